What follows belongs to an exercise in optimizing a design on an open flow for a short achievable clock period and few clock cycles; a production flow would make more cautious choices. RTL that was checked went through simulation tests only; none was proved equivalent to the original. Runs are listed by start time; runs that overlapped did not see each other's results, and the first one shown may already differ from the original design. The series may have gaps, and a smaller design here may also do less where the tests do not look. The RTL of run 1 was laid out without a check of its function. Power is estimated from default activity; no workload was simulated.

## flow/run.sh

```bash
#!/bin/bash
# synth_recipe.tcl (not shown) runs the flow's synth.tcl, then flattens the netlist and writes it again
# the make line also repeats each setting of config.mk as NAME=value (left out here)
make -C /OpenROAD-flow-scripts/flow DESIGN_CONFIG=/design/flow/config.mk WORK_HOME=/design/flow/orfs CLKGATE_MAP_FILE= SYNTH_SCRIPT=/design/flow/synth_recipe.tcl finish
```

## flow/config.mk

```make
export PLATFORM = sky130hd
export DESIGN_NAME = CPU_pipelined_module
export DESIGN_NICKNAME = CPU_pipelined_module
export VERILOG_FILES = /design/flow/design.v
export SDC_FILE = /design/flow/constraint.sdc
export NUM_CORES = 4
export LEC_CHECK = 0
export CAP_MARGIN = 20
export CORE_MARGIN = 2
export CORE_UTILIZATION = 40
export SETUP_SLACK_MARGIN = 1.0
export SLEW_MARGIN = 20
```

## flow/constraint.sdc

```tcl
create_clock -name core_clock -period 13.5 [get_ports {clk}]
set_input_delay 2.7000 -clock core_clock [delete_from_list [all_inputs] [get_ports {clk}]]
set_output_delay 2.7000 -clock core_clock [all_outputs]
set_load 0.01 [all_outputs]
```

## flow/design.v

```verilog
module alu_module (
        input [31:0] in_A,in_B,
        input [2:0] alu_sel,
        input variant_sel,
        output [31:0] alu_out
  );
  reg [31:0] alu_result;
  assign alu_out = alu_result;
  always @(*) begin
        case (alu_sel)
        3'b000: begin
            if (variant_sel == 1'b0) alu_result = in_A + in_B;
            else alu_result = in_A - in_B; 
        end
        3'b001: begin
            alu_result = in_A << in_B[4:0];
        end
        3'b010: begin
            if ($signed(in_A) < $signed(in_B)) alu_result = 1;
            else alu_result = 0;
        end
        3'b011: begin
            if (in_A < in_B) alu_result = 1;
            else alu_result = 0;
        end
        3'b100: alu_result = in_A ^ in_B;
        3'b110: alu_result = in_A | in_B;
        3'b111: alu_result = in_A & in_B;
        3'b101: begin
            if (variant_sel == 1'b0) alu_result = in_A >> in_B[4:0];
            else alu_result = $signed(in_A) >>> in_B[4:0];
        end
        default: alu_result = 0;
        endcase
    end
endmodule
module branch_comp(
    input [31:0] rs1,
    input [31:0] rs2,
    input [2:0] branch_sel,
    input branch_cmp_en,
    output branch_taken
    );
    reg branch_pass;
    wire bc_en;
    assign branch_taken = branch_pass;
    assign bc_en = branch_cmp_en;
    always @(*) begin
        if (bc_en == 1'b1) begin
            case (branch_sel)
                3'b000: branch_pass = (rs1 == rs2);
                3'b001: branch_pass = (rs1 != rs2);
                3'b100: branch_pass = ($signed(rs1) < $signed(rs2));
                3'b101: branch_pass = ($signed(rs1) >= $signed(rs2));
                3'b110: branch_pass = (rs1 < rs2);
                3'b111: branch_pass = (rs1 >= rs2);
                default: branch_pass = 0;
            endcase
         end else branch_pass = 0;
    end
endmodule
module instruction_decoder(
    input [31:0] inst_raw,  
    input nop_inject,  
    output reg [4:0] rs1,  
    output reg [4:0] rs2,  
    output [4:0] rd,  
    output reg [31:0] immediate,  
    output reg immediate_enabled,  
    output reg pc_enabled,  
    output reg [2:0] alu_sel,  
    output reg variant_sel,  
    output reg [2:0] branch_sel,  
    output reg branch_en,  
    output reg mem_write_en,  
    output reg mem_read_en,  
    output [2:0] mem_mask_sel,  
    output reg reg_write_en,  
    output reg jalr_en,  
    output reg jal_en,  
    output reg [31:0] jump_offset
);
    wire [31:0] instruction;
    assign instruction = nop_inject === 1 ? 32'h00000013 : inst_raw;
    assign rd = instruction[11:7];
    assign mem_mask_sel = instruction[14:12];
    always @(*) begin
        rs1 = instruction[19:15];
        rs2 = instruction[24:20];
        immediate_enabled = 1'b0;
        immediate = 0;
        alu_sel = 3'b000;
        branch_sel = 3'b0;
        branch_en = 1'b0;
        pc_enabled = 1'b0;
        mem_write_en = 1'b0;
        mem_read_en = 1'b0;
        reg_write_en = 1'b0;
        variant_sel = 1'b0;
        jalr_en = 1'b0;
        jal_en = 1'b0;
        jump_offset = 19'b0;
        case (instruction[6:2])
            5'b01101: begin
            alu_sel = 3'b000;
		      rs1 = 0;
                immediate = {instruction[31:12], 12'b0000_0000_0000};
                immediate_enabled = 1'b1;
		reg_write_en = 1'b1;
            end
            5'b00101: begin
		rs1 = 0;
                immediate = {instruction[31:12], 12'b0000_0000_0000};
                immediate_enabled = 1'b1;
		pc_enabled = 1'b1;
		reg_write_en = 1'b1;
            end
            5'b11011: begin
		rs2 = 0;
                jump_offset = $signed({instruction[19:12], instruction[20], instruction[30:21], 1'b0});
		immediate = 32'd4;
		immediate_enabled = 1'b1;
		pc_enabled = 1'b1;
		reg_write_en = 1'b1;
		jal_en = 1'b1;
		alu_sel = 3'b000;
		variant_sel = 1'b0;
            end
            5'b11001: begin
		rs2 = 0; 
                jump_offset = $signed({instruction[31:20]});
		immediate = 32'd4;
		immediate_enabled = 1'b1;
		pc_enabled = 1'b1;
		reg_write_en = 1'b1;
		jalr_en = 1'b1;
		alu_sel = 3'b000;
		variant_sel = 1'b0;
            end
            5'b11000: begin
                jump_offset = $signed({instruction[31], instruction[7], instruction[30:25], instruction[11:8], 1'b0});
		branch_sel = instruction[14:12];
		branch_en = 1'b1;
		pc_enabled = 1'b1;
            end
            5'b01000: begin
                immediate = {{21{instruction[31]}}, instruction[30:25], instruction[11:7]};
                immediate_enabled = 1'b1; 
		      mem_write_en = 1'b1;
           end
            5'b00000: begin
                rs2 = 0;
                immediate = {{21{instruction[31]}}, instruction[30:20]};
                immediate_enabled = 1'b1;
	           	mem_read_en = 1'b1;
		        reg_write_en = 1'b1;
            end
            5'b01100: begin
                immediate = 32'hXXXX_XXXX;
                alu_sel = instruction[14:12];
		reg_write_en = 1'b1;
		variant_sel = instruction[30];
	    end
            5'b00100: begin
                if (instruction[14:12] == 3'b001 || instruction[14:12] == 3'b101) begin
		    immediate = instruction[24:20];
		    variant_sel = instruction[30];
		end else begin
                    immediate = $signed({instruction[31:20]});
                end
                immediate_enabled = 1'b1;
                alu_sel = instruction[14:12];
		reg_write_en = 1'b1;
            end
        endcase
    end
endmodule
module reg_file (
    input clk,
    input we,
    input [4:0] ra1, ra2, wa,
    input [31:0] wd,
    output [31:0] rd1, rd2
);
    (* ram_style = "distributed" *) reg [31:0] registers [31:0];
    assign rd1 = ra1 == 0 ? 32'h00000000 : registers[ra1];
    assign rd2 = ra2 == 0 ? 32'h00000000 : registers[ra2];
    always @(posedge clk) begin
        if (we) begin
            if (wa != 5'b0) begin
                registers[wa] <= wd;
            end else begin
                registers[wa] <= 32'b0;
            end
        end else begin
            registers[wa] <= registers[wa];
        end
    end
endmodule
module mem_r_decoder(
    input [2:0] fnc,  
    input [1:0] byte_offset,  
    input [31:0] raw_data,  
    output [31:0] data_out
    );
    reg [31:0] dout_reg;
    assign data_out = dout_reg;
    always @(*) begin
        case (fnc)
            3'b010: dout_reg = raw_data;
            3'b001:
                case (byte_offset)
                    2'b00: dout_reg = {{16{raw_data[15]}}, raw_data[15:0]};
                    2'b01: dout_reg = {{16{raw_data[23]}}, raw_data[23:8]};
                    2'b10: dout_reg = {{16{raw_data[31]}}, raw_data[31:16]};
                default: dout_reg = 32'b0;
                endcase
            3'b000:
                case (byte_offset)
                    2'b00: dout_reg = {{24{raw_data[7]}}, raw_data[7:0]};
                    2'b01: dout_reg = {{24{raw_data[15]}}, raw_data[15:8]};
                    2'b10: dout_reg = {{24{raw_data[23]}}, raw_data[23:16]};
                    2'b11: dout_reg = {{24{raw_data[31]}}, raw_data[31:24]};
                default: dout_reg = 32'b0;
                endcase
            3'b101:
                case (byte_offset)
                    2'b00: dout_reg = {{16{1'b0}}, raw_data[15:0]};
                    2'b01: dout_reg = {{16{1'b0}}, raw_data[23:8]};
                    2'b10: dout_reg = {{16{1'b0}}, raw_data[31:16]};
                default: dout_reg = 32'b0;
                endcase
            3'b100:
                case (byte_offset)
                    2'b00: dout_reg = {{24{1'b0}}, raw_data[7:0]};
                    2'b01: dout_reg = {{24{1'b0}}, raw_data[15:8]};
                    2'b10: dout_reg = {{24{1'b0}}, raw_data[23:16]};
                    2'b11: dout_reg = {{24{1'b0}}, raw_data[31:24]};
                default: dout_reg = 32'b0;
                endcase
            default: dout_reg = 32'b0;
        endcase
    end
endmodule
module mem_wr_decoder(
    input [2:0] fnc,
    input [31:0] addr,
    input [31:0] wr_data,
    output reg [31:0] wr_dout,
    output reg [3:0] wr_mask,
    output reg invalid_addr
);
    always @(*) begin
        invalid_addr = 0;
        case (fnc)
        3'b010: begin
            wr_dout = wr_data;
            wr_mask = 4'b1111;
        end
        3'b001: begin
            case (addr[1:0])
                2'b00: begin
                    wr_mask = 4'b0011;
                    wr_dout = wr_data[15:0];
                end
                2'b01: begin
                    wr_mask = 4'b0110;
                    wr_dout = {8'h00, wr_data[15:0], 8'h00 };
                end
                2'b10: begin
                    wr_mask = 4'b1100;
                    wr_dout = {wr_data[15:0], 16'h0000};
                end
                default: begin
                    wr_mask = 0;
                    wr_dout = 0;
                    invalid_addr = 1'b1;
                end
            endcase
        end
        3'b000: begin
            case (addr[1:0])
                2'b00: begin
                    wr_mask = 4'b0001;
                    wr_dout = wr_data[7:0];
                end
                2'b01: begin
                    wr_mask = 4'b0010;
                    wr_dout = {16'h0000, wr_data[7:0], 8'h00};
                end
                2'b10: begin
                    wr_mask = 4'b0100;
                    wr_dout = {8'h00, wr_data[7:0], 16'h0000};
                end
                2'b11: begin
                    wr_mask = 4'b1000;
                    wr_dout = {wr_data[7:0], 24'h000000};
                end
            endcase
        end
        default: begin
            wr_mask = 0;
            wr_dout = 0;
            invalid_addr = 1'b1;
        end
        endcase
    end
endmodule
module hazard_control (
    input [4:0] ex_rs1, ex_rs2,
    input [4:0] ma_rd,
    input ma_rf_wb_en,
    input [31:0] ma_rd_val,
    input ma_load_en,
    output [31:0] forward_value_ex,
    output ex_rs1_fwd, ex_rs2_fwd
);
    assign forward_value_ex = ma_rd_val;
    assign ex_rs1_fwd = !ma_load_en && ma_rf_wb_en && ex_rs1 != 0 && ex_rs1 == ma_rd;
    assign ex_rs2_fwd = !ma_load_en && ma_rf_wb_en && ex_rs2 != 0 && ex_rs2 == ma_rd;
endmodule
module if_module(
    input clk,
    input rst,
    input [31:0] new_pc,
    input pc_override,
    output [31:0] pc
);
    reg [31:0] curr_pc;
    reg [31:0] next_pc;
    always @(posedge clk) begin
        if (rst) begin
            curr_pc <= 32'h40000000;
        end else if (pc_override) begin
            curr_pc <= new_pc;
        end else begin
            curr_pc <= next_pc;
        end
    end
    always @(*) begin
        if (rst) begin
            next_pc = 32'h40000000;
        end else if (pc_override) begin
            next_pc = new_pc + 4;
        end else begin
            next_pc = pc + 4;
        end
    end
    assign pc = curr_pc;
endmodule
module dex_module(
    input clk,  
    input rst,  
    input [31:0] pc,
    input [31:0] instruction,
    input rf_wb_enable,
    input [4:0] rf_wb_rd,
    input [31:0] rf_wb_data,
    output [31:0] alu_out,
    output [4:0] rd,
    output reg [31:0] pc_pl,
    output [31:0] mem_wr_data,
    output mem_write_enable,
    output mem_read_enable,
    output [2:0] mem_mask_sel,
    output rf_wb_later,
    output reg [31:0] new_pc,
    output pc_override,
    output reg stall,
    output [4:0] rs1,
    output [4:0] rs2,
    input rs1_fw_enable,
    input rs2_fw_enable,
    input [31:0] fw_val
);
    always @(posedge clk) begin
        if (rst) begin
            pc_pl <= 32'h40000000;
        end else begin
            pc_pl <= pc;
        end
    end
    wire [31:0] rs1_data_fw;
    wire [31:0] rs2_data_fw;
    wire [31:0] rs1_data;
    wire [31:0] rs2_data;
    assign rs1_data_fw = rs1_fw_enable ? fw_val : rs1_data;
    assign rs2_data_fw = rs2_fw_enable ? fw_val : rs2_data;
    assign mem_wr_data = rs2_data_fw;
    wire [31:0] immediate;
    wire immediate_enable;
    wire pc_enable;
    wire [2:0] alu_sel;
    wire variant_sel;
    wire [2:0] branch_sel;
    wire branch_enable;
    wire jal_enable;
    wire jalr_enable;
    wire [31:0] jump_offset;
    instruction_decoder decoder (
        .inst_raw(instruction),
        .nop_inject(stall),
        .rs1(rs1),
        .rs2(rs2),
        .rd(rd),
        .immediate(immediate),
        .immediate_enabled(immediate_enable),
        .pc_enabled(pc_enable),
        .alu_sel(alu_sel),
        .variant_sel(variant_sel),
        .branch_sel(branch_sel),
        .branch_en(branch_enable),
        .mem_write_en(mem_write_enable),
        .mem_read_en(mem_read_enable),
        .mem_mask_sel(mem_mask_sel),
        .reg_write_en(rf_wb_later),
        .jal_en(jal_enable),
        .jalr_en(jalr_enable),
        .jump_offset(jump_offset)
    );
    reg_file rf (
        .clk(clk),
        .we(rf_wb_enable),
        .ra1(rs1),
        .ra2(rs2),
        .wa(rf_wb_rd),
        .wd(rf_wb_data),
        .rd1(rs1_data),
        .rd2(rs2_data)
    );
    wire [31:0] alu_ina;
    wire [31:0] alu_inb;
    assign alu_ina = pc_enable ? pc_pl : rs1_data_fw;
    assign alu_inb = immediate_enable ? immediate : rs2_data_fw;
    alu_module alu (
        .in_A(alu_ina),
        .in_B(alu_inb),
        .alu_sel(alu_sel),
        .variant_sel(variant_sel),
        .alu_out(alu_out)
    );
    wire branch_taken;
    branch_comp bc (
        .rs1(rs1_data_fw),
        .rs2(rs2_data_fw),
        .branch_cmp_en(branch_enable),
        .branch_sel(branch_sel),
        .branch_taken(branch_taken)
    );
    always @(posedge clk) begin
        if (rst) begin
            stall <= 0;
        end else begin
            if (branch_taken || jal_enable || jalr_enable) begin
                stall <= 1;
            end else begin
                stall <= 0;
            end
        end 
    end
    assign pc_override = jal_enable || branch_taken || jalr_enable;
    always @(*) begin
        new_pc = 0;
        if (jal_enable || branch_taken) begin
            new_pc = pc_pl + jump_offset;
        end else if (jalr_enable) begin
            new_pc = (rs1_data_fw + jump_offset) & 32'hfffffffe;
        end
    end
endmodule
module ma_module(
    input clk,  
    input rst,  
    input [31:0] alu_out,  
    input rf_wb_later,
    input [4:0] rd,
    input [31:0] mem_wr_data,  
    input mem_wr_en,  
    input mem_rd_en,  
    input [2:0] mem_mask_sel,
    input [31:0] mem_data_rd,
    output mem_wr_en_out,
    output [31:0] mem_wr_data_out,
    output [31:0] mem_addr,  
    output [3:0] mem_wr_mask,
    output [31:0] wb_data_pl,  
    output reg wb_en_pl,
    output reg [4:0] wb_rd_pl
);
    reg mem_rd_en_pipe;  
    reg [31:0] alu_out_pipe;  
    wire [31:0] mem_data_rd_masked;
    reg [2:0] mem_mask_sel_pipe;
    reg [1:0] mem_byte_offset_pipe;
    wire invalid_addr;
    assign mem_wr_en_out = !invalid_addr && mem_wr_en;
    always @(posedge clk) begin
	if (rst) begin
            alu_out_pipe <= 0;
            mem_rd_en_pipe <= 0;
            mem_mask_sel_pipe <= 0;
            mem_byte_offset_pipe <= 0;
	    wb_en_pl <= 0;
	    wb_rd_pl <= 0;
	end else begin
	    alu_out_pipe <= alu_out;
	    mem_rd_en_pipe <= mem_rd_en;
	    mem_mask_sel_pipe <= mem_mask_sel;
	    mem_byte_offset_pipe <= alu_out[1:0];
	    wb_en_pl <= rf_wb_later;
	    wb_rd_pl <= rd;
	end
    end
    mem_r_decoder mem_read_decoder(
        .fnc(mem_mask_sel_pipe),
        .byte_offset(mem_byte_offset_pipe),
        .raw_data(mem_data_rd),
        .data_out(mem_data_rd_masked)
    );
    mem_wr_decoder mem_write_decoder (
        .fnc(mem_mask_sel),
        .addr(alu_out),
        .wr_data(mem_wr_data),
        .wr_dout(mem_wr_data_out),
        .wr_mask(mem_wr_mask),
        .invalid_addr(invalid_addr)
    );
    assign wb_data_pl = mem_rd_en_pipe ? mem_data_rd_masked: alu_out_pipe;
    assign mem_addr = alu_out & 32'hfffffffc;
endmodule
module CPU_pipelined_module (
    input clk,  
    input rst,  
    output [31:0] pc,  
    input [31:0] imem_data,  
    output [31:0] data_pc,  
    output data_wr_en,  
    output [31:0] data_addr,  
    output [3:0] data_wr_mask,
    output [31:0] data_wr_data,  
    input [31:0] data_rd_data  
);
    wire [31:0] new_pc;
    wire pc_override;
    if_module ifetch (
        .clk(clk),
        .rst(rst),
	.new_pc(new_pc),
	.pc_override(pc_override),
	.pc(pc)
    );
    wire [31:0] alu_out;
    wire [31:0] mem_wr_data;
    wire mem_wr_enable;
    wire mem_rd_enable;
    wire rf_wb_later;
    wire [2:0] mem_mask_sel;
    wire [4:0] rd;
    wire rf_wb_enable;
    wire [4:0] rf_wb_rd;
    wire [31:0] rf_wb_data;
    wire [4:0] rs1;
    wire [4:0] rs2;
    wire [31:0] fw_val;
    wire rs1_fw_enable;
    wire rs2_fw_enable;
    wire dex_stall;
    dex_module dex (
        .clk(clk),
        .rst(rst),
	   .stall(dex_stall),
	.pc(pc),
	.instruction(imem_data),
	.rf_wb_enable(rf_wb_enable),
	.rf_wb_rd(rf_wb_rd),
	.rf_wb_data(rf_wb_data),
	.alu_out(alu_out),
	.rd(rd),
	.pc_pl(data_pc),
	.mem_wr_data(mem_wr_data),
	.mem_write_enable(mem_wr_enable),
	.mem_read_enable(mem_rd_enable),
	.mem_mask_sel(mem_mask_sel),
	.rf_wb_later(rf_wb_later),
	.new_pc(new_pc),
	.pc_override(pc_override),
	.rs1(rs1),
	.rs2(rs2),
	.rs1_fw_enable(rs1_fw_enable),
	.rs2_fw_enable(rs2_fw_enable),
	.fw_val(fw_val)
    );
    wire rd_en_pl;
    ma_module ma (
        .clk(clk),
        .rst(rst),
        .alu_out(alu_out),
        .rf_wb_later(rf_wb_later),
        .rd(rd),
        .mem_wr_data(mem_wr_data),
        .mem_wr_en(mem_wr_enable),
        .mem_rd_en(mem_rd_enable),
        .mem_mask_sel(mem_mask_sel),
        .mem_data_rd(data_rd_data),
        .mem_wr_en_out(data_wr_en),
        .mem_wr_data_out(data_wr_data),
        .wb_data_pl(rf_wb_data),
        .wb_en_pl(rf_wb_enable),
        .wb_rd_pl(rf_wb_rd),
        .mem_addr(data_addr),
        .mem_wr_mask(data_wr_mask)
    );
    hazard_control haz_ctrl (
	.ex_rs1(rs1),
	.ex_rs2(rs2),
	.ma_rd(rf_wb_rd),
	.ma_rf_wb_en(rf_wb_enable),
	.ma_rd_val(rf_wb_data),
	.ma_load_en(1'b0),
	.forward_value_ex(fw_val),
	.ex_rs1_fwd(rs1_fw_enable), .ex_rs2_fwd(rs2_fw_enable)
    );
endmodule
```

==> results of run 1 <==
final cells by class:
class / count / area [um2]
fillers: 15800 / 85700
clock buffers: 154 / 3470
flip-flops and latches: 1131 / 32900
repair buffers: 1273 / 11300
well taps: 2325 / 2910
inverters: 207 / 797
multi-input cells: 5376 / 35700
diodes: 10 / 25.0
clock inverters: 83 / 827
repair_timing:
item | CTS | global route
setup buffers | 55 | 37
resized for setup | 368 | 209
hold buffers | 0 | 0
pin swaps | 80 | 95
setup endpoints to repair | 55 | 49
cloned | 6 | 3
worst max-delay path, delay by kind of cell:
kind | cells | cell delay (ps)
buffers and inverters | 15 | 2220
AO/OA/AOI/OAI | 16 | 3180
adder cells (fa/ha/maj) | 2 | 390
AND/OR/NAND/NOR | 7 | 1460
sequential cells by signal, indices dropped and copies added, names as in the netlist:
name                     count
ma.alu_out_pipe             31
ifetch.curr_pc              32
ma.mem_byte_offset_pipe      1
dex.stall                    1
dex.rf.registers          1024
dex.pc_pl                   32
ma.wb_rd_pl                  5
ma.mem_rd_en_pipe            1
ma.wb_en_pl                  1
ma.mem_mask_sel_pipe         3
cell families after synthesis:
group                      synth area share [%]
AOI/OAI and AO/OA                          21.0
xor gates and xnor gates                   1.33
adders and majority gates                  3.66
buffers and inverters                      4.88
DFF                                        47.1
muxes                                      5.36
other                                   0.00537
and+or+nand+nor                            16.7
synthesized netlist by cell type, drive strengths merged, types with 20 or more instances:
master  number
a211o       21
a211oi     139
a21o        62
a21oi      528
a221o       85
a221oi     196
a22oi       95
a311oi      65
a31oi      136
and2        45
and3       123
buf        215
clkbuf     385
dfxtp      107
edfxtp    1024
ha         198
inv        206
mux2        36
mux2i      285
mux4        21
nand2     1158
nand2b      30
nand3      307
nand4       33
nor2       502
nor2b       90
nor3       118
nor4        40
o211ai      83
o21a        23
o21ai      358
o21bai      22
o221ai      21
o22ai       99
or3         34
or4         20
xnor2       80
xor2        26
power by group through the flow:
stage | clock (mW) | combinational, mW | sequential (mW)
6_report | 3.61 | 4.43 | 4.21
5_1_grt | 3.76 | 4.57 | 4.21
4_1_cts | 3.63 | 4.12 | 4.21
3_5_place_dp | 0 | 3.96 | 4.28
3_3_place_gp | 0 | 3.94 | 4.29
2_1_floorplan | 0 | 2.00 | 4.27
layer usage:
| metal | global-route usage (%) | wire, um | vias up |
|---|---|---|---|
| met5 | 0 | 175 | - |
| met4 | 24.2 | 27800 | 6 |
| met3 | 10.2 | 49200 | 1248 |
| met2 | 55.7 | 148000 | 5911 |
| met1 | 50.8 | 132000 | 34200 |
| li1 | - | - | 29300 |
metrics by stage:
stage | hold slack, ps | cells | util (%) | setup WS [ps]
3_5_place_dp | 498 | 10200 | 46.5 | -1270
2_1_floorplan | 504 | 7313 | - | 1030
6_report | 501 | 10600 | 50.7 | 828
4_1_cts | 509 | 10500 | 49.9 | 772
3_3_place_gp | 494 | 10200 | 46.5 | -1240
5_1_grt | 535 | 10600 | 50.6 | 706
path summary, 6_finish.rpt:
| check | endpoint | depth (start not counted) | start |
|---|---|---|---|
| worst max-delay path | data_wr_en | 40 | imem_data[5] |
| worst min-delay path | dex.pc_pl[17] | 2 | ifetch.curr_pc[17] |
| worst max register to register | ifetch.curr_pc[30] | 31 | dex.stall |
| worst min register to register | dex.pc_pl[17] | 2 | ifetch.curr_pc[17] |
==> metrics.cfg, run 1 <==
[outcome]
run_status = finished clean

[worst_hold_path]
min_path_type = reg -> reg

[pwr]
worst_case_vdd_ir_drop_mv = 0.159
static-leakage-power_nw = 33.5
sequentialPowerShare_pct = 34.4
cell_internal_pwr_mw = 7.83
combinationalPowerShare_pct = 36.1
switching_part_of_the_total_power_pct = 36.1
total_switching_power_mw = 4.43
report.power.total_mw = 12.3
p_per_area_nw_per_um2 = 139
clock_power_share_pct = 29.5

[global_route]
overflow = 0
grt_pass1_vias = 65600
grt_first_pass_wirelength_um = 494000
antenna_found_initial = 18
largest_net_degree_at_the_start_of_global_routing = 82
gr_usage_total_pct = 38.4

[routing]
drt_iter0_markers = 11900
viasPerCell = 6.69
post_drt_wl_per_cell_um = 33.8
route.vias.total = 70700
remaining_drc_errors = 0
drt_pass1_iterations = 8
totalWireLength_um = 357000
ant_nets = 0

[cells_and_area]
layout_common_cells = 1141 x sky130_fd_sc_hd__nand2_1, 1024 x sky130_fd_sc_hd__edfxtp_1, 929 x sky130_fd_sc_hd__buf_4
final_layout_net_count = 8389
most_common_cell_after_layout_fill_and_taps_aside = sky130_fd_sc_hd__nand2_1
final_cell_area_um2 = 87900
drive_above_1_share_pct = 21.4
area_growth_pct = 25.9

[timing]
fin_tns_setup_ps = 0
grt_setup_unrepaired = true
post-route-period-util_pct = 93.9
hold_violations = 0
tightest_slew_ps = 1250
timing.final.max_slew_violations = 0
finClkSkew_ps = 42.4
fmax_mhz = 78.9
timing.final.crit_period_ps = 12670
setup_viol_count_final = 0
worst_slew_margin_rel_pct = 16.5

[worst_setup_path]
critPathArrivalTime_ps = 9970
critPathLaunchType = input port
crit_top_cell = sky130_fd_sc_hd__buf_6
critical-path-slowest-cell = sky130_fd_sc_hd__or4_4
critical_path_start_end_classification = in -> out
worstSetupEndpointType = output pin
ff2ff_setup_slack_ps = 5670
top_fanout_value_on_the_critical_path = 7
worst_ep_required_time_ps = 10800
critical_path.max_stage_delay_ps = 540

[clocking]
cts-root-to-sink-buffers = 3
clkTransAtPathRegs_ps = 50
tritoncts = yes
cts-htree-levels = 4
clk-insertion-delay-late_ps = 820
cts.root.buffer_cell = sky130_fd_sc_hd__clkbuf_16
cts_buffers = 132
clock_sinks = 1131

[placed_design]
hpwl_um = 242000
gp_congestion = 1.06
dpl_cell_area_um2 = 80700
port_buffers = 194

[floorplanning]
dieHeight_um = 422
dieWidth_um = 422
core_area_um2 = 174000
pin_count = 199
initial_utilization_pct = 40.2
die_area_um2 = 178000
fp-row-count = 153

[yosys]
synth-edff-count = 1024
synthDistinctLibCells = 115
post_synth_instance_area_um2 = 69900
synth_warnings = 9
post-synth-top-area-fraction_pct = 44.0
sequential_area_share_after_synthesis_pct = 47.1
ys_seq_elements = 1131
synth_top_cells_by_area = sky130_fd_sc_hd__edfxtp_1 44%, sky130_fd_sc_hd__nand2_1 6.2%, sky130_fd_sc_hd__mux2i_1 4.1%
ys_flop_type = sky130_fd_sc_hd__edfxtp_1
synth_top_area_cell = sky130_fd_sc_hd__edfxtp_1
synthArstFlopShare_pct = 0
synth.avg_cell_area_um2 = 9.56
synth_cells = 7312

[job]
max_cap_viol_count = 0

==> run 2: changes to the inputs <==
==> flow/design.v (replaced) <==
module alu_module (
    input [31:0] in_A, in_B,
    input [2:0] alu_sel,
    input variant_sel,
    output reg [31:0] alu_out
);
    wire [31:0] sum = variant_sel ? in_A - in_B : in_A + in_B;
    wire lt  = $signed(in_A) < $signed(in_B);
    wire ltu = in_A < in_B;
    wire [31:0] shl = in_A << in_B[4:0];
    wire [31:0] shr = $signed({variant_sel & in_A[31], in_A}) >>> in_B[4:0];
    always @(*) begin
        case (alu_sel)
        3'b000: alu_out = sum;
        3'b001:     alu_out = shl;
        3'b010:     alu_out = {31'd0, lt};
        3'b011:    alu_out = {31'd0, ltu};
        3'b100:     alu_out = in_A ^ in_B;
        3'b110:      alu_out = in_A | in_B;
        3'b111:     alu_out = in_A & in_B;
        default:      alu_out = shr;
        endcase
    end
endmodule
module branch_comp(
    input [31:0] rs1,
    input [31:0] rs2,
    input [2:0] branch_sel,
    output reg branch_taken
);
    wire eq  = rs1 == rs2;
    wire lt  = $signed(rs1) < $signed(rs2);
    wire ltu = rs1 < rs2;
    always @(*) begin
        case (branch_sel)
            3'b000:  branch_taken = eq;
            3'b001:  branch_taken = !eq;
            3'b100:  branch_taken = lt;
            3'b101:  branch_taken = !lt;
            3'b110: branch_taken = ltu;
            3'b111: branch_taken = !ltu;
            default:   branch_taken = 1'b0;
        endcase
    end
endmodule
module instruction_decoder(
    input [31:0] inst,
    output [4:0] rs1,
    output [4:0] rs2,
    output [4:0] rd,
    output uses_rs1,
    output uses_rs2,
    output reg_write,      
    output is_load,
    output is_store,
    output is_branch,
    output is_jal,
    output is_jalr,
    output a_pc,           
    output a_zero,         
    output b_imm,          
    output [2:0] alu_f3,
    output alu_alt,
    output [2:0] f3,
    output [31:0] alu_imm,
    output [31:0] tgt_imm  
);
    wire [4:0] op = inst[6:2];
    wire lui    = op == 5'b01101;
    wire auipc  = op == 5'b00101;
    wire jal    = op == 5'b11011;
    wire jalr   = op == 5'b11001;
    wire branch = op == 5'b11000;
    wire load   = op == 5'b00000;
    wire store  = op == 5'b01000;
    wire opimm  = op == 5'b00100;
    wire opreg  = op == 5'b01100;
    assign rs1 = inst[19:15];
    assign rs2 = inst[24:20];
    assign rd  = inst[11:7];
    assign f3  = inst[14:12];
    assign uses_rs1  = jalr | branch | load | store | opimm | opreg;
    assign uses_rs2  = branch | store | opreg;
    assign reg_write = lui | auipc | jal | jalr | load | opimm | opreg;
    assign is_load   = load;
    assign is_store  = store;
    assign is_branch = branch;
    assign is_jal    = jal;
    assign is_jalr   = jalr;
    assign a_pc      = auipc;
    assign a_zero    = lui;
    assign b_imm     = !opreg;
    assign alu_f3    = (opimm | opreg) ? inst[14:12] : 3'b000;
    assign alu_alt   = inst[30] & (opreg | (opimm & inst[14:12] == 3'b101));
    wire [31:0] imm_i = {{21{inst[31]}}, inst[30:20]};
    wire [31:0] imm_s = {{21{inst[31]}}, inst[30:25], inst[11:7]};
    wire [31:0] imm_u = {inst[31:12], 12'd0};
    wire [31:0] imm_b = {{20{inst[31]}}, inst[7], inst[30:25], inst[11:8], 1'b0};
    wire [31:0] imm_j = {{12{inst[31]}}, inst[19:12], inst[20], inst[30:21], 1'b0};
    assign alu_imm = (lui | auipc) ? imm_u : store ? imm_s : imm_i;
    assign tgt_imm = jal ? imm_j : jalr ? imm_i : imm_b;
endmodule
module reg_file (
    input clk,
    input we,
    input [4:0] ra1, ra2, wa,
    input [31:0] wd,
    output [31:0] rd1, rd2
);
    reg [31:0] registers [31:1];
    assign rd1 = ra1 == 5'd0 ? 32'h00000000 : registers[ra1];
    assign rd2 = ra2 == 5'd0 ? 32'h00000000 : registers[ra2];
    always @(posedge clk) begin
        if (we && wa != 5'd0)
            registers[wa] <= wd;
    end
endmodule
module mem_r_decoder(
    input [2:0] fnc,
    input [1:0] byte_offset,
    input [31:0] raw_data,
    output [31:0] data_out
);
    wire [15:0] half = byte_offset[1] ? raw_data[31:16] : raw_data[15:0];
    wire [7:0]  bsel = byte_offset[0] ? half[15:8] : half[7:0];
    wire sgn_b = !fnc[2] & bsel[7];
    wire sgn_h = !fnc[2] & half[15];
    assign data_out = fnc[1] ? raw_data :
                      fnc[0] ? {{16{sgn_h}}, half} :
                               {{24{sgn_b}}, bsel};
endmodule
module mem_wr_decoder(
    input [2:0] fnc,
    input [1:0] addr,
    input [31:0] wr_data,
    output reg [31:0] wr_dout,
    output reg [3:0] wr_mask
);
    always @(*) begin
        case (fnc[1:0])
        2'b00: begin
            wr_dout = {4{wr_data[7:0]}};
            wr_mask = 4'b0001 << addr;
        end
        2'b01: begin
            wr_dout = {2{wr_data[15:0]}};
            wr_mask = addr[1] ? 4'b1100 : 4'b0011;
        end
        default: begin
            wr_dout = wr_data;
            wr_mask = 4'b1111;
        end
        endcase
    end
endmodule
module hazard_control (
    input [4:0] rs1, rs2,
    input uses_rs1, uses_rs2,
    input [31:0] rf_rs1, rf_rs2,
    input ex_we, ex_ld,
    input [4:0] ex_rd,
    input [31:0] ex_val,
    input m1_we, m1_ld,
    input [4:0] m1_rd,
    input [31:0] m1_val,
    input m2_we,
    input [4:0] m2_rd,
    input [31:0] m2_val,
    output [31:0] rs1_val, rs2_val,
    output stall
);
    wire e1 = ex_we && rs1 == ex_rd;
    wire e2 = ex_we && rs2 == ex_rd;
    wire a1 = m1_we && rs1 == m1_rd;
    wire a2 = m1_we && rs2 == m1_rd;
    wire b1 = m2_we && rs1 == m2_rd;
    wire b2 = m2_we && rs2 == m2_rd;
    assign rs1_val = e1 ? ex_val : a1 ? m1_val : b1 ? m2_val : rf_rs1;
    assign rs2_val = e2 ? ex_val : a2 ? m1_val : b2 ? m2_val : rf_rs2;
    assign stall = (uses_rs1 && ((e1 && ex_ld) || (a1 && m1_ld))) ||
                   (uses_rs2 && ((e2 && ex_ld) || (a2 && m1_ld)));
endmodule
module if_module #(
    parameter ENTRIES = 4     
)(
    input clk,
    input rst,
    input hold,                  
    input redirect,              
    input [31:0] redirect_pc,
    input btb_we,                
    input [31:0] btb_wpc,
    input [31:0] btb_wtgt,
    output [31:0] pc,
    output pred_taken,           
    output [31:0] pred_tgt       
);
    reg [31:0] curr_pc;
    assign pc = curr_pc;
    reg [ENTRIES-1:0] valid;
    reg [29:0] tag [0:ENTRIES-1];
    reg [29:0] tgt [0:ENTRIES-1];
    reg [1:0] victim;
    reg hit;
    reg [29:0] hit_tgt;
    integer i;
    always @(*) begin
        hit = 1'b0;
        hit_tgt = 30'd0;
        for (i = 0; i < ENTRIES; i = i + 1) begin
            if (valid[i] && tag[i] == curr_pc[31:2]) begin
                hit = 1'b1;
                hit_tgt = hit_tgt | tgt[i];
            end
        end
    end
    assign pred_taken = hit;
    assign pred_tgt = {hit_tgt, 2'b00};
    always @(posedge clk) begin
        if (rst)
            curr_pc <= 32'h40000000;
        else if (redirect)
            curr_pc <= redirect_pc;
        else if (!hold)
            curr_pc <= hit ? {hit_tgt, 2'b00} : curr_pc + 32'd4;
    end
    always @(posedge clk) begin
        if (rst) begin
            valid <= 0;
            victim <= 0;
        end else if (btb_we) begin
            valid[victim] <= 1'b1;
            victim <= victim + 1'b1;
        end
    end
    always @(posedge clk) begin
        if (btb_we) begin
            tag[victim] <= btb_wpc[31:2];
            tgt[victim] <= btb_wtgt[31:2];
        end
    end
endmodule
module dex_module(
    input [31:0] pc,
    input [31:0] pc4,
    input [31:0] rs1_val,
    input [31:0] rs2_val,
    input [31:0] alu_imm,
    input [31:0] tgt_imm,
    input a_pc, a_zero, b_imm,
    input [2:0] alu_f3,
    input alu_alt,
    input [2:0] f3,
    input is_branch, is_jal, is_jalr,
    input pred_taken,
    input [31:0] pred_tgt,
    output [31:0] result,       
    output [31:0] addr,         
    output mispredict,          
    output [31:0] next_pc,      
    output learn                
);
    wire [31:0] alu_a = a_pc ? pc : a_zero ? 32'd0 : rs1_val;
    wire [31:0] alu_b = b_imm ? alu_imm : rs2_val;
    wire [31:0] alu_out;
    alu_module alu (
        .in_A(alu_a),
        .in_B(alu_b),
        .alu_sel(alu_f3),
        .variant_sel(alu_alt),
        .alu_out(alu_out)
    );
    assign result = (is_jal || is_jalr) ? pc4 : alu_out;
    assign addr = rs1_val + alu_imm;
    wire cond;
    branch_comp bc (
        .rs1(rs1_val),
        .rs2(rs2_val),
        .branch_sel(f3),
        .branch_taken(cond)
    );
    wire [31:0] tgt_sum = (is_jalr ? rs1_val : pc) + tgt_imm;
    wire [31:0] tgt = {tgt_sum[31:1], 1'b0};
    wire taken = (is_branch && cond) || is_jal || is_jalr;
    wire tgt_ok = tgt[31:2] == pred_tgt[31:2];
    assign mispredict = taken ? !(pred_taken && tgt_ok) : pred_taken;
    assign next_pc = taken ? tgt : pc4;
    assign learn = is_branch && cond && !(pred_taken && tgt_ok);
endmodule
module ma_module(
    input clk,
    input rst,
    input st_en,
    input [2:0] f3,
    input [31:0] addr,
    input [31:0] st_data,
    input [31:0] pc,
    output reg [31:0] mem_addr,
    output reg mem_wr_en,
    output reg [3:0] mem_wr_mask,
    output reg [31:0] mem_wr_data,
    output reg [31:0] mem_pc,
    input [2:0] ld_f3,
    input [1:0] ld_off,
    input [31:0] mem_rd_data,
    output [31:0] ld_data
);
    wire [31:0] wr_dout;
    wire [3:0] wr_mask;
    mem_wr_decoder wr_fmt (
        .fnc(f3),
        .addr(addr[1:0]),
        .wr_data(st_data),
        .wr_dout(wr_dout),
        .wr_mask(wr_mask)
    );
    always @(posedge clk) begin
        if (rst)
            mem_wr_en <= 1'b0;
        else
            mem_wr_en <= st_en;
        mem_addr <= {addr[31:2], 2'b00};
        mem_wr_mask <= wr_mask;
        mem_wr_data <= wr_dout;
        mem_pc <= pc;
    end
    mem_r_decoder rd_fmt (
        .fnc(ld_f3),
        .byte_offset(ld_off),
        .raw_data(mem_rd_data),
        .data_out(ld_data)
    );
endmodule
module CPU_pipelined_module (
    input clk,
    input rst,
    output [31:0] pc,
    input [31:0] imem_data,
    output [31:0] data_pc,
    output data_wr_en,
    output [31:0] data_addr,
    output [3:0] data_wr_mask,
    output [31:0] data_wr_data,
    input [31:0] data_rd_data
);
    wire stall;          
    wire redirect;       
    wire [31:0] redirect_pc;
    wire learn;
    wire pred_taken;
    wire [31:0] pred_tgt;
    reg        e_valid;
    reg [31:0] e_pc, e_pc4;
    if_module ifetch (
        .clk(clk),
        .rst(rst),
        .hold(stall),
        .redirect(redirect),
        .redirect_pc(redirect_pc),
        .btb_we(learn),
        .btb_wpc(e_pc),
        .btb_wtgt(redirect_pc),
        .pc(pc),
        .pred_taken(pred_taken),
        .pred_tgt(pred_tgt)
    );
    reg        d_valid;
    reg [31:0] d_pc;
    reg        d_pred;
    reg [31:0] d_ptgt;
    reg        stall_q;
    reg [31:0] held_ir;
    wire [31:0] ir = stall_q ? held_ir : imem_data;
    wire [4:0] rs1, rs2, rd;
    wire uses_rs1, uses_rs2, reg_write, is_load, is_store, is_branch, is_jal, is_jalr;
    wire a_pc, a_zero, b_imm, alu_alt;
    wire [2:0] alu_f3, f3;
    wire [31:0] alu_imm, tgt_imm;
    instruction_decoder dec (
        .inst(ir),
        .rs1(rs1), .rs2(rs2), .rd(rd),
        .uses_rs1(uses_rs1), .uses_rs2(uses_rs2),
        .reg_write(reg_write),
        .is_load(is_load), .is_store(is_store), .is_branch(is_branch),
        .is_jal(is_jal), .is_jalr(is_jalr),
        .a_pc(a_pc), .a_zero(a_zero), .b_imm(b_imm),
        .alu_f3(alu_f3), .alu_alt(alu_alt), .f3(f3),
        .alu_imm(alu_imm), .tgt_imm(tgt_imm)
    );
    reg        m2_we, m2_ld;
    reg [4:0]  m2_rd;
    reg [31:0] m2_res;
    reg [2:0]  m2_f3;
    reg [1:0]  m2_off;
    wire [31:0] ld_data;
    wire [31:0] wb_val = m2_ld ? ld_data : m2_res;
    wire [31:0] rf_rs1, rf_rs2;
    reg_file rf (
        .clk(clk),
        .we(m2_we),
        .ra1(rs1), .ra2(rs2), .wa(m2_rd),
        .wd(wb_val),
        .rd1(rf_rs1), .rd2(rf_rs2)
    );
    reg [31:0] e_rs1v, e_rs2v, e_aimm, e_timm, e_ptgt;
    reg [4:0]  e_rd;
    reg        e_we, e_ld, e_st, e_br, e_jal, e_jalr, e_apc, e_azero, e_bimm, e_alt, e_pred;
    reg [2:0]  e_aluf3, e_f3;
    wire [31:0] ex_result;
    reg        m1_we, m1_ld;
    reg [4:0]  m1_rd;
    reg [31:0] m1_res;
    reg [2:0]  m1_f3;
    reg [1:0]  m1_off;
    wire [31:0] rs1_val, rs2_val;
    wire haz;
    hazard_control haz_ctrl (
        .rs1(rs1), .rs2(rs2),
        .uses_rs1(uses_rs1), .uses_rs2(uses_rs2),
        .rf_rs1(rf_rs1), .rf_rs2(rf_rs2),
        .ex_we(e_we), .ex_ld(e_ld), .ex_rd(e_rd), .ex_val(ex_result),
        .m1_we(m1_we), .m1_ld(m1_ld), .m1_rd(m1_rd), .m1_val(m1_res),
        .m2_we(m2_we), .m2_rd(m2_rd), .m2_val(wb_val),
        .rs1_val(rs1_val), .rs2_val(rs2_val),
        .stall(haz)
    );
    assign stall = d_valid && haz;
    wire go = d_valid && !stall && !redirect;    
    always @(posedge clk) begin
        held_ir <= ir;
        if (rst) begin
            d_valid <= 1'b0;
            stall_q <= 1'b0;
        end else if (redirect) begin
            d_valid <= 1'b0;
            stall_q <= 1'b0;
        end else if (stall) begin
            stall_q <= 1'b1;
        end else begin
            d_valid <= 1'b1;
            stall_q <= 1'b0;
        end
        if (!stall) begin
            d_pc <= pc;
            d_pred <= pred_taken;
            d_ptgt <= pred_tgt;
        end
    end
    always @(posedge clk) begin
        if (rst) begin
            e_valid <= 1'b0;
            e_we <= 1'b0;
            e_ld <= 1'b0;
            e_st <= 1'b0;
            e_br <= 1'b0;
            e_jal <= 1'b0;
            e_jalr <= 1'b0;
            e_pred <= 1'b0;
        end else begin
            e_valid <= go;
            e_we <= go && reg_write && rd != 5'd0;
            e_ld <= go && is_load;
            e_st <= go && is_store;
            e_br <= go && is_branch;
            e_jal <= go && is_jal;
            e_jalr <= go && is_jalr;
            e_pred <= go && d_pred;
        end
        e_pc <= d_pc;
        e_pc4 <= d_pc + 32'd4;
        e_rs1v <= rs1_val;
        e_rs2v <= rs2_val;
        e_aimm <= alu_imm;
        e_timm <= tgt_imm;
        e_ptgt <= d_ptgt;
        e_rd <= rd;
        e_apc <= a_pc;
        e_azero <= a_zero;
        e_bimm <= b_imm;
        e_aluf3 <= alu_f3;
        e_alt <= alu_alt;
        e_f3 <= f3;
    end
    wire [31:0] ex_addr;
    wire mispredict;
    dex_module dex (
        .pc(e_pc), .pc4(e_pc4),
        .rs1_val(e_rs1v), .rs2_val(e_rs2v),
        .alu_imm(e_aimm), .tgt_imm(e_timm),
        .a_pc(e_apc), .a_zero(e_azero), .b_imm(e_bimm),
        .alu_f3(e_aluf3), .alu_alt(e_alt), .f3(e_f3),
        .is_branch(e_br), .is_jal(e_jal), .is_jalr(e_jalr),
        .pred_taken(e_pred), .pred_tgt(e_ptgt),
        .result(ex_result),
        .addr(ex_addr),
        .mispredict(mispredict),
        .next_pc(redirect_pc),
        .learn(learn)
    );
    assign redirect = e_valid && mispredict;
    ma_module ma (
        .clk(clk),
        .rst(rst),
        .st_en(e_st),
        .f3(e_f3),
        .addr(ex_addr),
        .st_data(e_rs2v),
        .pc(e_pc),
        .mem_addr(data_addr),
        .mem_wr_en(data_wr_en),
        .mem_wr_mask(data_wr_mask),
        .mem_wr_data(data_wr_data),
        .mem_pc(data_pc),
        .ld_f3(m2_f3),
        .ld_off(m2_off),
        .mem_rd_data(data_rd_data),
        .ld_data(ld_data)
    );
    always @(posedge clk) begin
        if (rst) begin
            m1_we <= 1'b0;
            m1_ld <= 1'b0;
            m2_we <= 1'b0;
            m2_ld <= 1'b0;
        end else begin
            m1_we <= e_we;
            m1_ld <= e_ld;
            m2_we <= m1_we;
            m2_ld <= m1_ld;
        end
        m1_rd <= e_rd;
        m1_res <= ex_result;
        m1_f3 <= e_f3;
        m1_off <= ex_addr[1:0];
        m2_rd <= m1_rd;
        m2_res <= m1_res;
        m2_f3 <= m1_f3;
        m2_off <= m1_off;
    end
endmodule
--- a/flow/config.mk
+++ b/flow/config.mk
@@ -6,7 +6,8 @@
 export NUM_CORES = 4
 export LEC_CHECK = 0
+export ABC_CLOCK_PERIOD_IN_PS = 3500
 export CAP_MARGIN = 20
 export CORE_MARGIN = 2
 export CORE_UTILIZATION = 40
-export SETUP_SLACK_MARGIN = 1.0
+export SETUP_SLACK_MARGIN = 5
 export SLEW_MARGIN = 20
==> run 2 against run 1 <==
Effect of this change:
- maximum frequency rose by 77%
- combinational power fell by 41%
- via count rose by 10%
- non-clock buffer count fell by 895
- sequential share of layout area rose by 9.7 points
- synthesized cell count rose by 29%
- critical path depth fell by 26
- wire length rose by 2.6%
- critical endpoint is now ifetch.curr_pc[30]
==> metrics.cfg, run 2 <==
[outcome]
run_status = finished clean

[clocking]
tritoncts = yes
clock_sinks = 1768
clkTransAtPathRegs_ps = 60
post_cts_resized = 0
cts-root-to-sink-buffers = 3
clk-insertion-delay-late_ps = 870
cts.root.buffer_cell = sky130_fd_sc_hd__clkbuf_16
post_cts.repair.setup_buffers = 0
cts-htree-levels = 4
hold_buffers = 0
cts_buffers = 188

[routing]
remaining_drc_errors = 0
totalWireLength_um = 366000
drt_iter0_markers = 10200
route.vias.total = 78000
drt_pass1_iterations = 7
ant_nets = 0
viasPerCell = 6.25
post_drt_wl_per_cell_um = 29.3

[timing]
timing.final.max_slew_violations = 0
post-route-period-util_pct = 53.0
fin_tns_setup_ps = 0
setup_viol_count_final = 0
fmax_mhz = 140
worst_slew_margin_rel_pct = 12.6
timing.final.crit_period_ps = 7160
grt_setup_unrepaired = false
tightest_slew_ps = 1300
finClkSkew_ps = 40.1
hold_violations = 0

[worst_setup_path]
timing.reg2reg.worst_path_depth = 15
critical_path_start_end_classification = in -> reg
worstSetupEndpointType = flop
worst_ep_required_time_ps = 14180
top_fanout_value_on_the_critical_path = 119
critPathLaunchType = input port
ff2ff_setup_slack_ps = 7020
critPathArrivalTime_ps = 7840

[yosys]
ys_seq_elements = 1768
yosys.cell_count.top_type = sky130_fd_sc_hd__nand2_1
post_synth_most_frequent_cells = 2267 x sky130_fd_sc_hd__nand2_1, 1295 x sky130_fd_sc_hd__edfxtp_1, 874 x sky130_fd_sc_hd__nand3_1
sequential_area_share_after_synthesis_pct = 52.9
synth_cells = 9465
synthDistinctLibCells = 95
synth_top_cells_by_area = sky130_fd_sc_hd__edfxtp_1 43%, sky130_fd_sc_hd__dfxtp_1 10%, sky130_fd_sc_hd__nand2_1 9.3%
ys_flop_type = sky130_fd_sc_hd__edfxtp_1
synth-edff-count = 1295
synth_warnings = 7
post_synth_instance_area_um2 = 91500
synthArstFlopShare_pct = 0
post-synth-top-area-fraction_pct = 42.5
synth.avg_cell_area_um2 = 9.66
synth_top_area_cell = sky130_fd_sc_hd__edfxtp_1

[global_route]
gr_usage_total_pct = 30.6
grt_first_pass_wirelength_um = 519000
largest_net_degree_at_the_start_of_global_routing = 156
overflow = 0
grt_pass1_vias = 72600
antenna_found_initial = 22

[floorplanning]
dieHeight_um = 482
fp-row-count = 175
pin_count = 199
die_area_um2 = 233000
dieWidth_um = 482
initial_utilization_pct = 40.2
core_area_um2 = 227000

[placed_design]
port_buffers = 194
hpwl_um = 237000
gp_congestion = 0.996

[cells_and_area]
most_common_cell_after_layout_fill_and_taps_aside = sky130_fd_sc_hd__nand2_1
drive_above_1_share_pct = 7.72
final_layout_net_count = 9575
top_register = rf.registers
flip_flop_count_of_the_largest_register_all_copies_and_words_added = 992
final.fill_count = 21200
reg_top3 = rf.registers x992, ifetch.tag x120, ifetch.tgt x120
layout.core_utilization_pct = 45.2
area_growth_pct = 12.3
layout_common_cells = 2267 x sky130_fd_sc_hd__nand2_1, 1295 x sky130_fd_sc_hd__edfxtp_1, 867 x sky130_fd_sc_hd__nand3_1

[pwr]
static-leakage-power_nw = 37.9
worst_case_vdd_ir_drop_mv = 0.140
p_per_area_nw_per_um2 = 140

[job]
max_cap_viol_count = 0

[worst_hold_path]
min_path_type = reg -> reg
hold_depth = 0

run 2: changes by cell type after synthesis, sizes merged, moves of 67 or more:
cell and change:
xnor2 +102, clkbuf +180, a221oi -188, o22ai -86
mux2i -136, nor2 -145, a221o -79, xor2 +67
a21oi -152, dfxtp +366, edfxtp +271, nand3 +567
nand2 +1110, a311oi +207
run 2: stage by stage:
| stage | instances | hold slack (ps) | total power, mW | worst slack [ps] | area [um2] |
|---|---|---|---|---|---|
| floorplan | 9466 | 310 | 7.99 | 6790 | 91500 |
| global placement | 12100 | 314 | 9.12 | 5650 | 96400 |
| detailed placement | 12100 | 316 | 9.16 | 5550 | 96400 |
| CTS | 12500 | 330 | 14.3 | 6440 | 103000 |
| global route | 12500 | 334 | 14.8 | 6080 | 103000 |
| finish | 12500 | 327 | 14.4 | 6340 | 103000 |
run 2: worst paths after layout:
| path | from | end |
|---|---|---|
| max reg2reg | e_bimm | e_rs2v[29] |
| max | imem_data[20] | ifetch.curr_pc[30] |
| min reg2reg | m1_f3[0] | m2_f3[0] |
| min | m1_f3[0] | m2_f3[0] |
run 2: critical path, cell delays in order:
cell and delay (ps):
sky130_fd_sc_hd__clkdlybuf4s50_1 490, sky130_fd_sc_hd__mux2i_4 200, sky130_fd_sc_hd__buf_12 310, sky130_fd_sc_hd__buf_4 630, sky130_fd_sc_hd__buf_12 450, sky130_fd_sc_hd__xnor2_1 130
sky130_fd_sc_hd__nand4b_1 260, sky130_fd_sc_hd__a211oi_1 450, sky130_fd_sc_hd__o21a_1 190, sky130_fd_sc_hd__buf_4 440, sky130_fd_sc_hd__inv_2 470, sky130_fd_sc_hd__buf_4 460
sky130_fd_sc_hd__o21ai_0 210, sky130_fd_sc_hd__a41oi_1 130
run 2: routing by layer:
| metal | GRT usage [%] | wire, um | up-vias |
|---|---|---|---|
| li1 | - | - | 34100 |
| met4 | 17.9 | 25200 | 16 |
| met2 | 48.3 | 167000 | 4805 |
| met1 | 38.3 | 137000 | 38000 |
| met3 | 6.96 | 37700 | 1025 |
| met5 | 0 | 103 | - |
run 2: cells by family (layout without fill, tap and decap cells):
family	after synthesis	count (layout)	share of synthesized area (%)
mux	280	280	3.88
fa+ha+maj	202	202	2.80
compound gates	1896	1896	14.2
other cells	1	10	0.00410
xor+xnor	282	282	2.81
flops	1768	1768	52.9
simple gates	4043	4043	19.3
buf+inv	993	994	4.19
run 2: where the power goes:
group	leakage (nW)	total, mW	internal [mW]	switching (mW)
combinational	19.0	2.61	0.744	1.86
clock	3.06	5.23	3.01	2.23
sequential	15.9	6.53	6.35	0.182
run 2: final cells by class:
type	count	area [um2]	share of cell area [%]
clock inverter	96	933	0.909
timing repair buffer	378	3510	3.41
multi-input combinational	6705	39800	38.7
inverter	266	1030	1.00
antenna	8	20.0	0.0195
sequential	1768	48400	47.1
clock buffer	254	5330	5.18
tap	3009	3760	3.66
Testbench counts for the RTL of run 2, summed over its fixed seeds: cycles 122,614.
==> run 3: changes to the inputs <==
==> flow/flow/run.sh (new file) <==
#!/bin/bash
set -euo pipefail
bash standard.sh SETUP_SLACK_MARGIN=9.5 finish > flow_make.log 2>&1
==> flow/standard.sh (new file) <==
#!/bin/bash
# synth_recipe.tcl (not shown) runs the flow's synth.tcl, then flattens the netlist and writes it again
# the make line also repeats each setting of config.mk as NAME=value (left out here)
make -C /OpenROAD-flow-scripts/flow DESIGN_CONFIG=/design/flow/config.mk WORK_HOME=/design/flow/orfs CLKGATE_MAP_FILE= SYNTH_SCRIPT=/design/flow/synth_recipe.tcl "${@:-finish}"
removed: flow/run.sh
==> run 3 against run 2 <==
Effect of this change:
- still clean
- critical path depth grew 3
- clock power increased by 2%
- utilization up 10 points
- die area unchanged
- power increased by 9.1%
- setup slack improved by 2400 ps
- maximum frequency grew 49%
==> metrics.cfg, run 3 <==
[clocking]
cts-htree-levels = 4
clk-insertion-delay-late_ps = 920
cts.root.buffer_cell = sky130_fd_sc_hd__clkbuf_16
cts-root-to-sink-buffers = 3
cts_buffers = 187
hold_buffers = 0
clkTransAtPathRegs_ps = 60
tritoncts = yes
clock_sinks = 1768

[worst_setup_path]
reg2reg_to = ifetch.tgt[3][1]
top_fanout_value_on_the_critical_path = 8
critPathArrivalTime_ps = 5510
worstSetupEndpointType = flop
ff2ff_setup_slack_ps = 8780
critPathLaunchType = input port
critical_path_start_end_classification = in -> reg
timing.reg2reg.worst_path_depth = 19
reg_to_reg_startpoint = e_jalr
worst_ep_required_time_ps = 14220

[cells_and_area]
final_layout_net_count = 10400
layout_common_cells = 2103 x sky130_fd_sc_hd__nand2_1, 1295 x sky130_fd_sc_hd__edfxtp_1, 790 x sky130_fd_sc_hd__nand3_1
top_register = rf.registers
area_growth_pct = 37.1
reg_top3 = rf.registers x992, ifetch.tag x120, ifetch.tgt x120
most_common_cell_after_layout_fill_and_taps_aside = sky130_fd_sc_hd__nand2_1
flip_flop_count_of_the_largest_register_all_copies_and_words_added = 992
final.fill_count = 18400
drive_above_1_share_pct = 29.0

[yosys]
synth_cells = 9465
main_combinational_cell_family_by_area_after_synthesis = simple AND/OR/NAND/NOR gates
synth_warnings = 7
post_synth_instance_area_um2 = 91500
ys_flop_type = sky130_fd_sc_hd__edfxtp_1
synthArstFlopShare_pct = 0
synth_top_cells_by_area = sky130_fd_sc_hd__edfxtp_1 43%, sky130_fd_sc_hd__dfxtp_1 10%, sky130_fd_sc_hd__nand2_1 9.3%
synth-edff-count = 1295
synthDistinctLibCells = 95
synth.avg_cell_area_um2 = 9.66
post_synth_most_frequent_cells = 2267 x sky130_fd_sc_hd__nand2_1, 1295 x sky130_fd_sc_hd__edfxtp_1, 874 x sky130_fd_sc_hd__nand3_1
synth-simple-area-share_pct = 19.3
post_synth_fa_ha_maj_area_fraction_pct = 2.80
post-synth-top-area-fraction_pct = 42.5
ys_seq_elements = 1768
post_synthesis_share_of_cell_area_spent_on_xor_and_xnor_gates_pct = 2.81
synth_top_area_cell = sky130_fd_sc_hd__edfxtp_1
yosys.cell_count.top_type = sky130_fd_sc_hd__nand2_1
synth-compound-area-share_pct = 14.2
sequential_area_share_after_synthesis_pct = 52.9
synth_mux_area_share_pct = 3.88

[worst_hold_path]
worstHoldStart = d_ptgt[23]
min_delay_worst_endpoint = e_ptgt[23]
min_path_type = reg -> reg
hold_depth = 0

[global_route]
groute.layer.met3.usage_pct = 14.7
grt_pass1_vias = 83800
largest_net_degree_at_the_start_of_global_routing = 65
globalRouteMet1Util_pct = 44.6
antenna_found_initial = 45
top_usage_layer = met2
met2_resource_use_gr_pct = 58.0
gr_usage_total_pct = 39.3
grt_first_pass_wirelength_um = 644000
overflow = 0

[floorplanning]
initial_utilization_pct = 40.2
die_area_um2 = 233000
dieWidth_um = 482
core_area_um2 = 227000
dieHeight_um = 482
pin_count = 199
fp-row-count = 175

[pwr]
p_per_area_nw_per_um2 = 125
worst_case_vdd_ir_drop_mv = 0.145
report.power.total_mw = 15.7
static-leakage-power_nw = 47.0

[timing]
fin_tns_setup_ps = 0
hold_violations = 0
timing.final.crit_period_ps = 4790
post-route-period-util_pct = 35.5
setup_viol_count_final = 0
finClkSkew_ps = 76.1
timing.final.max_slew_violations = 0
timing.final.ws_setup_ps = 8710
worst_slew_margin_rel_pct = 19.0
fmax_mhz = 209
tightest_slew_ps = 1200
grt_setup_unrepaired = true

[routing]
drt_pass1_iterations = 9
ant_nets = 0
post_drt_wl_per_cell_um = 35.8
route.vias.total = 89700
totalWireLength_um = 478000
drt_iter0_markers = 15500
remaining_drc_errors = 0
viasPerCell = 6.72

[placed_design]
port_buffers = 194
gp_congestion = 1.01
hpwl_um = 235000
place_ws_ps = 5520

[outcome]
run_status = finished clean

[job]
max_cap_viol_count = 0

run 3: worst max path at each step:
stage / startpoint / to / slack [ps] / cells past startpoint
after floorplan: imem_data[18] / ifetch.curr_pc[8] / 8730 / 12
after global placement: imem_data[20] / e_rs2v[23] / 5630 / 16
after detailed placement: imem_data[18] / ifetch.curr_pc[17] / 5520 / 16
after CTS: imem_data[20] / e_rs2v[19] / 8930 / 17
after global routing: imem_data[20] / e_rs2v[5] / 8700 / 17
final: imem_data[20] / e_rs2v[4] / 8710 / 17
run 3: kinds of logic after synthesis:
logic type / after synthesis
simple gates: 4043
xor+xnor: 282
compound gates: 1896
mux: 280
flops: 1768
fa+ha+maj: 202
other cells: 1
buf+inv: 993
run 3: cell type report:
type | count | area, um2 | area share, %
diodes | 24 | 60.1 | 0.0479
clock buffers | 259 | 5220 | 4.16
clock inverters | 86 | 1020 | 0.815
inverters | 266 | 1250 | 0.998
multi-input cells | 6741 | 48200 | 38.5
flip-flops and latches | 1768 | 48600 | 38.8
well taps | 3009 | 3760 | 3.00
repair buffers | 1165 | 16900 | 13.5
repair inverters | 26 | 339 | 0.270
run 3: report_power, final:
group          switching (mW)  internal (mW)  total [mW]
Sequential              0.220           6.34        6.56
Combinational            2.42           1.39        3.81
Clock                    2.32           2.99        5.31
run 3: routing by layer:
layer	wire length (um)	part of all wire, %
met5	480	0.10
met4	53700	11
met3	68400	14
met2	201000	42
met1	154000	32
run 3: what timing repair did:
item	in CTS	in global routing
buffers inserted	471	123
pin swaps	489	307
setup endpoints to repair	1689	1013
gates resized for setup	2426	609
cloned	251	18
run 3: critical path: stages:
cell	delay, ps
sky130_fd_sc_hd__buf_8	100
sky130_fd_sc_hd__mux2i_4	190
sky130_fd_sc_hd__buf_12	190
sky130_fd_sc_hd__buf_12	140
sky130_fd_sc_hd__clkinv_16	130
sky130_fd_sc_hd__buf_12	170
sky130_fd_sc_hd__buf_16	160
sky130_fd_sc_hd__buf_12	140
sky130_fd_sc_hd__buf_16	140
sky130_fd_sc_hd__nand2_4	50
sky130_fd_sc_hd__nand3_2	70
sky130_fd_sc_hd__a311oi_2	320
sky130_fd_sc_hd__a2111oi_2	90
sky130_fd_sc_hd__a21oi_2	430
sky130_fd_sc_hd__o221ai_2	190
sky130_fd_sc_hd__o211ai_1	160
sky130_fd_sc_hd__o21ai_1	100
run 3: stage by stage:
step | hold slack [ps] | util (%) | instance area (um2) | std cells
after floorplan | 310 | - | 93900 | 9466
after global placement | 315 | 42.7 | 97000 | 12100
after detailed placement | 314 | 42.7 | 97000 | 12100
after CTS | 329 | 53.1 | 121000 | 13200
after global routing | 334 | 55.2 | 125000 | 13300
final | 324 | 55.2 | 125000 | 13300
==> run 4: changes to the inputs <==
--- a/flow/design.v
+++ b/flow/design.v
@@ -189,4 +189,6 @@
     input redirect,              
     input [31:0] redirect_pc,
+    input d_redirect,            
+    input [31:0] d_redirect_pc,
     input btb_we,                
     input [31:0] btb_wpc,
@@ -222,12 +224,26 @@
         else if (redirect)
             curr_pc <= redirect_pc;
-        else if (!hold)
+        else if (hold)
+            curr_pc <= curr_pc;
+        else if (d_redirect)
+            curr_pc <= d_redirect_pc;
+        else
             curr_pc <= hit ? {hit_tgt, 2'b00} : curr_pc + 32'd4;
     end
+    reg        w_en;
+    reg [29:0] w_tag, w_tgt;
+    always @(posedge clk) begin
+        if (rst)
+            w_en <= 1'b0;
+        else
+            w_en <= btb_we;
+        w_tag <= btb_wpc[31:2];
+        w_tgt <= btb_wtgt[31:2];
+    end
     always @(posedge clk) begin
         if (rst) begin
             valid <= 0;
             victim <= 0;
-        end else if (btb_we) begin
+        end else if (w_en) begin
             valid[victim] <= 1'b1;
             victim <= victim + 1'b1;
@@ -235,7 +251,7 @@
     end
     always @(posedge clk) begin
-        if (btb_we) begin
-            tag[victim] <= btb_wpc[31:2];
-            tgt[victim] <= btb_wtgt[31:2];
+        if (w_en) begin
+            tag[victim] <= w_tag;
+            tgt[victim] <= w_tgt;
         end
     end
@@ -248,4 +264,5 @@
     input [31:0] alu_imm,
     input [31:0] tgt_imm,
+    input [31:0] tgt,           
     input a_pc, a_zero, b_imm,
     input [2:0] alu_f3,
@@ -253,6 +270,7 @@
     input [2:0] f3,
     input is_branch, is_jal, is_jalr,
-    input pred_taken,
-    input [31:0] pred_tgt,
+    input btb_hit,              
+    input [31:0] btb_tgt,
+    input d_jump,               
     output [31:0] result,       
     output [31:0] addr,         
@@ -280,11 +298,15 @@
         .branch_taken(cond)
     );
-    wire [31:0] tgt_sum = (is_jalr ? rs1_val : pc) + tgt_imm;
-    wire [31:0] tgt = {tgt_sum[31:1], 1'b0};
-    wire taken = (is_branch && cond) || is_jal || is_jalr;
-    wire tgt_ok = tgt[31:2] == pred_tgt[31:2];
-    assign mispredict = taken ? !(pred_taken && tgt_ok) : pred_taken;
-    assign next_pc = taken ? tgt : pc4;
-    assign learn = is_branch && cond && !(pred_taken && tgt_ok);
+    wire [31:0] jalr_sum = rs1_val + tgt_imm;
+    wire btb_ok = tgt[31:2] == btb_tgt[31:2];
+    wire pred_ok = btb_hit ? btb_ok : d_jump;
+    wire pred_taken = btb_hit || d_jump;
+    assign mispredict = is_jalr ? 1'b1 :
+                        is_jal ? !pred_ok :
+                        is_branch ? (cond ? !pred_ok : pred_taken) :
+                        pred_taken;
+    assign next_pc = is_jalr ? {jalr_sum[31:1], 1'b0} :
+                     (is_jal || (is_branch && cond)) ? tgt : pc4;
+    assign learn = is_branch && cond && !(btb_hit && btb_ok);
 endmodule
 module ma_module(
@@ -347,9 +369,10 @@
     wire redirect;       
     wire [31:0] redirect_pc;
+    wire d_redirect;     
+    wire [31:0] d_tgt;
     wire learn;
     wire pred_taken;
     wire [31:0] pred_tgt;
-    reg        e_valid;
-    reg [31:0] e_pc, e_pc4;
+    reg [31:0] e_pc;
     if_module ifetch (
         .clk(clk),
@@ -358,4 +381,6 @@
         .redirect(redirect),
         .redirect_pc(redirect_pc),
+        .d_redirect(d_redirect),
+        .d_redirect_pc(d_tgt),
         .btb_we(learn),
         .btb_wpc(e_pc),
@@ -365,11 +390,15 @@
         .pred_tgt(pred_tgt)
     );
+    reg        f2_valid;
+    reg [31:0] f2_pc;
+    reg        f2_pred;
+    reg [31:0] f2_ptgt;
+    reg        stall_q;
+    reg        s_valid;
+    reg [31:0] s_ir, s_pc, s_ptgt;
+    reg        s_pred;
     reg        d_valid;
-    reg [31:0] d_pc;
+    reg [31:0] d_ir, d_pc, d_ptgt;
     reg        d_pred;
-    reg [31:0] d_ptgt;
-    reg        stall_q;
-    reg [31:0] held_ir;
-    wire [31:0] ir = stall_q ? held_ir : imem_data;
     wire [4:0] rs1, rs2, rd;
     wire uses_rs1, uses_rs2, reg_write, is_load, is_store, is_branch, is_jal, is_jalr;
@@ -378,5 +407,5 @@
     wire [31:0] alu_imm, tgt_imm;
     instruction_decoder dec (
-        .inst(ir),
+        .inst(d_ir),
         .rs1(rs1), .rs2(rs2), .rd(rd),
         .uses_rs1(uses_rs1), .uses_rs2(uses_rs2),
@@ -403,7 +432,9 @@
         .rd1(rf_rs1), .rd2(rf_rs2)
     );
-    reg [31:0] e_rs1v, e_rs2v, e_aimm, e_timm, e_ptgt;
+    reg        e_valid;
+    reg [31:0] e_pc4, e_rs1v, e_rs2v, e_aimm, e_timm, e_tgt, e_ptgt;
     reg [4:0]  e_rd;
-    reg        e_we, e_ld, e_st, e_br, e_jal, e_jalr, e_apc, e_azero, e_bimm, e_alt, e_pred;
+    reg        e_we, e_ld, e_st, e_br, e_jal, e_jalr, e_apc, e_azero, e_bimm, e_alt;
+    reg        e_btbhit, e_djump;
     reg [2:0]  e_aluf3, e_f3;
     wire [31:0] ex_result;
@@ -427,22 +458,41 @@
     assign stall = d_valid && haz;
     wire go = d_valid && !stall && !redirect;    
+    wire d_jump = !d_pred && (is_jal || (is_branch && d_ir[31]));
+    assign d_tgt = d_pc + tgt_imm;
+    assign d_redirect = go && d_jump;
     always @(posedge clk) begin
-        held_ir <= ir;
+        f2_pc <= pc;
+        f2_pred <= pred_taken;
+        f2_ptgt <= pred_tgt;
         if (rst) begin
-            d_valid <= 1'b0;
+            f2_valid <= 1'b0;
             stall_q <= 1'b0;
-        end else if (redirect) begin
+            s_valid <= 1'b0;
             d_valid <= 1'b0;
+        end else if (redirect) begin
+            f2_valid <= 1'b0;
             stall_q <= 1'b0;
+            d_valid <= 1'b0;
         end else if (stall) begin
+            f2_valid <= 1'b1;
             stall_q <= 1'b1;
+            if (!stall_q)
+                s_valid <= f2_valid;
         end else begin
-            d_valid <= 1'b1;
+            f2_valid <= !d_redirect;
             stall_q <= 1'b0;
+            d_valid <= !d_redirect && (stall_q ? s_valid : f2_valid);
+        end
+        if (!stall_q) begin
+            s_ir <= imem_data;
+            s_pc <= f2_pc;
+            s_pred <= f2_pred;
+            s_ptgt <= f2_ptgt;
         end
         if (!stall) begin
-            d_pc <= pc;
-            d_pred <= pred_taken;
-            d_ptgt <= pred_tgt;
+            d_ir <= stall_q ? s_ir : imem_data;
+            d_pc <= stall_q ? s_pc : f2_pc;
+            d_pred <= stall_q ? s_pred : f2_pred;
+            d_ptgt <= stall_q ? s_ptgt : f2_ptgt;
         end
     end
@@ -456,5 +506,6 @@
             e_jal <= 1'b0;
             e_jalr <= 1'b0;
-            e_pred <= 1'b0;
+            e_btbhit <= 1'b0;
+            e_djump <= 1'b0;
         end else begin
             e_valid <= go;
@@ -465,5 +516,6 @@
             e_jal <= go && is_jal;
             e_jalr <= go && is_jalr;
-            e_pred <= go && d_pred;
+            e_btbhit <= go && d_pred;
+            e_djump <= go && d_jump;
         end
         e_pc <= d_pc;
@@ -473,4 +525,5 @@
         e_aimm <= alu_imm;
         e_timm <= tgt_imm;
+        e_tgt <= d_tgt;
         e_ptgt <= d_ptgt;
         e_rd <= rd;
@@ -487,9 +540,9 @@
         .pc(e_pc), .pc4(e_pc4),
         .rs1_val(e_rs1v), .rs2_val(e_rs2v),
-        .alu_imm(e_aimm), .tgt_imm(e_timm),
+        .alu_imm(e_aimm), .tgt_imm(e_timm), .tgt(e_tgt),
         .a_pc(e_apc), .a_zero(e_azero), .b_imm(e_bimm),
         .alu_f3(e_aluf3), .alu_alt(e_alt), .f3(e_f3),
         .is_branch(e_br), .is_jal(e_jal), .is_jalr(e_jalr),
-        .pred_taken(e_pred), .pred_tgt(e_ptgt),
+        .btb_hit(e_btbhit), .btb_tgt(e_ptgt), .d_jump(e_djump),
         .result(ex_result),
         .addr(ex_addr),
--- a/flow/config.mk
+++ b/flow/config.mk
@@ -9,5 +9,5 @@
 export CAP_MARGIN = 20
 export CORE_MARGIN = 2
-export CORE_UTILIZATION = 40
+export CORE_UTILIZATION = 30
 export SETUP_SLACK_MARGIN = 5
 export SLEW_MARGIN = 20
==> run 4 against run 3 <==
Effect of this change:
- wire length shrank 24%
- setup slack improved by 620 ps
- area after synthesis grew 5.5%
- utilization down 19 points
- clock skew increased by 39 ps
- combinational power fell by 19%
- via count fell by 24%
- critical path type is now reg -> reg
- critical endpoint is now m1_res[28]
==> metrics.cfg, run 4 <==
[cells_and_area]
final.fill_count = 30500
footprint_of_the_multi_input_gates_um2 = 42900
top_register = rf.registers
layout_common_cells = 1325 x sky130_fd_sc_hd__edfxtp_1, 604 x sky130_fd_sc_hd__mux4_2, 537 x sky130_fd_sc_hd__dfxtp_1
most_common_cell_after_layout_fill_and_taps_aside = sky130_fd_sc_hd__edfxtp_1
reg_top3 = rf.registers x992, ifetch.tag x120, ifetch.tgt x120
area_growth_pct = 20.9
flip_flop_count_of_the_largest_register_all_copies_and_words_added = 992
layout.core_utilization_pct = 36.4
final_layout_net_count = 7861
drive_above_1_share_pct = 28.5
ff_latch_area_um2 = 54000

[yosys]
synthDistinctLibCells = 101
yosys.cell_count.top_type = sky130_fd_sc_hd__edfxtp_1
synth-edff-count = 1325
synthArstFlopShare_pct = 0
post-synth-top-area-fraction_pct = 41.2
synth_warnings = 7
synth_top_cells_by_area = sky130_fd_sc_hd__edfxtp_1 41%, sky130_fd_sc_hd__dfxtp_1 14%, sky130_fd_sc_hd__mux4_2 14%
post_synth_most_frequent_cells = 1325 x sky130_fd_sc_hd__edfxtp_1, 690 x sky130_fd_sc_hd__dfxtp_1, 604 x sky130_fd_sc_hd__mux4_2
sequential_area_share_after_synthesis_pct = 55.5
synth.avg_cell_area_um2 = 13.4
post_synth_instance_area_um2 = 96500
synth_top_area_cell = sky130_fd_sc_hd__edfxtp_1
ys_seq_elements = 2015
ys_flop_type = sky130_fd_sc_hd__edfxtp_1
synth_cells = 7190

[floorplanning]
fp-row-count = 208
dieWidth_um = 571
die_area_um2 = 326000
initial_utilization_pct = 30.1
pin_count = 199
dieHeight_um = 571
core_area_um2 = 321000

[routing]
ant_nets = 0
route.vias.total = 68100
post_drt_wl_per_cell_um = 30.0
drt_pass1_iterations = 8
remaining_drc_errors = 0
totalWireLength_um = 362000
viasPerCell = 5.64
drt_iter0_markers = 8399

[placed_design]
place_ws_ps = 7550
port_buffers = 194
hpwl_um = 230000
gp_congestion = 1.00

[timing]
timing.final.crit_period_ps = 4170
post-route-period-util_pct = 30.9
worst_slew_margin_rel_pct = 17.2
fmax_mhz = 240
tightest_slew_ps = 1230
timing.final.ws_setup_ps = 9330
fin_tns_setup_ps = 0
grt_setup_unrepaired = true
setup_viol_count_final = 0
timing.final.max_slew_violations = 0
hold_violations = 0
finClkSkew_ps = 116

[worst_setup_path]
critPathArrivalTime_ps = 4940
worstSetupEndpointType = flop
critPathLaunchType = flop
critical_path_start_end_classification = reg -> reg
crit_top_cell = sky130_fd_sc_hd__buf_12
critical_path_buf_inv_count = 5
critical-path-slowest-cell = sky130_fd_sc_hd__fa_2
timing.reg2reg.worst_path_depth = 18
path_depth = 18
worst_ep_required_time_ps = 14280
critical_path.max_stage_delay_ps = 420
crit_family = compound AO/OA/AOI/OAI gates
timing.critical_path.cells = buf_12, mux2i_4, buf_12, clkinv_8, buf_12, ha_4, fa_2, nor2_4, o211ai_1, nand3_2, a311o_1, buf_6, a211oi_4, o211a_1, or3_4, a211oi_2, and3b_2, o31ai_2
top_fanout_value_on_the_critical_path = 5

[pwr]
sequentialPowerShare_pct = 44.9
clock_power_share_pct = 36.3
worst_case_vdd_ir_drop_mv = 0.115
switching_part_of_the_total_power_pct = 28.9
cell_internal_pwr_mw = 11.7
combinationalPowerShare_pct = 18.8
static-leakage-power_nw = 41.4
p_per_area_nw_per_um2 = 140
total_switching_power_mw = 4.73
report.power.total_mw = 16.4

[clocking]
tritoncts = yes
cts-root-to-sink-buffers = 4
hold_buffers = 0
cts.root.buffer_cell = sky130_fd_sc_hd__clkbuf_16
cts_buffers = 210
clock_sinks = 2015
clk-insertion-delay-late_ps = 930
clkTransAtPathRegs_ps = 60
cts-htree-levels = 4

[outcome]
run_status = finished clean

[global_route]
largest_net_degree_at_the_start_of_global_routing = 99
grt_pass1_vias = 66400
antenna_found_initial = 34
gr_usage_total_pct = 21.4
grt_first_pass_wirelength_um = 500000
overflow = 0

[worst_hold_path]
hold_depth = 0
min_path_type = reg -> reg

[job]
max_cap_viol_count = 0

-- run 4: cell types whose count changed after synthesis, moves of 114 or more --
cell	change
sky130_fd_sc_hd__o21ai_0	-186
sky130_fd_sc_hd__nand3_1	-786
sky130_fd_sc_hd__nand2_1	-1849
sky130_fd_sc_hd__nor2_1	+114
sky130_fd_sc_hd__and3_1	-120
sky130_fd_sc_hd__clkbuf_1	-243
sky130_fd_sc_hd__a311oi_1	-264
sky130_fd_sc_hd__dfxtp_1	+217
sky130_fd_sc_hd__mux2i_1	+121
sky130_fd_sc_hd__mux4_2	+553
-- run 4: logic make-up (layout without fill, tap and decap cells) --
kind of cell,Yosys count,in the layout,share of synthesized area [%]
other,1,32,0.00389
XOR/XNOR,321,321,2.91
AND/OR/NAND/NOR,1453,1454,7.00
multiplexers,1024,1024,18.7
flip-flops,2015,2015,55.5
adder cells (fa/ha/maj),237,237,3.11
AO/OA/AOI/OAI,1413,1436,9.76
buffers and inverters,726,1241,2.99
-- run 4: path summary, 6_finish.rpt --
check | endpoint | from | slack [ps]
hold / removal | m2_f3[1] | m1_f3[1] | 330
setup / recovery | m1_res[28] | e_bimm | 9330
setup reg to reg | m1_res[28] | e_bimm | 9330
hold reg to reg | m2_f3[1] | m1_f3[1] | 330
-- run 4: final cells by class --
class / instances / area share, %
Antenna cell: 30 / 0.0644
Clock buffer: 273 / 4.99
Clock inverter: 111 / 1.02
Inverter: 235 / 0.808
Multi-Input combinational cell: 4474 / 36.7
Sequential cell: 2015 / 46.3
Tap cell: 4305 / 4.62
Timing Repair Buffer: 619 / 5.44
Timing Repair inverter: 3 / 0.0204
-- run 4: worst register-to-register path: cells and delay by family (launching register included) --
family | cells | cell delay (ps)
adder cells (fa/ha/maj) | 2 | 590
AND/OR/NAND/NOR | 4 | 1020
AO/OA/AOI/OAI | 6 | 1160
flip-flops | 1 | 400
multiplexers | 1 | 300
buffers and inverters | 5 | 630
-- run 4: per-layer routing --
layer  global-route usage, %  up-vias  part of all wire, %
met5                       0        -                0.015
met4                    14.0       10                  7.4
met3                    4.54      941                  9.4
met2                    34.3     3883                   47
met1                    26.1    34700                   37
li1                        -    28600                    -
-- run 4: metrics by stage --
| step | cells | instance area [um2] | hold slack, ps |
|---|---|---|---|
| finish | 12100 | 117000 | 330 |
| global route | 12100 | 117000 | 339 |
| CTS | 12000 | 115000 | 322 |
| detailed placement | 11400 | 104000 | 314 |
| global placement | 11400 | 104000 | 317 |
| floorplan | 7191 | 96800 | 310 |
-- run 4: power by group through the flow --
| stage | combinational, mW | clock [mW] | sequential, mW |
|---|---|---|---|
| final | 3.07 | 5.95 | 7.36 |
| after CTS | 2.89 | 6.03 | 7.34 |
| after detailed placement | 2.55 | 0 | 7.48 |
| after global routing | 3.22 | 6.27 | 7.36 |
| after floorplan | 1.54 | 0 | 7.35 |
| after global placement | 2.50 | 0 | 7.48 |
-- run 4: timing repair --
action / 4_1_cts / 5_1_grt
gates cloned: 42 / 2
endpoints found under the setup margin: 1145 / 357
buffers inserted: 193 / 57
gates resized for setup: 1187 / 225
pin swaps: 96 / 81
Testbench counts for the RTL of run 4, summed over its fixed seeds: cycles 127,278.
==> run 5: changes to the inputs <==
--- a/flow/design.v
+++ b/flow/design.v
@@ -371,4 +371,6 @@
     wire d_redirect;     
     wire [31:0] d_tgt;
+    wire f2_redirect;    
+    wire [31:0] f2_tgt;
     wire learn;
     wire pred_taken;
@@ -381,6 +383,6 @@
         .redirect(redirect),
         .redirect_pc(redirect_pc),
-        .d_redirect(d_redirect),
-        .d_redirect_pc(d_tgt),
+        .d_redirect(d_redirect || f2_redirect),
+        .d_redirect_pc(d_redirect ? d_tgt : f2_tgt),
         .btb_we(learn),
         .btb_wpc(e_pc),
@@ -394,4 +396,6 @@
     reg        f2_pred;
     reg [31:0] f2_ptgt;
+    reg [10:0] f2_hj, f2_hj_p, f2_hj_m;
+    reg [18:0] f2_hb, f2_hb_p, f2_hb_m;
     reg        stall_q;
     reg        s_valid;
@@ -401,4 +405,5 @@
     reg [31:0] d_ir, d_pc, d_ptgt;
     reg        d_pred;
+    reg        d_fj;         
     wire [4:0] rs1, rs2, rd;
     wire uses_rs1, uses_rs2, reg_write, is_load, is_store, is_branch, is_jal, is_jalr;
@@ -458,9 +463,25 @@
     assign stall = d_valid && haz;
     wire go = d_valid && !stall && !redirect;    
-    wire d_jump = !d_pred && (is_jal || (is_branch && d_ir[31]));
+    wire d_jump = !d_pred && !d_fj && (is_jal || (is_branch && d_ir[31]));
     assign d_tgt = d_pc + tgt_imm;
     assign d_redirect = go && d_jump;
+    wire [31:0] fi = imem_data;
+    wire f2_jal = fi[6:0] == 7'b1101111;
+    wire f2_bb  = fi[6:0] == 7'b1100011 && fi[31];
+    wire [21:0] f2_lj = {1'b0, f2_pc[20:0]} + {1'b0, fi[31], fi[19:12], fi[20], fi[30:21], 1'b0};
+    wire [13:0] f2_lb = {1'b0, f2_pc[12:0]} + {1'b0, fi[31], fi[7], fi[30:25], fi[11:8], 1'b0};
+    wire [10:0] f2_uj = (f2_lj[21] == fi[31]) ? f2_hj : f2_lj[21] ? f2_hj_p : f2_hj_m;
+    wire [18:0] f2_ub = (f2_lb[13] == fi[31]) ? f2_hb : f2_lb[13] ? f2_hb_p : f2_hb_m;
+    wire f2_jump = !f2_pred && (f2_jal || f2_bb);
+    assign f2_tgt = f2_jal ? {f2_uj, f2_lj[20:0]} : {f2_ub, f2_lb[12:0]};
+    assign f2_redirect = f2_valid && !stall_q && !stall && !redirect && !d_redirect && f2_jump;
     always @(posedge clk) begin
         f2_pc <= pc;
+        f2_hj <= pc[31:21];
+        f2_hj_p <= pc[31:21] + 11'd1;
+        f2_hj_m <= pc[31:21] - 11'd1;
+        f2_hb <= pc[31:13];
+        f2_hb_p <= pc[31:13] + 19'd1;
+        f2_hb_m <= pc[31:13] - 19'd1;
         f2_pred <= pred_taken;
         f2_ptgt <= pred_tgt;
@@ -480,5 +501,5 @@
                 s_valid <= f2_valid;
         end else begin
-            f2_valid <= !d_redirect;
+            f2_valid <= !d_redirect && !f2_redirect;
             stall_q <= 1'b0;
             d_valid <= !d_redirect && (stall_q ? s_valid : f2_valid);
@@ -495,4 +516,5 @@
             d_pred <= stall_q ? s_pred : f2_pred;
             d_ptgt <= stall_q ? s_ptgt : f2_ptgt;
+            d_fj <= f2_redirect;
         end
     end
@@ -517,5 +539,5 @@
             e_jalr <= go && is_jalr;
             e_btbhit <= go && d_pred;
-            e_djump <= go && d_jump;
+            e_djump <= go && (d_jump || d_fj);
         end
         e_pc <= d_pc;
==> run 5 against run 4 <==
Effect of this change:
- global-route usage increased by 1.6 points
- die area up 3.8%
- sequential share of layout area is 1.4 points lower
- clock power is 5.5% higher
- combinational power increased by 7.2%
==> metrics.cfg, run 5 <==
[worst_setup_path]
critPathLaunchType = input port
critPathArrivalTime_ps = 5600
worstSetupEndpointType = flop
critical_path_start_end_classification = in -> reg
timing.reg2reg.worst_path_depth = 17
top_fanout_value_on_the_critical_path = 6
worst_ep_required_time_ps = 14290

[pwr]
p_per_area_nw_per_um2 = 140
static-leakage-power_nw = 44.2
worst_case_vdd_ir_drop_mv = 0.106

[clocking]
clock_sinks = 2074
clk-insertion-delay-late_ps = 940
cts-htree-levels = 4
clkTransAtPathRegs_ps = 60
cts_buffers = 220
cts.root.buffer_cell = sky130_fd_sc_hd__clkbuf_16
cts-root-to-sink-buffers = 4
tritoncts = yes

[placed_design]
place_ws_ps = 6650
gp_congestion = 0.975
port_buffers = 196
hpwl_um = 259000

[global_route]
gr_usage_total_pct = 23.1
grt_pass1_vias = 72600
overflow = 0
antenna_found_initial = 31
largest_net_degree_at_the_start_of_global_routing = 111
grt_first_pass_wirelength_um = 559000

[routing]
viasPerCell = 5.79
ant_nets = 0
totalWireLength_um = 406000
drt_iter0_markers = 9743
remaining_drc_errors = 0
route.vias.total = 74300
drt_pass1_iterations = 7
post_drt_wl_per_cell_um = 31.7

[floorplanning]
die_area_um2 = 339000
pin_count = 199
fp-row-count = 212
initial_utilization_pct = 30.1
dieHeight_um = 582
core_area_um2 = 333000
dieWidth_um = 582

[worst_hold_path]
hold_depth = 0
min_path_type = reg -> reg

[cells_and_area]
drive_above_1_share_pct = 29.6
final_layout_net_count = 8556
top_register = rf.registers
footprint_of_the_multi_input_gates_um2 = 46500
reg_top3 = rf.registers x992, ifetch.tag x120, ifetch.tgt x120
most_common_cell_after_layout_fill_and_taps_aside = sky130_fd_sc_hd__edfxtp_1
flip_flop_count_of_the_largest_register_all_copies_and_words_added = 992
area_growth_pct = 22.8
layout_common_cells = 1326 x sky130_fd_sc_hd__edfxtp_1, 600 x sky130_fd_sc_hd__nand2_1, 596 x sky130_fd_sc_hd__mux4_2
final.fill_count = 31300
ff_latch_area_um2 = 55200

[timing]
grt_setup_unrepaired = true
tightest_slew_ps = 1270
setup_viol_count_final = 0
timing.final.crit_period_ps = 4810
post-route-period-util_pct = 35.6
fmax_mhz = 208
worst_slew_margin_rel_pct = 14.9
hold_violations = 0
timing.final.ws_setup_ps = 8690
fin_tns_setup_ps = 0
finClkSkew_ps = 85.2
timing.final.max_slew_violations = 0

[yosys]
synthArstFlopShare_pct = 0
sequential_area_share_after_synthesis_pct = 54.7
synthDistinctLibCells = 87
synth_cells = 7748
synth_top_cells_by_area = sky130_fd_sc_hd__edfxtp_1 40%, sky130_fd_sc_hd__dfxtp_1 15%, sky130_fd_sc_hd__mux4_2 13%
synth-simple-area-share_pct = 7.45
synth.avg_cell_area_um2 = 12.9
yosys.cell_count.top_type = sky130_fd_sc_hd__edfxtp_1
synth-compound-area-share_pct = 10.2
ys_flop_type = sky130_fd_sc_hd__edfxtp_1
post_synth_instance_area_um2 = 100000
ys_seq_elements = 2074
post_synth_fa_ha_maj_area_fraction_pct = 3.42
synth_warnings = 7
main_combinational_cell_family_by_area_after_synthesis = multiplexers
synth_mux_area_share_pct = 17.8
synth-edff-count = 1326
synth_top_area_cell = sky130_fd_sc_hd__edfxtp_1
post_synth_most_frequent_cells = 1326 x sky130_fd_sc_hd__edfxtp_1, 748 x sky130_fd_sc_hd__dfxtp_1, 620 x sky130_fd_sc_hd__nand2_1
post-synth-top-area-fraction_pct = 39.7
post_synthesis_share_of_cell_area_spent_on_xor_and_xnor_gates_pct = 3.56

[job]
max_cap_viol_count = 0

[outcome]
run_status = finished clean

## run 5: changes by cell type in the layout (fill, tap and decap cells not counted), moves of 29 or more
cell | before | now
sky130_fd_sc_hd__nand3_1 | 85 | 117
sky130_fd_sc_hd__a21oi_1 | 288 | 334
sky130_fd_sc_hd__buf_4 | 328 | 398
sky130_fd_sc_hd__a21o_1 | 101 | 70
sky130_fd_sc_hd__nand2_1 | 409 | 600
sky130_fd_sc_hd__a31oi_1 | 65 | 33
sky130_fd_sc_hd__dfxtp_1 | 537 | 581
sky130_fd_sc_hd__nor2_1 | 431 | 395
sky130_fd_sc_hd__xor2_1 | 78 | 132
sky130_fd_sc_hd__o211ai_1 | 53 | 138
sky130_fd_sc_hd__clkdlybuf4s50_1 | 49 | 20
sky130_fd_sc_hd__buf_6 | 124 | 155
sky130_fd_sc_hd__o21ai_0 | 171 | 252
## run 5: timing repair
item	CTS	global route
gates cloned	39	8
gates resized for setup	1479	299
endpoints found under the setup margin	1171	429
buffers inserted	240	81
hold buffers	0	0
pin swaps	188	165
endpoints found under the hold margin	0	0
## run 5: power breakdown
part | internal, mW | total [mW] | switching (mW)
Combinational | 1.20 | 3.29 | 2.09
Sequential | 7.32 | 7.61 | 0.294
Clock | 3.63 | 6.28 | 2.64
Total | 12.1 | 17.2 | 5.03
## run 5: logic make-up (layout without fill, tap and decap cells)
logic type | after synthesis | in the layout
flops | 2074 | 2074
buf+inv | 748 | 1378
compound gates | 1585 | 1608
fa+ha+maj | 270 | 270
simple gates | 1645 | 1651
mux | 1018 | 1018
xor+xnor | 407 | 407
other cells | 1 | 33
## run 5: cell type report
| class | instances | share of cell area, % |
|---|---|---|
| Inverter | 240 | 0.784 |
| Antenna cell | 31 | 0.0630 |
| Sequential cell | 2074 | 44.9 |
| Clock inverter | 116 | 1.01 |
| Timing Repair Buffer | 725 | 5.95 |
| Clock buffer | 294 | 5.06 |
| Timing Repair inverter | 3 | 0.0163 |
| Multi-Input combinational cell | 4956 | 37.8 |
| Tap cell | 4387 | 4.46 |
## run 5: final timing paths
check | from | endpoint | slack [ps]
max | imem_data[21] | ifetch.curr_pc[31] | 8690
min | m1_off[1] | m2_off[1] | 330
max reg2reg | e_bimm | e_rs2v[30] | 8990
min reg2reg | m1_off[1] | m2_off[1] | 330
## run 5: layer usage
layer | vias to the layer above | track usage (%) | wire, um
met4 | 16 | 14.1 | 29900
met1 | 37800 | 28.4 | 150000
li1 | 30700 | - | -
met2 | 4659 | 36.7 | 186000
met5 | - | 0 | 171
met3 | 1116 | 5.38 | 41200
## run 5: through the flow
| stage | cells | total power, mW | instance area [um2] | hold WS, ps | utilization (%) |
|---|---|---|---|---|---|
| 2_1_floorplan | 7749 | 9.16 | 101000 | 310 | - |
| 3_3_place_gp | 12000 | 10.4 | 108000 | 316 | 32.5 |
| 3_5_place_dp | 12000 | 10.4 | 108000 | 315 | 32.5 |
| 4_1_cts | 12700 | 17.0 | 121000 | 332 | 36.3 |
| 5_1_grt | 12800 | 17.6 | 123000 | 340 | 36.9 |
| 6_report | 12800 | 17.2 | 123000 | 332 | 36.9 |
## run 5: worst max-delay path: stages
cell and delay (ps):
sky130_fd_sc_hd__buf_8 80, sky130_fd_sc_hd__ha_4 130, sky130_fd_sc_hd__inv_2 40, sky130_fd_sc_hd__fa_2 330, sky130_fd_sc_hd__nand2b_4 160, sky130_fd_sc_hd__a211oi_4 310, sky130_fd_sc_hd__o311a_4 280, sky130_fd_sc_hd__nor4_4 50
sky130_fd_sc_hd__o21ai_2 240, sky130_fd_sc_hd__nand2_4 160, sky130_fd_sc_hd__buf_6 170, sky130_fd_sc_hd__mux2i_1 110, sky130_fd_sc_hd__mux2_4 280, sky130_fd_sc_hd__o211ai_1 230, sky130_fd_sc_hd__a21oi_1 100, sky130_fd_sc_hd__o31ai_1 240
Testbench counts for the RTL of run 5, summed over its fixed seeds: cycles 124,762.
==> run 6: changes to the inputs <==
--- a/flow/design.v
+++ b/flow/design.v
@@ -88,5 +88,5 @@
     assign is_jal    = jal;
     assign is_jalr   = jalr;
-    assign a_pc      = auipc;
+    assign a_pc      = auipc | jal | jalr;
     assign a_zero    = lui;
     assign b_imm     = !opreg;
@@ -98,5 +98,5 @@
     wire [31:0] imm_b = {{20{inst[31]}}, inst[7], inst[30:25], inst[11:8], 1'b0};
     wire [31:0] imm_j = {{12{inst[31]}}, inst[19:12], inst[20], inst[30:21], 1'b0};
-    assign alu_imm = (lui | auipc) ? imm_u : store ? imm_s : imm_i;
+    assign alu_imm = (lui | auipc) ? imm_u : store ? imm_s : (jal | jalr) ? 32'd4 : imm_i;
     assign tgt_imm = jal ? imm_j : jalr ? imm_i : imm_b;
 endmodule
@@ -158,4 +158,6 @@
     input uses_rs1, uses_rs2,
     input [31:0] rf_rs1, rf_rs2,
+    input a_pc, a_zero, b_imm,
+    input [31:0] pc, imm,
     input ex_we, ex_ld,
     input [4:0] ex_rd,
@@ -164,8 +166,13 @@
     input [4:0] m1_rd,
     input [31:0] m1_val,
-    input m2_we,
+    input m2_we, m2_ld,
     input [4:0] m2_rd,
     input [31:0] m2_val,
-    output [31:0] rs1_val, rs2_val,
+    input [31:0] m2_ld_val,
+    input w_we,
+    input [4:0] w_rd,
+    input [31:0] w_val,
+    output [31:0] rs1_val, rs2_val,    
+    output [31:0] a_val, b_val,        
     output stall
 );
@@ -176,6 +183,22 @@
     wire b1 = m2_we && rs1 == m2_rd;
     wire b2 = m2_we && rs2 == m2_rd;
-    assign rs1_val = e1 ? ex_val : a1 ? m1_val : b1 ? m2_val : rf_rs1;
-    assign rs2_val = e2 ? ex_val : a2 ? m1_val : b2 ? m2_val : rf_rs2;
+    wire c1 = w_we && rs1 == w_rd;
+    wire c2 = w_we && rs2 == w_rd;
+    wire l1 = b1 && m2_ld && !e1 && !a1;
+    wire l2 = b2 && m2_ld && !e2 && !a2;
+    wire [31:0] r1 = a1 ? m1_val : b1 ? m2_val : c1 ? w_val : rf_rs1;
+    wire [31:0] r2 = a2 ? m1_val : b2 ? m2_val : c2 ? w_val : rf_rs2;
+    function [31:0] pick3;
+        input s_ex, s_ld;
+        input [31:0] v_ex, v_ld, v_other;
+        pick3 = ({32{s_ex}} & v_ex) | ({32{s_ld}} & v_ld) | ({32{!s_ex && !s_ld}} & v_other);
+    endfunction
+    assign rs1_val = pick3(e1, l1, ex_val, m2_ld_val, r1);
+    assign rs2_val = pick3(e2, l2, ex_val, m2_ld_val, r2);
+    wire a_reg = !a_pc && !a_zero;
+    wire [31:0] a_early = a_pc ? pc : a_zero ? 32'd0 : r1;
+    wire [31:0] b_early = b_imm ? imm : r2;
+    assign a_val = pick3(a_reg && e1, a_reg && l1, ex_val, m2_ld_val, a_early);
+    assign b_val = pick3(!b_imm && e2, !b_imm && l2, ex_val, m2_ld_val, b_early);
     assign stall = (uses_rs1 && ((e1 && ex_ld) || (a1 && m1_ld))) ||
                    (uses_rs2 && ((e2 && ex_ld) || (a2 && m1_ld)));
@@ -194,10 +217,14 @@
     input [31:0] btb_wpc,
     input [31:0] btb_wtgt,
-    output [31:0] pc,
+    output [31:0] pc,            
+    output [31:0] pc_int,        
     output pred_taken,           
     output [31:0] pred_tgt       
 );
     reg [31:0] curr_pc;
+    reg [31:0] pc_n;
+    wire [31:0] pc_i = ~pc_n;
     assign pc = curr_pc;
+    assign pc_int = pc_i;
     reg [ENTRIES-1:0] valid;
     reg [29:0] tag [0:ENTRIES-1];
@@ -211,5 +238,5 @@
         hit_tgt = 30'd0;
         for (i = 0; i < ENTRIES; i = i + 1) begin
-            if (valid[i] && tag[i] == curr_pc[31:2]) begin
+            if (valid[i] && tag[i] == pc_i[31:2]) begin
                 hit = 1'b1;
                 hit_tgt = hit_tgt | tgt[i];
@@ -219,15 +246,20 @@
     assign pred_taken = hit;
     assign pred_tgt = {hit_tgt, 2'b00};
-    always @(posedge clk) begin
+    reg [31:0] next_pc;
+    always @(*) begin
         if (rst)
-            curr_pc <= 32'h40000000;
+            next_pc = 32'h40000000;
         else if (redirect)
-            curr_pc <= redirect_pc;
+            next_pc = redirect_pc;
         else if (hold)
-            curr_pc <= curr_pc;
+            next_pc = pc_i;
         else if (d_redirect)
-            curr_pc <= d_redirect_pc;
+            next_pc = d_redirect_pc;
         else
-            curr_pc <= hit ? {hit_tgt, 2'b00} : curr_pc + 32'd4;
+            next_pc = hit ? {hit_tgt, 2'b00} : pc_i + 32'd4;
+    end
+    always @(posedge clk) begin
+        curr_pc <= next_pc;
+        pc_n <= ~next_pc;
     end
     reg        w_en;
@@ -265,5 +297,5 @@
     input [31:0] tgt_imm,
     input [31:0] tgt,           
-    input a_pc, a_zero, b_imm,
+    input [31:0] alu_a, alu_b,   
     input [2:0] alu_f3,
     input alu_alt,
@@ -279,6 +311,4 @@
     output learn                
 );
-    wire [31:0] alu_a = a_pc ? pc : a_zero ? 32'd0 : rs1_val;
-    wire [31:0] alu_b = b_imm ? alu_imm : rs2_val;
     wire [31:0] alu_out;
     alu_module alu (
@@ -289,5 +319,5 @@
         .alu_out(alu_out)
     );
-    assign result = (is_jal || is_jalr) ? pc4 : alu_out;
+    assign result = alu_out;    
     assign addr = rs1_val + alu_imm;
     wire cond;
@@ -371,10 +401,9 @@
     wire d_redirect;     
     wire [31:0] d_tgt;
-    wire f2_redirect;    
-    wire [31:0] f2_tgt;
     wire learn;
     wire pred_taken;
     wire [31:0] pred_tgt;
     reg [31:0] e_pc;
+    wire [31:0] f1_pc;   
     if_module ifetch (
         .clk(clk),
@@ -383,10 +412,11 @@
         .redirect(redirect),
         .redirect_pc(redirect_pc),
-        .d_redirect(d_redirect || f2_redirect),
-        .d_redirect_pc(d_redirect ? d_tgt : f2_tgt),
+        .d_redirect(d_redirect),
+        .d_redirect_pc(d_tgt),
         .btb_we(learn),
         .btb_wpc(e_pc),
         .btb_wtgt(redirect_pc),
         .pc(pc),
+        .pc_int(f1_pc),
         .pred_taken(pred_taken),
         .pred_tgt(pred_tgt)
@@ -396,6 +426,4 @@
     reg        f2_pred;
     reg [31:0] f2_ptgt;
-    reg [10:0] f2_hj, f2_hj_p, f2_hj_m;
-    reg [18:0] f2_hb, f2_hb_p, f2_hb_m;
     reg        stall_q;
     reg        s_valid;
@@ -405,5 +433,4 @@
     reg [31:0] d_ir, d_pc, d_ptgt;
     reg        d_pred;
-    reg        d_fj;         
     wire [4:0] rs1, rs2, rd;
     wire uses_rs1, uses_rs2, reg_write, is_load, is_store, is_branch, is_jal, is_jalr;
@@ -429,10 +456,13 @@
     wire [31:0] ld_data;
     wire [31:0] wb_val = m2_ld ? ld_data : m2_res;
+    reg        w_we;
+    reg [4:0]  w_rd;
+    reg [31:0] w_val;
     wire [31:0] rf_rs1, rf_rs2;
     reg_file rf (
         .clk(clk),
-        .we(m2_we),
-        .ra1(rs1), .ra2(rs2), .wa(m2_rd),
-        .wd(wb_val),
+        .we(w_we),
+        .ra1(rs1), .ra2(rs2), .wa(w_rd),
+        .wd(w_val),
         .rd1(rf_rs1), .rd2(rf_rs2)
     );
@@ -440,5 +470,6 @@
     reg [31:0] e_pc4, e_rs1v, e_rs2v, e_aimm, e_timm, e_tgt, e_ptgt;
     reg [4:0]  e_rd;
-    reg        e_we, e_ld, e_st, e_br, e_jal, e_jalr, e_apc, e_azero, e_bimm, e_alt;
+    reg        e_we, e_ld, e_st, e_br, e_jal, e_jalr, e_alt;
+    reg [31:0] e_a, e_b;
     reg        e_btbhit, e_djump;
     reg [2:0]  e_aluf3, e_f3;
@@ -449,5 +480,5 @@
     reg [2:0]  m1_f3;
     reg [1:0]  m1_off;
-    wire [31:0] rs1_val, rs2_val;
+    wire [31:0] rs1_val, rs2_val, a_val, b_val;
     wire haz;
     hazard_control haz_ctrl (
@@ -457,31 +488,21 @@
         .ex_we(e_we), .ex_ld(e_ld), .ex_rd(e_rd), .ex_val(ex_result),
         .m1_we(m1_we), .m1_ld(m1_ld), .m1_rd(m1_rd), .m1_val(m1_res),
-        .m2_we(m2_we), .m2_rd(m2_rd), .m2_val(wb_val),
+        .m2_we(m2_we), .m2_ld(m2_ld), .m2_rd(m2_rd), .m2_val(m2_res), .m2_ld_val(ld_data),
+        .w_we(w_we), .w_rd(w_rd), .w_val(w_val),
+        .a_pc(a_pc), .a_zero(a_zero), .b_imm(b_imm),
+        .pc(d_pc), .imm(alu_imm),
         .rs1_val(rs1_val), .rs2_val(rs2_val),
+        .a_val(a_val), .b_val(b_val),
         .stall(haz)
     );
     assign stall = d_valid && haz;
     wire go = d_valid && !stall && !redirect;    
-    wire d_jump = !d_pred && !d_fj && (is_jal || (is_branch && d_ir[31]));
-    assign d_tgt = d_pc + tgt_imm;
+    wire d_jump = !d_pred && (is_jal || (is_branch && d_ir[31]));
+    wire [31:0] d_tgt_j = d_pc + {{12{d_ir[31]}}, d_ir[19:12], d_ir[20], d_ir[30:21], 1'b0};
+    wire [31:0] d_tgt_b = d_pc + {{20{d_ir[31]}}, d_ir[7], d_ir[30:25], d_ir[11:8], 1'b0};
+    assign d_tgt = is_jal ? d_tgt_j : d_tgt_b;
     assign d_redirect = go && d_jump;
-    wire [31:0] fi = imem_data;
-    wire f2_jal = fi[6:0] == 7'b1101111;
-    wire f2_bb  = fi[6:0] == 7'b1100011 && fi[31];
-    wire [21:0] f2_lj = {1'b0, f2_pc[20:0]} + {1'b0, fi[31], fi[19:12], fi[20], fi[30:21], 1'b0};
-    wire [13:0] f2_lb = {1'b0, f2_pc[12:0]} + {1'b0, fi[31], fi[7], fi[30:25], fi[11:8], 1'b0};
-    wire [10:0] f2_uj = (f2_lj[21] == fi[31]) ? f2_hj : f2_lj[21] ? f2_hj_p : f2_hj_m;
-    wire [18:0] f2_ub = (f2_lb[13] == fi[31]) ? f2_hb : f2_lb[13] ? f2_hb_p : f2_hb_m;
-    wire f2_jump = !f2_pred && (f2_jal || f2_bb);
-    assign f2_tgt = f2_jal ? {f2_uj, f2_lj[20:0]} : {f2_ub, f2_lb[12:0]};
-    assign f2_redirect = f2_valid && !stall_q && !stall && !redirect && !d_redirect && f2_jump;
     always @(posedge clk) begin
-        f2_pc <= pc;
-        f2_hj <= pc[31:21];
-        f2_hj_p <= pc[31:21] + 11'd1;
-        f2_hj_m <= pc[31:21] - 11'd1;
-        f2_hb <= pc[31:13];
-        f2_hb_p <= pc[31:13] + 19'd1;
-        f2_hb_m <= pc[31:13] - 19'd1;
+        f2_pc <= f1_pc;
         f2_pred <= pred_taken;
         f2_ptgt <= pred_tgt;
@@ -501,5 +522,5 @@
                 s_valid <= f2_valid;
         end else begin
-            f2_valid <= !d_redirect && !f2_redirect;
+            f2_valid <= !d_redirect;
             stall_q <= 1'b0;
             d_valid <= !d_redirect && (stall_q ? s_valid : f2_valid);
@@ -516,5 +537,4 @@
             d_pred <= stall_q ? s_pred : f2_pred;
             d_ptgt <= stall_q ? s_ptgt : f2_ptgt;
-            d_fj <= f2_redirect;
         end
     end
@@ -539,5 +559,5 @@
             e_jalr <= go && is_jalr;
             e_btbhit <= go && d_pred;
-            e_djump <= go && (d_jump || d_fj);
+            e_djump <= go && d_jump;
         end
         e_pc <= d_pc;
@@ -550,7 +570,6 @@
         e_ptgt <= d_ptgt;
         e_rd <= rd;
-        e_apc <= a_pc;
-        e_azero <= a_zero;
-        e_bimm <= b_imm;
+        e_a <= a_val;
+        e_b <= b_val;
         e_aluf3 <= alu_f3;
         e_alt <= alu_alt;
@@ -563,5 +582,5 @@
         .rs1_val(e_rs1v), .rs2_val(e_rs2v),
         .alu_imm(e_aimm), .tgt_imm(e_timm), .tgt(e_tgt),
-        .a_pc(e_apc), .a_zero(e_azero), .b_imm(e_bimm),
+        .alu_a(e_a), .alu_b(e_b),
         .alu_f3(e_aluf3), .alu_alt(e_alt), .f3(e_f3),
         .is_branch(e_br), .is_jal(e_jal), .is_jalr(e_jalr),
@@ -598,4 +617,5 @@
             m2_we <= 1'b0;
             m2_ld <= 1'b0;
+            w_we <= 1'b0;
         end else begin
             m1_we <= e_we;
@@ -603,4 +623,5 @@
             m2_we <= m1_we;
             m2_ld <= m1_ld;
+            w_we <= m2_we;
         end
         m1_rd <= e_rd;
@@ -612,4 +633,6 @@
         m2_f3 <= m1_f3;
         m2_off <= m1_off;
+        w_rd <= m2_rd;
+        w_val <= wb_val;
     end
 endmodule
==> flow/flow/run.sh (replaced) <==
#!/bin/bash
set -euo pipefail
bash standard.sh SETUP_SLACK_MARGIN=9.8 finish > flow_make.log 2>&1
--- a/flow/config.mk
+++ b/flow/config.mk
@@ -9,5 +9,7 @@
 export CAP_MARGIN = 20
 export CORE_MARGIN = 2
-export CORE_UTILIZATION = 30
+export CORE_UTILIZATION = 40
+export CTS_CLUSTER_DIAMETER = 100
+export CTS_CLUSTER_SIZE = 20
 export SETUP_SLACK_MARGIN = 5
 export SLEW_MARGIN = 20
==> run 6 against run 5 <==
Effect of this change:
- still clean on timing, DRC and antenna
- sequential share of layout area up 3.2 points
- clock power down 33%
- worst hold slack worse by 4.2 ps
- setup slack better by 660 ps
- non-clock buffer count up 12
- die area down 25%
- utilization up 11 points
- highest routed layer unchanged
==> metrics.cfg, run 6 <==
[clocking]
tritoncts = yes
cts.root.buffer_cell = sky130_fd_sc_hd__clkbuf_16
cts-root-to-sink-buffers = 3
clock_sinks = 2146
clkTransAtPathRegs_ps = 80
cts_buffers = 130
cts-htree-levels = 4
clk-insertion-delay-late_ps = 840

[placed_design]
hpwl_um = 239000
placed_cells = 10500
dpl_cell_area_um2 = 105000
gp_congestion = 1.02
port_buffers = 194
place_ws_ps = 7810

[worst_setup_path]
critical_path_start_end_classification = reg -> reg
critical_path_buf_inv_count = 5
crit_top_cell = sky130_fd_sc_hd__buf_6
critical-path-slowest-cell = sky130_fd_sc_hd__edfxtp_1
crit_family = compound AO/OA/AOI/OAI gates
worstSetupEndpointType = flop
critPathArrivalTime_ps = 4860
timing.critical_path.cells = nor2b_4, nand4_1, buf_6, buf_6, o21ai_4, buf_6, inv_2, fa_2, nand2b_4, a21o_1, a21o_1, nand4_1, nand3_4, o21ai_4, buf_6, xor2_4, nor2_1, o31a_1, a211oi_4
worst_ep_required_time_ps = 14210
top_fanout_value_on_the_critical_path = 4
critical_path.max_stage_delay_ps = 560
critPathLaunchType = flop

[pwr]
static-leakage-power_nw = 42.0
clock_power_share_pct = 27.1
report.power.total_mw = 15.5
sequentialPowerShare_pct = 53.6
combinationalPowerShare_pct = 19.3
worst_case_vdd_ir_drop_mv = 0.164
total_switching_power_mw = 4.69
p_per_area_nw_per_um2 = 131
switching_part_of_the_total_power_pct = 30.4
cell_internal_pwr_mw = 10.8

[timing]
fmax_mhz = 241
timing.final.crit_period_ps = 4150
timing.final.max_slew_violations = 0
grt_setup_unrepaired = true
fin_tns_setup_ps = 0
post-route-period-util_pct = 30.7
timing.final.ws_setup_ps = 9350
hold_violations = 0
tightest_slew_ps = 1120
hold-worst-slack_ps = 328
worst_slew_margin_rel_pct = 24.7
setup_viol_count_final = 0
finClkSkew_ps = 42.1

[floorplanning]
die_area_um2 = 253000
dieHeight_um = 503
initial_utilization_pct = 40.1
core_area_um2 = 248000
dieWidth_um = 503
fp-row-count = 183
pin_count = 199

[cells_and_area]
final_cell_area_um2 = 118000
reg_top3 = rf.registers x992, ifetch.tag x120, ifetch.tgt x120
final_cells = 11100
layout_common_cells = 1325 x sky130_fd_sc_hd__edfxtp_1, 623 x sky130_fd_sc_hd__mux4_2, 602 x sky130_fd_sc_hd__dfxtp_1
area_growth_pct = 18.8
flip_flop_count_of_the_largest_register_all_copies_and_words_added = 992
ff_latch_area_um2 = 56700
footprint_of_the_multi_input_gates_um2 = 44300
final_layout_net_count = 7987
layout.core_utilization_pct = 47.6
drive_above_1_share_pct = 31.7
most_common_cell_after_layout_fill_and_taps_aside = sky130_fd_sc_hd__edfxtp_1
final.fill_count = 21400
top_register = rf.registers

[routing]
drt_pass1_iterations = 6
drt_iter0_markers = 9636
viasPerCell = 6.31
totalWireLength_um = 379000
route.vias.total = 70100
post_drt_wl_per_cell_um = 34.1
ant_nets = 0
remaining_drc_errors = 0

[yosys]
post-synth-top-area-fraction_pct = 40.0
yosys.cell_count.top_type = sky130_fd_sc_hd__edfxtp_1
synthDistinctLibCells = 89
ys_seq_elements = 2146
synth.avg_cell_area_um2 = 13.6
synth-edff-count = 1325
ys_flop_type = sky130_fd_sc_hd__edfxtp_1
synthArstFlopShare_pct = 0
synth_warnings = 8
synth_top_cells_by_area = sky130_fd_sc_hd__edfxtp_1 40%, sky130_fd_sc_hd__dfxtp_1 17%, sky130_fd_sc_hd__mux4_2 14%
synth_top_area_cell = sky130_fd_sc_hd__edfxtp_1
synth_cells = 7298
post_synth_instance_area_um2 = 99400
post_synth_most_frequent_cells = 1325 x sky130_fd_sc_hd__edfxtp_1, 821 x sky130_fd_sc_hd__dfxtp_1, 623 x sky130_fd_sc_hd__mux4_2
sequential_area_share_after_synthesis_pct = 56.6

[global_route]
grt_first_pass_wirelength_um = 521000
antenna_found_initial = 24
gr_usage_total_pct = 29.1
overflow = 0
largest_net_degree_at_the_start_of_global_routing = 68
grt_pass1_vias = 67100

[worst_hold_path]
min_path_type = reg -> reg

[job]
max_cap_viol_count = 0

[outcome]
run_status = finished clean

run 6: changes by cell type after synthesis, sizes merged, moves of 66 or more:
| cell | delta |
|---|---|
| nand2 | -249 |
| o21ai | -95 |
| o211ai | -92 |
| mux2i | -83 |
| dfxtp | +73 |
| mux2 | +66 |
run 6: kinds of logic (layout without fill, tap and decap cells):
kind of cell / after synthesis / in the layout / synth area share [%]
flip-flops: 2146 / 2146 / 56.6
AO/OA/AOI/OAI: 1431 / 1431 / 9.65
AND/OR/NAND/NOR: 1385 / 1387 / 6.33
multiplexers: 1024 / 1024 / 18.4
buffers and inverters: 735 / 1199 / 3.07
XOR/XNOR: 341 / 341 / 3.00
adder cells (fa/ha/maj): 235 / 235 / 3.00
other: 1 / 15 / 0.00377
run 6: area by class of cell:
cell class | count | share of cell area [%]
flip-flops and latches | 2146 | 48.0
multi-input cells | 4420 | 37.5
repair buffers | 737 | 6.83
well taps | 3330 | 3.53
clock buffers | 187 | 3.02
inverters | 251 | 0.836
clock inverters | 24 | 0.273
diodes | 13 | 0.0275
run 6: final timing paths:
kind                  from            endpoint  slack [ps]  cells past startpoint
setup reg to reg   d_ir[5]  ifetch.curr_pc[21]        9350                     19
setup / recovery   d_ir[5]  ifetch.curr_pc[21]        9350                     19
hold reg to reg   e_pc[30]       ma.mem_pc[30]         330                      0
hold / removal    e_pc[30]       ma.mem_pc[30]         330                      0
run 6: layer usage:
layer  global-route usage [%]  routed length [um]  vias up
li1                         -                   -    28800
met1                     38.3              144000    36000
met2                     44.8              170000     4366
met3                     6.47               39700      903
met4                     16.0               24700       14
met5                        0                  94        -
run 6: power groups by stage:
stage               Clock [mW]  Combinational [mW]  Sequential [mW]
floorplan                    0                1.40             8.13
global placement             0                2.37             8.39
detailed placement           0                2.37             8.42
CTS                       4.23                2.72             8.27
global route              4.46                3.08             8.34
finish                    4.19                2.98             8.29
run 6: timing repair:
item / in CTS / in global routing
buffers inserted: 233 / 108
resized for setup: 1533 / 351
setup endpoints to repair: 439 / 304
gates cloned: 35 / 9
pin swaps: 197 / 149
hold buffers: 0 / 0
run 6: worst reg2reg max path: stages, from the launching register on:
cell	delay, ps
sky130_fd_sc_hd__edfxtp_1	560
sky130_fd_sc_hd__nor2b_4	260
sky130_fd_sc_hd__nand4_1	150
sky130_fd_sc_hd__buf_6	180
sky130_fd_sc_hd__buf_6	120
sky130_fd_sc_hd__o21ai_4	190
sky130_fd_sc_hd__buf_6	120
sky130_fd_sc_hd__inv_2	30
sky130_fd_sc_hd__fa_2	350
sky130_fd_sc_hd__nand2b_4	150
sky130_fd_sc_hd__a21o_1	200
sky130_fd_sc_hd__a21o_1	200
sky130_fd_sc_hd__nand4_1	150
sky130_fd_sc_hd__nand3_4	130
sky130_fd_sc_hd__o21ai_4	250
sky130_fd_sc_hd__buf_6	150
sky130_fd_sc_hd__xor2_4	160
sky130_fd_sc_hd__nor2_1	70
sky130_fd_sc_hd__o31a_1	310
sky130_fd_sc_hd__a211oi_4	310
Testbench counts for the RTL of run 6, summed over its fixed seeds: cycles 127,278.
==> run 7: changes to the inputs <==
--- a/flow/design.v
+++ b/flow/design.v
@@ -270,6 +270,8 @@
         else
             w_en <= btb_we;
-        w_tag <= btb_wpc[31:2];
-        w_tgt <= btb_wtgt[31:2];
+        if (btb_we) begin
+            w_tag <= btb_wpc[31:2];
+            w_tgt <= btb_wtgt[31:2];
+        end
     end
     always @(posedge clk) begin
==> run 7 against run 6 <==
Effect of this change:
- still clean on timing, DRC and antenna
- setup slack worse by 76 ps
- via count is 2.3% lower
- area after synthesis is 0.89% higher
- critical path depth is 8 lower
- power is 1.0% lower
- highest routed layer unchanged
==> metrics.cfg, run 7 <==
[timing]
finClkSkew_ps = 61.3
timing.final.max_slew_violations = 0
fmax_mhz = 237
fin_tns_setup_ps = 0
hold-worst-slack_ps = 339
post-route-period-util_pct = 31.3
setup_viol_count_final = 0
hold_violations = 0
tightest_slew_ps = 1150
timing.final.crit_period_ps = 4220
worst_slew_margin_rel_pct = 22.7
grt_setup_unrepaired = true

[clocking]
clk-insertion-delay-late_ps = 850
hold_buffers = 0
clock_sinks = 2176
cts.root.buffer_cell = sky130_fd_sc_hd__clkbuf_16
cts-root-to-sink-buffers = 3
cts_buffers = 131
cts-htree-levels = 4
clkTransAtPathRegs_ps = 90
tritoncts = yes

[yosys]
ys_seq_elements = 2176
synth_top_cells_by_area = sky130_fd_sc_hd__edfxtp_1 41%, sky130_fd_sc_hd__dfxtp_1 16%, sky130_fd_sc_hd__mux4_2 14%
synth_cells = 7371
post_synth_most_frequent_cells = 1385 x sky130_fd_sc_hd__edfxtp_1, 791 x sky130_fd_sc_hd__dfxtp_1, 620 x sky130_fd_sc_hd__mux4_2
main_combinational_cell_family_by_area_after_synthesis = multiplexers
synth.avg_cell_area_um2 = 13.6
synth-simple-area-share_pct = 6.59
ys_flop_type = sky130_fd_sc_hd__edfxtp_1
post_synth_fa_ha_maj_area_fraction_pct = 2.97
synth-edff-count = 1385
synth_warnings = 8
synth-compound-area-share_pct = 9.34
synthDistinctLibCells = 101
post-synth-top-area-fraction_pct = 41.5
synth_mux_area_share_pct = 17.9
synthArstFlopShare_pct = 0
synth_top_area_cell = sky130_fd_sc_hd__edfxtp_1
post_synthesis_share_of_cell_area_spent_on_xor_and_xnor_gates_pct = 3.03
post_synth_instance_area_um2 = 100000
yosys.cell_count.top_type = sky130_fd_sc_hd__edfxtp_1
sequential_area_share_after_synthesis_pct = 57.2

[placed_design]
gp_congestion = 0.969
hpwl_um = 224000
port_buffers = 194
placed_cells = 10600

[global_route]
antenna_found_initial = 15
overflow = 0
grt_first_pass_wirelength_um = 488000
grt_pass1_vias = 65600
gr_usage_total_pct = 26.5
largest_net_degree_at_the_start_of_global_routing = 69

[worst_setup_path]
ff2ff_setup_slack_ps = 9280
worstSetupEndpointType = flop
critical_path_start_end_classification = reg -> reg
top_fanout_value_on_the_critical_path = 31
critical_path_buf_inv_count = 2
crit_family = simple AND/OR/NAND/NOR gates
worst_ep_required_time_ps = 14080
timing.critical_path.cells = xor2_1, nand4_1, or4_1, nor4_2, buf_6, nor4_4, buf_4, a21oi_1, o21ai_0, nand2_1, a21oi_1
critical-path-slowest-cell = sky130_fd_sc_hd__dfxtp_1
critPathLaunchType = flop
critPathArrivalTime_ps = 4800
critical_path.max_stage_delay_ps = 670
crit_top_cell = sky130_fd_sc_hd__a21oi_1

[floorplanning]
core_area_um2 = 249000
dieHeight_um = 505
pin_count = 199
dieWidth_um = 505
die_area_um2 = 255000
initial_utilization_pct = 40.3
fp-row-count = 183

[cells_and_area]
top_register = rf.registers
reg_top3 = rf.registers x992, ifetch.tag x120, ifetch.tgt x120
layout_common_cells = 1385 x sky130_fd_sc_hd__edfxtp_1, 620 x sky130_fd_sc_hd__mux4_2, 592 x sky130_fd_sc_hd__dfxtp_1
flip_flop_count_of_the_largest_register_all_copies_and_words_added = 992
final_layout_net_count = 8004
final_cells = 11100
most_common_cell_after_layout_fill_and_taps_aside = sky130_fd_sc_hd__edfxtp_1
drive_above_1_share_pct = 29.8
area_growth_pct = 17.7

[pwr]
static-leakage-power_nw = 41.5
worst_case_vdd_ir_drop_mv = 0.142
p_per_area_nw_per_um2 = 130

[routing]
totalWireLength_um = 353000
drt_iter0_markers = 8368
drt_pass1_iterations = 6
remaining_drc_errors = 0
route.vias.total = 68500
post_drt_wl_per_cell_um = 31.7
viasPerCell = 6.17
ant_nets = 0

[job]
max_cap_viol_count = 0

[worst_hold_path]
min_path_type = reg -> reg

[outcome]
run_status = finished clean

run 7: changes by cell type in the layout (fill, tap and decap cells not counted), sizes merged, moves of 21 or more:
cell and delta:
xnor2 -47, edfxtp +60, a221oi -40, o21ai +55, buf -62, o22ai -39
dfxtp -30, mux2 -38, nand2 +42, nor3 -39, xor2 +53, a21oi +49
nand3 +21
run 7: repair_timing:
item / 4_1_cts / 5_1_grt
setup buffers: 170 / 116
endpoints found under the setup margin: 529 / 430
resized for setup: 1223 / 416
pin swaps: 119 / 142
cloned: 30 / 13
run 7: logic make-up (layout without fill, tap and decap cells):
| kind of cell | Yosys count | after routing |
|---|---|---|
| xor+xnor | 347 | 347 |
| mux | 1002 | 1002 |
| compound gates | 1441 | 1441 |
| simple gates | 1440 | 1445 |
| buf+inv | 729 | 1124 |
| flops | 2176 | 2176 |
| other cells | 1 | 9 |
| fa+ha+maj | 235 | 235 |
run 7: cell type report:
type / instances / area (um2)
sequential: 2176 / 57800
clock buffer: 176 / 3500
fill: 21600 / 131000
inverter: 248 / 957
antenna: 7 / 17.5
multi-input combinational: 4472 / 44000
timing repair buffer: 674 / 7160
clock inverter: 26 / 470
tap: 3330 / 4170
run 7: path summary, 6_finish.rpt:
| check | endpoint | from | cells after the start |
|---|---|---|---|
| max reg2reg | ifetch.curr_pc[0] | ifetch.pc_n[29] | 11 |
| min | e_ptgt[30] | d_ptgt[30] | 0 |
| max | ifetch.curr_pc[0] | ifetch.pc_n[29] | 11 |
| min reg2reg | e_ptgt[30] | d_ptgt[30] | 0 |
run 7: per-stage QoR:
stage	power [mW]	setup slack (ps)	area, um2	utilization (%)
2_1_floorplan	9.59	9160	101000	-
3_3_place_gp	10.7	7740	106000	42.8
3_5_place_dp	10.7	7560	106000	42.8
4_1_cts	15.1	9380	115000	46.2
5_1_grt	15.8	9250	118000	47.4
6_report	15.3	9280	118000	47.4
run 7: power breakdown:
part           switching, mW  internal [mW]  total, mW
Combinational           1.56           1.16       2.72
Clock                   2.31           1.90       4.20
Sequential             0.654           7.72       8.38
Total                   4.52           10.8       15.3
run 7: layer usage:
layer	share of wire (%)	routed length, um	vias to the layer above	GRT usage, %
li1	-	-	28900	-
met1	39	138000	35300	35.4
met2	47	165000	3618	42.2
met3	8.7	30600	682	4.34
met4	5.4	19100	4	12.9
met5	0.0077	27	-	0
Testbench counts for the RTL of run 7, summed over its fixed seeds: cycles 127,278.
==> run 8: changes to the inputs <==
--- a/flow/design.v
+++ b/flow/design.v
@@ -1,7 +1,7 @@
 module alu_module (
     input [31:0] in_A, in_B,
-    input [2:0] alu_sel,
+    input [7:0] alu_sel,
     input variant_sel,
-    output reg [31:0] alu_out
+    output [31:0] alu_out
 );
     wire [31:0] sum = variant_sel ? in_A - in_B : in_A + in_B;
@@ -10,16 +10,12 @@
     wire [31:0] shl = in_A << in_B[4:0];
     wire [31:0] shr = $signed({variant_sel & in_A[31], in_A}) >>> in_B[4:0];
-    always @(*) begin
-        case (alu_sel)
-        3'b000: alu_out = sum;
-        3'b001:     alu_out = shl;
-        3'b010:     alu_out = {31'd0, lt};
-        3'b011:    alu_out = {31'd0, ltu};
-        3'b100:     alu_out = in_A ^ in_B;
-        3'b110:      alu_out = in_A | in_B;
-        3'b111:     alu_out = in_A & in_B;
-        default:      alu_out = shr;
-        endcase
-    end
+    assign alu_out = ({32{alu_sel[3'b000]}} & sum) |
+                     ({32{alu_sel[3'b001]}}     & shl) |
+                     {31'd0, alu_sel[3'b010]  & lt} |
+                     {31'd0, alu_sel[3'b011] & ltu} |
+                     ({32{alu_sel[3'b100]}}     & (in_A ^ in_B)) |
+                     ({32{alu_sel[3'b110]}}      & (in_A | in_B)) |
+                     ({32{alu_sel[3'b111]}}     & (in_A & in_B)) |
+                     ({32{alu_sel[3'b101]}} & shr);
 endmodule
 module branch_comp(
@@ -212,7 +208,6 @@
     input redirect,              
     input [31:0] redirect_pc,
-    input d_redirect,            
-    input [31:0] d_redirect_pc,
     input btb_we,                
+    input btb_clear,             
     input [31:0] btb_wpc,
     input [31:0] btb_wtgt,
@@ -228,5 +223,5 @@
     assign pc_int = pc_i;
     reg [ENTRIES-1:0] valid;
-    reg [29:0] tag [0:ENTRIES-1];
+    reg [19:0] tag [0:ENTRIES-1];
     reg [29:0] tgt [0:ENTRIES-1];
     reg [1:0] victim;
@@ -238,5 +233,5 @@
         hit_tgt = 30'd0;
         for (i = 0; i < ENTRIES; i = i + 1) begin
-            if (valid[i] && tag[i] == pc_i[31:2]) begin
+            if (valid[i] && tag[i] == pc_i[21:2]) begin
                 hit = 1'b1;
                 hit_tgt = hit_tgt | tgt[i];
@@ -246,17 +241,17 @@
     assign pred_taken = hit;
     assign pred_tgt = {hit_tgt, 2'b00};
-    reg [31:0] next_pc;
+    reg [31:0] other_pc;
     always @(*) begin
         if (rst)
-            next_pc = 32'h40000000;
+            other_pc = 32'h40000000;
         else if (redirect)
-            next_pc = redirect_pc;
+            other_pc = redirect_pc;
         else if (hold)
-            next_pc = pc_i;
-        else if (d_redirect)
-            next_pc = d_redirect_pc;
+            other_pc = pc_i;
         else
-            next_pc = hit ? {hit_tgt, 2'b00} : pc_i + 32'd4;
+            other_pc = pc_i + 32'd4;
     end
+    wire use_btb = hit && !rst && !redirect && !hold;
+    wire [31:0] next_pc = use_btb ? {hit_tgt, 2'b00} : other_pc;
     always @(posedge clk) begin
         curr_pc <= next_pc;
@@ -264,5 +259,6 @@
     end
     reg        w_en;
-    reg [29:0] w_tag, w_tgt;
+    reg [19:0] w_tag;
+    reg [29:0] w_tgt;
     always @(posedge clk) begin
         if (rst)
@@ -271,10 +267,10 @@
             w_en <= btb_we;
         if (btb_we) begin
-            w_tag <= btb_wpc[31:2];
+            w_tag <= btb_wpc[21:2];
             w_tgt <= btb_wtgt[31:2];
         end
     end
     always @(posedge clk) begin
-        if (rst) begin
+        if (rst || btb_clear) begin
             valid <= 0;
             victim <= 0;
@@ -298,7 +294,6 @@
     input [31:0] alu_imm,
     input [31:0] tgt_imm,
-    input [31:0] tgt,           
     input [31:0] alu_a, alu_b,   
-    input [2:0] alu_f3,
+    input [7:0] alu_sel,        
     input alu_alt,
     input [2:0] f3,
@@ -306,9 +301,10 @@
     input btb_hit,              
     input [31:0] btb_tgt,
-    input d_jump,               
     output [31:0] result,       
     output [31:0] addr,         
     output mispredict,          
     output [31:0] next_pc,      
+    output [31:0] tgt,          
+    output btb_wrong,           
     output learn                
 );
@@ -317,5 +313,5 @@
         .in_A(alu_a),
         .in_B(alu_b),
-        .alu_sel(alu_f3),
+        .alu_sel(alu_sel),
         .variant_sel(alu_alt),
         .alu_out(alu_out)
@@ -330,15 +326,13 @@
         .branch_taken(cond)
     );
+    assign tgt = pc + tgt_imm;
     wire [31:0] jalr_sum = rs1_val + tgt_imm;
-    wire btb_ok = tgt[31:2] == btb_tgt[31:2];
-    wire pred_ok = btb_hit ? btb_ok : d_jump;
-    wire pred_taken = btb_hit || d_jump;
+    wire taken = is_jal || (is_branch && cond);
     assign mispredict = is_jalr ? 1'b1 :
-                        is_jal ? !pred_ok :
-                        is_branch ? (cond ? !pred_ok : pred_taken) :
-                        pred_taken;
+                        taken ? !btb_hit : btb_hit;
     assign next_pc = is_jalr ? {jalr_sum[31:1], 1'b0} :
-                     (is_jal || (is_branch && cond)) ? tgt : pc4;
-    assign learn = is_branch && cond && !(btb_hit && btb_ok);
+                     taken ? tgt : pc4;
+    assign btb_wrong = btb_hit && taken && tgt[31:2] != btb_tgt[31:2];
+    assign learn = is_branch && cond && !btb_hit;
 endmodule
 module ma_module(
@@ -401,7 +395,10 @@
     wire redirect;       
     wire [31:0] redirect_pc;
-    wire d_redirect;     
-    wire [31:0] d_tgt;
+    wire ex_redirect;
+    wire [31:0] ex_next_pc;
     wire learn;
+    reg        m1_bad;       
+    reg [31:0] m1_tgt;       
+    wire btb_clear = m1_bad;
     wire pred_taken;
     wire [31:0] pred_tgt;
@@ -414,9 +411,8 @@
         .redirect(redirect),
         .redirect_pc(redirect_pc),
-        .d_redirect(d_redirect),
-        .d_redirect_pc(d_tgt),
         .btb_we(learn),
+        .btb_clear(btb_clear),
         .btb_wpc(e_pc),
-        .btb_wtgt(redirect_pc),
+        .btb_wtgt(ex_next_pc),
         .pc(pc),
         .pc_int(f1_pc),
@@ -470,10 +466,11 @@
     );
     reg        e_valid;
-    reg [31:0] e_pc4, e_rs1v, e_rs2v, e_aimm, e_timm, e_tgt, e_ptgt;
+    reg [31:0] e_pc4, e_rs1v, e_rs2v, e_aimm, e_timm, e_ptgt;
     reg [4:0]  e_rd;
     reg        e_we, e_ld, e_st, e_br, e_jal, e_jalr, e_alt;
     reg [31:0] e_a, e_b;
-    reg        e_btbhit, e_djump;
-    reg [2:0]  e_aluf3, e_f3;
+    reg        e_btbhit;
+    reg [2:0]  e_f3;
+    reg [7:0]  e_alusel;     
     wire [31:0] ex_result;
     reg        m1_we, m1_ld;
@@ -500,9 +497,4 @@
     assign stall = d_valid && haz;
     wire go = d_valid && !stall && !redirect;    
-    wire d_jump = !d_pred && (is_jal || (is_branch && d_ir[31]));
-    wire [31:0] d_tgt_j = d_pc + {{12{d_ir[31]}}, d_ir[19:12], d_ir[20], d_ir[30:21], 1'b0};
-    wire [31:0] d_tgt_b = d_pc + {{20{d_ir[31]}}, d_ir[7], d_ir[30:25], d_ir[11:8], 1'b0};
-    assign d_tgt = is_jal ? d_tgt_j : d_tgt_b;
-    assign d_redirect = go && d_jump;
     always @(posedge clk) begin
         f2_pc <= f1_pc;
@@ -524,7 +516,7 @@
                 s_valid <= f2_valid;
         end else begin
-            f2_valid <= !d_redirect;
+            f2_valid <= 1'b1;
             stall_q <= 1'b0;
-            d_valid <= !d_redirect && (stall_q ? s_valid : f2_valid);
+            d_valid <= stall_q ? s_valid : f2_valid;
         end
         if (!stall_q) begin
@@ -551,5 +543,4 @@
             e_jalr <= 1'b0;
             e_btbhit <= 1'b0;
-            e_djump <= 1'b0;
         end else begin
             e_valid <= go;
@@ -561,5 +552,4 @@
             e_jalr <= go && is_jalr;
             e_btbhit <= go && d_pred;
-            e_djump <= go && d_jump;
         end
         e_pc <= d_pc;
@@ -569,34 +559,47 @@
         e_aimm <= alu_imm;
         e_timm <= tgt_imm;
-        e_tgt <= d_tgt;
         e_ptgt <= d_ptgt;
         e_rd <= rd;
         e_a <= a_val;
         e_b <= b_val;
-        e_aluf3 <= alu_f3;
+        e_alusel <= 8'd1 << alu_f3;
         e_alt <= alu_alt;
         e_f3 <= f3;
     end
     wire [31:0] ex_addr;
-    wire mispredict;
+    wire mispredict, btb_wrong, ex_learn;
+    wire [31:0] ex_tgt;
     dex_module dex (
         .pc(e_pc), .pc4(e_pc4),
         .rs1_val(e_rs1v), .rs2_val(e_rs2v),
-        .alu_imm(e_aimm), .tgt_imm(e_timm), .tgt(e_tgt),
+        .alu_imm(e_aimm), .tgt_imm(e_timm),
         .alu_a(e_a), .alu_b(e_b),
-        .alu_f3(e_aluf3), .alu_alt(e_alt), .f3(e_f3),
+        .alu_sel(e_alusel), .alu_alt(e_alt), .f3(e_f3),
         .is_branch(e_br), .is_jal(e_jal), .is_jalr(e_jalr),
-        .btb_hit(e_btbhit), .btb_tgt(e_ptgt), .d_jump(e_djump),
+        .btb_hit(e_btbhit), .btb_tgt(e_ptgt),
         .result(ex_result),
         .addr(ex_addr),
         .mispredict(mispredict),
-        .next_pc(redirect_pc),
-        .learn(learn)
+        .next_pc(ex_next_pc),
+        .tgt(ex_tgt),
+        .btb_wrong(btb_wrong),
+        .learn(ex_learn)
     );
-    assign redirect = e_valid && mispredict;
+    wire ex_live = e_valid && !m1_bad;
+    assign ex_redirect = ex_live && mispredict;
+    assign redirect = m1_bad || ex_redirect;
+    assign redirect_pc = m1_bad ? m1_tgt : ex_next_pc;
+    assign learn = ex_live && ex_learn;
+    always @(posedge clk) begin
+        if (rst)
+            m1_bad <= 1'b0;
+        else
+            m1_bad <= ex_live && btb_wrong;
+        m1_tgt <= ex_tgt;
+    end
     ma_module ma (
         .clk(clk),
         .rst(rst),
-        .st_en(e_st),
+        .st_en(e_st && !m1_bad),
         .f3(e_f3),
         .addr(ex_addr),
@@ -621,6 +624,6 @@
             w_we <= 1'b0;
         end else begin
-            m1_we <= e_we;
-            m1_ld <= e_ld;
+            m1_we <= e_we && !m1_bad;
+            m1_ld <= e_ld && !m1_bad;
             m2_we <= m1_we;
             m2_ld <= m1_ld;
==> run 8 against run 7 <==
Effect of this change:
- still clean on timing, DRC and antenna
- clock-buffer cell count decreased by 1
- worst hold slack got worse by 9.5 ps
- area after synthesis fell by 1.7%
- register-to-register slack gained 50 ps
- via count down 2.7%
- maximum frequency rose by 1.2%
- global-route usage is 0.41 points higher
- power shrank 3.0%
- clock power decreased by 8.1%
- die area fell by 1.7%
- largest cell class unchanged
==> metrics.cfg, run 8 <==
[timing]
hold_violations = 0
setup_viol_count_final = 0
worst_slew_margin_rel_pct = 23.5
post-route-period-util_pct = 30.9
finClkSkew_ps = 62.9
grt_setup_unrepaired = true
timing.final.crit_period_ps = 4180
timing.final.max_slew_violations = 0
fin_tns_setup_ps = 0
timing.final.ws_setup_ps = 9320
fmax_mhz = 239
tightest_slew_ps = 1150

[pwr]
worst_case_vdd_ir_drop_mv = 0.127
p_per_area_nw_per_um2 = 129
static-leakage-power_nw = 40.5

[global_route]
gr_usage_total_pct = 26.9
grt_first_pass_wirelength_um = 484000
overflow = 0
antenna_found_initial = 19
largest_net_degree_at_the_start_of_global_routing = 69
grt_pass1_vias = 64300

[yosys]
synth-compound-area-share_pct = 9.93
post_synth_fa_ha_maj_area_fraction_pct = 3.06
synth_mux_area_share_pct = 17.9
post-synth-top-area-fraction_pct = 40.7
post_synth_most_frequent_cells = 1335 x sky130_fd_sc_hd__edfxtp_1, 797 x sky130_fd_sc_hd__dfxtp_1, 611 x sky130_fd_sc_hd__mux4_2
synth-edff-count = 1335
main_combinational_cell_family_by_area_after_synthesis = multiplexers
ys_seq_elements = 2132
post_synthesis_share_of_cell_area_spent_on_xor_and_xnor_gates_pct = 2.82
synthDistinctLibCells = 102
synth_top_area_cell = sky130_fd_sc_hd__edfxtp_1
synth.avg_cell_area_um2 = 13.6
synth_warnings = 7
synth_top_cells_by_area = sky130_fd_sc_hd__edfxtp_1 41%, sky130_fd_sc_hd__dfxtp_1 16%, sky130_fd_sc_hd__mux4_2 14%
synth-simple-area-share_pct = 6.46
sequential_area_share_after_synthesis_pct = 56.9
ys_flop_type = sky130_fd_sc_hd__edfxtp_1
yosys.cell_count.top_type = sky130_fd_sc_hd__edfxtp_1
post_synth_instance_area_um2 = 98600
synth_cells = 7233
synthArstFlopShare_pct = 0

[placed_design]
placed_cells = 10300
port_buffers = 194
gp_congestion = 0.951
place_ws_ps = 7190
hpwl_um = 223000

[cells_and_area]
top_register = rf.registers
most_common_cell_after_layout_fill_and_taps_aside = sky130_fd_sc_hd__edfxtp_1
area_growth_pct = 16.8
flip_flop_count_of_the_largest_register_all_copies_and_words_added = 992
final_layout_net_count = 7785
reg_top3 = rf.registers x992, ifetch.tgt x120, ifetch.tag x80
final_cells = 10800
footprint_of_the_multi_input_gates_um2 = 43500
layout_common_cells = 1335 x sky130_fd_sc_hd__edfxtp_1, 611 x sky130_fd_sc_hd__mux4_2, 604 x sky130_fd_sc_hd__dfxtp_1
ff_latch_area_um2 = 56400
final.fill_count = 21300
drive_above_1_share_pct = 29.0

[routing]
remaining_drc_errors = 0
route.vias.total = 66700
ant_nets = 0
drt_pass1_iterations = 6
totalWireLength_um = 348000
post_drt_wl_per_cell_um = 32.3
viasPerCell = 6.19
drt_iter0_markers = 7402

[job]
max_cap_viol_count = 0

[clocking]
cts-root-to-sink-buffers = 3
clock_sinks = 2132
cts_buffers = 119
clkTransAtPathRegs_ps = 90
clk-insertion-delay-late_ps = 850
cts.root.buffer_cell = sky130_fd_sc_hd__clkbuf_16
cts-htree-levels = 3
tritoncts = yes

[worst_hold_path]
worstHoldStart = m1_f3[1]
min_path_type = reg -> reg
hold_depth = 0

[floorplanning]
fp-row-count = 182
dieHeight_um = 500
pin_count = 199
core_area_um2 = 245000
initial_utilization_pct = 40.2
die_area_um2 = 250000
dieWidth_um = 500

[outcome]
run_status = finished clean

[worst_setup_path]
worstSetupEndpointType = flop
reg_to_reg_startpoint = ifetch.pc_n[12]
critPathLaunchType = flop
worst_ep_required_time_ps = 14200
critPathArrivalTime_ps = 4880
top_fanout_value_on_the_critical_path = 31
cp-startpoint = ifetch.pc_n[12]
critical_path_start_end_classification = reg -> reg
timing.reg2reg.worst_path_depth = 14

## run 8: changes by cell type after synthesis, moves of 21 or more
cell	before	now
sky130_fd_sc_hd__a2111oi_0	13	35
sky130_fd_sc_hd__a21oi_1	394	363
sky130_fd_sc_hd__a222oi_1	1	28
sky130_fd_sc_hd__buf_1	58	33
sky130_fd_sc_hd__clkbuf_1	329	361
sky130_fd_sc_hd__edfxtp_1	1385	1335
sky130_fd_sc_hd__mux2_2	154	175
sky130_fd_sc_hd__mux2i_1	228	188
sky130_fd_sc_hd__o211ai_1	58	30
sky130_fd_sc_hd__o21ai_0	317	213
sky130_fd_sc_hd__o21ai_1	9	43
sky130_fd_sc_hd__o221ai_1	10	46
sky130_fd_sc_hd__xor2_1	163	118
## run 8: kinds of logic (layout without fill, tap and decap cells)
kind of cell	Yosys count	in the layout
fa+ha+maj	238	238
simple gates	1395	1400
compound gates	1433	1433
xor+xnor	317	317
mux	975	975
flops	2132	2132
buf+inv	742	1053
other cells	1	10
## run 8: what timing repair did
item | CTS | global route
setup endpoints to repair | 503 | 418
resized for setup | 1244 | 324
pin swaps | 122 | 122
cloned | 33 | 3
hold buffers | 0 | 0
buffers inserted | 188 | 69
## run 8: per-layer routing
layer,routed length (um),up-vias,track usage (%)
li1,-,28400,-
met1,139000,34600,35.8
met2,164000,3191,43.6
met3,28100,575,4.41
met4,17700,8,11.6
met5,56,-,0
## run 8: worst max-delay path, stage by stage (launching register included)
cell                       delay, ps
sky130_fd_sc_hd__dfxtp_1         810
sky130_fd_sc_hd__xor2_1          270
sky130_fd_sc_hd__nand2_1          70
sky130_fd_sc_hd__or3b_2          460
sky130_fd_sc_hd__nor4_2          310
sky130_fd_sc_hd__buf_4           500
sky130_fd_sc_hd__or4_1           450
sky130_fd_sc_hd__and3_4          320
sky130_fd_sc_hd__buf_12          130
sky130_fd_sc_hd__nor2_4           50
sky130_fd_sc_hd__buf_12          190
sky130_fd_sc_hd__buf_8           120
sky130_fd_sc_hd__o2111a_1        120
sky130_fd_sc_hd__a21oi_2         160
sky130_fd_sc_hd__inv_1            60
## run 8: worst paths after layout
check / slack [ps] / end
min: 330 / m2_f3[1]
min reg2reg: 330 / m2_f3[1]
max reg2reg: 9320 / ifetch.curr_pc[4]
max: 9320 / ifetch.curr_pc[4]
## run 8: power by group
| group | switching, mW | internal [mW] | leakage, nW | total (mW) |
|---|---|---|---|---|
| combinational | 1.55 | 1.20 | 20.1 | 2.74 |
| clock | 2.18 | 1.68 | 1.65 | 3.86 |
| sequential | 0.663 | 7.57 | 18.8 | 8.23 |
## run 8: through the flow
| step | power [mW] | instance area, um2 | utilization (%) | hold WS [ps] |
|---|---|---|---|---|
| 3_5_place_dp | 10.5 | 104000 | 42.5 | 317 |
| 4_1_cts | 14.7 | 113000 | 46.0 | 322 |
| 6_report | 14.8 | 115000 | 46.9 | 329 |
| 2_1_floorplan | 9.40 | 99100 | - | 310 |
| 3_3_place_gp | 10.5 | 104000 | 42.5 | 313 |
| 5_1_grt | 15.3 | 115000 | 46.9 | 338 |
## run 8: layout make-up
| type | instances | share of cell area [%] |
|---|---|---|
| sequential | 2132 | 49.0 |
| multi-input combinational | 4365 | 37.8 |
| timing repair buffer | 610 | 5.85 |
| tap | 3220 | 3.50 |
| clock buffer | 175 | 2.81 |
| inverter | 254 | 0.857 |
| clock inverter | 14 | 0.191 |
| antenna | 8 | 0.0174 |
Testbench counts for the RTL of run 8, summed over its fixed seeds: cycles 129,393.
==> run 9: changes to the inputs <==
--- a/flow/design.v
+++ b/flow/design.v
@@ -208,6 +208,7 @@
     input redirect,              
     input [31:0] redirect_pc,
+    input d_redirect,            
+    input [31:0] d_redirect_pc,
     input btb_we,                
-    input btb_clear,             
     input [31:0] btb_wpc,
     input [31:0] btb_wtgt,
@@ -223,5 +224,5 @@
     assign pc_int = pc_i;
     reg [ENTRIES-1:0] valid;
-    reg [19:0] tag [0:ENTRIES-1];
+    reg [29:0] tag [0:ENTRIES-1];
     reg [29:0] tgt [0:ENTRIES-1];
     reg [1:0] victim;
@@ -233,5 +234,5 @@
         hit_tgt = 30'd0;
         for (i = 0; i < ENTRIES; i = i + 1) begin
-            if (valid[i] && tag[i] == pc_i[21:2]) begin
+            if (valid[i] && tag[i] == pc_i[31:2]) begin
                 hit = 1'b1;
                 hit_tgt = hit_tgt | tgt[i];
@@ -241,17 +242,17 @@
     assign pred_taken = hit;
     assign pred_tgt = {hit_tgt, 2'b00};
-    reg [31:0] other_pc;
+    reg [31:0] next_pc;
     always @(*) begin
         if (rst)
-            other_pc = 32'h40000000;
+            next_pc = 32'h40000000;
         else if (redirect)
-            other_pc = redirect_pc;
+            next_pc = redirect_pc;
         else if (hold)
-            other_pc = pc_i;
+            next_pc = pc_i;
+        else if (d_redirect)
+            next_pc = d_redirect_pc;
         else
-            other_pc = pc_i + 32'd4;
+            next_pc = hit ? {hit_tgt, 2'b00} : pc_i + 32'd4;
     end
-    wire use_btb = hit && !rst && !redirect && !hold;
-    wire [31:0] next_pc = use_btb ? {hit_tgt, 2'b00} : other_pc;
     always @(posedge clk) begin
         curr_pc <= next_pc;
@@ -259,6 +260,5 @@
     end
     reg        w_en;
-    reg [19:0] w_tag;
-    reg [29:0] w_tgt;
+    reg [29:0] w_tag, w_tgt;
     always @(posedge clk) begin
         if (rst)
@@ -266,11 +266,9 @@
         else
             w_en <= btb_we;
-        if (btb_we) begin
-            w_tag <= btb_wpc[21:2];
-            w_tgt <= btb_wtgt[31:2];
-        end
+        w_tag <= btb_wpc[31:2];
+        w_tgt <= btb_wtgt[31:2];
     end
     always @(posedge clk) begin
-        if (rst || btb_clear) begin
+        if (rst) begin
             valid <= 0;
             victim <= 0;
@@ -294,4 +292,5 @@
     input [31:0] alu_imm,
     input [31:0] tgt_imm,
+    input [31:0] tgt,           
     input [31:0] alu_a, alu_b,   
     input [7:0] alu_sel,        
@@ -301,10 +300,9 @@
     input btb_hit,              
     input [31:0] btb_tgt,
+    input d_jump,               
     output [31:0] result,       
     output [31:0] addr,         
     output mispredict,          
     output [31:0] next_pc,      
-    output [31:0] tgt,          
-    output btb_wrong,           
     output learn                
 );
@@ -326,13 +324,15 @@
         .branch_taken(cond)
     );
-    assign tgt = pc + tgt_imm;
     wire [31:0] jalr_sum = rs1_val + tgt_imm;
-    wire taken = is_jal || (is_branch && cond);
+    wire btb_ok = tgt[31:2] == btb_tgt[31:2];
+    wire pred_ok = btb_hit ? btb_ok : d_jump;
+    wire pred_taken = btb_hit || d_jump;
     assign mispredict = is_jalr ? 1'b1 :
-                        taken ? !btb_hit : btb_hit;
+                        is_jal ? !pred_ok :
+                        is_branch ? (cond ? !pred_ok : pred_taken) :
+                        pred_taken;
     assign next_pc = is_jalr ? {jalr_sum[31:1], 1'b0} :
-                     taken ? tgt : pc4;
-    assign btb_wrong = btb_hit && taken && tgt[31:2] != btb_tgt[31:2];
-    assign learn = is_branch && cond && !btb_hit;
+                     (is_jal || (is_branch && cond)) ? tgt : pc4;
+    assign learn = is_branch && cond && !(btb_hit && btb_ok);
 endmodule
 module ma_module(
@@ -395,10 +395,7 @@
     wire redirect;       
     wire [31:0] redirect_pc;
-    wire ex_redirect;
-    wire [31:0] ex_next_pc;
+    wire d_redirect;     
+    wire [31:0] d_tgt;
     wire learn;
-    reg        m1_bad;       
-    reg [31:0] m1_tgt;       
-    wire btb_clear = m1_bad;
     wire pred_taken;
     wire [31:0] pred_tgt;
@@ -411,8 +408,9 @@
         .redirect(redirect),
         .redirect_pc(redirect_pc),
+        .d_redirect(d_redirect),
+        .d_redirect_pc(d_tgt),
         .btb_we(learn),
-        .btb_clear(btb_clear),
         .btb_wpc(e_pc),
-        .btb_wtgt(ex_next_pc),
+        .btb_wtgt(redirect_pc),
         .pc(pc),
         .pc_int(f1_pc),
@@ -466,9 +464,9 @@
     );
     reg        e_valid;
-    reg [31:0] e_pc4, e_rs1v, e_rs2v, e_aimm, e_timm, e_ptgt;
+    reg [31:0] e_pc4, e_rs1v, e_rs2v, e_aimm, e_timm, e_tgt, e_ptgt;
     reg [4:0]  e_rd;
     reg        e_we, e_ld, e_st, e_br, e_jal, e_jalr, e_alt;
     reg [31:0] e_a, e_b;
-    reg        e_btbhit;
+    reg        e_btbhit, e_djump;
     reg [2:0]  e_f3;
     reg [7:0]  e_alusel;     
@@ -497,4 +495,9 @@
     assign stall = d_valid && haz;
     wire go = d_valid && !stall && !redirect;    
+    wire d_jump = !d_pred && (is_jal || (is_branch && d_ir[31]));
+    wire [31:0] d_tgt_j = d_pc + {{12{d_ir[31]}}, d_ir[19:12], d_ir[20], d_ir[30:21], 1'b0};
+    wire [31:0] d_tgt_b = d_pc + {{20{d_ir[31]}}, d_ir[7], d_ir[30:25], d_ir[11:8], 1'b0};
+    assign d_tgt = is_jal ? d_tgt_j : d_tgt_b;
+    assign d_redirect = go && d_jump;
     always @(posedge clk) begin
         f2_pc <= f1_pc;
@@ -516,7 +519,7 @@
                 s_valid <= f2_valid;
         end else begin
-            f2_valid <= 1'b1;
+            f2_valid <= !d_redirect;
             stall_q <= 1'b0;
-            d_valid <= stall_q ? s_valid : f2_valid;
+            d_valid <= !d_redirect && (stall_q ? s_valid : f2_valid);
         end
         if (!stall_q) begin
@@ -543,4 +546,5 @@
             e_jalr <= 1'b0;
             e_btbhit <= 1'b0;
+            e_djump <= 1'b0;
         end else begin
             e_valid <= go;
@@ -552,4 +556,5 @@
             e_jalr <= go && is_jalr;
             e_btbhit <= go && d_pred;
+            e_djump <= go && d_jump;
         end
         e_pc <= d_pc;
@@ -559,4 +564,5 @@
         e_aimm <= alu_imm;
         e_timm <= tgt_imm;
+        e_tgt <= d_tgt;
         e_ptgt <= d_ptgt;
         e_rd <= rd;
@@ -568,38 +574,24 @@
     end
     wire [31:0] ex_addr;
-    wire mispredict, btb_wrong, ex_learn;
-    wire [31:0] ex_tgt;
+    wire mispredict;
     dex_module dex (
         .pc(e_pc), .pc4(e_pc4),
         .rs1_val(e_rs1v), .rs2_val(e_rs2v),
-        .alu_imm(e_aimm), .tgt_imm(e_timm),
+        .alu_imm(e_aimm), .tgt_imm(e_timm), .tgt(e_tgt),
         .alu_a(e_a), .alu_b(e_b),
         .alu_sel(e_alusel), .alu_alt(e_alt), .f3(e_f3),
         .is_branch(e_br), .is_jal(e_jal), .is_jalr(e_jalr),
-        .btb_hit(e_btbhit), .btb_tgt(e_ptgt),
+        .btb_hit(e_btbhit), .btb_tgt(e_ptgt), .d_jump(e_djump),
         .result(ex_result),
         .addr(ex_addr),
         .mispredict(mispredict),
-        .next_pc(ex_next_pc),
-        .tgt(ex_tgt),
-        .btb_wrong(btb_wrong),
-        .learn(ex_learn)
+        .next_pc(redirect_pc),
+        .learn(learn)
     );
-    wire ex_live = e_valid && !m1_bad;
-    assign ex_redirect = ex_live && mispredict;
-    assign redirect = m1_bad || ex_redirect;
-    assign redirect_pc = m1_bad ? m1_tgt : ex_next_pc;
-    assign learn = ex_live && ex_learn;
-    always @(posedge clk) begin
-        if (rst)
-            m1_bad <= 1'b0;
-        else
-            m1_bad <= ex_live && btb_wrong;
-        m1_tgt <= ex_tgt;
-    end
+    assign redirect = e_valid && mispredict;
     ma_module ma (
         .clk(clk),
         .rst(rst),
-        .st_en(e_st && !m1_bad),
+        .st_en(e_st),
         .f3(e_f3),
         .addr(ex_addr),
@@ -624,6 +616,6 @@
             w_we <= 1'b0;
         end else begin
-            m1_we <= e_we && !m1_bad;
-            m1_ld <= e_ld && !m1_bad;
+            m1_we <= e_we;
+            m1_ld <= e_ld;
             m2_we <= m1_we;
             m2_ld <= m1_ld;
==> run 9 against run 8 <==
Effect of this change:
- sequential share of layout area fell by 0.60 points
- combinational power rose by 2%
- largest power group unchanged
- via count rose by 3.6%
- sequential power barely moved
- clock skew rose by 42 ps
- first-iteration DRC count rose by 18%
==> metrics.cfg, run 9 <==
[worst_setup_path]
critPathLaunchType = flop
top_fanout_value_on_the_critical_path = 5
critical_path.max_stage_delay_ps = 400
worstSetupEndpointType = output pin
cp-startpoint = ma.mem_pc[17]
critical-path-slowest-cell = sky130_fd_sc_hd__dfxtp_4
critical_path_start_end_classification = reg -> out
reg_to_reg_startpoint = e_b[0]
worst_ep_required_time_ps = 10800
critPathArrivalTime_ps = 1350
timing.critical_path.cells = buf_6
crit_family = flip-flops
critical_path_buf_inv_count = 1

[outcome]
run_status = finished clean

[cells_and_area]
flip_flop_count_of_the_largest_register_all_copies_and_words_added = 992
drive_above_1_share_pct = 30.2
top_register = rf.registers
area_growth_pct = 17.6
most_common_cell_after_layout_fill_and_taps_aside = sky130_fd_sc_hd__edfxtp_1
reg_top3 = rf.registers x992, ifetch.tag x120, ifetch.tgt x120
final.fill_count = 21400
layout_common_cells = 1325 x sky130_fd_sc_hd__edfxtp_1, 611 x sky130_fd_sc_hd__mux4_2, 607 x sky130_fd_sc_hd__dfxtp_1
final_layout_net_count = 8020

[pwr]
report.power.total_mw = 15.0
worst_case_vdd_ir_drop_mv = 0.119
static-leakage-power_nw = 41.7
p_per_area_nw_per_um2 = 128

[clocking]
cts_buffers = 120
cts-htree-levels = 3
cts-root-to-sink-buffers = 3
hold_buffers = 0
clock_sinks = 2151
clkTransAtPathRegs_ps = 90
clk-insertion-delay-late_ps = 860
tritoncts = yes
cts.root.buffer_cell = sky130_fd_sc_hd__clkbuf_16

[timing]
finClkSkew_ps = 105
worst_slew_margin_rel_pct = 14.3
timing.final.max_slew_violations = 0
tightest_slew_ps = 1270
hold_violations = 0
post-route-period-util_pct = 30.0
grt_setup_unrepaired = true
setup_viol_count_final = 0
fin_tns_setup_ps = 0
fmax_mhz = 247
timing.final.crit_period_ps = 4050

[floorplanning]
die_area_um2 = 253000
core_area_um2 = 248000
pin_count = 199
initial_utilization_pct = 40.2
dieHeight_um = 503
dieWidth_um = 503
fp-row-count = 183

[yosys]
synthArstFlopShare_pct = 0
synth_warnings = 7
post-synth-top-area-fraction_pct = 39.9
synth.avg_cell_area_um2 = 13.6
sequential_area_share_after_synthesis_pct = 56.4
synth_top_cells_by_area = sky130_fd_sc_hd__edfxtp_1 40%, sky130_fd_sc_hd__dfxtp_1 17%, sky130_fd_sc_hd__mux4_2 14%
synth_cells = 7362
ys_flop_type = sky130_fd_sc_hd__edfxtp_1
synth_top_area_cell = sky130_fd_sc_hd__edfxtp_1
post_synth_instance_area_um2 = 99800
post_synth_most_frequent_cells = 1325 x sky130_fd_sc_hd__edfxtp_1, 826 x sky130_fd_sc_hd__dfxtp_1, 611 x sky130_fd_sc_hd__mux4_2
synthDistinctLibCells = 96
yosys.cell_count.top_type = sky130_fd_sc_hd__edfxtp_1
synth-edff-count = 1325
ys_seq_elements = 2151

[job]
max_cap_viol_count = 0

[routing]
remaining_drc_errors = 0
route.vias.total = 69100
viasPerCell = 6.21
totalWireLength_um = 355000
ant_nets = 0
drt_pass1_iterations = 8
post_drt_wl_per_cell_um = 31.9
drt_iter0_markers = 8724

[global_route]
largest_net_degree_at_the_start_of_global_routing = 104
grt_pass1_vias = 66400
overflow = 0
antenna_found_initial = 21
gr_usage_total_pct = 27.1
grt_first_pass_wirelength_um = 492000

[worst_hold_path]
min_path_type = reg -> reg
worstHoldStart = d_ptgt[5]

[placed_design]
port_buffers = 194
gp_congestion = 0.988
hpwl_um = 222000

[run 9: cell count changes after synthesis, moves of 19 or more]
cell	change
sky130_fd_sc_hd__xor2_1	+44
sky130_fd_sc_hd__buf_2	+28
sky130_fd_sc_hd__a222oi_1	-28
sky130_fd_sc_hd__clkbuf_1	-82
sky130_fd_sc_hd__o221ai_1	-36
sky130_fd_sc_hd__inv_1	-29
sky130_fd_sc_hd__buf_4	+22
sky130_fd_sc_hd__nor2_1	+19
sky130_fd_sc_hd__a22o_1	-21
sky130_fd_sc_hd__a211o_1	+30
sky130_fd_sc_hd__o211ai_1	+24
sky130_fd_sc_hd__dfxtp_1	+29
sky130_fd_sc_hd__o2111ai_1	-26
[run 9: through the flow]
step	hold WS (ps)	cells	setup slack, ps	util (%)	area, um2
floorplan	310	7363	9310	-	100000
finish	278	11100	9450	47.2	117000
detailed placement	314	10600	8020	42.6	106000
global route	277	11100	9420	47.2	117000
CTS	283	11000	9390	46.1	115000
global placement	313	10600	8070	42.6	106000
[run 9: path summary, 6_finish.rpt]
check | endpoint | slack [ps] | cells past startpoint
min | e_ptgt[5] | 280 | 0
min reg2reg | e_ptgt[5] | 280 | 0
max | data_pc[17] | 9450 | 1
max reg2reg | e_b[16] | 9480 | 13
[run 9: layer usage]
metal	track usage, %	vias to the layer above	part of all wire (%)
li1	-	29000	-
met1	35.6	35400	38
met2	42.7	3854	46
met3	4.93	845	9.5
met4	14.4	4	6.5
met5	0	-	0.011
[run 9: layout make-up]
cell class | instances | area (um2) | share of cell area, %
clock inverters | 12 | 241 | 0.206
clock buffers | 179 | 3280 | 2.79
flip-flops and latches | 2151 | 56800 | 48.4
repair inverters | 1 | 6.26 | 0.00533
well taps | 3330 | 4170 | 3.55
inverters | 226 | 895 | 0.762
diodes | 10 | 25.0 | 0.0213
multi-input cells | 4503 | 44200 | 37.7
repair buffers | 716 | 7700 | 6.56
[run 9: kinds of logic after synthesis]
| family | count (synthesis) | share of synthesized area, % |
|---|---|---|
| AOI/OAI and AO/OA | 1458 | 9.87 |
| DFF | 2151 | 56.4 |
| and+or+nand+nor | 1470 | 6.75 |
| buffers and inverters | 712 | 3.09 |
| xor gates and xnor gates | 343 | 3.01 |
| muxes | 992 | 17.8 |
| adders and majority gates | 235 | 2.98 |
| other | 1 | 0.00376 |
[run 9: where the power goes]
group	leakage (nW)	total, mW	switching (mW)	internal (mW)
Clock	1.68	3.92	2.20	1.71
Sequential	19.1	8.26	0.640	7.62
Combinational	20.9	2.80	1.59	1.21
Total	41.7	15.0	4.43	10.5
[run 9: repair_timing]
| action | CTS | global route |
|---|---|---|
| pin swaps | 129 | 182 |
| gates cloned | 33 | 10 |
| setup buffers | 232 | 81 |
| resized for setup | 1319 | 392 |
| endpoints found under the setup margin | 475 | 300 |
Testbench counts for the RTL of run 9, summed over its fixed seeds: cycles 127,278.
==> run 10: changes to the inputs <==
--- a/flow/design.v
+++ b/flow/design.v
@@ -266,6 +266,8 @@
         else
             w_en <= btb_we;
-        w_tag <= btb_wpc[31:2];
-        w_tgt <= btb_wtgt[31:2];
+        if (btb_we) begin
+            w_tag <= btb_wpc[31:2];
+            w_tgt <= btb_wtgt[31:2];
+        end
     end
     always @(posedge clk) begin
==> run 10 against run 9 <==
Effect of this change:
- critical endpoint is now data_wr_data[4]
- power is 2.0% higher
- still clean
- synthesized cell count is 1.4% lower
- cell count is 1.3% lower
==> metrics.cfg, run 10 <==
[clocking]
tritoncts = yes
clkTransAtPathRegs_ps = 90
cts-root-to-sink-buffers = 3
hold_buffers = 0
cts_buffers = 130
clk-insertion-delay-late_ps = 850
cts-htree-levels = 4
clock_sinks = 2181
cts.root.buffer_cell = sky130_fd_sc_hd__clkbuf_16

[cells_and_area]
ff_latch_area_um2 = 57900
final_layout_net_count = 7876
layout.core_utilization_pct = 46.9
flip_flop_count_of_the_largest_register_all_copies_and_words_added = 992
drive_above_1_share_pct = 30.2
top_register = rf.registers
final_cell_area_um2 = 117000
area_growth_pct = 16.4
layout_common_cells = 1385 x sky130_fd_sc_hd__edfxtp_1, 612 x sky130_fd_sc_hd__mux4_2, 586 x sky130_fd_sc_hd__dfxtp_1
final.fill_count = 21700
most_common_cell_after_layout_fill_and_taps_aside = sky130_fd_sc_hd__edfxtp_1
reg_top3 = rf.registers x992, ifetch.tag x120, ifetch.tgt x120
footprint_of_the_multi_input_gates_um2 = 43200

[worst_setup_path]
ff2ff_setup_slack_ps = 9520
worstSetupEndpointType = output pin
timing.critical_path.cells = buf_6
critical_path_buf_inv_count = 1
critical_path_start_end_classification = reg -> out
reg2reg_to = ifetch.curr_pc[31]
top_fanout_value_on_the_critical_path = 1
worst_ep_required_time_ps = 10800
critical-path-slowest-cell = sky130_fd_sc_hd__dfxtp_2
critPathArrivalTime_ps = 1290
critical_path.max_stage_delay_ps = 340
timing.reg2reg.worst_path_depth = 16
critPathLaunchType = flop
crit_family = flip-flops
reg_to_reg_startpoint = d_ir[4]

[timing]
tightest_slew_ps = 1180
fin_tns_setup_ps = 0
timing.final.max_slew_violations = 0
fmax_mhz = 250
setup_viol_count_final = 0
timing.final.crit_period_ps = 3990
grt_setup_unrepaired = true
timing.final.ws_setup_ps = 9510
finClkSkew_ps = 51.7
hold_violations = 0
hold-worst-slack_ps = 329
post-route-period-util_pct = 29.6
worst_slew_margin_rel_pct = 21.0

[routing]
viasPerCell = 6.17
totalWireLength_um = 351000
drt_iter0_markers = 8261
remaining_drc_errors = 0
routed-wl-met3_um = 33200
post_drt_wl_per_cell_um = 32.0
drt_pass1_iterations = 8
routed.top_layer = met5
route.layer.met1.wl_um = 137000
met2_length_um = 160000
ant_nets = 0
route.vias.total = 67700

[floorplanning]
core_area_um2 = 249000
die_area_um2 = 255000
pin_count = 199
fp-row-count = 183
initial_utilization_pct = 40.3
dieHeight_um = 505
dieWidth_um = 505

[job]
max_cap_viol_count = 0

[yosys]
synthArstFlopShare_pct = 0
synth_top_cells_by_area = sky130_fd_sc_hd__edfxtp_1 41%, sky130_fd_sc_hd__dfxtp_1 16%, sky130_fd_sc_hd__mux4_2 14%
post-synth-top-area-fraction_pct = 41.4
post_synth_instance_area_um2 = 100000
synth-edff-count = 1385
synth_cells = 7261
ys_seq_elements = 2181
synth_warnings = 7
post_synth_most_frequent_cells = 1385 x sky130_fd_sc_hd__edfxtp_1, 796 x sky130_fd_sc_hd__dfxtp_1, 612 x sky130_fd_sc_hd__mux4_2
yosys.cell_count.top_type = sky130_fd_sc_hd__edfxtp_1
synthDistinctLibCells = 105
ys_flop_type = sky130_fd_sc_hd__edfxtp_1
synth.avg_cell_area_um2 = 13.8
synth_top_area_cell = sky130_fd_sc_hd__edfxtp_1
sequential_area_share_after_synthesis_pct = 57.3

[pwr]
combinationalPowerShare_pct = 18.2
clock_power_share_pct = 26.9
worst_case_vdd_ir_drop_mv = 0.153
static-leakage-power_nw = 41.7
sequentialPowerShare_pct = 54.9
cell_internal_pwr_mw = 10.8
total_switching_power_mw = 4.51
switching_part_of_the_total_power_pct = 29.5
p_per_area_nw_per_um2 = 131

[placed_design]
place_ws_ps = 8000
gp_congestion = 0.963
hpwl_um = 221000
port_buffers = 194
dpl_cell_area_um2 = 106000

[outcome]
run_status = finished clean

[global_route]
grt_first_pass_wirelength_um = 490000
gr_usage_total_pct = 26.6
grt_pass1_vias = 65800
antenna_found_initial = 20
overflow = 0
largest_net_degree_at_the_start_of_global_routing = 69

[worst_hold_path]
min_path_type = reg -> reg
worstHoldStart = d_ptgt[3]
hold_depth = 0
min_delay_worst_endpoint = e_ptgt[3]

-- run 10: power by group through the flow --
stage / logic, mW / registers [mW] / clock network (mW)
after floorplan: 1.39 / 8.24 / 0
after global placement: 2.21 / 8.49 / 0
after detailed placement: 2.22 / 8.53 / 0
after CTS: 2.52 / 8.37 / 4.18
after global routing: 2.92 / 8.45 / 4.40
final: 2.78 / 8.39 / 4.11
-- run 10: what timing repair did --
| action | CTS | global route |
|---|---|---|
| resized for setup | 1255 | 324 |
| pin swaps | 154 | 169 |
| buffers inserted | 167 | 99 |
| setup endpoints to repair | 490 | 308 |
| cloned | 25 | 8 |
-- run 10: worst register-to-register path, stage by stage, from the launching register on --
cell	delay, ps
sky130_fd_sc_hd__edfxtp_1	400
sky130_fd_sc_hd__and3b_2	310
sky130_fd_sc_hd__and3_4	280
sky130_fd_sc_hd__mux2_4	330
sky130_fd_sc_hd__ha_4	170
sky130_fd_sc_hd__inv_2	50
sky130_fd_sc_hd__fa_2	220
sky130_fd_sc_hd__nor2b_2	50
sky130_fd_sc_hd__o31a_1	280
sky130_fd_sc_hd__o2111ai_2	210
sky130_fd_sc_hd__o211ai_1	270
sky130_fd_sc_hd__a21boi_2	260
sky130_fd_sc_hd__a21oi_2	90
sky130_fd_sc_hd__a31o_4	260
sky130_fd_sc_hd__a2111oi_4	300
sky130_fd_sc_hd__o21ai_1	120
sky130_fd_sc_hd__a31o_2	290
-- run 10: worst max path at each step --
stage / depth (start not counted) / startpoint / to
floorplan: 7 / data_rd_data[15] / e_b[14]
global placement: 10 / data_rd_data[31] / e_a[23]
detailed placement: 10 / data_rd_data[31] / e_a[23]
CTS: 1 / ifetch.curr_pc[31] / pc[31]
global route: 16 / d_ir[4] / ifetch.curr_pc[31]
finish: 1 / ma.mem_wr_data[4] / data_wr_data[4]
-- run 10: cell families after synthesis --
group	Yosys count	share of synthesized area, %
adders and majority gates	235	2.97
other	1	0.00373
and+or+nand+nor	1322	6.07
xor gates and xnor gates	344	3.00
DFF	2181	57.3
buffers and inverters	742	3.23
muxes	1010	17.9
AOI/OAI and AO/OA	1426	9.52
-- run 10: layer usage --
layer / vias to the layer above / GRT usage [%]
li1: 28500 / -
met1: 34800 / 35.6
met2: 3715 / 41.3
met3: 739 / 5.36
met4: 6 / 13.5
met5: - / 0
-- run 10: final cells by class --
type | instances | share of cell area (%)
sequential | 2181 | 49.5
multi-input combinational | 4342 | 37.0
timing repair buffer | 660 | 5.81
tap | 3330 | 3.57
clock buffer | 173 | 2.94
inverter | 260 | 0.865
clock inverter | 23 | 0.304
antenna | 12 | 0.0257
-- run 10: metrics by stage --
stage	power [mW]	cells
after detailed placement	10.7	10500
final	15.3	11000
after floorplan	9.63	7262
after global routing	15.8	11000
after CTS	15.1	10900
after global placement	10.7	10500
Testbench counts for the RTL of run 10, summed over its fixed seeds: cycles 127,278.
==> run 11: changes to the inputs <==
--- a/flow/design.v
+++ b/flow/design.v
@@ -426,9 +426,11 @@
     reg        stall_q;
     reg        s_valid;
-    reg [31:0] s_ir, s_pc, s_ptgt;
-    reg        s_pred;
+    reg [31:0] s_ir, s_pc, s_ptgt, s_toff;
+    reg        s_pred, s_isjump;
     reg        d_valid;
     reg [31:0] d_ir, d_pc, d_ptgt;
     reg        d_pred;
+    reg [31:0] d_toff;       
+    reg        d_isjump;     
     wire [4:0] rs1, rs2, rd;
     wire uses_rs1, uses_rs2, reg_write, is_load, is_store, is_branch, is_jal, is_jalr;
@@ -497,9 +499,11 @@
     assign stall = d_valid && haz;
     wire go = d_valid && !stall && !redirect;    
-    wire d_jump = !d_pred && (is_jal || (is_branch && d_ir[31]));
-    wire [31:0] d_tgt_j = d_pc + {{12{d_ir[31]}}, d_ir[19:12], d_ir[20], d_ir[30:21], 1'b0};
-    wire [31:0] d_tgt_b = d_pc + {{20{d_ir[31]}}, d_ir[7], d_ir[30:25], d_ir[11:8], 1'b0};
-    assign d_tgt = is_jal ? d_tgt_j : d_tgt_b;
+    wire d_jump = !d_pred && d_isjump;
+    assign d_tgt = d_pc + d_toff;
     assign d_redirect = go && d_jump;
+    wire [31:0] fi = imem_data;
+    wire [31:0] f2_toff = fi[3] ? {{12{fi[31]}}, fi[19:12], fi[20], fi[30:21], 1'b0}
+                                : {{20{fi[31]}}, fi[7], fi[30:25], fi[11:8], 1'b0};
+    wire f2_isjump = fi[6:0] == 7'b1101111 || (fi[6:0] == 7'b1100011 && fi[31]);
     always @(posedge clk) begin
         f2_pc <= f1_pc;
@@ -530,4 +534,6 @@
             s_pred <= f2_pred;
             s_ptgt <= f2_ptgt;
+            s_toff <= f2_toff;
+            s_isjump <= f2_isjump;
         end
         if (!stall) begin
@@ -536,4 +542,6 @@
             d_pred <= stall_q ? s_pred : f2_pred;
             d_ptgt <= stall_q ? s_ptgt : f2_ptgt;
+            d_toff <= stall_q ? s_toff : f2_toff;
+            d_isjump <= stall_q ? s_isjump : f2_isjump;
         end
     end
==> run 11 against run 10 <==
Effect of this change:
- flip-flop and latch count up 67
- worst hold slack worse by 8.2 ps
- still clean on timing, DRC and antenna
- power up 2.1%
- synthesized cell count up 2.9%
- critical path type unchanged
- highest routed layer unchanged
- critical endpoint is now pc[31]
- die area up 1.6%
- sequential share of layout area up 0.94 points
- setup slack worse by 85 ps
- register-to-register slack better by 110 ps
- area after synthesis up 1.6%
- wire length up 4.3%
- utilization down 0.40 points
==> metrics.cfg, run 11 <==
[outcome]
run_status = finished clean

[worst_setup_path]
top_fanout_value_on_the_critical_path = 1
critical_path_buf_inv_count = 1
timing.reg2reg.worst_path_depth = 13
reg_to_reg_startpoint = e_b[0]
critPathArrivalTime_ps = 1380
critical-path-slowest-cell = sky130_fd_sc_hd__dfxtp_4
ff2ff_setup_slack_ps = 9630
critPathLaunchType = flop
worst_ep_required_time_ps = 10800
timing.critical_path.cells = buf_6
crit_family = flip-flops
critical_path_sink = pc[31]
critical_path_start_end_classification = reg -> out
worstSetupEndpointType = output pin
cp-startpoint = ifetch.curr_pc[31]
path_depth = 1
reg2reg_to = e_a[31]
critical_path.max_stage_delay_ps = 410

[cells_and_area]
drive_above_1_share_pct = 27.6
area_growth_pct = 15.8
final_layout_net_count = 8038
layout_common_cells = 1418 x sky130_fd_sc_hd__edfxtp_1, 613 x sky130_fd_sc_hd__mux4_2, 611 x sky130_fd_sc_hd__dfxtp_1
flip_flop_count_of_the_largest_register_all_copies_and_words_added = 992
most_common_cell_after_layout_fill_and_taps_aside = sky130_fd_sc_hd__edfxtp_1
layout.core_utilization_pct = 46.5
top_register = rf.registers
reg_top3 = rf.registers x992, ifetch.tag x120, ifetch.tgt x120
final.fill_count = 22200
footprint_of_the_multi_input_gates_um2 = 43000
ff_latch_area_um2 = 59600

[routing]
post_drt_wl_per_cell_um = 32.8
remaining_drc_errors = 0
drt_pass1_iterations = 6
routed-wl-met3_um = 33500
routed.top_layer = met5
met2_length_um = 164000
drt_iter0_markers = 9595
viasPerCell = 6.21
ant_nets = 0
route.vias.total = 69500
route.layer.met1.wl_um = 149000
totalWireLength_um = 367000

[yosys]
ys_seq_elements = 2248
synthDistinctLibCells = 94
ys_flop_type = sky130_fd_sc_hd__edfxtp_1
synth_cells = 7471
synth_warnings = 7
yosys.cell_count.top_type = sky130_fd_sc_hd__edfxtp_1
post_synth_instance_area_um2 = 102000
synth-edff-count = 1418
synthArstFlopShare_pct = 0
synth_top_area_cell = sky130_fd_sc_hd__edfxtp_1
sequential_area_share_after_synthesis_pct = 58.0
synth.avg_cell_area_um2 = 13.7
post_synth_most_frequent_cells = 1418 x sky130_fd_sc_hd__edfxtp_1, 830 x sky130_fd_sc_hd__dfxtp_1, 613 x sky130_fd_sc_hd__mux4_2
post-synth-top-area-fraction_pct = 41.7
synth_top_cells_by_area = sky130_fd_sc_hd__edfxtp_1 42%, sky130_fd_sc_hd__dfxtp_1 16%, sky130_fd_sc_hd__mux4_2 14%

[placed_design]
gp_congestion = 1.00
hpwl_um = 238000
port_buffers = 196
place_ws_ps = 8030

[clocking]
cts.root.buffer_cell = sky130_fd_sc_hd__clkbuf_16
clk-insertion-delay-late_ps = 850
cts-root-to-sink-buffers = 3
cts_buffers = 134
cts-htree-levels = 4
clkTransAtPathRegs_ps = 90
clock_sinks = 2248
tritoncts = yes

[timing]
tightest_slew_ps = 1080
timing.final.crit_period_ps = 4080
fmax_mhz = 245
setup_viol_count_final = 0
hold_violations = 0
post-route-period-util_pct = 30.2
finClkSkew_ps = 68.2
timing.final.max_slew_violations = 0
timing.final.ws_setup_ps = 9420
worst_slew_margin_rel_pct = 27.7
fin_tns_setup_ps = 0
grt_setup_unrepaired = true

[pwr]
combinationalPowerShare_pct = 17.7
static-leakage-power_nw = 42.1
p_per_area_nw_per_um2 = 132
total_switching_power_mw = 4.62
worst_case_vdd_ir_drop_mv = 0.134
switching_part_of_the_total_power_pct = 29.6
clock_power_share_pct = 27.6
sequentialPowerShare_pct = 54.8
cell_internal_pwr_mw = 11.0

[floorplanning]
dieHeight_um = 509
initial_utilization_pct = 40.2
die_area_um2 = 259000
core_area_um2 = 254000
dieWidth_um = 509
pin_count = 199
fp-row-count = 185

[job]
max_cap_viol_count = 0

[global_route]
largest_net_degree_at_the_start_of_global_routing = 84
grt_first_pass_wirelength_um = 506000
antenna_found_initial = 25
gr_usage_total_pct = 27.4
grt_pass1_vias = 65800
overflow = 0

[worst_hold_path]
min_path_type = reg -> reg

[run 11: cell types whose count changed after synthesis, moves of 23 or more]
cell / delta
sky130_fd_sc_hd__a211oi_1: -30
sky130_fd_sc_hd__a21oi_1: +53
sky130_fd_sc_hd__a222oi_1: -31
sky130_fd_sc_hd__buf_4: -27
sky130_fd_sc_hd__dfxtp_1: +34
sky130_fd_sc_hd__edfxtp_1: +33
sky130_fd_sc_hd__nand2_1: +128
sky130_fd_sc_hd__nor2_1: +39
sky130_fd_sc_hd__o21a_1: -23
sky130_fd_sc_hd__o21ai_0: +104
sky130_fd_sc_hd__o21ai_1: -36
[run 11: what timing repair did]
action / in CTS / in global routing
gates cloned: 21 / 11
pin swaps: 87 / 135
setup endpoints to repair: 565 / 293
hold buffers: 0 / 0
hold endpoints to repair: 0 / 0
setup buffers: 130 / 90
resized for setup: 1228 / 331
[run 11: layer usage]
| metal | track usage [%] | up-vias |
|---|---|---|
| li1 | - | 29100 |
| met1 | 38.4 | 35800 |
| met4 | 12.5 | 10 |
| met2 | 41.8 | 3843 |
| met5 | 0 | - |
| met3 | 4.54 | 714 |
[run 11: worst min path at each step]
stage                          start       endpoint  slack [ps]  cells past startpoint
final                     d_ptgt[24]     e_ptgt[24]         320                      0
after global placement      m1_f3[1]       m2_f3[1]         320                      0
after global routing        e_pc[18]  ma.mem_pc[18]         340                      0
after floorplan             m1_f3[0]       m2_f3[0]         310                      0
after detailed placement    m1_f3[1]       m2_f3[1]         320                      0
after CTS                    e_pc[4]   ma.mem_pc[4]         330                      0
[run 11: power by group through the flow]
stage,sequential (mW),combinational [mW],clock [mW]
floorplan,8.45,1.33,0
global placement,8.67,2.24,0
detailed placement,8.69,2.26,0
CTS,8.52,2.53,4.35
global route,8.59,2.89,4.59
finish,8.55,2.75,4.30
[run 11: final cells by class]
| cell class | count | share of cell area (%) |
|---|---|---|
| sequential | 2248 | 50.5 |
| multi-input combinational | 4521 | 36.4 |
| timing repair buffer | 603 | 5.39 |
| tap | 3366 | 3.57 |
| clock buffer | 183 | 3.02 |
| inverter | 228 | 0.754 |
| clock inverter | 24 | 0.335 |
| antenna | 11 | 0.0233 |
[run 11: cell families (layout without fill, tap and decap cells)]
kind of cell             Yosys count  after routing  synth area share [%]
flip-flops                      2248           2248                  58.0
multiplexers                     986            986                  17.4
buffers and inverters            705           1038                  2.89
other                              1             13               0.00368
adder cells (fa/ha/maj)          236            236                  2.93
XOR/XNOR                         351            351                  3.01
AND/OR/NAND/NOR                 1498           1500                  6.63
AO/OA/AOI/OAI                   1446           1446                  9.10
[run 11: per-stage QoR]
stage               power (mW)  hold WS [ps]  std cells  instance area, um2
finish                    15.6           320      11200              118000
global route              16.1           335      11200              118000
CTS                       15.4           332      11100              116000
detailed placement        11.0           318      10700              108000
global placement          10.9           319      10700              108000
floorplan                 9.78           310       7472              102000
Testbench counts for the RTL of run 11, summed over its fixed seeds: cycles 127,278.
==> run 12: changes to the inputs <==
--- a/flow/design.v
+++ b/flow/design.v
@@ -153,4 +153,5 @@
     input [4:0] rs1, rs2,
     input uses_rs1, uses_rs2,
+    input is_store,            
     input [31:0] rf_rs1, rf_rs2,
     input a_pc, a_zero, b_imm,
@@ -171,4 +172,5 @@
     output [31:0] rs1_val, rs2_val,    
     output [31:0] a_val, b_val,        
+    output st_from_ld,         
     output stall
 );
@@ -197,6 +199,7 @@
     assign a_val = pick3(a_reg && e1, a_reg && l1, ex_val, m2_ld_val, a_early);
     assign b_val = pick3(!b_imm && e2, !b_imm && l2, ex_val, m2_ld_val, b_early);
+    assign st_from_ld = is_store && !e2 && a2 && m1_ld;
     assign stall = (uses_rs1 && ((e1 && ex_ld) || (a1 && m1_ld))) ||
-                   (uses_rs2 && ((e2 && ex_ld) || (a2 && m1_ld)));
+                   (uses_rs2 && ((e2 && ex_ld) || (a2 && m1_ld && !is_store)));
 endmodule
 module if_module #(
@@ -266,8 +269,6 @@
         else
             w_en <= btb_we;
-        if (btb_we) begin
-            w_tag <= btb_wpc[31:2];
-            w_tgt <= btb_wtgt[31:2];
-        end
+        w_tag <= btb_wpc[31:2];
+        w_tgt <= btb_wtgt[31:2];
     end
     always @(posedge clk) begin
@@ -426,11 +427,9 @@
     reg        stall_q;
     reg        s_valid;
-    reg [31:0] s_ir, s_pc, s_ptgt, s_toff;
-    reg        s_pred, s_isjump;
+    reg [31:0] s_ir, s_pc, s_ptgt;
+    reg        s_pred;
     reg        d_valid;
     reg [31:0] d_ir, d_pc, d_ptgt;
     reg        d_pred;
-    reg [31:0] d_toff;       
-    reg        d_isjump;     
     wire [4:0] rs1, rs2, rd;
     wire uses_rs1, uses_rs2, reg_write, is_load, is_store, is_branch, is_jal, is_jalr;
@@ -483,7 +482,10 @@
     wire [31:0] rs1_val, rs2_val, a_val, b_val;
     wire haz;
+    wire st_from_ld;
+    reg  e_stld;         
     hazard_control haz_ctrl (
         .rs1(rs1), .rs2(rs2),
         .uses_rs1(uses_rs1), .uses_rs2(uses_rs2),
+        .is_store(is_store),
         .rf_rs1(rf_rs1), .rf_rs2(rf_rs2),
         .ex_we(e_we), .ex_ld(e_ld), .ex_rd(e_rd), .ex_val(ex_result),
@@ -495,15 +497,14 @@
         .rs1_val(rs1_val), .rs2_val(rs2_val),
         .a_val(a_val), .b_val(b_val),
+        .st_from_ld(st_from_ld),
         .stall(haz)
     );
     assign stall = d_valid && haz;
     wire go = d_valid && !stall && !redirect;    
-    wire d_jump = !d_pred && d_isjump;
-    assign d_tgt = d_pc + d_toff;
+    wire d_jump = !d_pred && (is_jal || (is_branch && d_ir[31]));
+    wire [31:0] d_tgt_j = d_pc + {{12{d_ir[31]}}, d_ir[19:12], d_ir[20], d_ir[30:21], 1'b0};
+    wire [31:0] d_tgt_b = d_pc + {{20{d_ir[31]}}, d_ir[7], d_ir[30:25], d_ir[11:8], 1'b0};
+    assign d_tgt = is_jal ? d_tgt_j : d_tgt_b;
     assign d_redirect = go && d_jump;
-    wire [31:0] fi = imem_data;
-    wire [31:0] f2_toff = fi[3] ? {{12{fi[31]}}, fi[19:12], fi[20], fi[30:21], 1'b0}
-                                : {{20{fi[31]}}, fi[7], fi[30:25], fi[11:8], 1'b0};
-    wire f2_isjump = fi[6:0] == 7'b1101111 || (fi[6:0] == 7'b1100011 && fi[31]);
     always @(posedge clk) begin
         f2_pc <= f1_pc;
@@ -534,6 +535,4 @@
             s_pred <= f2_pred;
             s_ptgt <= f2_ptgt;
-            s_toff <= f2_toff;
-            s_isjump <= f2_isjump;
         end
         if (!stall) begin
@@ -542,6 +541,4 @@
             d_pred <= stall_q ? s_pred : f2_pred;
             d_ptgt <= stall_q ? s_ptgt : f2_ptgt;
-            d_toff <= stall_q ? s_toff : f2_toff;
-            d_isjump <= stall_q ? s_isjump : f2_isjump;
         end
     end
@@ -582,4 +579,5 @@
         e_alt <= alu_alt;
         e_f3 <= f3;
+        e_stld <= st_from_ld;
     end
     wire [31:0] ex_addr;
@@ -606,5 +604,5 @@
         .f3(e_f3),
         .addr(ex_addr),
-        .st_data(e_rs2v),
+        .st_data(e_stld ? ld_data : e_rs2v),
         .pc(e_pc),
         .mem_addr(data_addr),
==> run 12 against run 11 <==
Effect of this change:
- still clean
- sequential power is 3.4% lower
- area after synthesis is 2.4% lower
- highest routed layer unchanged
- sequential share of layout area is 2.0 points lower
- non-clock buffer count is 78 higher
- critical path type unchanged
- largest power group unchanged
==> metrics.cfg, run 12 <==
[clocking]
clock_sinks = 2152
clkTransAtPathRegs_ps = 100
cts-htree-levels = 4
tritoncts = yes
clk-insertion-delay-late_ps = 840
cts-root-to-sink-buffers = 3
cts.root.buffer_cell = sky130_fd_sc_hd__clkbuf_16
cts_buffers = 131

[yosys]
synth_top_area_cell = sky130_fd_sc_hd__edfxtp_1
ys_seq_elements = 2152
synth_top_cells_by_area = sky130_fd_sc_hd__edfxtp_1 40%, sky130_fd_sc_hd__dfxtp_1 17%, sky130_fd_sc_hd__mux4_2 14%
ys_flop_type = sky130_fd_sc_hd__edfxtp_1
post_synth_instance_area_um2 = 99500
synth_warnings = 7
yosys.cell_count.top_type = sky130_fd_sc_hd__edfxtp_1
post-synth-top-area-fraction_pct = 40.0
post_synth_most_frequent_cells = 1325 x sky130_fd_sc_hd__edfxtp_1, 827 x sky130_fd_sc_hd__dfxtp_1, 627 x sky130_fd_sc_hd__mux4_2
synth_cells = 7251
synth-edff-count = 1325
synthArstFlopShare_pct = 0
synth.avg_cell_area_um2 = 13.7
synthDistinctLibCells = 99
sequential_area_share_after_synthesis_pct = 56.6

[floorplanning]
die_area_um2 = 253000
initial_utilization_pct = 40.1
dieWidth_um = 503
fp-row-count = 183
core_area_um2 = 248000
dieHeight_um = 503
pin_count = 199

[cells_and_area]
area_growth_pct = 17.8
final_cells = 11000
final_layout_net_count = 7887
reg_top3 = rf.registers x992, ifetch.tag x120, ifetch.tgt x120
drive_above_1_share_pct = 30.9
flip_flop_count_of_the_largest_register_all_copies_and_words_added = 992
layout_common_cells = 1325 x sky130_fd_sc_hd__edfxtp_1, 627 x sky130_fd_sc_hd__mux4_2, 609 x sky130_fd_sc_hd__dfxtp_1
top_register = rf.registers
layout.core_utilization_pct = 47.3
most_common_cell_after_layout_fill_and_taps_aside = sky130_fd_sc_hd__edfxtp_1

[global_route]
largest_net_degree_at_the_start_of_global_routing = 62
overflow = 0
gr_usage_total_pct = 27.9
grt_first_pass_wirelength_um = 502000
grt_pass1_vias = 65800
antenna_found_initial = 27

[worst_setup_path]
path_depth = 1
timing.critical_path.cells = buf_6
critical_path_sink = data_wr_data[29]
critPathArrivalTime_ps = 1400
critical_path.max_stage_delay_ps = 440
crit_family = flip-flops
critical_path_buf_inv_count = 1
timing.reg2reg.worst_path_depth = 20
cp-startpoint = ma.mem_wr_data[29]
ff2ff_setup_slack_ps = 9460
reg2reg_to = ifetch.curr_pc[30]
top_fanout_value_on_the_critical_path = 1
critical-path-slowest-cell = sky130_fd_sc_hd__dfxtp_4
reg_to_reg_startpoint = d_ir[4]
worst_ep_required_time_ps = 10800
worstSetupEndpointType = output pin
critical_path_start_end_classification = reg -> out
critPathLaunchType = flop

[pwr]
cell_internal_pwr_mw = 10.7
clock_power_share_pct = 27.5
combinationalPowerShare_pct = 18.5
static-leakage-power_nw = 41.5
worst_case_vdd_ir_drop_mv = 0.139
total_switching_power_mw = 4.57
sequentialPowerShare_pct = 54.0
switching_part_of_the_total_power_pct = 29.9
p_per_area_nw_per_um2 = 130

[placed_design]
placed_cells = 10500
hpwl_um = 230000
gp_congestion = 0.991
port_buffers = 194

[worst_hold_path]
min_path_type = reg -> reg

[outcome]
run_status = finished clean

[routing]
drt_pass1_iterations = 8
route.vias.total = 68900
ant_nets = 0
viasPerCell = 6.26
remaining_drc_errors = 0
post_drt_wl_per_cell_um = 33.1
totalWireLength_um = 365000
drt_iter0_markers = 8968

[timing]
timing.final.max_slew_violations = 0
timing.final.crit_period_ps = 4100
post-route-period-util_pct = 30.4
hold_violations = 0
finClkSkew_ps = 50.4
grt_setup_unrepaired = true
fin_tns_setup_ps = 0
fmax_mhz = 244
worst_slew_margin_rel_pct = 12.9
setup_viol_count_final = 0
tightest_slew_ps = 1290

[job]
max_cap_viol_count = 0

==> run 12: changes by cell type after synthesis, moves of 45 or more <==
cell                       before   now
sky130_fd_sc_hd__nor2_1       535   444
sky130_fd_sc_hd__o21ai_0      322   257
sky130_fd_sc_hd__a21oi_1      451   345
sky130_fd_sc_hd__o22ai_1       12    57
sky130_fd_sc_hd__nand2_1      485   350
sky130_fd_sc_hd__edfxtp_1    1418  1325
sky130_fd_sc_hd__mux2i_1      213   151
sky130_fd_sc_hd__mux2_2       159   205
==> run 12: per-stage QoR <==
stage / power [mW] / worst slack, ps / instance area, um2 / hold WS, ps
after floorplan: 9.51 / 9260 / 99800 / 310
after global placement: 10.6 / 7560 / 106000 / 313
after detailed placement: 10.7 / 7540 / 106000 / 312
after CTS: 15.1 / 9360 / 115000 / 328
after global routing: 15.7 / 9330 / 117000 / 331
final: 15.3 / 9400 / 117000 / 325
==> run 12: power groups by stage <==
stage | registers (mW) | clock network, mW | logic, mW
floorplan | 8.10 | 0 | 1.41
global placement | 8.36 | 0 | 2.27
detailed placement | 8.39 | 0 | 2.28
CTS | 8.24 | 4.26 | 2.61
global route | 8.31 | 4.48 | 2.95
finish | 8.26 | 4.20 | 2.82
==> run 12: final cells by class <==
class / count / area, um2
diodes: 22 / 55.1
clock buffers: 188 / 3530
clock inverters: 24 / 382
fillers: 21500 / 131000
inverters: 262 / 1000
multi-input cells: 4358 / 43700
flip-flops and latches: 2152 / 56800
well taps: 3330 / 4170
repair buffers: 681 / 7530
==> run 12: logic make-up (layout without fill, tap and decap cells) <==
logic type	Yosys count	after routing	synth area share, %
AOI/OAI and AO/OA	1468	1468	10.0
xor gates and xnor gates	341	341	3.00
adders and majority gates	235	235	2.99
buffers and inverters	744	1155	3.10
DFF	2152	2152	56.6
muxes	984	984	18.0
other	1	24	0.00377
and+or+nand+nor	1326	1328	6.23
==> run 12: worst min path at each step <==
stage	to	slack, ps	start	cells after the start
after floorplan	ifetch.w_tag[29]	310	e_pc[31]	0
after global placement	ma.mem_pc[16]	310	e_pc[16]	0
after detailed placement	ma.mem_pc[17]	310	e_pc[17]	0
after CTS	ma.mem_pc[17]	330	e_pc[17]	0
after global routing	ma.mem_pc[27]	330	e_pc[27]	0
final	ma.mem_pc[4]	320	e_pc[4]	0
==> run 12: metal layers <==
layer / up-vias / GRT usage [%] / part of all wire, %
li1: 28800 / - / -
met1: 35500 / 37.3 / 39
met2: 3812 / 43.9 / 46
met3: 847 / 4.64 / 8.9
met4: 6 / 14.6 / 6.3
met5: - / 0 / 0.013
==> run 12: repair_timing <==
item	in CTS	in global routing
hold buffers	0	0
endpoints found under the setup margin	464	302
resized for setup	1421	339
buffers inserted	200	73
gates cloned	31	12
pin swaps	165	151
Testbench counts for the RTL of run 12, summed over its fixed seeds: cycles 126,349.
==> run 13: changes to the inputs <==
--- a/flow/design.v
+++ b/flow/design.v
@@ -269,6 +269,8 @@
         else
             w_en <= btb_we;
-        w_tag <= btb_wpc[31:2];
-        w_tgt <= btb_wtgt[31:2];
+        if (btb_we) begin
+            w_tag <= btb_wpc[31:2];
+            w_tgt <= btb_wtgt[31:2];
+        end
     end
     always @(posedge clk) begin
@@ -427,9 +429,11 @@
     reg        stall_q;
     reg        s_valid;
-    reg [31:0] s_ir, s_pc, s_ptgt;
-    reg        s_pred;
+    reg [31:0] s_ir, s_pc, s_ptgt, s_toff;
+    reg        s_pred, s_isjump;
     reg        d_valid;
     reg [31:0] d_ir, d_pc, d_ptgt;
     reg        d_pred;
+    reg [31:0] d_toff;       
+    reg        d_isjump;     
     wire [4:0] rs1, rs2, rd;
     wire uses_rs1, uses_rs2, reg_write, is_load, is_store, is_branch, is_jal, is_jalr;
@@ -502,9 +506,11 @@
     assign stall = d_valid && haz;
     wire go = d_valid && !stall && !redirect;    
-    wire d_jump = !d_pred && (is_jal || (is_branch && d_ir[31]));
-    wire [31:0] d_tgt_j = d_pc + {{12{d_ir[31]}}, d_ir[19:12], d_ir[20], d_ir[30:21], 1'b0};
-    wire [31:0] d_tgt_b = d_pc + {{20{d_ir[31]}}, d_ir[7], d_ir[30:25], d_ir[11:8], 1'b0};
-    assign d_tgt = is_jal ? d_tgt_j : d_tgt_b;
+    wire d_jump = !d_pred && d_isjump;
+    assign d_tgt = d_pc + d_toff;
     assign d_redirect = go && d_jump;
+    wire [31:0] fi = imem_data;
+    wire [31:0] f2_toff = fi[3] ? {{12{fi[31]}}, fi[19:12], fi[20], fi[30:21], 1'b0}
+                                : {{20{fi[31]}}, fi[7], fi[30:25], fi[11:8], 1'b0};
+    wire f2_isjump = fi[6:0] == 7'b1101111 || (fi[6:0] == 7'b1100011 && fi[31]);
     always @(posedge clk) begin
         f2_pc <= f1_pc;
@@ -535,4 +541,6 @@
             s_pred <= f2_pred;
             s_ptgt <= f2_ptgt;
+            s_toff <= f2_toff;
+            s_isjump <= f2_isjump;
         end
         if (!stall) begin
@@ -541,4 +549,6 @@
             d_pred <= stall_q ? s_pred : f2_pred;
             d_ptgt <= stall_q ? s_ptgt : f2_ptgt;
+            d_toff <= stall_q ? s_toff : f2_toff;
+            d_isjump <= stall_q ? s_isjump : f2_isjump;
         end
     end
==> run 13 against run 12 <==
Effect of this change:
- utilization fell by 0.42 points
- clock power increased by 2%
- critical path depth is the same
- clock-buffer cell count decreased by 2
- combinational power down 2%
- setup slack improved by 10 ps
- first-iteration DRC count is 13% higher
- cell count is 2.0% higher
- flip-flop and latch count is 97 higher
- via count increased by 3.8%
- clock skew is 11 ps higher
- area after synthesis rose by 3.3%
- highest routed layer unchanged
==> metrics.cfg, run 13 <==
[outcome]
run_status = finished clean

[cells_and_area]
layout_common_cells = 1418 x sky130_fd_sc_hd__edfxtp_1, 627 x sky130_fd_sc_hd__mux4_2, 601 x sky130_fd_sc_hd__dfxtp_1
final_layout_net_count = 8074
ff_latch_area_um2 = 59700
flip_flop_count_of_the_largest_register_all_copies_and_words_added = 992
most_common_cell_after_layout_fill_and_taps_aside = sky130_fd_sc_hd__edfxtp_1
final.fill_count = 22100
reg_top3 = rf.registers x992, ifetch.tag x120, ifetch.tgt x120
area_growth_pct = 16.7
drive_above_1_share_pct = 29.4
footprint_of_the_multi_input_gates_um2 = 44100
top_register = rf.registers
layout.core_utilization_pct = 46.8

[worst_setup_path]
critical_path_sink = pc[29]
top_fanout_value_on_the_critical_path = 1
timing.critical_path.cells = buf_6
ff2ff_setup_slack_ps = 9630
critical_path_buf_inv_count = 1
critical-path-slowest-cell = sky130_fd_sc_hd__dfxtp_4
cp-startpoint = ifetch.curr_pc[29]
worstSetupEndpointType = output pin
critPathArrivalTime_ps = 1390
reg2reg_to = e_a[28]
crit_family = flip-flops
path_depth = 1
critPathLaunchType = flop
critical_path_start_end_classification = reg -> out
timing.reg2reg.worst_path_depth = 9
worst_ep_required_time_ps = 10800
critical_path.max_stage_delay_ps = 400

[floorplanning]
die_area_um2 = 261000
fp-row-count = 186
core_area_um2 = 256000
initial_utilization_pct = 40.1
dieHeight_um = 511
dieWidth_um = 511
pin_count = 199

[yosys]
synth-edff-count = 1418
synth.avg_cell_area_um2 = 13.8
post-synth-top-area-fraction_pct = 41.4
synthArstFlopShare_pct = 0
synth_warnings = 7
synth_top_area_cell = sky130_fd_sc_hd__edfxtp_1
sequential_area_share_after_synthesis_pct = 57.6
synth_mux_area_share_pct = 17.4
synthDistinctLibCells = 100
yosys.cell_count.top_type = sky130_fd_sc_hd__edfxtp_1
post_synth_most_frequent_cells = 1418 x sky130_fd_sc_hd__edfxtp_1, 831 x sky130_fd_sc_hd__dfxtp_1, 627 x sky130_fd_sc_hd__mux4_2
post_synth_instance_area_um2 = 103000
post_synthesis_share_of_cell_area_spent_on_xor_and_xnor_gates_pct = 2.92
synth-compound-area-share_pct = 9.50
synth_cells = 7449
post_synth_fa_ha_maj_area_fraction_pct = 2.91
main_combinational_cell_family_by_area_after_synthesis = multiplexers
synth_top_cells_by_area = sky130_fd_sc_hd__edfxtp_1 41%, sky130_fd_sc_hd__dfxtp_1 16%, sky130_fd_sc_hd__mux4_2 14%
synth-simple-area-share_pct = 6.72
ys_seq_elements = 2249
ys_flop_type = sky130_fd_sc_hd__edfxtp_1

[placed_design]
hpwl_um = 250000
port_buffers = 196
gp_congestion = 0.981

[clocking]
cts.root.buffer_cell = sky130_fd_sc_hd__clkbuf_16
clock_sinks = 2249
cts-htree-levels = 4
tritoncts = yes
cts_buffers = 133
clkTransAtPathRegs_ps = 90
cts-root-to-sink-buffers = 3
clk-insertion-delay-late_ps = 870

[timing]
worst_slew_margin_rel_pct = 14.1
hold_violations = 0
post-route-period-util_pct = 30.3
timing.final.max_slew_violations = 0
timing.final.crit_period_ps = 4090
hold-worst-slack_ps = 329
setup_viol_count_final = 0
fmax_mhz = 244
fin_tns_setup_ps = 0
grt_setup_unrepaired = true
tightest_slew_ps = 1290
finClkSkew_ps = 61.0

[pwr]
worst_case_vdd_ir_drop_mv = 0.150
report.power.total_mw = 15.7
p_per_area_nw_per_um2 = 131
static-leakage-power_nw = 42.5

[routing]
post_drt_wl_per_cell_um = 34.5
drt_iter0_markers = 10200
remaining_drc_errors = 0
viasPerCell = 6.37
ant_nets = 0
route.vias.total = 71600
totalWireLength_um = 388000
drt_pass1_iterations = 11

[global_route]
overflow = 0
largest_net_degree_at_the_start_of_global_routing = 72
grt_pass1_vias = 67500
antenna_found_initial = 28
gr_usage_total_pct = 28.6
grt_first_pass_wirelength_um = 532000

[job]
max_cap_viol_count = 0

[worst_hold_path]
min_path_type = reg -> reg
worstHoldStart = m1_off[0]

==> run 13: changes by cell type in the layout (fill, tap and decap cells not counted), sizes merged, moves of 18 or more <==
cell and delta:
a211oi -25, nand2 +60, o21ai -46, xor2 +18, edfxtp +93, o211ai -22
==> run 13: final cells by class <==
class                           instances  share of cell area [%]
Antenna cell                           13                  0.0271
Clock buffer                          186                    2.97
Clock inverter                         22                   0.325
Inverter                              265                   0.845
Multi-Input combinational cell       4461                    36.7
Sequential cell                      2249                    49.7
Tap cell                             3384                    3.53
Timing Repair Buffer                  662                    5.84
==> run 13: worst min-delay path by stage <==
stage	end	slack [ps]	cells after the start
detailed placement	m2_off[1]	320	0
global placement	m2_f3[0]	310	0
floorplan	m2_f3[0]	310	0
finish	m2_off[0]	330	0
CTS	m2_f3[1]	330	0
global route	m2_off[0]	340	0
==> run 13: where the power goes <==
part / internal [mW] / switching [mW] / total, mW
Combinational: 1.16 / 1.60 / 2.76
Sequential: 7.95 / 0.667 / 8.62
Clock: 1.90 / 2.40 / 4.30
==> run 13: layer usage <==
metal,part of all wire (%),vias to the layer above,routed length (um),global-route usage (%)
met2,44,4306,171000,42.9
met1,40,36800,154000,39.2
met5,0.027,-,103,0
li1,-,29500,-,-
met3,9.6,964,37300,5.58
met4,6.6,14,25600,15.7
==> run 13: per-stage QoR <==
step                instance area, um2  setup WS [ps]  instances
finish                          120000           9410      11200
detailed placement              109000           7540      10700
CTS                             117000           9390      11100
floorplan                       103000           9180       7450
global placement                109000           7550      10700
global route                    120000           9390      11200
==> run 13: cells by family (layout without fill, tap and decap cells) <==
family                   after synthesis  count (layout)
flip-flops                          2249            2249
other                                  1              15
XOR/XNOR                             343             343
AND/OR/NAND/NOR                     1457            1467
adder cells (fa/ha/maj)              236             236
buffers and inverters                750            1135
multiplexers                         984             984
AO/OA/AOI/OAI                       1429            1429
==> run 13: what timing repair did <==
item                                    in CTS  in global routing
hold buffers                                 0                  0
setup buffers                              170                100
resized for setup                         1331                372
pin swaps                                  102                118
cloned                                      29                  8
endpoints found under the setup margin     593                362
Testbench counts for the RTL of run 13, summed over its fixed seeds: cycles 126,349.
==> run 14: changes to the inputs <==
--- a/flow/config.mk
+++ b/flow/config.mk
@@ -12,4 +12,5 @@
 export CTS_CLUSTER_DIAMETER = 100
 export CTS_CLUSTER_SIZE = 20
+export PLACE_DENSITY = 0.75
 export SETUP_SLACK_MARGIN = 5
 export SLEW_MARGIN = 20
==> run 14 against run 13 <==
Effect of this change:
- still clean
- clock power hardly changed
- sequential share of layout area hardly changed
- clock-buffer cell count is 12 higher
- via count is 2.1% higher
- area after synthesis stayed put
- cell count hardly changed
- die area stayed put
- worst hold slack worse by 3.3 ps
- first-iteration DRC count is 7.8% higher
- setup slack better by 25 ps
- global-route usage is 0.75 points lower
- wire length is 1.9% lower
- largest cell class unchanged
- highest routed layer unchanged
==> metrics.cfg, run 14 <==
[outcome]
run_status = finished clean

[worst_setup_path]
timing.critical_path.cells = buf_6
critical_path.max_stage_delay_ps = 410
top_fanout_value_on_the_critical_path = 1
reg2reg_to = e_a[28]
worst_ep_required_time_ps = 10800
critical-path-slowest-cell = sky130_fd_sc_hd__dfxtp_4
timing.reg2reg.worst_path_depth = 14
critPathLaunchType = flop
crit_family = flip-flops
critical_path_buf_inv_count = 1
critPathArrivalTime_ps = 1370
ff2ff_setup_slack_ps = 9650
critical_path_start_end_classification = reg -> out
worstSetupEndpointType = output pin

[cells_and_area]
layout_common_cells = 1418 x sky130_fd_sc_hd__edfxtp_1, 627 x sky130_fd_sc_hd__mux4_2, 590 x sky130_fd_sc_hd__dfxtp_1
final_layout_net_count = 8076
flip_flop_count_of_the_largest_register_all_copies_and_words_added = 992
most_common_cell_after_layout_fill_and_taps_aside = sky130_fd_sc_hd__edfxtp_1
reg_top3 = rf.registers x992, ifetch.tag x120, ifetch.tgt x120
drive_above_1_share_pct = 29.4
top_register = rf.registers
area_growth_pct = 16.7

[routing]
drt_pass1_iterations = 9
drt_iter0_markers = 11000
ant_nets = 0
viasPerCell = 6.50
route.vias.total = 73100
post_drt_wl_per_cell_um = 33.8
remaining_drc_errors = 0
totalWireLength_um = 381000

[pwr]
total_switching_power_mw = 4.65
report.power.total_mw = 15.7
sequentialPowerShare_pct = 54.7
clock_power_share_pct = 27.2
switching_part_of_the_total_power_pct = 29.6
combinationalPowerShare_pct = 18.1
p_per_area_nw_per_um2 = 131
static-leakage-power_nw = 42.5
worst_case_vdd_ir_drop_mv = 0.130
cell_internal_pwr_mw = 11.1

[floorplanning]
pin_count = 199
die_area_um2 = 261000
dieHeight_um = 511
initial_utilization_pct = 40.1
dieWidth_um = 511
core_area_um2 = 256000
fp-row-count = 186

[placed_design]
port_buffers = 196
hpwl_um = 244000
gp_congestion = 1.07

[global_route]
antenna_found_initial = 23
overflow = 0
largest_net_degree_at_the_start_of_global_routing = 78
gr_usage_total_pct = 27.9
grt_pass1_vias = 70400
grt_first_pass_wirelength_um = 526000

[timing]
tightest_slew_ps = 1230
timing.final.crit_period_ps = 4070
grt_setup_unrepaired = true
timing.final.max_slew_violations = 0
hold_violations = 0
fin_tns_setup_ps = 0
setup_viol_count_final = 0
post-route-period-util_pct = 30.1
worst_slew_margin_rel_pct = 17.5
fmax_mhz = 246
finClkSkew_ps = 52.0

[yosys]
post-synth-top-area-fraction_pct = 41.4
synth.avg_cell_area_um2 = 13.8
synth_top_cells_by_area = sky130_fd_sc_hd__edfxtp_1 41%, sky130_fd_sc_hd__dfxtp_1 16%, sky130_fd_sc_hd__mux4_2 14%
synthDistinctLibCells = 100
synth_top_area_cell = sky130_fd_sc_hd__edfxtp_1
post_synth_instance_area_um2 = 103000
yosys.cell_count.top_type = sky130_fd_sc_hd__edfxtp_1
post_synth_most_frequent_cells = 1418 x sky130_fd_sc_hd__edfxtp_1, 831 x sky130_fd_sc_hd__dfxtp_1, 627 x sky130_fd_sc_hd__mux4_2
ys_flop_type = sky130_fd_sc_hd__edfxtp_1
ys_seq_elements = 2249
synth_cells = 7449
synthArstFlopShare_pct = 0
synth_warnings = 7
synth-edff-count = 1418
sequential_area_share_after_synthesis_pct = 57.6

[worst_hold_path]
hold_depth = 0
min_path_type = reg -> reg
worstHoldStart = d_ptgt[15]
min_delay_worst_endpoint = e_ptgt[15]

[clocking]
cts_buffers = 132
clkTransAtPathRegs_ps = 100
tritoncts = yes
cts-htree-levels = 4
cts.root.buffer_cell = sky130_fd_sc_hd__clkbuf_16
hold_buffers = 0
clock_sinks = 2249
cts-root-to-sink-buffers = 3
clk-insertion-delay-late_ps = 850

[job]
max_cap_viol_count = 0

-- run 14: changes by cell type in the layout (fill, tap and decap cells not counted), sizes merged, moves of 2 or more --
cell,delta
clkbuf,+25
buf,-4
clkinvlp,+2
dlygate4sd2,-3
clkdlybuf4s50,-8
clkdlybuf4s15,+2
clkinv,-2
inv,-5
-- run 14: how the worst max path moves through the flow --
stage | from | end | slack, ps | cells after the start
final | ifetch.curr_pc[28] | pc[28] | 9430 | 1
after global routing | ifetch.curr_pc[25] | pc[25] | 9400 | 1
after CTS | ifetch.curr_pc[25] | pc[25] | 9390 | 1
after detailed placement | data_rd_data[31] | e_b[14] | 7970 | 10
after global placement | data_rd_data[28] | ma.mem_wr_data[28] | 8010 | 10
after floorplan | data_rd_data[15] | e_b[14] | 9180 | 9
-- run 14: stage by stage --
| stage | setup slack, ps | instances | instance area [um2] | hold WS [ps] | utilization (%) |
|---|---|---|---|---|---|
| 3_3_place_gp | 8010 | 10700 | 109000 | 311 | 42.4 |
| 5_1_grt | 9400 | 11200 | 120000 | 340 | 46.8 |
| 3_5_place_dp | 7970 | 10700 | 109000 | 312 | 42.4 |
| 6_report | 9430 | 11300 | 120000 | 326 | 46.8 |
| 2_1_floorplan | 9180 | 7450 | 103000 | 310 | - |
| 4_1_cts | 9390 | 11100 | 117000 | 319 | 45.9 |
-- run 14: metal layers --
| layer | track usage (%) | wire length, um |
|---|---|---|
| met5 | 0 | 68 |
| met4 | 16.6 | 27500 |
| met3 | 6.45 | 44900 |
| met2 | 43.3 | 172000 |
| met1 | 35.6 | 136000 |
-- run 14: area by class of cell --
class	count	area (um2)
Clock inverter	17	305
Timing Repair Buffer	662	7080
Fill cell	21600	136000
Sequential cell	2249	59700
Tap cell	3384	4230
Antenna cell	13	32.5
Clock buffer	198	3650
Inverter	265	1020
Multi-Input combinational cell	4463	44000
Timing Repair inverter	1	7.51
-- run 14: power groups by stage --
| stage | combinational (mW) | sequential (mW) | clock, mW |
|---|---|---|---|
| 2_1_floorplan | 1.37 | 8.43 | 0 |
| 3_3_place_gp | 2.25 | 8.68 | 0 |
| 3_5_place_dp | 2.28 | 8.71 | 0 |
| 4_1_cts | 2.58 | 8.57 | 4.29 |
| 5_1_grt | 2.95 | 8.64 | 4.50 |
| 6_report | 2.85 | 8.60 | 4.27 |
-- run 14: logic make-up (layout without fill, tap and decap cells) --
family | count (synthesis) | in the layout | share of synthesized area, %
AO/OA/AOI/OAI | 1429 | 1430 | 9.50
XOR/XNOR | 343 | 343 | 2.92
adder cells (fa/ha/maj) | 236 | 236 | 2.91
buffers and inverters | 750 | 1143 | 2.92
flip-flops | 2249 | 2249 | 57.6
multiplexers | 984 | 984 | 17.4
other | 1 | 15 | 0.00365
AND/OR/NAND/NOR | 1457 | 1468 | 6.72
-- run 14: what timing repair did --
action / 4_1_cts / 5_1_grt
setup buffers: 178 / 105
gates resized for setup: 1314 / 368
setup endpoints to repair: 596 / 402
pin swaps: 103 / 122
gates cloned: 37 / 9

==> separate check: timing with driven ports <==
Ports are ideal in the flow. The routed layouts listed here were re-timed in OpenROAD.
Step 1 assumes that a clkbuf_16 drives the clock port and a buf_2 every other input.
Step 2 moves the port delays by t, midway between the first and last clock arrival at a register: inputs arrive t later, outputs are due t later. That takes back most of the time a late clock gives input paths.
Slacks: ideal / step 1 / step 2; pairs: ideal / step 1.
run	t, ns	slack for setup (ns)	hold slack, ns	worst data-port slew with drivers (ns)
run 1	0.881	0.828 / 0.711 / 0.711	0.501 / 0.501 / 0.501	0.19
run 2	0.936	6.344 / 6.410 / 5.474	0.327 / 0.327 / 0.327	0.14
run 3	0.974	8.708 / 8.763 / 7.789	0.324 / 0.324 / 0.324	0.10
run 4	0.972	9.332 / 9.238 / 8.451	0.330 / 0.330 / 0.330	0.25
run 5	0.991	8.694 / 8.728 / 7.737	0.332 / 0.332 / 0.332	0.12
run 6	0.920	9.352 / 9.285 / 8.786	0.328 / 0.328 / 0.328	0.09
run 7	0.913	9.276 / 9.276 / 8.730	0.339 / 0.339 / 0.339	0.06
run 8	0.905	9.324 / 9.324 / 8.489	0.329 / 0.329 / 0.329	0.05
run 9	0.899	9.453 / 9.360 / 8.878	0.278 / 0.278 / 0.278	0.13
run 10	0.919	9.507 / 9.416 / 8.870	0.329 / 0.329 / 0.329	0.05
run 11	0.913	9.422 / 9.329 / 8.743	0.320 / 0.320 / 0.320	0.09
run 12	0.909	9.397 / 9.302 / 8.668	0.325 / 0.325 / 0.325	0.30
run 13	0.933	9.408 / 9.312 / 8.748	0.329 / 0.329 / 0.329	0.14
run 14	0.918	9.433 / 9.341 / 8.722	0.326 / 0.326 / 0.326	0.16
After both steps every run listed still meets setup and hold. The setup slack of run 5, which loses most, moves by +0.034 ns with the drivers and by -0.957 ns with both steps.
